From an optimization exercise on the open Yosys and OpenROAD flow, aimed at small area, a short achievable clock period and few clock cycles per item; shortcuts taken in it are not production practice. RTL that was checked went through simulation tests only; none was proved equivalent to the original. The runs stand in the order in which they began. Some may have run side by side, so a run need not build on the results above it, and the first need not be the original design. Some runs may be left out. An edit can pass the tests and still lose a function that they never use. Only the layout flow was run in runs 3 to 11, 16 and 17; the RTL was not checked for function there.

--- flow/config.mk ---
export PLATFORM = sky130hd
export DESIGN_NAME = cordic
export DESIGN_NICKNAME = cordic
export VERILOG_FILES = /design/flow/design.v
export SDC_FILE = /design/flow/constraint.sdc
export NUM_CORES = 4
export LEC_CHECK = 0
export CAP_MARGIN = 20
export CORE_MARGIN = 2
export CORE_UTILIZATION = 40
export SLEW_MARGIN = 20
--- flow/constraint.sdc ---
create_clock -name core_clock -period 9.0 [get_ports {clk}]
set_input_delay 1.8000 -clock core_clock [delete_from_list [all_inputs] [get_ports {clk}]]
set_output_delay 1.8000 -clock core_clock [all_outputs]
set_load 0.01 [all_outputs]
--- flow/design.v ---
module cordic #(
    parameter WIDTH = 16,
    parameter ITERATIONS = 16,
    parameter FRAC_BITS = 14
) (
    input wire clk,
    input wire rst,
    input wire start,
    input wire signed [WIDTH-1:0] theta,
    output wire signed [WIDTH-1:0] cos_out,
    output wire signed [WIDTH-1:0] sin_out,
    output reg done
);
    reg signed [15:0] x, y, z;
    reg [3:0] cnt;           
    wire busy = |cnt;
    assign cos_out = x;
    assign sin_out = y;
    reg signed [15:0] atab;
    always @(*) begin
        case (cnt)
            4'd2:  atab = 16'h1DAC;
            4'd3:  atab = 16'h0FAD;
            4'd4:  atab = 16'h07F5;
            4'd5:  atab = 16'h03FE;
            4'd6:  atab = 16'h01FF;
            4'd7:  atab = 16'h00FF;
            4'd8:  atab = 16'h007F;
            4'd9:  atab = 16'h003F;
            4'd10: atab = 16'h001F;
            4'd11: atab = 16'h000F;
            4'd12: atab = 16'h0007;
            4'd13: atab = 16'h0003;
            4'd14: atab = 16'h0001;
            default: atab = 16'h0000;
        endcase
    end
    wire d0n = theta[15];
    wire signed [15:0] z1 = d0n ? theta + 16'sh3243 : theta - 16'sh3243;
    wire d1n = z1[15];
    wire signed [15:0] x2 = (d0n ^ d1n) ? 16'sh7497 : 16'sh26DD;
    wire signed [15:0] y2 = d0n ? (d1n ? 16'sh8B69 : 16'shD923)
                                : (d1n ? 16'sh26DD : 16'sh7497);
    wire signed [15:0] zn = z[15] ? z + atab : z - atab;
    wire dn = zn[15];
    wire signed [15:0] xs = x >>> cnt;
    wire signed [15:0] ys = y >>> cnt;
    wire signed [15:0] xn = dn ? x + ys : x - ys;
    wire signed [15:0] yn = dn ? y - xs : y + xs;
    always @(posedge clk or posedge rst) begin
        if (rst) begin
            cnt <= 4'd0;
            done <= 1'b0;
        end else if (start && !busy) begin
            cnt <= 4'd2;
            done <= 1'b0;
        end else if (busy) begin
            cnt <= cnt + 4'd1;
            if (cnt == 4'd15) done <= 1'b1;
        end
    end
    always @(posedge clk) begin
        if (start && !busy) begin
            x <= x2;
            y <= y2;
            z <= z1;
        end else if (busy) begin
            x <= xn;
            y <= yn;
            z <= zn;
        end
    end
endmodule
--- flow/run.sh ---
#!/bin/bash
# synth_recipe.tcl (not shown) runs the flow's synth.tcl, then flattens the netlist and writes it again
# the make line also repeats each setting of config.mk as NAME=value (left out here)
make -C /OpenROAD-flow-scripts/flow DESIGN_CONFIG=/design/flow/config.mk WORK_HOME=/design/flow/orfs CLKGATE_MAP_FILE= SYNTH_SCRIPT=/design/flow/synth_recipe.tcl finish
==> summary.md, run 1 <==
| Metric | Value |
|---|---|
| Commonest non-fill, non-tap cell in the layout | nand2_1 |
| Synthesis-to-finish area growth | 12.0% |
| Nets@finish | 911 |
| Sequential share of the synthesized area | 21.9% |
| Worst EP required | ~9.0 ns |
| Remaining global-route overflow | 0 |
| First-pass GRT wire length | roughly 31,000 µm |
| Clock root cell | clkbuf_16 |
| Post-CTS Hold Buffers | 0 |
| Die ar. | 19,000 µm² |
| Number of synthesized flops with an enable pin | 48 |
| Hold Path Depth | 2 |
| DRT iter0 DRCs | 476 |
| Drt total wl | 19,300 µm |
| Worst hold path class | reg -> reg |
| Fmax | around 0.14 GHz |
| Max Cap Viol | 0 |
| Uppermost layer routed | met4 |
| Hpwl dp | ~15,000 µm |
| I/O Buffers | 51 |
| Crit path arrival time | roughly 7.3 ns |
| Antenna diodes | 0 |
| Vias in the first global route | between 5,000 and 6,000 |
| Final setup violation count | 0 |
| Die height | between 100 and 150 µm |
| Vias/cell | ~5.9 |
| Fin crit period | ~7.3 ns |
| CP endpoint kind | flip-flop |
| IO Pins | 52 |
| Avg WL per Cell | ~18 µm |
| Yosys warning total | 1 |
| Crit-path max FO | between 40 and 50 |
| Initial antenna violation count | 0 |
| Die W | 138 µm |
| DR WL met3 | slightly below 1000 µm |
| Reg clk slew, reported paths | 0.08 ns |
| Most frequent cells in the layout | nand2_1, ha_1, nor2_1 |
| Flop and latch count out of synthesis | between 50 and 60 |
| Area of the mapped netlist | 7150 µm² |
| Final hold violations | 0 |
| Setup Fix Bufs, Post-CTS | 0 |
| R2r setup slk | ~1.7 ns |
| Post-synth ARST share | around a tenth |
| Vias | between 6,000 and 7,000 |
| CP Launch Type | flip-flop |
| Worst setup path category | reg -> reg |
| Slew Limit Fails | 0 |
| Starting Density | about two fifths |
| WL met2 | just over 8000 µm |
| Setup TNS | 0 ns |
| Post_cts resized | 0 |
| Final period util | around four fifths |
| Clk buf depth | 2 |
| Share of layout cells above drive strength 1 | under 10% |
| DRC viols | 0 |
| CTS buffer count | 5 |
| Gr usage total | between 20% and 30% |
| Placer Congestion | 0.926 |
| Mean post-synth cell area | around 9.1 µm² |
| M1 WL | around 9700 µm |
| Clock Skew | between 0.009 and 0.01 ns |
| Clk sinks | 53 |
| Ys flop type | edfxtp_1 |
| Iteration count of the initial detailed-routing pass | 5 |
| Worst r2r path cells | 24 |
| Worst Max-Slew Pin Slew | 0.921 ns |
| Syn nets | just under 900 |
| Row count | 48 |
| Status | no timing/DRC/antenna violations |
| Netlist cell types | 71 |
| Core ar. | 17,400 µm² |
| Worst-Skew Late Latency | approximately 0.32 ns |
| CTS tree | done |
| ANT nets after route | 0 |
| Unrepaired setup endpoints after global routing | false |
| Largest net degree at the start of global routing | 42 |
| Slew margin rel. | 38.6% |
| H-tree levels | 2 |
| Synthesized netlist cell count | 787 |
## stage by stage
stage          utilization, %  worst slack [ns]  area, µm²  hold WS (ns)  std cells
6_report                 46.1              1.71       8010         0.538       1048
5_1_grt                  46.1             0.940       8010         0.596       1048
4_1_cts                  46.1              1.77       8000         0.534       1048
3_5_place_dp             45.3              1.77       7860         0.517       1040
3_3_place_gp             45.3              1.95       7860         0.500       1040
2_1_floorplan               -              2.55       7150         0.529        787
## worst max-delay path, stage by stage, from the launching register on
cell	delay, ns
dfrtp_2	0.97
inv_1	0.31
ha_1	0.38
nor3_1	0.20
a211oi_1	0.07
buf_4	0.18
or3_1	0.35
nand2_1	0.07
ha_1	0.29
and4_1	0.23
a32oi_1	0.14
inv_1	0.05
a311o_1	0.39
a211o_1	0.32
nand3_1	0.47
o21ai_0	0.25
xor2_1	0.20
ha_1	0.24
a2111oi_0	0.41
a2bb2oi_1	0.20
o41ai_1	0.34
o21ai_0	0.23
mux2i_1	0.18
a2111oi_0	0.41
a311oi_1	0.09
## cell type report
type	instances	area, µm²
well taps	225	282
repair buffers	61	586
inverters	33	124
multi-input cells	668	5310
fillers	1700	9350
clock inverters	1	5.00
flip-flops and latches	53	1570
clock buffers	7	133
## flip-flops by register name, summed over array words and instances, names as in the netlist
signal and count:
x 16, cnt 4, z 16, y 16
done 1
## routing by layer
layer | global-route usage, % | vias up
met5 | 0 | -
met4 | 4.88 | 0
met3 | 4.27 | 17
met2 | 31.4 | 141
met1 | 32.0 | 3009
li1 | - | 3039
## worst paths after layout
check	from	endpoint
max	cnt[0]$_DFFE_PP0P_	y[15]$_DFFE_PP_
max reg2reg	cnt[0]$_DFFE_PP0P_	y[15]$_DFFE_PP_
min reg2reg	done$_DFFE_PP0P_	done$_DFFE_PP0P_
min in group asynchronous	rst	done$_DFFE_PP0P_
min	done$_DFFE_PP0P_	done$_DFFE_PP0P_
max in group asynchronous	rst	cnt[0]$_DFFE_PP0P_
## Yosys cell counts, drive strengths merged, types with 4 or more instances
master	number	area (µm²)
a211oi	8	60.1
buf	16	92.6
o21a	13	97.6
nand2b	11	68.8
o21ai	63	319
nand2	70	263
nor2	55	206
inv	33	124
ha	66	826
nand3	21	105
fa	4	80.1
mux2i	17	170
or2	9	56.3
o21bai	6	45.0
a21o	21	158
mux4	38	867
mux2	7	78.8
a21boi	6	45.0
a31oi	10	62.6
and2	5	31.3
dfrtp	5	125
a21oi	51	255
or3	9	56.3
edfxtp	48	1440
nor4	5	37.5
nor3	19	95.1
nor2b	5	31.3
xnor2	49	429
clkbuf	17	63.8
o31ai	13	97.6
xor2	35	307
## cells by family after synthesis
family	Yosys count	synth area share (%)
AOI/OAI and AO/OA	224	20.1
xor gates and xnor gates	84	10.3
adders and majority gates	70	12.7
buffers and inverters	66	3.92
DFF	53	21.9
muxes	62	15.6
and+or+nand+nor	228	15.5
Testbench counts, summed over its fixed seeds: cycles 48,000, items 3,200.
Power of run 1 is left out: the tool's default activity adds up to more than one toggle a clock period on the data nets, which glitch-free logic cannot reach.
==> inputs of run 2 (changes only) <==
--- a/flow/config.mk
+++ b/flow/config.mk
@@ -6,6 +6,8 @@
 export NUM_CORES = 4
 export LEC_CHECK = 0
+export ABC_CLOCK_PERIOD_IN_PS = 3000
 export CAP_MARGIN = 20
 export CORE_MARGIN = 2
 export CORE_UTILIZATION = 40
+export SETUP_SLACK_MARGIN = 5.0
 export SLEW_MARGIN = 20
==> summary.md, run 2 <==
| Metric | Value |
|---|---|
| Synthesized netlist cell count | 787 (unchanged) |
| Unrepaired setup endpoints after global routing | true |
| Critical Path Start | cnt[1]$_DFFE_PP0P_ |
| Core ar. | 17,400 µm² (unchanged) |
| Most common library cells after synthesis | nand2_1, ha_1, nor2_1, a21oi_1 |
| Crit-path max cell delay | 0.51 ns (-0.46 ns) |
| IO Pins | 52 (unchanged) |
| Fin cells | 1,117 (+6.6%) |
| Vias/cell | 6.12 (+3.4%) |
| Worst-Skew Late Latency | 0.31 ns (about the same) |
| Clk buf depth | 2 (unchanged) |
| Antenna diodes | 0 (unchanged) |
| First-pass GRT wire length | 36,200 µm (+16%) |
| CTS tree | done |
| Fin crit period | 5.69 ns (-1.61 ns) |
| Syn nets | 876 (unchanged) |
| Reg area | 1580 µm² (+0.40%) |
| Worst hold path class | reg -> reg |
| CTS buffer count | 5 (unchanged) |
| DRC viols | 0 (unchanged) |
| Drt total wl | 23,500 µm (+22%) |
| CP bufs+invs | 3 (unchanged) |
| Area of the mapped netlist | 7150 µm² (unchanged) |
| Leading cell type by number of instances after synthesis | nand2_1 |
| Gr usage total | 24.9% (+3.6 points) |
| Slew Limit Fails | 0 (unchanged) |
| Placed instance count | 1,036 (-0.38%) |
| Reg clk slew, reported paths | 0.07 ns (about the same) |
| Worst path slowest cell | dfrtp_4 |
| Setup TNS | 0 ns (unchanged) |
| Die W | 138 µm (unchanged) |
| Clock root cell | clkbuf_16 |
| Clk sinks | 53 (unchanged) |
| Max Cap Viol | 0 (unchanged) |
| Largest net degree at the start of global routing | 50 (+19%) |
| Post-synth top area cell | edfxtp_1 |
| Worst setup path category | reg -> reg |
| CP Launch Type | flip-flop |
| Placer Congestion | 0.870 (-6.1%) |
| WP depth | 26 (+8.3%) |
| Hpwl dp | 15,700 µm (+7.8%) |
| Multi-input gate area | 6030 µm² (+14%) |
| I/O Buffers | 51 (unchanged) |
| Final Core Density | 54.1% (+7.9 points) |
| DRT iter0 DRCs | 614 (+29%) |
| Starting Density | 41.2% (unchanged) |
| Share of layout cells above drive strength 1 | 27.9% (+19 points) |
| Final period util | 63.2% (-18 points) |
| R2r setup slk | 3.31 ns (+1.61 ns) |
| Vias | 6,839 (+10%) |
| Fmax | 0.176 GHz (+28%) |
| Crit path arrival time | 5.74 ns (-1.58 ns) |
| Iteration count of the initial detailed-routing pass | 4 (-1) |
| Initial antenna violation count | 0 (unchanged) |
| Number of synthesized flops with an enable pin | 48 (unchanged) |
| Proportion of netlist area held by the largest area contributor | 20.2% (unchanged) |
| Worst EP required | 9.06 ns (+0.03 ns) |
| Mean post-synth cell area | 9.08 µm² (unchanged) |
| Worst Max-Slew Pin Slew | 0.719 ns (-0.202 ns) |
| Hold_ws | 0.508 ns (-0.0304 ns) |
| Largest cells by area after synthesis | edfxtp_1, ha_1, mux4_2 |
| Most frequent cells in the layout | nand2_1, buf_4, ha_1 |
| ANT nets after route | 0 (unchanged) |
| Status | no timing/DRC/antenna violations |
| Slew margin rel. | 52.1% (+13 points) |
| # fillers | 1,510 (-11%) |
| Final hold violations | 0 (unchanged) |
| Netlist cell types | 71 (unchanged) |
| Family with the most delay on the worst path | compound AO/OA/AOI/OAI gates |
| Vias in the first global route | 6,597 (+14%) |
| Nets@finish | 980 (+7.6%) |
| Hold Path Depth | 2 (unchanged) |
| Remaining global-route overflow | 0 (unchanged) |
| Die ar. | 19,000 µm² (unchanged) |
| Flop and latch count out of synthesis | 53 (unchanged) |
| Post-synth ARST share | 9.43% (unchanged) |
| H-tree levels | 2 (unchanged) |
| Ys flop type | edfxtp_1 |
| Final setup violation count | 0 (unchanged) |
| Hold wc startpoint | done$_DFFE_PP0P_ |
| Avg WL per Cell | 21.0 µm (+14%) |
| Worst r2r path cells | 26 (+8.3%) |
| Crit-path max FO | 6 (-85%) |
| Reg2Reg Launch Point | cnt[1]$_DFFE_PP0P_ |
| Row count | 48 (unchanged) |
| Commonest non-fill, non-tap cell in the layout | nand2_1 |
| Yosys warning total | 1 (unchanged) |
| Clock Skew | 0.00536 ns (-0.00447 ns) |
| Synthesis-to-finish area growth | 31.2% |
| Largest regs | x (16), y (16), z (16) |
| Sequential share of the synthesized area | 21.9% (unchanged) |
| Die height | 138 µm (unchanged) |
| CP endpoint kind | flip-flop |
==> run 2: cell types whose count changed in the layout (fill, tap and decap cells not counted), moves of 7 or more <==
cell,previous run,this run
o21ai_0,49,27
o21ai_1,13,25
buf_4,10,63
ha_1,66,54
a21oi_1,51,39
a21oi_2,0,10
o21ai_2,1,8
a211oi_1,8,1
==> run 2: kinds of logic (layout without fill, tap and decap cells) <==
group	Yosys count	in the layout	share of synthesized area, %
simple gates	228	230	15.5
compound gates	224	224	20.1
xor+xnor	84	84	10.3
fa+ha+maj	70	70	12.7
buf+inv	66	169	3.92
mux	62	62	15.6
flops	53	53	21.9
==> run 2: worst reg2reg max path: stages, from the launching register on <==
cell	delay, ns
dfrtp_4	0.51
buf_12	0.14
ha_4	0.14
or4_4	0.43
o31ai_4	0.07
and2_4	0.21
nor2_4	0.05
xor2_1	0.18
ha_1	0.34
and4_1	0.18
a32oi_1	0.14
inv_1	0.05
a311o_1	0.36
a211o_4	0.39
nand3_4	0.13
buf_4	0.14
nor2_2	0.04
a21o_1	0.17
fa_2	0.37
nor2b_4	0.14
o21ai_4	0.08
a21boi_4	0.20
o21ai_2	0.10
a211oi_2	0.25
o311a_1	0.22
nor3_1	0.06
or3b_4	0.36
==> run 2: stage by stage <==
| stage | setup WS [ns] | cell area [µm²] |
|---|---|---|
| 2_1_floorplan | 3.59 | 7350 |
| 3_3_place_gp | 2.37 | 7980 |
| 3_5_place_dp | 2.18 | 7980 |
| 4_1_cts | 3.39 | 8840 |
| 5_1_grt | 3.11 | 9380 |
| 6_report | 3.31 | 9380 |
==> run 2: worst paths after layout <==
| path | to |
|---|---|
| setup / recovery | y[14]$_DFFE_PP_ |
| hold / removal | done$_DFFE_PP0P_ |
| min in group asynchronous | done$_DFFE_PP0P_ |
| max in group asynchronous | cnt[1]$_DFFE_PP0P_ |
| setup reg to reg | y[14]$_DFFE_PP_ |
| hold reg to reg | done$_DFFE_PP0P_ |
==> run 2: per-layer routing <==
metal | share of wire [%] | GRT usage [%]
met5 | 0 | 0
met4 | 2.0 | 5.44
met3 | 5.7 | 3.86
met2 | 47 | 39.3
met1 | 46 | 35.9
==> run 2: timing repair <==
item,in CTS,in global routing
gates resized for setup,74,83
pin swaps,33,69
hold buffers,0,0
setup buffers,43,26
cloned,3,1
endpoints found under the setup margin,42,36
==> run 2: cell type report <==
class | count | share of cell area (%)
Multi-Input combinational cell | 670 | 64.2
Sequential cell | 53 | 16.8
Timing Repair Buffer | 127 | 12.9
Tap cell | 225 | 3.00
Inverter | 33 | 1.49
Clock buffer | 7 | 1.41
Clock inverter | 1 | 0.0800
Timing Repair inverter | 1 | 0.0533
Power of run 2 is left out for the same reason.
==> inputs of run 3 (changes only) <==
==> flow/design.v (replaced) <==
module cordic #(
    parameter WIDTH = 16,
    parameter ITERATIONS = 16,
    parameter FRAC_BITS = 14
) (
    input wire clk,
    input wire rst,
    input wire start,
    input wire signed [WIDTH-1:0] theta,
    output wire signed [WIDTH-1:0] cos_out,
    output wire signed [WIDTH-1:0] sin_out,
    output reg done
);
    reg signed [15:0] x, y, z;
    reg [3:0] cnt;           
    wire busy = |cnt;
    assign cos_out = x;
    assign sin_out = y;
    reg signed [15:0] atab;
    always @(*) begin
        case (cnt)
            4'd1:  atab = 16'h1DAC;
            4'd2:  atab = 16'h0FAD;
            4'd3:  atab = 16'h07F5;
            4'd4:  atab = 16'h03FE;
            4'd5:  atab = 16'h01FF;
            4'd6:  atab = 16'h00FF;
            4'd7:  atab = 16'h007F;
            4'd8:  atab = 16'h003F;
            4'd9:  atab = 16'h001F;
            4'd10: atab = 16'h000F;
            4'd11: atab = 16'h0007;
            4'd12: atab = 16'h0003;
            4'd13: atab = 16'h0001;
            default: atab = 16'h0000;
        endcase
    end
    wire d0n = theta[15];
    wire signed [15:0] z1 = theta + (d0n ? 16'sh3243 : -16'sh3243);
    wire signed [15:0] y1 = d0n ? -16'sh4DBA : 16'sh4DBA;
    wire dn = z[15];
    wire signed [15:0] zn = z + (atab ^ {16{~dn}}) + {15'd0, ~dn};
    wire signed [15:0] xs = x >>> cnt;
    wire signed [15:0] ys = y >>> cnt;
    wire signed [15:0] xn = x + (ys ^ {16{~dn}}) + {15'd0, ~dn};
    wire signed [15:0] yn = y + (xs ^ {16{dn}}) + {15'd0, dn};
    always @(posedge clk or posedge rst) begin
        if (rst) begin
            cnt <= 4'd0;
            done <= 1'b0;
        end else if (start && !busy) begin
            cnt <= 4'd1;
            done <= 1'b0;
        end else if (busy) begin
            cnt <= cnt + 4'd1;
            if (cnt == 4'd15) done <= 1'b1;
        end
    end
    always @(posedge clk) begin
        if (start && !busy) begin
            x <= 16'sh4DBA;
            y <= y1;
            z <= z1;
        end else if (busy) begin
            x <= xn;
            y <= yn;
            z <= zn;
        end
    end
endmodule
==> summary.md, run 3 <==
| Metric | Value |
|---|---|
| Syn nets | 867 (-1.0%) |
| Starting Density | 40.8% (-0.38 points) |
| Worst-Skew Late Latency | 0.31 ns (about the same) |
| Max Cap Viol | 0 (unchanged) |
| Flop and latch count out of synthesis | 53 (unchanged) |
| Slew margin rel. | 35.3% (-17 points) |
| Clk sinks | 53 (unchanged) |
| Post-synth ARST share | 9.43% (unchanged) |
| Remaining global-route overflow | 0 (unchanged) |
| Ys flop type | edfxtp_1 |
| Largest net degree at the start of global routing | 42 (-16%) |
| Crit-path max cell delay | 0.55 ns (+0.04 ns) |
| Reg area | 1410 µm² (-10%) |
| Area of the mapped netlist | 6460 µm² (-9.7%) |
| Initial antenna violation count | 0 (unchanged) |
| CP Launch Type | flip-flop |
| Critical Path Start | cnt[1]$_DFFE_PP0P_ |
| CTS buffer count | 5 (unchanged) |
| IO Pins | 52 (unchanged) |
| Clock root cell | clkbuf_16 |
| Reg clk slew, reported paths | 0.08 ns (about the same) |
| Mean post-synth cell area | 8.28 µm² (-8.8%) |
| Row count | 46 (-4.2%) |
| Nets@finish | 957 (-2.3%) |
| Worst EP required | 9.05 ns (about the same) |
| Clk buf depth | 2 (unchanged) |
| Synthesis-to-finish area growth | 26.4% |
| Leading cell type by number of instances after synthesis | a21oi_1 |
| Largest cells by area after synthesis | edfxtp_1, ha_1, xnor2_1 |
| Die W | 131 µm (-4.8%) |
| Ordered list of cells on the worst path | buf_8 > mux2i_4 > nand2_2 > nand2_2 > mux2i_2 > mux2i_1 > xnor2_1 > ha_1 > a21o_1 > a21oi_2 > mux2_4 > o32a_1 > a21oi_2 > o31a_1 > o311a_1 > mux2i_1 > nand3_1 |
| # fillers | 1,450 (-4.0%) |
| I/O Buffers | 51 (unchanged) |
| Placer Congestion | 0.935 (+7.4%) |
| Post-synth top area cell | edfxtp_1 |
| CTS tree | done |
| Drt total wl | 19,500 µm (-17%) |
| Most frequent cells in the layout | xnor2_1, a21oi_1, nand2_1 |
| Most common library cells after synthesis | a21oi_1, o21ai_0, xnor2_1, nand2_1, ha_1 |
| Final hold violations | 0 (unchanged) |
| Reg2Reg Launch Point | cnt[1]$_DFFE_PP0P_ |
| Status | no timing/DRC/antenna violations |
| DRT iter0 DRCs | 427 (-30%) |
| Vias | 6,242 (-8.7%) |
| Worst hold path class | reg -> reg |
| Setup TNS | 0 ns (unchanged) |
| Unrepaired setup endpoints after global routing | true |
| Worst setup path category | reg -> reg |
| Die height | 131 µm (-4.8%) |
| Proportion of netlist area held by the largest area contributor | 14.9% (-5.3 points) |
| Antenna diodes | 0 (unchanged) |
| Number of synthesized flops with an enable pin | 32 (-33%) |
| Netlist cell types | 62 (-13%) |
| Crit-path max FO | 7 (+1) |
| Clock Skew | 0.00863 ns (+0.00328 ns) |
| Fmax | 0.252 GHz (+43%) |
| Share of layout cells above drive strength 1 | 18.6% (-9.3 points) |
| Vias/cell | 5.74 (-6.2%) |
| CP endpoint kind | flip-flop |
| H-tree levels | 2 (unchanged) |
| Gr usage total | 22.3% (-2.6 points) |
| Hold wc startpoint | done$_DFFE_PP0P_ |
| First-pass GRT wire length | 30,300 µm (-16%) |
| Core ar. | 15,800 µm² (-8.8%) |
| Final setup violation count | 0 (unchanged) |
| DRC viols | 0 (unchanged) |
| Iteration count of the initial detailed-routing pass | 5 (+1) |
| Largest regs | x (16), y (16), z (16) |
| Synthesized netlist cell count | 780 (-0.89%) |
| Vias in the first global route | 6,081 (-7.8%) |
| Commonest non-fill, non-tap cell in the layout | xnor2_1 |
| Fin crit period | 3.96 ns (-1.72 ns) |
| Hpwl dp | 12,900 µm (-18%) |
| Worst path slowest cell | dfrtp_4 |
| Slew Limit Fails | 0 (unchanged) |
| Final period util | 44.0% (-19 points) |
| Worst Max-Slew Pin Slew | 0.968 ns (+0.249 ns) |
| Sequential share of the synthesized area | 21.8% (-0.14 points) |
| Avg WL per Cell | 17.9 µm (-15%) |
| Crit path arrival time | 4.01 ns (-1.73 ns) |
| Yosys warning total | 1 (unchanged) |
| Hold_ws | 0.543 ns (+0.0351 ns) |
| Multi-input gate area | 5060 µm² (-16%) |
| Die ar. | 17,200 µm² (-9.4%) |
| ANT nets after route | 0 (unchanged) |
[run 3: cell types whose count changed after synthesis, moves of 9 or more]
| cell | delta |
|---|---|
| a21oi_1 | +25 |
| o21ai_0 | +25 |
| xnor2_1 | +25 |
| mux4_2 | -20 |
| xor2_1 | -19 |
| dfxtp_1 | +16 |
| edfxtp_1 | -16 |
| mux2i_1 | +15 |
| o21a_1 | -11 |
| a21o_1 | -10 |
| nand3_1 | -10 |
| buf_1 | +9 |
[run 3: cell families (layout without fill, tap and decap cells)]
family / count (synthesis) / after routing / share of synthesized area [%]
and+or+nand+nor: 208 / 208 / 14.9
AOI/OAI and AO/OA: 235 / 235 / 21.6
buffers and inverters: 71 / 162 / 4.30
xor gates and xnor gates: 90 / 90 / 12.2
adders and majority gates: 68 / 68 / 13.6
DFF: 53 / 53 / 21.8
muxes: 55 / 55 / 11.6
[run 3: repair_timing]
item	in CTS	in global routing
buffers inserted	29	26
resized for setup	35	67
hold buffers	0	0
pin swaps	11	42
endpoints found under the setup margin	30	21
gates cloned	2	2
[run 3: metrics by stage]
stage | cells | utilization [%] | area, µm² | setup WS [ns]
5_1_grt | 1087 | 51.6 | 8160 | 4.85
3_5_place_dp | 1020 | 45.3 | 7170 | 3.83
3_3_place_gp | 1020 | 45.3 | 7170 | 3.90
6_report | 1087 | 51.6 | 8160 | 5.04
4_1_cts | 1059 | 48.3 | 7640 | 4.97
2_1_floorplan | 780 | - | 6470 | 5.01
[run 3: layout make-up]
type	instances	area share, %
clock buffer	6	1.58
timing repair buffer	116	13.5
timing repair inverter	2	0.153
inverter	36	1.93
multi-input combinational	656	62.0
clock inverter	2	0.169
sequential	53	17.3
tap	216	3.31
[run 3: routing by layer]
| layer | part of all wire (%) | wire, µm | vias up | global-route usage (%) |
|---|---|---|---|---|
| li1 | - | - | 3010 | - |
| met1 | 45 | 8740 | 2935 | 29.8 |
| met2 | 46 | 8910 | 233 | 36.3 |
| met3 | 5.2 | 1020 | 64 | 2.92 |
| met4 | 4.0 | 788 | 0 | 9.45 |
| met5 | 0 | 0 | - | 0 |
[run 3: final timing paths]
kind	end	slack, ns	cells past startpoint
setup / recovery	y[15]$_DFFE_PP_	5.04	17
min in group asynchronous	done$_DFFE_PP0P_	1.69	2
setup reg to reg	y[15]$_DFFE_PP_	5.04	17
max in group asynchronous	cnt[1]$_DFFE_PP0P_	7.11	2
hold / removal	done$_DFFE_PP0P_	0.54	2
hold reg to reg	done$_DFFE_PP0P_	0.54	2
[run 3: critical path: cells and delay by family (launching register included)]
| family | cells | cell delay (ns) |
|---|---|---|
| simple gates | 3 | 0.25 |
| mux | 5 | 0.99 |
| compound gates | 6 | 1.22 |
| xor+xnor | 1 | 0.17 |
| buf+inv | 1 | 0.17 |
| flops | 1 | 0.55 |
| fa+ha+maj | 1 | 0.36 |
Power of run 3 is left out for the same reason.
==> inputs of run 4 (changes only) <==
--- a/flow/config.mk
+++ b/flow/config.mk
@@ -6,8 +6,6 @@
 export NUM_CORES = 4
 export LEC_CHECK = 0
-export ABC_CLOCK_PERIOD_IN_PS = 3000
 export CAP_MARGIN = 20
 export CORE_MARGIN = 2
 export CORE_UTILIZATION = 40
-export SETUP_SLACK_MARGIN = 5.0
 export SLEW_MARGIN = 20
==> summary.md, run 4 <==
| Metric | Value |
|---|---|
| Hold_ws | 0.533 ns (-0.0101 ns) |
| Starting Density | 40.8% (unchanged) |
| Status | no timing/DRC/antenna violations |
| Drt total wl | 17,700 µm (-8.9%) |
| Final period util | 54.2% (+10 points) |
| Largest regs | x (16), y (16), z (16) |
| Area of the mapped netlist | 6460 µm² (unchanged) |
| CP bufs+invs | 2 (+1) |
| Mean post-synth cell area | 8.28 µm² (unchanged) |
| H-tree levels | 2 (unchanged) |
| Vias in the first global route | 5,607 (-7.8%) |
| Core ar. | 15,800 µm² (unchanged) |
| Max Cap Viol | 0 (unchanged) |
| Clock Skew | 0.0120 ns (+0.00332 ns) |
| Clk buf depth | 2 (unchanged) |
| Clk sinks | 53 (unchanged) |
| Leading cell type by number of instances after synthesis | a21oi_1 |
| Final hold violations | 0 (unchanged) |
| Reg clk slew, reported paths | 0.07 ns (about the same) |
| Most frequent cells in the layout | a21oi_1, o21ai_0, xnor2_1 |
| I/O Buffers | 51 (unchanged) |
| CP Launch Type | primary input |
| Yosys warning total | 1 (unchanged) |
| Final setup violation count | 0 (unchanged) |
| Multi-input gate area | 4780 µm² (-5.7%) |
| # fillers | 1,540 (+6.2%) |
| Post_cts resized | 0 (-100%) |
| Worst hold path class | reg -> reg |
| CP most frequent cell | o21ai_0 |
| Family with the most delay on the worst path | compound AO/OA/AOI/OAI gates |
| Commonest non-fill, non-tap cell in the layout | a21oi_1 |
| Post-synth top area cell | edfxtp_1 |
| First-pass GRT wire length | 28,700 µm (-5.1%) |
| Post-synth ARST share | 9.43% (unchanged) |
| Number of synthesized flops with an enable pin | 32 (unchanged) |
| Fmax | 0.205 GHz (-19%) |
| Hpwl dp | 13,100 µm (+1.2%) |
| DRT iter0 DRCs | 343 (-20%) |
| Worst path slowest cell | clkdlybuf4s50_1 |
| Compound-gate portion of the synthesized area | 21.6% (unchanged) |
| Post-synthesis xor/xnor area fraction | 12.2% (unchanged) |
| Iteration count of the initial detailed-routing pass | 4 (-1) |
| Worst setup path category | in -> reg |
| Post-synthesis adder-cell area fraction | 13.6% (unchanged) |
| Main combinational cell family by area after synthesis | compound AO/OA/AOI/OAI gates |
| Initial antenna violation count | 0 (unchanged) |
| Clock root cell | clkbuf_16 |
| Remaining global-route overflow | 0 (unchanged) |
| Post-CTS Hold Buffers | 0 (unchanged) |
| Crit-path max cell delay | 0.64 ns (+0.09 ns) |
| Gr usage total | 21.2% (-1.1 points) |
| CP endpoint kind | flip-flop |
| Vias/cell | 5.71 (-0.55%) |
| Largest cells by area after synthesis | edfxtp_1, ha_1, xnor2_1 |
| CTS tree | done |
| Setup Fix Bufs, Post-CTS | 0 (-100%) |
| Reg area | 1410 µm² (-0.27%) |
| Worst EP required | 9.02 ns (-0.03 ns) |
| Nets@finish | 898 (-6.2%) |
| Simple-gate share of the synthesized area | 14.9% (unchanged) |
| CTS buffer count | 5 (unchanged) |
| Most common library cells after synthesis | a21oi_1, o21ai_0, xnor2_1, nand2_1, ha_1 |
| Ys flop type | edfxtp_1 |
| Synthesized netlist cell count | 780 (unchanged) |
| Proportion of synthesized area in mux cells | 11.6% (unchanged) |
| Die height | 131 µm (unchanged) |
| Sequential share of the synthesized area | 21.8% (unchanged) |
| Worst Max-Slew Pin Slew | 0.993 ns (+0.0252 ns) |
| Fin crit period | 4.88 ns (+0.912 ns) |
| Slew margin rel. | 33.8% (-1.5 points) |
| Setup TNS | 0 ns (unchanged) |
| Row count | 46 (unchanged) |
| Die ar. | 17,200 µm² (unchanged) |
| Worst-Skew Late Latency | 0.31 ns (about the same) |
| Placer Congestion | 0.906 (-3.0%) |
| IO Pins | 52 (unchanged) |
| Vias | 5,871 (-5.9%) |
| Crit path arrival time | 4.90 ns (+0.89 ns) |
| Netlist cell types | 62 (unchanged) |
| Proportion of netlist area held by the largest area contributor | 14.9% (unchanged) |
| Crit-path max FO | 11 (+4) |
| Slew Limit Fails | 0 (unchanged) |
| Syn nets | 867 (unchanged) |
| DRC viols | 0 (unchanged) |
| Ordered list of cells on the worst path | clkdlybuf4s50_1 > inv_1 > ha_1 > nor2b_1 > o21ai_0 > a21boi_0 > o311ai_0 > a21oi_1 > o211ai_1 > o21ai_0 > xnor2_1 > o21ai_0 |
| Share of layout cells above drive strength 1 | 5.91% (-13 points) |
| Flop and latch count out of synthesis | 53 (unchanged) |
| Antenna diodes | 0 (unchanged) |
| Synthesis-to-finish area growth | 13.1% |
| Die W | 131 µm (unchanged) |
| Unrepaired setup endpoints after global routing | false |
| Avg WL per Cell | 17.2 µm (-3.7%) |
| Largest net degree at the start of global routing | 49 (+17%) |
| ANT nets after route | 0 (unchanged) |
[run 4: routing by layer]
layer | GRT usage, % | vias up | part of all wire (%)
li1 | - | 2896 | -
met1 | 29.1 | 2792 | 47
met2 | 34.4 | 154 | 46
met3 | 3.04 | 29 | 4.5
met4 | 6.76 | 0 | 2.4
met5 | 0 | - | 0
[run 4: layout make-up]
class,instances,area share (%)
sequential,53,19.3
tap,216,3.70
multi-input combinational,656,65.4
timing repair buffer,59,7.81
clock inverter,2,0.188
clock buffer,6,1.76
inverter,36,1.85
[run 4: worst min-delay path, stage by stage, from the launching register on]
cell and delay, ns:
dfrtp_1 0.36, a21oi_1 0.05, nor2_1 0.09
[run 4: per-stage QoR]
stage	std cells	utilization [%]	area [µm²]	worst slack (ns)
after CTS	1028	46.1	7300	4.09
after global routing	1028	46.1	7300	3.75
after floorplan	780	-	6460	4.53
after detailed placement	1020	45.2	7160	3.78
final	1028	46.1	7300	4.12
after global placement	1020	45.2	7160	3.84
[run 4: cell families (layout without fill, tap and decap cells)]
group                      count (synthesis)  in the layout
AOI/OAI and AO/OA                        235            235
xor gates and xnor gates                  90             90
adders and majority gates                 68             68
buffers and inverters                     71            103
DFF                                       53             53
muxes                                     55             55
and+or+nand+nor                          208            208
[run 4: final timing paths]
kind / start / end / slack (ns) / depth (start not counted)
min in group asynchronous: rst / done$_DFFE_PP0P_ / 1.70 / 2
max in group asynchronous: rst / cnt[1]$_DFFE_PP0P_ / 7.11 / 2
worst min register to register: done$_DFFE_PP0P_ / done$_DFFE_PP0P_ / 0.53 / 2
worst min-delay path: done$_DFFE_PP0P_ / done$_DFFE_PP0P_ / 0.53 / 2
worst max-delay path: theta[15] / z[14]$_DFFE_PP_ / 4.12 / 12
worst max register to register: cnt[1]$_DFFE_PP0P_ / y[14]$_DFFE_PP_ / 4.13 / 15
Power of run 4 is left out for the same reason.
==> inputs of run 5 (changes only) <==
--- a/flow/config.mk
+++ b/flow/config.mk
@@ -6,6 +6,8 @@
 export NUM_CORES = 4
 export LEC_CHECK = 0
+export ABC_AREA = 1
 export CAP_MARGIN = 20
 export CORE_MARGIN = 2
 export CORE_UTILIZATION = 40
+export SETUP_SLACK_MARGIN = 5.0
 export SLEW_MARGIN = 20
==> summary.md, run 5 <==
| Metric | Value |
|---|---|
| Share of layout cells above drive strength 1 | 5.49% (-0.42 points) |
| Leading cell type by number of instances after synthesis | nand2_1 |
| Antenna diodes | 0 (unchanged) |
| Worst EP required | 9.04 ns (+0.02 ns) |
| CTS buffer count | 5 (unchanged) |
| Gr usage total | 21.3% (+0.14 points) |
| Reg2Reg Launch Point | cnt[0]$_DFFE_PP0P_ |
| CP Launch Type | flip-flop |
| Worst Max-Slew Pin Slew | 0.981 ns (-0.0124 ns) |
| Vias/cell | 5.28 (-7.5%) |
| Met2 Track Usage GR | 32.0% (-2.4 points) |
| Placer Congestion | 0.925 (+2.0%) |
| Flop and latch count out of synthesis | 53 (unchanged) |
| CTS tree | done |
| CP endpoint kind | flip-flop |
| Netlist cell types | 52 (-16%) |
| Sequential share of the synthesized area | 21.8% (about the same) |
| DRC viols | 0 (unchanged) |
| Die height | 131 µm (about the same) |
| # fillers | 1,685 (+9.4%) |
| Synthesis-to-finish area growth | 13.8% |
| Final hold violations | 0 (unchanged) |
| Max Cap Viol | 0 (unchanged) |
| Most common library cells after synthesis | nand2_1, o21ai_0, a21oi_1, inv_1, nand3_1 |
| Status | no timing/DRC/antenna violations |
| I/O Buffers | 51 (unchanged) |
| R2r setup slk | 5.29 ns (+1.16 ns) |
| Mean post-synth cell area | 6.70 µm² (-19%) |
| Number of synthesized flops with an enable pin | 32 (unchanged) |
| Die ar. | 17,200 µm² (about the same) |
| Die W | 131 µm (about the same) |
| Hold path endpoint | x[6]$_SDFFE_PP0P_ |
| IO Pins | 52 (unchanged) |
| Vias | 6,428 (+9.5%) |
| Largest cells by area after synthesis | nand2_1, edfxtp_1, ha_1 |
| Initial antenna violation count | 0 (unchanged) |
| Post-synth ARST share | 9.43% (unchanged) |
| Iteration count of the initial detailed-routing pass | 5 (+1) |
| Yosys warning total | 1 (unchanged) |
| Worst r2r path cells | 18 (+3) |
| Ys flop type | edfxtp_1 |
| Vias in the first global route | 5,896 (+5.2%) |
| Largest net degree at the start of global routing | 44 (-10%) |
| Unrepaired setup endpoints after global routing | false |
| Crit-path max FO | 34 (+23) |
| Core ar. | 15,800 µm² (unchanged) |
| Post-synth top area cell | nand2_1 |
| Syn nets | 1,052 (+21%) |
| Largest regs | x (16), y (16), z (16) |
| Area of the mapped netlist | 6460 µm² (about the same) |
| Hpwl dp | 14,000 µm (+7.1%) |
| Final period util | 41.2% (-13 points) |
| R2R Path End | y[12]$_DFFE_PP_ |
| Fmax | 0.269 GHz (+31%) |
| Clock root cell | clkbuf_16 |
| Worst hold path class | reg -> reg |
| Final setup violation count | 0 (unchanged) |
| GR Util met1 | 32.2% (+3.1 points) |
| Clock Skew | 0.00442 ns (-0.00753 ns) |
| Nets@finish | 1,087 (+21%) |
| Clk buf depth | 2 (unchanged) |
| Row count | 46 (unchanged) |
| Clk sinks | 53 (unchanged) |
| Slew Limit Fails | 0 (unchanged) |
| Remaining global-route overflow | 0 (unchanged) |
| Fin crit period | 3.71 ns (-1.16 ns) |
| Post-CTS Hold Buffers | 0 (unchanged) |
| Avg WL per Cell | 15.1 µm (-12%) |
| GRT met3 Usage | 2.93% (-0.11 points) |
| Most frequent cells in the layout | nand2_1, a21oi_1, o21ai_0 |
| Setup TNS | 0 ns (unchanged) |
| Starting Density | 40.8% (about the same) |
| Drt total wl | 18,400 µm (+4.0%) |
| Slew margin rel. | 34.5% (+0.73 points) |
| Worst-Skew Late Latency | 0.30 ns (about the same) |
| H-tree levels | 2 (unchanged) |
| Synthesized netlist cell count | 965 (+24%) |
| Crit path arrival time | 3.75 ns (-1.15 ns) |
| First-pass GRT wire length | 30,300 µm (+5.4%) |
| Worst setup path category | reg -> reg |
| Proportion of netlist area held by the largest area contributor | 15.3% (+0.40 points) |
| DRT iter0 DRCs | 548 (+60%) |
| Reg clk slew, reported paths | 0.07 ns (about the same) |
| Busiest grt layer | met1 |
| Hold Path Depth | 2 (unchanged) |
| Hold wc startpoint | x[6]$_SDFFE_PP0P_ |
| ANT nets after route | 0 (unchanged) |
| Commonest non-fill, non-tap cell in the layout | nand2_1 |
-- run 5: how the worst max path moves through the flow --
stage	from	to	cells past startpoint
after floorplan	theta[15]	z[12]$_DFFE_PP_	14
after global placement	theta[15]	z[12]$_DFFE_PP_	15
after detailed placement	theta[15]	z[12]$_DFFE_PP_	15
after CTS	theta[0]	z[12]$_DFFE_PP_	15
after global routing	cnt[0]$_DFFE_PP0P_	y[12]$_DFFE_PP_	18
final	cnt[0]$_DFFE_PP0P_	y[12]$_DFFE_PP_	18
-- run 5: what timing repair did --
action	4_1_cts	5_1_grt
pin swaps	0	2
setup endpoints to repair	21	8
resized for setup	13	24
gates cloned	0	0
setup buffers	0	5
-- run 5: cell families (layout without fill, tap and decap cells) --
family                   Yosys count  in the layout  share of synthesized area (%)
flip-flops                        53             53                           21.8
adder cells (fa/ha/maj)           68             68                           13.6
AO/OA/AOI/OAI                    246            246                           20.9
buffers and inverters            116            152                           7.57
AND/OR/NAND/NOR                  419            419                           27.6
XOR/XNOR                          60             60                           8.13
multiplexers                       3              3                          0.465
-- run 5: final cells by class --
type / count / area, µm² / area share (%)
clock buffers: 8 / 146 / 1.99
inverters: 84 / 330 / 4.49
multi-input cells: 796 / 4590 / 62.4
well taps: 216 / 270 / 3.67
repair buffers: 60 / 609 / 8.28
flip-flops and latches: 53 / 1410 / 19.2
-- run 5: stage by stage --
step / setup slack [ns] / instances / area (µm²) / util (%) / hold WS, ns
finish: 5.29 / 1217 / 7360 / 46.5 / 0.542
global route: 5.01 / 1217 / 7360 / 46.5 / 0.558
CTS: 5.00 / 1211 / 7260 / 45.9 / 0.539
detailed placement: 4.06 / 1203 / 7090 / 44.8 / 0.528
global placement: 4.14 / 1203 / 7090 / 44.8 / 0.518
floorplan: 5.23 / 965 / 6460 / - / 0.512
-- run 5: worst max-delay path, cell delays in order, from the launching register on --
cell	delay (ns)
dfrtp_1	0.40
buf_8	0.19
inv_6	0.22
nand2_1	0.07
o21ai_1	0.14
o21ai_0	0.17
nand2_1	0.08
o21ai_0	0.15
a32oi_1	0.28
xor2_1	0.16
fa_1	0.43
nand3_1	0.09
nand2_1	0.10
a21oi_2	0.20
o21ai_1	0.12
a21boi_1	0.22
o21ai_0	0.13
xor2_1	0.18
o21ai_0	0.09
-- run 5: metal layers --
metal	share of wire [%]	vias to the layer above
met5	0	-
met4	1.3	0
met3	6.0	18
met2	43	175
met1	50	2884
li1	-	3351
Power of run 5 is left out for the same reason.
==> inputs of run 6 (changes only) <==
--- a/flow/config.mk
+++ b/flow/config.mk
@@ -6,5 +6,5 @@
 export NUM_CORES = 4
 export LEC_CHECK = 0
-export ABC_AREA = 1
+export ABC_CLOCK_PERIOD_IN_PS = 2000
 export CAP_MARGIN = 20
 export CORE_MARGIN = 2
==> summary.md, run 6 <==
| Metric | Value |
|---|---|
| Worst EP required | 9.05 ns (about the same) |
| Clk sinks | 53 (unchanged) |
| Synthesized netlist cell count | 780 (-19%) |
| Remaining global-route overflow | 0 (unchanged) |
| Crit path arrival time | 4.01 ns (+0.26 ns) |
| Initial antenna violation count | 0 (unchanged) |
| Row count | 46 (unchanged) |
| Unrepaired setup endpoints after global routing | true |
| Post-synth ARST share | 9.43% (unchanged) |
| First-pass GRT wire length | 30,300 µm (about the same) |
| Die height | 131 µm (about the same) |
| H-tree levels | 2 (unchanged) |
| Placer Congestion | 0.935 (+1.1%) |
| Area of the mapped netlist | 6460 µm² (about the same) |
| Commonest non-fill, non-tap cell in the layout | xnor2_1 |
| Most frequent cells in the layout | xnor2_1, a21oi_1, nand2_1 |
| Placed cell areas | 7170 µm² (+1.0%) |
| Final setup violation count | 0 (unchanged) |
| Ys flop type | edfxtp_1 |
| Largest regs | x (16), y (16), z (16) |
| Clock Skew | 0.00863 ns (+0.00421 ns) |
| Drt total wl | 19,500 µm (+5.6%) |
| Die W | 131 µm (about the same) |
| CP endpoint kind | flip-flop |
| Final period util | 44.0% (+2.8 points) |
| Worst setup path category | reg -> reg |
| Crit-path max FO | 7 (-79%) |
| CP Launch Type | flip-flop |
| Vias/cell | 5.74 (+8.7%) |
| Flop and latch count out of synthesis | 53 (unchanged) |
| Leading cell type by number of instances after synthesis | a21oi_1 |
| Finished layout cell area | 8160 µm² (+11%) |
| Netlist cell types | 62 (+19%) |
| Sequential share of the synthesized area | 21.8% (about the same) |
| Core ar. | 15,800 µm² (unchanged) |
| Starting Density | 40.8% (about the same) |
| CP bufs+invs | 1 (-1) |
| Antenna diodes | 0 (unchanged) |
| Reg2Reg Launch Point | cnt[1]$_DFFE_PP0P_ |
| Status | no timing/DRC/antenna violations |
| Worst path slowest cell | dfrtp_4 |
| Gr usage total | 22.3% (+0.98 points) |
| Fmax | 0.252 GHz (-6.4%) |
| Vias in the first global route | 6,081 (+3.1%) |
| WP depth | 17 (-1) |
| Worst-Skew Late Latency | 0.31 ns (about the same) |
| Proportion of synthesized area in mux cells | 11.6% (+11 points) |
| DRC viols | 0 (unchanged) |
| Syn nets | 867 (-18%) |
| Multi-input gate area | 5060 µm² (+10%) |
| Worst hold path class | reg -> reg |
| Setup TNS | 0 ns (unchanged) |
| Crit-path max cell delay | 0.55 ns (+0.12 ns) |
| Die ar. | 17,200 µm² (about the same) |
| Slew margin rel. | 35.3% (+0.79 points) |
| Nets@finish | 957 (-12%) |
| CTS tree | done |
| Worst r2r path cells | 17 (-1) |
| Worst Max-Slew Pin Slew | 0.968 ns (-0.0128 ns) |
| Hpwl dp | 12,900 µm (-7.8%) |
| Critical Path Start | cnt[1]$_DFFE_PP0P_ |
| Placed instance count | 1,020 (-15%) |
| Ordered list of cells on the worst path | buf_8 > mux2i_4 > nand2_2 > nand2_2 > mux2i_2 > mux2i_1 > xnor2_1 > ha_1 > a21o_1 > a21oi_2 > mux2_4 > o32a_1 > a21oi_2 > o31a_1 > o311a_1 > mux2i_1 > nand3_1 |
| Post-synth top area cell | edfxtp_1 |
| Fin cells | 1,087 (-11%) |
| Max Cap Viol | 0 (unchanged) |
| ANT nets after route | 0 (unchanged) |
| Iteration count of the initial detailed-routing pass | 5 (unchanged) |
| Mean post-synth cell area | 8.28 µm² (+24%) |
| R2R Path End | y[15]$_DFFE_PP_ |
| Share of layout cells above drive strength 1 | 18.6% (+13 points) |
| Final hold violations | 0 (unchanged) |
| Post-synthesis adder-cell area fraction | 13.6% (about the same) |
| Clock root cell | clkbuf_16 |
| Yosys warning total | 1 (unchanged) |
| I/O Buffers | 51 (unchanged) |
| R2r setup slk | 5.04 ns (-0.25 ns) |
| Post-CTS Hold Buffers | 0 (unchanged) |
| Reg area | 1410 µm² (unchanged) |
| Largest net degree at the start of global routing | 42 (-4.5%) |
| Number of synthesized flops with an enable pin | 32 (unchanged) |
| # fillers | 1,450 (-14%) |
| Slew Limit Fails | 0 (unchanged) |
| Compound-gate portion of the synthesized area | 21.6% (+0.67 points) |
| Avg WL per Cell | 17.9 µm (+18%) |
| IO Pins | 52 (unchanged) |
| Fin crit period | 3.96 ns (+0.253 ns) |
| Most common library cells after synthesis | a21oi_1, o21ai_0, xnor2_1, nand2_1, ha_1 |
| CP endpoint | y[15]$_DFFE_PP_ |
| CTS buffer count | 5 (unchanged) |
| DRT iter0 DRCs | 427 (-22%) |
| Clk buf depth | 2 (unchanged) |
| Family with the most delay on the worst path | compound AO/OA/AOI/OAI gates |
| Main combinational cell family by area after synthesis | compound AO/OA/AOI/OAI gates |
| Reg clk slew, reported paths | 0.08 ns (about the same) |
| Synthesis-to-finish area growth | 26.4% |
| Largest cells by area after synthesis | edfxtp_1, ha_1, xnor2_1 |
| Simple-gate share of the synthesized area | 14.9% (-13 points) |
| Post-synthesis xor/xnor area fraction | 12.2% (+4.1 points) |
| Proportion of netlist area held by the largest area contributor | 14.9% (-0.40 points) |
| Vias | 6,242 (-2.9%) |
run 6: worst min-delay path by stage:
stage	end	startpoint	cells past startpoint	slack (ns)
2_1_floorplan	x[9]$_SDFFE_PP0P_	x[9]$_SDFFE_PP0P_	2	0.51
3_3_place_gp	done$_DFFE_PP0P_	done$_DFFE_PP0P_	2	0.52
3_5_place_dp	done$_DFFE_PP0P_	done$_DFFE_PP0P_	2	0.53
4_1_cts	x[9]$_SDFFE_PP0P_	x[9]$_SDFFE_PP0P_	2	0.54
5_1_grt	done$_DFFE_PP0P_	done$_DFFE_PP0P_	2	0.57
6_report	done$_DFFE_PP0P_	done$_DFFE_PP0P_	2	0.54
run 6: through the flow:
| stage | setup WS (ns) | utilization [%] | hold slack, ns |
|---|---|---|---|
| after global placement | 3.90 | 45.3 | 0.522 |
| after CTS | 4.97 | 48.3 | 0.543 |
| after detailed placement | 3.83 | 45.3 | 0.529 |
| after global routing | 4.85 | 51.6 | 0.570 |
| final | 5.04 | 51.6 | 0.543 |
| after floorplan | 5.01 | - | 0.514 |
run 6: cell families after synthesis:
group                    Yosys count
XOR/XNOR                          90
AND/OR/NAND/NOR                  208
buffers and inverters             71
AO/OA/AOI/OAI                    235
adder cells (fa/ha/maj)           68
flip-flops                        53
multiplexers                      55
run 6: area by class of cell:
| class | count | share of cell area (%) |
|---|---|---|
| well taps | 216 | 3.31 |
| repair buffers | 116 | 13.5 |
| repair inverters | 2 | 0.153 |
| clock inverters | 2 | 0.169 |
| multi-input cells | 656 | 62.0 |
| clock buffers | 6 | 1.58 |
| inverters | 36 | 1.93 |
| flip-flops and latches | 53 | 17.3 |
run 6: what timing repair did:
action / 4_1_cts / 5_1_grt
setup endpoints to repair: 30 / 21
setup buffers: 29 / 26
pin swaps: 11 / 42
resized for setup: 35 / 67
cloned: 2 / 2
run 6: tightest hold or removal path, delay by kind of cell (launching register included):
| kind | cells | cell delay (ns) |
|---|---|---|
| compound gates | 1 | 0.05 |
| flops | 1 | 0.37 |
| simple gates | 1 | 0.08 |
run 6: layer usage:
metal  wire length [µm]  share of wire, %  track usage, %  vias to the layer above
met1               8740                45            29.8                     2935
met5                  0                 0               0                        -
li1                   -                 -               -                     3010
met3               1020               5.2            2.92                       64
met2               8910                46            36.3                      233
met4                788               4.0            9.45                        0
Power of run 6 is left out for the same reason.
==> inputs of run 7 (changes only) <==
--- a/flow/design.v
+++ b/flow/design.v
@@ -15,10 +15,10 @@
     reg [3:0] cnt;           
     wire busy = |cnt;
+    wire first = (cnt == 4'd1);
     assign cos_out = x;
     assign sin_out = y;
-    reg signed [15:0] atab;
+    reg [15:0] atab;
     always @(*) begin
         case (cnt)
-            4'd1:  atab = 16'h1DAC;
             4'd2:  atab = 16'h0FAD;
             4'd3:  atab = 16'h07F5;
@@ -36,9 +36,12 @@
         endcase
     end
-    wire d0n = theta[15];
-    wire signed [15:0] z1 = theta + (d0n ? 16'sh3243 : -16'sh3243);
-    wire signed [15:0] y1 = d0n ? -16'sh4DBA : 16'sh4DBA;
-    wire dn = z[15];
-    wire signed [15:0] zn = z + (atab ^ {16{~dn}}) + {15'd0, ~dn};
+    wire n0 = z[15];
+    wire [15:0] z1 = z + (n0 ? 16'h3243 : 16'hCDBD);
+    wire n1 = z1[15];
+    wire [15:0] c01 = n0 ? (n1 ? 16'h4FEF : 16'h1497)
+                         : (n1 ? 16'hEB69 : 16'hB011);
+    wire dn = first ? n1 : z[15];
+    wire [15:0] zadd = first ? c01 : (atab ^ {16{~dn}});
+    wire signed [15:0] zn = z + zadd + {15'd0, ~first & ~dn};
     wire signed [15:0] xs = x >>> cnt;
     wire signed [15:0] ys = y >>> cnt;
@@ -60,6 +63,6 @@
         if (start && !busy) begin
             x <= 16'sh4DBA;
-            y <= y1;
-            z <= z1;
+            y <= theta[15] ? -16'sh4DBA : 16'sh4DBA;
+            z <= theta;
         end else if (busy) begin
             x <= xn;
--- a/flow/config.mk
+++ b/flow/config.mk
@@ -6,5 +6,5 @@
 export NUM_CORES = 4
 export LEC_CHECK = 0
-export ABC_CLOCK_PERIOD_IN_PS = 2000
+export ABC_AREA = 1
 export CAP_MARGIN = 20
 export CORE_MARGIN = 2
==> summary.md, run 7 <==
| Metric | Value |
|---|---|
| Multi-input gate area | 4570 µm² (-9.8%) |
| Slew Limit Fails | 0 (unchanged) |
| Final setup violation count | 0 (unchanged) |
| Unrepaired setup endpoints after global routing | true |
| Clk buf depth | 2 (unchanged) |
| Crit-path max FO | 11 (+4) |
| Die ar. | 16,900 µm² (-1.8%) |
| Final period util | 42.3% (-1.7 points) |
| Nets@finish | 1,085 (+13%) |
| Worst setup path category | reg -> reg |
| Clk sinks | 53 (unchanged) |
| Hpwl dp | 13,900 µm (+7.6%) |
| Vias | 6,411 (+2.7%) |
| Die W | 130 µm (-0.92%) |
| Worst Max-Slew Pin Slew | 0.645 ns (-0.323 ns) |
| Reg area | 1410 µm² (unchanged) |
| Largest regs | x (16), y (16), z (16) |
| Most common library cells after synthesis | nand2_1, inv_1, nand3_1, o21ai_0, a21oi_1 |
| Fin crit period | 3.81 ns (-0.153 ns) |
| Proportion of netlist area held by the largest area contributor | 15.2% (+0.28 points) |
| Reg clk slew, reported paths | 0.08 ns (about the same) |
| Area of the mapped netlist | 6340 µm² (-1.9%) |
| CP endpoint kind | flip-flop |
| H-tree levels | 2 (unchanged) |
| Hold Path Depth | 2 (unchanged) |
| Final hold violations | 0 (unchanged) |
| Number of synthesized flops with an enable pin | 32 (unchanged) |
| Post-synth top area cell | edfxtp_1 |
| Syn nets | 1,026 (+18%) |
| CTS buffer count | 5 (unchanged) |
| Leading cell type by number of instances after synthesis | nand2_1 |
| Largest cells by area after synthesis | edfxtp_1, nand2_1, ha_1 |
| Largest net degree at the start of global routing | 40 (-4.8%) |
| Crit path arrival time | 3.87 ns (-0.14 ns) |
| Setup TNS | 0 ns (unchanged) |
| First-pass GRT wire length | 30,500 µm (+0.68%) |
| Gr usage total | 23.0% (+0.75 points) |
| CTS tree | done |
| DRT iter0 DRCs | 556 (+30%) |
| Flop and latch count out of synthesis | 53 (unchanged) |
| # fillers | 1,614 (+11%) |
| Ordered list of cells on the worst path | clkinvlp_4 > buf_4 > ha_4 > nor2_2 > nand3_1 > nor2_1 > nand2_2 > nand3_2 > nand2_2 > buf_4 > bufbuf_16 > xnor2_1 > ha_1 > nand2_1 > o21ai_0 > inv_1 > nand2_2 > nand2_1 > nand2_1 > nand2_1 > nand3_1 > nand2_1 |
| Vias in the first global route | 5,964 (-1.9%) |
| Sequential share of the synthesized area | 22.2% (+0.42 points) |
| Antenna diodes | 0 (unchanged) |
| Post-CTS Hold Buffers | 0 (unchanged) |
| Worst r2r path cells | 22 (+5) |
| ANT nets after route | 0 (unchanged) |
| Placer Congestion | 0.924 (-1.1%) |
| Mean post-synth cell area | 6.78 µm² (-18%) |
| Commonest non-fill, non-tap cell in the layout | nand2_1 |
| Share of layout cells above drive strength 1 | 12.1% (-6.5 points) |
| Worst path slowest cell | edfxtp_1 |
| Core ar. | 15,700 µm² (-1.1%) |
| Fmax | 0.262 GHz (+4.0%) |
| CP most frequent cell | nand2_1 |
| Starting Density | 40.5% (-0.33 points) |
| Synthesized netlist cell count | 935 (+20%) |
| Iteration count of the initial detailed-routing pass | 5 (unchanged) |
| Crit-path max cell delay | 0.47 ns (-0.08 ns) |
| Worst hold path class | reg -> reg |
| Netlist cell types | 49 (-21%) |
| Clock Skew | 0.00968 ns (+0.00105 ns) |
| Yosys warning total | 1 (unchanged) |
| Avg WL per Cell | 15.7 µm (-12%) |
| Synthesis-to-finish area growth | 20.1% |
| I/O Buffers | 51 (unchanged) |
| Worst-Skew Late Latency | 0.31 ns (about the same) |
| Worst EP required | 9.06 ns (about the same) |
| Die height | 130 µm (-0.92%) |
| Most frequent cells in the layout | nand2_1, nand3_1, inv_1 |
| DRC viols | 0 (unchanged) |
| Ys flop type | edfxtp_1 |
| Initial antenna violation count | 0 (unchanged) |
| CP Launch Type | flip-flop |
| Vias/cell | 5.29 (-7.8%) |
| Drt total wl | 19,100 µm (-2.1%) |
| Status | no timing/DRC/antenna violations |
| Remaining global-route overflow | 0 (unchanged) |
| Clock root cell | clkbuf_16 |
| Final worst slack | 5.19 ns (+0.153 ns) |
| Slew margin rel. | 57.0% (+22 points) |
| IO Pins | 52 (unchanged) |
| Row count | 46 (unchanged) |
| Post-synth ARST share | 9.43% (unchanged) |
| Setup Slack @ Placement | 4.23 ns (+0.396 ns) |
| Max Cap Viol | 0 (unchanged) |
## run 7: metal layers
metal,part of all wire [%],track usage (%),vias to the layer above
met1,49,33.6,2889
met3,5.2,2.38,30
met4,2.2,7.08,0
met2,43,35.8,198
li1,-,-,3294
met5,0,0,-
## run 7: logic make-up after synthesis
logic type                 after synthesis  share of synthesized area (%)
buffers and inverters                  120                           8.39
AOI/OAI and AO/OA                      213                           18.6
xor gates and xnor gates                52                           7.19
adders and majority gates               72                           14.7
and+or+nand+nor                        425                           28.9
DFF                                     53                           22.2
## run 7: per-stage QoR
step,cells,hold WS [ns],instance area [µm²],utilization [%]
5_1_grt,1211,0.585,7610,48.6
3_3_place_gp,1178,0.520,6980,44.6
2_1_floorplan,935,0.514,6340,-
3_5_place_dp,1178,0.520,6980,44.6
6_report,1211,0.536,7610,48.6
4_1_cts,1198,0.542,7330,46.8
## run 7: timing repair
| item | 4_1_cts | 5_1_grt |
|---|---|---|
| hold endpoints to repair | 0 | 0 |
| pin swaps | 3 | 16 |
| endpoints found under the setup margin | 50 | 44 |
| resized for setup | 23 | 46 |
| buffers inserted | 9 | 12 |
| cloned | 3 | 1 |
## run 7: critical path, delay by kind of cell, from the launching register on
| family | cells | cell delay, ns |
|---|---|---|
| simple gates | 13 | 1.20 |
| flops | 1 | 0.47 |
| buf+inv | 5 | 0.91 |
| compound gates | 1 | 0.26 |
| xor+xnor | 1 | 0.13 |
| fa+ha+maj | 2 | 0.58 |
## run 7: worst paths after layout
path | start | to | slack, ns
max in group asynchronous | rst | cnt[1]$_DFFE_PP0P_ | 7.08
max reg2reg | z[15]$_DFFE_PP_ | y[15]$_DFFE_PP_ | 5.19
max | z[15]$_DFFE_PP_ | y[15]$_DFFE_PP_ | 5.19
min | done$_DFFE_PP0P_ | done$_DFFE_PP0P_ | 0.54
min reg2reg | done$_DFFE_PP0P_ | done$_DFFE_PP0P_ | 0.54
min in group asynchronous | rst | done$_DFFE_PP0P_ | 1.70
## run 7: final cells by class
class,count,share of cell area [%]
clock inverter,2,0.460
sequential,53,18.5
tap,216,3.55
multi-input combinational,762,60.0
inverter,89,4.95
timing repair buffer,81,10.7
clock buffer,6,1.69
timing repair inverter,2,0.164
Power of run 7 is left out for the same reason.
==> inputs of run 8 (changes only) <==
--- a/flow/design.v
+++ b/flow/design.v
@@ -15,10 +15,10 @@
     reg [3:0] cnt;           
     wire busy = |cnt;
-    wire first = (cnt == 4'd1);
     assign cos_out = x;
     assign sin_out = y;
-    reg [15:0] atab;
+    reg signed [15:0] atab;
     always @(*) begin
         case (cnt)
+            4'd1:  atab = 16'h1DAC;
             4'd2:  atab = 16'h0FAD;
             4'd3:  atab = 16'h07F5;
@@ -36,12 +36,9 @@
         endcase
     end
-    wire n0 = z[15];
-    wire [15:0] z1 = z + (n0 ? 16'h3243 : 16'hCDBD);
-    wire n1 = z1[15];
-    wire [15:0] c01 = n0 ? (n1 ? 16'h4FEF : 16'h1497)
-                         : (n1 ? 16'hEB69 : 16'hB011);
-    wire dn = first ? n1 : z[15];
-    wire [15:0] zadd = first ? c01 : (atab ^ {16{~dn}});
-    wire signed [15:0] zn = z + zadd + {15'd0, ~first & ~dn};
+    wire d0n = theta[15];
+    wire signed [15:0] z1 = theta + (d0n ? 16'sh3243 : -16'sh3243);
+    wire signed [15:0] y1 = d0n ? -16'sh4DBA : 16'sh4DBA;
+    wire dn = z[15];
+    wire signed [15:0] zn = z + (atab ^ {16{~dn}}) + {15'd0, ~dn};
     wire signed [15:0] xs = x >>> cnt;
     wire signed [15:0] ys = y >>> cnt;
@@ -63,6 +60,6 @@
         if (start && !busy) begin
             x <= 16'sh4DBA;
-            y <= theta[15] ? -16'sh4DBA : 16'sh4DBA;
-            z <= theta;
+            y <= y1;
+            z <= z1;
         end else if (busy) begin
             x <= xn;
==> flow/flow/run.sh (new file) <==
#!/bin/bash
# The standard layout, with repair_timing aiming at a tighter period
# than the clock's (the SDC and everything else stay as they are).
set -euo pipefail
bash standard.sh SETUP_SLACK_MARGIN=6.0 finish > flow_make.log 2>&1
==> flow/standard.sh (new file) <==
#!/bin/bash
# synth_recipe.tcl (not shown) runs the flow's synth.tcl, then flattens the netlist and writes it again
# the make line also repeats each setting of config.mk as NAME=value (left out here)
make -C /OpenROAD-flow-scripts/flow DESIGN_CONFIG=/design/flow/config.mk WORK_HOME=/design/flow/orfs CLKGATE_MAP_FILE= SYNTH_SCRIPT=/design/flow/synth_recipe.tcl "${@:-finish}"
removed: flow/run.sh
==> summary.md, run 8 <==
| Metric | Value |
|---|---|
| Clk sinks | 53 (unchanged) |
| Avg WL per Cell | 16.8 µm (+7.0%) |
| Crit-path max FO | 5 (-6) |
| CP endpoint kind | flip-flop |
| Worst Max-Slew Pin Slew | 0.559 ns (-0.0860 ns) |
| Largest regs | x (16), y (16), z (16) |
| Setup TNS | 0 ns (unchanged) |
| Starting Density | 40.8% (+0.35 points) |
| Placer Congestion | 0.947 (+2.5%) |
| Die ar. | 17,200 µm² (+1.9%) |
| Area of the mapped netlist | 6460 µm² (+2.0%) |
| I/O Buffers | 51 (unchanged) |
| CP Launch Type | primary input |
| Fin crit period | 3.38 ns (-0.428 ns) |
| First-pass GRT wire length | 34,600 µm (+13%) |
| Clk buf depth | 2 (unchanged) |
| Worst EP required | 9.06 ns (about the same) |
| Clock Skew | 0.00781 ns (-0.00188 ns) |
| Ordered list of cells on the worst path | buf_12 > clkinvlp_4 > buf_6 > buf_6 > ha_4 > a21oi_2 > o21ai_2 > nand2_1 > nand4_1 > nand3_1 > nand2_1 > xor2_1 > nand2_1 > o21ai_1 |
| Antenna diodes | 0 (unchanged) |
| Mean post-synth cell area | 6.70 µm² (-1.2%) |
| Sequential share of the synthesized area | 21.8% (-0.43 points) |
| ANT nets after route | 0 (unchanged) |
| Drt total wl | 22,100 µm (+16%) |
| Crit-path max cell delay | 0.22 ns (-0.25 ns) |
| Yosys warning total | 1 (unchanged) |
| Core ar. | 15,800 µm² (+1.1%) |
| Final period util | 37.6% (-4.8 points) |
| Final setup violation count | 0 (unchanged) |
| Nets@finish | 1,185 (+9.2%) |
| CTS tree | done |
| Synthesized netlist cell count | 965 (+3.2%) |
| Remaining global-route overflow | 0 (unchanged) |
| CTS buffer count | 5 (unchanged) |
| Most frequent cells in the layout | nand2_1, buf_4, a21oi_1 |
| Initial antenna violation count | 0 (unchanged) |
| Proportion of netlist area held by the largest area contributor | 15.3% (+0.11 points) |
| Fmax | 0.296 GHz (+13%) |
| Most common library cells after synthesis | nand2_1, o21ai_0, a21oi_1, inv_1, nand3_1 |
| Post-CTS Hold Buffers | 0 (unchanged) |
| Die W | 131 µm (+0.95%) |
| Hpwl dp | 14,000 µm (+0.32%) |
| Worst setup path category | in -> reg |
| Syn nets | 1,052 (+2.5%) |
| Netlist cell types | 52 (+6.1%) |
| Gr usage total | 24.6% (+1.5 points) |
| Slew margin rel. | 62.7% (+5.7 points) |
| Synthesis-to-finish area growth | 42.8% |
| IO Pins | 52 (unchanged) |
| Largest cells by area after synthesis | nand2_1, edfxtp_1, ha_1 |
| Reg clk slew, reported paths | 0.07 ns (about the same) |
| Flop and latch count out of synthesis | 53 (unchanged) |
| Status | no timing/DRC/antenna violations |
| Row count | 46 (unchanged) |
| H-tree levels | 2 (unchanged) |
| Die height | 131 µm (+0.95%) |
| Largest net degree at the start of global routing | 44 (+10%) |
| Unrepaired setup endpoints after global routing | true |
| Worst hold path class | reg -> reg |
| Commonest non-fill, non-tap cell in the layout | nand2_1 |
| Final hold violations | 0 (unchanged) |
| Leading cell type by number of instances after synthesis | nand2_1 |
| Number of synthesized flops with an enable pin | 32 (unchanged) |
| Max Cap Viol | 0 (unchanged) |
| Worst-Skew Late Latency | 0.31 ns (about the same) |
| Vias in the first global route | 6,689 (+12%) |
| Hold_ws | 0.500 ns (-0.0361 ns) |
| Worst path slowest cell | ha_4 |
| DRT iter0 DRCs | 525 (-5.6%) |
| Vias/cell | 5.46 (+3.1%) |
| Post-synth ARST share | 9.43% (unchanged) |
| Post-synth top area cell | nand2_1 |
| Vias | 7,177 (+12%) |
| Iteration count of the initial detailed-routing pass | 5 (unchanged) |
| Crit path arrival time | 3.45 ns (-0.42 ns) |
| CP most frequent cell | nand2_1 |
| Share of layout cells above drive strength 1 | 31.3% (+19 points) |
| DRC viols | 0 (unchanged) |
| Clock root cell | clkbuf_16 |
| Slew Limit Fails | 0 (unchanged) |
| Ys flop type | edfxtp_1 |
-- run 8: cell families (layout without fill, tap and decap cells) --
family | count (synthesis) | in the layout | synth area share (%)
fa+ha+maj | 68 | 68 | 13.6
flops | 53 | 53 | 21.8
xor+xnor | 60 | 60 | 8.13
simple gates | 419 | 420 | 27.6
mux | 3 | 3 | 0.465
buf+inv | 116 | 249 | 7.57
compound gates | 246 | 246 | 20.9
-- run 8: timing repair --
item / in CTS / in global routing
pin swaps: 61 / 76
resized for setup: 271 / 114
setup buffers: 77 / 25
gates cloned: 3 / 0
endpoints found under the setup margin: 114 / 54
-- run 8: final cells by class --
class / count / area (µm²)
fill: 1441 / 6600
multi-input combinational: 797 / 5560
sequential: 53 / 1440
timing repair buffer: 155 / 1420
inverter: 84 / 390
tap: 216 / 270
clock buffer: 8 / 136
timing repair inverter: 2 / 16.3
-- run 8: path summary, 6_finish.rpt --
check | slack, ns | cells past startpoint | to | startpoint
setup / recovery | 5.62 | 14 | z[13]$_DFFE_PP_ | theta[15]
hold / removal | 0.50 | 2 | x[9]$_SDFFE_PP0P_ | x[9]$_SDFFE_PP0P_
setup reg to reg | 5.68 | 20 | y[12]$_DFFE_PP_ | cnt[0]$_DFFE_PP0P_
hold reg to reg | 0.50 | 2 | x[9]$_SDFFE_PP0P_ | x[9]$_SDFFE_PP0P_
max in group asynchronous | 7.08 | 2 | cnt[1]$_DFFE_PP0P_ | rst
min in group asynchronous | 1.70 | 2 | cnt[0]$_DFFE_PP0P_ | rst
-- run 8: critical path: cells and delay by family --
family / cells / cell delay, ns
fa+ha+maj: 1 / 0.22
buf+inv: 4 / 0.52
simple gates: 5 / 0.47
compound gates: 3 / 0.30
xor+xnor: 1 / 0.15
-- run 8: per-layer routing --
| layer | global-route usage (%) | wire [µm] | vias up |
|---|---|---|---|
| met3 | 3.32 | 1350 | 46 |
| met4 | 6.40 | 539 | 0 |
| met1 | 35.6 | 10300 | 3332 |
| met5 | 0 | 0 | - |
| met2 | 38.5 | 9950 | 241 |
| li1 | - | - | 3558 |
-- run 8: stage by stage --
| step | cell area, µm² | worst slack [ns] | instances | utilization [%] |
|---|---|---|---|---|
| floorplan | 6510 | 5.48 | 965 | - |
| global placement | 7120 | 4.30 | 1202 | 45.0 |
| detailed placement | 7120 | 4.23 | 1202 | 45.0 |
| CTS | 8620 | 5.57 | 1290 | 54.5 |
| global route | 9230 | 5.48 | 1315 | 58.3 |
| finish | 9230 | 5.62 | 1315 | 58.3 |
Power of run 8 is left out for the same reason.
==> inputs of run 9 (changes only) <==
==> flow/flow/run.sh (replaced) <==
#!/bin/bash
# The standard layout, with repair_timing aiming at a tighter period
# than the clock's and plain buffers on the ports (the SDC and everything
# else stay as they are).
set -euo pipefail
bash standard.sh SETUP_SLACK_MARGIN=6.0 "BUFFER_PORTS_ARGS=-buffer_cell sky130_fd_sc_hd__buf_2" finish > flow_make.log 2>&1
==> summary.md, run 9 <==
| Metric | Value |
|---|---|
| Status | no timing/DRC/antenna violations |
| Most frequent cells in the layout | nand2_1, inv_1, a21oi_1 |
| Post-CTS Hold Buffers | 0 (unchanged) |
| Slew margin rel. | 59.6% (-3.1 points) |
| Mean post-synth cell area | 6.70 µm² (unchanged) |
| DRT iter0 DRCs | 510 (-2.9%) |
| DRC viols | 0 (unchanged) |
| Clock root cell | clkbuf_16 |
| Gr usage total | 23.5% (-1.1 points) |
| Nets@finish | 1,157 (-2.4%) |
| Unrepaired setup endpoints after global routing | true |
| Placer Congestion | 0.947 (unchanged) |
| Setup TNS | 0 ns (unchanged) |
| Flop and latch count out of synthesis | 53 (unchanged) |
| Syn nets | 1,052 (unchanged) |
| CTS buffer count | 5 (unchanged) |
| Vias | 7,081 (-1.3%) |
| Avg WL per Cell | 17.0 µm (+1.1%) |
| Share of layout cells above drive strength 1 | 33.4% (+2.1 points) |
| GR Util met1 | 34.3% (-1.2 points) |
| Worst EP required | 9.08 ns (+0.02 ns) |
| I/O Buffers | 51 (unchanged) |
| Post-synth ARST share | 9.43% (unchanged) |
| Vias/cell | 5.50 (+0.81%) |
| Busiest grt layer | met2 |
| Crit-path max FO | 6 (+1) |
| Clock Skew | 0.00883 ns (+0.00102 ns) |
| Largest regs | x (16), y (16), z (16) |
| # fillers | 1,462 (+1.5%) |
| R2R Path End | z[12]$_DFFE_PP_ |
| IO Pins | 52 (unchanged) |
| GRT met3 Usage | 2.93% (-0.39 points) |
| Slew Limit Fails | 0 (unchanged) |
| Netlist cell types | 52 (unchanged) |
| Starting Density | 40.8% (unchanged) |
| Hpwl dp | 14,200 µm (+1.5%) |
| Synthesized netlist cell count | 965 (unchanged) |
| Largest cells by area after synthesis | nand2_1, edfxtp_1, ha_1 |
| Synthesis-to-finish area growth | 36.2% |
| Yosys warning total | 1 (unchanged) |
| Worst-Skew Late Latency | 0.31 ns (about the same) |
| Crit-path max cell delay | 0.41 ns (+0.19 ns) |
| Die W | 131 µm (unchanged) |
| Ys flop type | edfxtp_1 |
| Reg2Reg Launch Point | cnt[3]$_DFFE_PP0P_ |
| H-tree levels | 2 (unchanged) |
| Post-synth top area cell | nand2_1 |
| Initial antenna violation count | 0 (unchanged) |
| Area of the mapped netlist | 6460 µm² (unchanged) |
| Hold Path Depth | 2 (unchanged) |
| R2r setup slk | 5.74 ns (+0.06 ns) |
| Sequential share of the synthesized area | 21.8% (unchanged) |
| Clk buf depth | 2 (unchanged) |
| Core ar. | 15,800 µm² (unchanged) |
| Hold wc startpoint | x[6]$_SDFFE_PP0P_ |
| CTS tree | done |
| Most common library cells after synthesis | nand2_1, o21ai_0, a21oi_1, inv_1, nand3_1 |
| Fmax | 0.290 GHz (-2.0%) |
| Ordered list of cells on the worst path | buf_12 > clkinvlp_4 > fa_2 > inv_2 > nand3_2 > nand2_2 > inv_2 > o21ai_4 > nand3_2 > nand2_2 > a21boi_2 > o21ai_2 > a21oi_2 > o21ai_1 > nand2_1 |
| Worst hold path class | reg -> reg |
| Final setup violation count | 0 (unchanged) |
| Fin crit period | 3.45 ns (+0.0689 ns) |
| Vias in the first global route | 6,428 (-3.9%) |
| Clk sinks | 53 (unchanged) |
| Drt total wl | 21,900 µm (-1.1%) |
| Hold path endpoint | x[6]$_SDFFE_PP0P_ |
| Worst Max-Slew Pin Slew | 0.606 ns (+0.0473 ns) |
| Proportion of netlist area held by the largest area contributor | 15.3% (unchanged) |
| Die height | 131 µm (unchanged) |
| Iteration count of the initial detailed-routing pass | 5 (unchanged) |
| CP endpoint kind | flip-flop |
| Number of synthesized flops with an enable pin | 32 (unchanged) |
| ANT nets after route | 0 (unchanged) |
| Worst r2r path cells | 14 (-30%) |
| Antenna diodes | 0 (unchanged) |
| Worst setup path category | in -> reg |
| Remaining global-route overflow | 0 (unchanged) |
| Met2 Track Usage GR | 35.9% (-2.6 points) |
| CP Launch Type | primary input |
| Row count | 46 (unchanged) |
| Die ar. | 17,200 µm² (unchanged) |
| Leading cell type by number of instances after synthesis | nand2_1 |
| Final period util | 38.3% (+0.77 points) |
| First-pass GRT wire length | 33,200 µm (-4.0%) |
| Worst path slowest cell | fa_2 |
| Reg clk slew, reported paths | 0.08 ns (about the same) |
| Final hold violations | 0 (unchanged) |
| Max Cap Viol | 0 (unchanged) |
| Crit path arrival time | 3.53 ns (+0.08 ns) |
| Largest net degree at the start of global routing | 44 (unchanged) |
| Commonest non-fill, non-tap cell in the layout | nand2_1 |
run 9: cell types whose count changed in the layout (fill, tap and decap cells not counted), sizes merged:
cell | previous run | this run
dlygate4sd2 | 36 | 0
bufinv | 0 | 1
nand2 | 271 | 270
clkdlybuf4s50 | 9 | 0
dlymetal6s2s | 2 | 0
clkbuf | 9 | 7
clkinv | 2 | 3
buf | 107 | 127
run 9: through the flow:
step                      instance area [µm²]  setup WS (ns)  hold slack, ns  util (%)  std cells
final                                    8800           5.55           0.550      55.6       1287
after floorplan                          6510           5.48           0.512         -        965
after detailed placement                 6870           4.78           0.526      43.4       1203
after global placement                   6870           4.76           0.524      43.4       1203
after global routing                     8800           5.43           0.582      55.6       1287
after CTS                                7900           5.53           0.545      49.9       1260
run 9: critical path, delay by kind of cell:
kind / cells / cell delay (ns)
buf+inv: 4 / 0.38
simple gates: 5 / 0.38
fa+ha+maj: 1 / 0.41
compound gates: 5 / 0.55
run 9: worst max-delay path by stage:
stage	startpoint	endpoint	slack, ns	cells after the start
final	theta[15]	z[12]$_DFFE_PP_	5.55	15
after detailed placement	theta[15]	z[12]$_DFFE_PP_	4.78	14
after global placement	theta[15]	z[12]$_DFFE_PP_	4.76	14
after floorplan	theta[15]	z[12]$_DFFE_PP_	5.48	14
after CTS	theta[15]	z[12]$_DFFE_PP_	5.53	15
after global routing	theta[15]	z[12]$_DFFE_PP_	5.43	15
run 9: timing repair:
action                     CTS  global route
pin swaps                   43            83
cloned                       2             1
buffers inserted            47            26
resized for setup          152           177
setup endpoints to repair   80            36
run 9: area by class of cell:
type,instances,area (µm²),area share (%)
Multi-Input combinational cell,796,5570,63.3
Inverter,84,374,4.25
Tap cell,216,270,3.07
Timing Repair Buffer,128,986,11.2
Clock buffer,6,129,1.46
Timing Repair inverter,2,23.8,0.270
Sequential cell,53,1420,16.1
Clock inverter,2,33.8,0.384
run 9: layer usage:
metal	vias to the layer above	wire length (µm)
met3	52	1180
li1	3501	-
met1	3288	10300
met2	240	9800
met5	-	0
met4	0	612
run 9: cell families after synthesis:
group	Yosys count	share of synthesized area (%)
flops	53	21.8
buf+inv	116	7.57
mux	3	0.465
compound gates	246	20.9
simple gates	419	27.6
xor+xnor	60	8.13
fa+ha+maj	68	13.6
Power of run 9 is left out for the same reason.
==> inputs of run 10 (changes only) <==
==> flow/flow/run.sh (replaced) <==
#!/bin/bash
# The standard layout with plain buffers on the ports.
set -euo pipefail
bash standard.sh "BUFFER_PORTS_ARGS=-buffer_cell sky130_fd_sc_hd__buf_1" finish > flow_make.log 2>&1
--- a/flow/config.mk
+++ b/flow/config.mk
@@ -9,5 +9,5 @@
 export CAP_MARGIN = 20
 export CORE_MARGIN = 2
-export CORE_UTILIZATION = 40
+export CORE_UTILIZATION = 65
 export SETUP_SLACK_MARGIN = 5.0
 export SLEW_MARGIN = 20
==> summary.md, run 10 <==
| Metric | Value |
|---|---|
| Status | no timing/DRC/antenna violations |
| Nets@finish | 1,083 (-6.4%) |
| Starting Density | 66.4% (+26 points) |
| Netlist cell types | 52 (unchanged) |
| Crit-path max FO | 34 (+28) |
| I/O Buffers | 51 (unchanged) |
| Placed instance count | 1,120 (-6.9%) |
| Family with the most delay on the worst path | compound AO/OA/AOI/OAI gates |
| Yosys warning total | 1 (unchanged) |
| Clk sinks | 53 (unchanged) |
| Fmax | 0.268 GHz (-7.4%) |
| Iteration count of the initial detailed-routing pass | 8 (+3) |
| Most common library cells after synthesis | nand2_1, o21ai_0, a21oi_1, inv_1, nand3_1 |
| DRT iter0 DRCs | 804 (+58%) |
| Worst EP required | 9.09 ns (about the same) |
| Antenna diodes | 0 (unchanged) |
| Vias | 6,897 (-2.6%) |
| Avg WL per Cell | 16.5 µm (-2.8%) |
| First-pass GRT wire length | 30,600 µm (-7.7%) |
| Worst-Skew Late Latency | 0.33 ns (+0.02 ns) |
| Final period util | 41.4% (+3.1 points) |
| Post-synth ARST share | 9.43% (unchanged) |
| Crit path arrival time | 3.81 ns (+0.28 ns) |
| Synthesized netlist cell count | 965 (unchanged) |
| Final hold violations | 0 (unchanged) |
| Core ar. | 9730 µm² (-39%) |
| Post-CTS Hold Buffers | 0 (unchanged) |
| Mean post-synth cell area | 6.70 µm² (unchanged) |
| Ordered list of cells on the worst path | buf_6 > inv_6 > ha_1 > inv_1 > nand2_1 > o21ai_0 > xor2_1 > fa_1 > nand3_1 > nand2_1 > a21oi_2 > o21ai_0 > a21boi_1 > o21ai_0 > o21ai_0 > nand2_1 |
| Ys flop type | edfxtp_1 |
| H-tree levels | 2 (unchanged) |
| Synthesis-to-finish area growth | 5.48% |
| Die ar. | 10,800 µm² (-37%) |
| Number of synthesized flops with an enable pin | 32 (unchanged) |
| DRC viols | 0 (unchanged) |
| IO Pins | 52 (unchanged) |
| Vias/cell | 6.10 (+11%) |
| Most frequent cells in the layout | nand2_1, a21oi_1, o21ai_0 |
| Commonest non-fill, non-tap cell in the layout | nand2_1 |
| Fin cells | 1,130 (-12%) |
| Leading cell type by number of instances after synthesis | nand2_1 |
| Worst setup path category | reg -> reg |
| CP endpoint kind | flip-flop |
| Hpwl dp | 14,300 µm (+0.56%) |
| Largest regs | x (16), y (16), z (16) |
| Fin crit period | 3.73 ns (+0.276 ns) |
| Clock Skew | 0.0147 ns (+0.00588 ns) |
| Max Cap Viol | 0 (unchanged) |
| Flop and latch count out of synthesis | 53 (unchanged) |
| Final setup violation count | 0 (unchanged) |
| CTS buffer count | 5 (unchanged) |
| Worst hold path class | reg -> reg |
| Initial antenna violation count | 0 (unchanged) |
| CP most frequent cell | o21ai_0 |
| Setup TNS | 0 ns (unchanged) |
| Largest cells by area after synthesis | nand2_1, edfxtp_1, ha_1 |
| Remaining global-route overflow | 0 (unchanged) |
| Largest net degree at the start of global routing | 44 (unchanged) |
| CP bufs+invs | 3 (-1) |
| Proportion of netlist area held by the largest area contributor | 15.3% (unchanged) |
| Worst path slowest cell | fa_1 |
| Sequential share of the synthesized area | 21.8% (unchanged) |
| Share of layout cells above drive strength 1 | 5.12% (-28 points) |
| Slew Limit Fails | 0 (unchanged) |
| Die height | 104 µm (-21%) |
| Post-synth top area cell | nand2_1 |
| Reg clk slew, reported paths | 0.12 ns (+0.04 ns) |
| Area of the mapped netlist | 6460 µm² (unchanged) |
| CP Launch Type | flip-flop |
| Finished layout cell area | 6820 µm² (-23%) |
| Syn nets | 1,052 (unchanged) |
| Worst Max-Slew Pin Slew | 0.993 ns (+0.387 ns) |
| Slew margin rel. | 33.7% (-26 points) |
| Clock root cell | clkbuf_8 |
| Crit-path max cell delay | 0.47 ns (+0.06 ns) |
| Gr usage total | 34.3% (+11 points) |
| Placed cell areas | 6670 µm² (-2.9%) |
| Die W | 104 µm (-21%) |
| Placer Congestion | 0.952 (+0.49%) |
| Drt total wl | 18,700 µm (-15%) |
| Clk buf depth | 2 (unchanged) |
| Row count | 36 (-22%) |
| ANT nets after route | 0 (unchanged) |
| CTS tree | done |
| Unrepaired setup endpoints after global routing | true |
| Vias in the first global route | 6,467 (+0.61%) |
[run 10: final timing paths]
path	from	slack [ns]	endpoint	depth (start not counted)
max in group asynchronous	rst	7.42	cnt[1]$_DFFE_PP0P_	2
max	cnt[0]$_DFFE_PP0P_	5.27	z[12]$_DFFE_PP_	16
min in group asynchronous	rst	1.35	cnt[1]$_DFFE_PP0P_	2
min reg2reg	done$_DFFE_PP0P_	0.53	done$_DFFE_PP0P_	2
min	done$_DFFE_PP0P_	0.53	done$_DFFE_PP0P_	2
max reg2reg	cnt[0]$_DFFE_PP0P_	5.27	z[12]$_DFFE_PP_	16
[run 10: kinds of logic after synthesis]
logic type	share of synthesized area (%)
adder cells (fa/ha/maj)	13.6
AND/OR/NAND/NOR	27.6
multiplexers	0.465
XOR/XNOR	8.13
buffers and inverters	7.57
flip-flops	21.8
AO/OA/AOI/OAI	20.9
[run 10: routing by layer]
metal	share of wire, %	wire, µm	GRT usage [%]	up-vias
li1	-	-	-	3359
met3	9.8	1830	6.04	48
met5	0	0	0	-
met1	44	8190	47.1	3153
met2	44	8250	55.7	337
met4	2.3	434	9.94	0
[run 10: worst register-to-register path: stages, from the launching register on]
cell,delay (ns)
dfrtp_1,0.36
buf_6,0.27
inv_6,0.16
ha_1,0.23
inv_1,0.10
nand2_1,0.09
o21ai_0,0.33
xor2_1,0.18
fa_1,0.47
nand3_1,0.10
nand2_1,0.10
a21oi_2,0.27
o21ai_0,0.19
a21boi_1,0.27
o21ai_0,0.15
o21ai_0,0.17
nand2_1,0.06
[run 10: timing repair]
item	in CTS	in global routing
gates resized for setup	5	17
gates cloned	0	1
endpoints found under the setup margin	8	7
setup buffers	0	1
pin swaps	0	1
[run 10: layout make-up]
| cell class | count | area (µm²) |
|---|---|---|
| clock buffers | 5 | 68.8 |
| clock inverters | 3 | 21.3 |
| fillers | 884 | 2910 |
| inverters | 84 | 335 |
| multi-input cells | 796 | 4580 |
| flip-flops and latches | 53 | 1410 |
| well taps | 133 | 166 |
| repair buffers | 55 | 230 |
| repair inverters | 1 | 5.00 |
[run 10: metrics by stage]
step | setup slack (ns) | utilization, % | hold WS, ns
2_1_floorplan | 5.23 | - | 0.512
3_3_place_gp | 4.56 | 68.6 | 0.486
3_5_place_dp | 4.35 | 68.6 | 0.510
4_1_cts | 4.95 | 69.5 | 0.536
5_1_grt | 4.97 | 70.1 | 0.596
6_report | 5.27 | 70.1 | 0.533
Power of run 10 is left out for the same reason.
==> inputs of run 11 (changes only) <==
==> flow/flow/run.sh (replaced) <==
#!/bin/bash
# The standard layout with plain buffers on the ports.
set -euo pipefail
bash standard.sh "BUFFER_PORTS_ARGS=-buffer_cell sky130_fd_sc_hd__buf_2" finish > flow_make.log 2>&1
--- a/flow/config.mk
+++ b/flow/config.mk
@@ -9,5 +9,5 @@
 export CAP_MARGIN = 20
 export CORE_MARGIN = 2
-export CORE_UTILIZATION = 65
+export CORE_UTILIZATION = 40
 export SETUP_SLACK_MARGIN = 5.0
 export SLEW_MARGIN = 20
==> summary.md, run 11 <==
| Metric | Value |
|---|---|
| Leading cell type by number of instances after synthesis | nand2_1 |
| Family with the most delay on the worst path | compound AO/OA/AOI/OAI gates |
| I/O Buffers | 51 (unchanged) |
| Post-CTS Hold Buffers | 0 (unchanged) |
| Clock Skew | 0.00816 ns (-0.00655 ns) |
| Vias in the first global route | 5,900 (-8.8%) |
| Number of synthesized flops with an enable pin | 32 (unchanged) |
| Syn nets | 1,052 (unchanged) |
| R2R Path End | z[12]$_DFFE_PP_ |
| Slew margin rel. | 33.2% (-0.48 points) |
| Clock root cell | clkbuf_16 |
| Area of the mapped netlist | 6460 µm² (unchanged) |
| Largest cells by area after synthesis | nand2_1, edfxtp_1, ha_1 |
| Slew Limit Fails | 0 (unchanged) |
| Iteration count of the initial detailed-routing pass | 5 (-3) |
| Multi-input gate area | 4570 µm² (-0.16%) |
| Reg clk slew, reported paths | 0.08 ns (-0.04 ns) |
| Status | no timing/DRC/antenna violations |
| CTS tree | done |
| Post-synth top area cell | nand2_1 |
| WP depth | 15 (-1) |
| Synthesis-to-finish area growth | 9.78% |
| Vias | 6,477 (-6.1%) |
| Nets@finish | 1,089 (+0.55%) |
| Worst-Skew Late Latency | 0.31 ns (-0.02 ns) |
| Critical Path Start | theta[15] |
| First-pass GRT wire length | 29,800 µm (-2.9%) |
| Worst EP required | 9.07 ns (-0.02 ns) |
| Crit path arrival time | 3.79 ns (-0.02 ns) |
| Row count | 46 (+28%) |
| Commonest non-fill, non-tap cell in the layout | nand2_1 |
| Antenna diodes | 0 (unchanged) |
| Post-synth ARST share | 9.43% (unchanged) |
| Die ar. | 17,200 µm² (+60%) |
| Worst hold path class | reg -> reg |
| CP bufs+invs | 4 (+1) |
| Setup TNS | 0 ns (unchanged) |
| Avg WL per Cell | 15.2 µm (-8.4%) |
| Fmax | 0.269 GHz (+0.19%) |
| Share of layout cells above drive strength 1 | 10.4% (+5.3 points) |
| Hold wc startpoint | x[13]$_SDFFE_PP0P_ |
| Die W | 131 µm (+26%) |
| # fillers | 1,683 (+90%) |
| Reg area | 1410 µm² (unchanged) |
| DRT iter0 DRCs | 500 (-38%) |
| Drt total wl | 18,500 µm (-1.1%) |
| Flop and latch count out of synthesis | 53 (unchanged) |
| CP Launch Type | primary input |
| Initial antenna violation count | 0 (unchanged) |
| IO Pins | 52 (unchanged) |
| Worst r2r path cells | 16 (unchanged) |
| Worst path slowest cell | fa_1 |
| Gr usage total | 21.1% (-13 points) |
| Final period util | 41.3% (-0.077 points) |
| ANT nets after route | 0 (unchanged) |
| Most common library cells after synthesis | nand2_1, o21ai_0, a21oi_1, inv_1, nand3_1 |
| Largest net degree at the start of global routing | 44 (unchanged) |
| Final hold violations | 0 (unchanged) |
| Vias/cell | 5.31 (-13%) |
| Hold_ws | 0.551 ns (+0.0180 ns) |
| Ys flop type | edfxtp_1 |
| Synthesized netlist cell count | 965 (unchanged) |
| Worst setup path category | in -> reg |
| CTS buffer count | 5 (unchanged) |
| Hpwl dp | 14,000 µm (-1.4%) |
| Largest regs | x (16), y (16), z (16) |
| Yosys warning total | 1 (unchanged) |
| Clk buf depth | 2 (unchanged) |
| Remaining global-route overflow | 0 (unchanged) |
| Sequential share of the synthesized area | 21.8% (unchanged) |
| Placer Congestion | 0.946 (-0.63%) |
| Crit-path max FO | 8 (-76%) |
| R2r setup slk | 5.37 ns (+0.10 ns) |
| H-tree levels | 2 (unchanged) |
| Clk sinks | 53 (unchanged) |
| DRC viols | 0 (unchanged) |
| Final setup violation count | 0 (unchanged) |
| Starting Density | 40.8% (-26 points) |
| Unrepaired setup endpoints after global routing | true |
| Mean post-synth cell area | 6.70 µm² (unchanged) |
| Fin crit period | 3.72 ns (-0.00691 ns) |
| Max Cap Viol | 0 (unchanged) |
| CP most frequent cell | nand2_1 |
| Worst Max-Slew Pin Slew | 1.00 ns (+0.00719 ns) |
| Crit-path max cell delay | 0.42 ns (-0.05 ns) |
| Die height | 131 µm (+26%) |
| Most frequent cells in the layout | nand2_1, a21oi_1, o21ai_0 |
| Core ar. | 15,800 µm² (+63%) |
| Netlist cell types | 52 (unchanged) |
| CP endpoint | z[12]$_DFFE_PP_ |
| Proportion of netlist area held by the largest area contributor | 15.3% (unchanged) |
| Ordered list of cells on the worst path | clkbuf_4 > clkinvlp_4 > fa_1 > inv_1 > nand3_1 > nand2_1 > inv_1 > o21ai_2 > nand3_1 > nand2_1 > a21boi_1 > o21ai_1 > a21oi_1 > o21ai_0 > nand2_1 |
| CP endpoint kind | flip-flop |
| Reg2Reg Launch Point | cnt[3]$_DFFE_PP0P_ |
## run 11: cell counts after synthesis
Identical to the previous run, type by type.
## run 11: per-stage QoR
stage / area (µm²) / setup WS (ns) / cells / utilization (%)
floorplan: 6460 / 5.23 / 965 / -
global placement: 6840 / 4.68 / 1203 / 43.2
detailed placement: 6840 / 4.61 / 1203 / 43.2
CTS: 7000 / 5.07 / 1211 / 44.2
global route: 7090 / 4.95 / 1219 / 44.8
finish: 7090 / 5.28 / 1219 / 44.8
## run 11: worst reg2reg max path, cell delays in order (launching register included)
cell and delay [ns]:
dfrtp_1 0.36, buf_4 0.24, inv_4 0.27, nand2_2 0.20
o221ai_2 0.25, nand2_1 0.10, o21ai_1 0.17, inv_1 0.09
fa_1 0.40, nand3_1 0.10, nand2_1 0.08, a21oi_1 0.28
o21ai_0 0.19, a21boi_1 0.24, o21ai_0 0.14, o21ai_0 0.18
nand2_1 0.07
## run 11: repair_timing
item / 4_1_cts / 5_1_grt
gates cloned: 0 / 1
pin swaps: 0 / 2
buffers inserted: 0 / 7
gates resized for setup: 4 / 18
setup endpoints to repair: 7 / 9
## run 11: layer usage
metal | wire length, µm | part of all wire, % | track usage (%)
met1 | 9680 | 52 | 32.0
met2 | 7640 | 41 | 31.5
met4 | 345 | 1.9 | 5.56
met3 | 822 | 4.4 | 2.51
met5 | 0 | 0 | 0
## run 11: final cells by class
type,instances,share of cell area [%]
sequential,53,19.9
multi-input combinational,796,64.4
tap,216,3.81
timing repair inverter,1,0.0705
clock buffer,7,2.17
timing repair buffer,61,4.74
clock inverter,1,0.0705
inverter,84,4.81
## run 11: how the worst min path moves through the flow
| stage | end | depth (start not counted) | slack (ns) |
|---|---|---|---|
| after floorplan | x[13]$_SDFFE_PP0P_ | 2 | 0.51 |
| after global placement | x[13]$_SDFFE_PP0P_ | 2 | 0.53 |
| after detailed placement | x[13]$_SDFFE_PP0P_ | 2 | 0.53 |
| after CTS | x[13]$_SDFFE_PP0P_ | 2 | 0.54 |
| after global routing | x[12]$_SDFFE_PP0P_ | 2 | 0.60 |
| final | x[13]$_SDFFE_PP0P_ | 2 | 0.55 |
## run 11: cell families (layout without fill, tap and decap cells)
group,after synthesis,in the layout,synth area share [%]
simple gates,419,419,27.6
compound gates,246,246,20.9
buf+inv,116,154,7.57
fa+ha+maj,68,68,13.6
xor+xnor,60,60,8.13
flops,53,53,21.8
mux,3,3,0.465
Power of run 11 is left out for the same reason.
==> inputs of run 12 (changes only) <==
--- a/flow/design.v
+++ b/flow/design.v
@@ -13,12 +13,12 @@
 );
     reg signed [15:0] x, y, z;
+    reg dir;
     reg [3:0] cnt;           
     wire busy = |cnt;
     assign cos_out = x;
     assign sin_out = y;
-    reg signed [15:0] atab;
+    reg [15:0] atab;
     always @(*) begin
         case (cnt)
-            4'd1:  atab = 16'h1DAC;
             4'd2:  atab = 16'h0FAD;
             4'd3:  atab = 16'h07F5;
@@ -36,13 +36,15 @@
         endcase
     end
-    wire d0n = theta[15];
-    wire signed [15:0] z1 = theta + (d0n ? 16'sh3243 : -16'sh3243);
-    wire signed [15:0] y1 = d0n ? -16'sh4DBA : 16'sh4DBA;
-    wire dn = z[15];
-    wire signed [15:0] zn = z + (atab ^ {16{~dn}}) + {15'd0, ~dn};
+    wire [15:0] c01 = z[15] ? (dir ? 16'h4FEF : 16'h1497)
+                            : (dir ? 16'hEB69 : 16'hB011);
+    wire first = (cnt == 4'd1);
+    wire [15:0] zadd = first ? c01 : (atab ^ {16{~dir}});
+    wire zcin = ~dir & ~first;
+    wire [15:0] zn = z + zadd + {15'd0, zcin};
+    wire [15:0] t1 = theta + (theta[15] ? 16'h3243 : 16'hCDBD);
     wire signed [15:0] xs = x >>> cnt;
     wire signed [15:0] ys = y >>> cnt;
-    wire signed [15:0] xn = x + (ys ^ {16{~dn}}) + {15'd0, ~dn};
-    wire signed [15:0] yn = y + (xs ^ {16{dn}}) + {15'd0, dn};
+    wire signed [15:0] xn = x + (ys ^ {16{~dir}}) + {15'd0, ~dir};
+    wire signed [15:0] yn = y + (xs ^ {16{dir}}) + {15'd0, dir};
     always @(posedge clk or posedge rst) begin
         if (rst) begin
@@ -58,12 +60,17 @@
     end
     always @(posedge clk) begin
+        if (busy) begin
+            z <= zn;
+            dir <= zn[15];
+        end else begin
+            z <= theta;
+            dir <= t1[15];
+        end
         if (start && !busy) begin
             x <= 16'sh4DBA;
-            y <= y1;
-            z <= z1;
+            y <= theta[15] ? -16'sh4DBA : 16'sh4DBA;
         end else if (busy) begin
             x <= xn;
             y <= yn;
-            z <= zn;
         end
     end
--- a/flow/config.mk
+++ b/flow/config.mk
@@ -9,5 +9,5 @@
 export CAP_MARGIN = 20
 export CORE_MARGIN = 2
-export CORE_UTILIZATION = 40
+export CORE_UTILIZATION = 65
 export SETUP_SLACK_MARGIN = 5.0
 export SLEW_MARGIN = 20
==> summary.md, run 12 <==
| Metric | Value |
|---|---|
| Initial antenna violation count | 0 (unchanged) |
| # fillers | 814 (-52%) |
| Setup Slack @ Placement | 4.35 ns (-0.252 ns) |
| First-pass GRT wire length | 28,600 µm (-3.8%) |
| Final hold violations | 0 (unchanged) |
| Syn nets | 1,017 (-3.3%) |
| Share of layout cells above drive strength 1 | 9.05% (-1.3 points) |
| Most frequent cells in the layout | nand2_1, inv_1, o21ai_0 |
| Remaining global-route overflow | 0 (unchanged) |
| Antenna diodes | 0 (unchanged) |
| Clock root cell | clkbuf_8 |
| Fmax | 0.264 GHz (-1.7%) |
| ANT nets after route | 0 (unchanged) |
| Reg area | 1270 µm² (-9.8%) |
| Hpwl dp | 13,300 µm (-5.0%) |
| Ys flop type | dfxtp_1 |
| DRT iter0 DRCs | 578 (+16%) |
| Clk buf depth | 2 (unchanged) |
| Most common library cells after synthesis | nand2_1, inv_1, o21ai_0, a21oi_1 |
| Vias in the first global route | 6,140 (+4.1%) |
| Largest net degree at the start of global routing | 35 (-20%) |
| Largest regs | x (16), y (16), z (16) |
| I/O Buffers | 51 (unchanged) |
| Clk sinks | 54 (+1.9%) |
| Flop and latch count out of synthesis | 54 (+1.9%) |
| Final setup violation count | 0 (unchanged) |
| Die height | 101 µm (-23%) |
| Hold Path Depth | 2 (unchanged) |
| Area of the mapped netlist | 6110 µm² (-5.4%) |
| Setup TNS | 0 ns (unchanged) |
| Final worst slack | 5.22 ns (-0.0626 ns) |
| Ordered list of cells on the worst path | inv_6 > nand2_1 > and2_1 > o21ai_0 > o21ai_0 > a21oi_1 > xor2_1 > ha_1 > nand3_1 > nand2_1 > inv_1 > o21a_1 > o21ai_1 > a21boi_0 > o21ai_0 > a21oi_1 > o21ai_0 > nand2_1 |
| Synthesis-to-finish area growth | 6.92% |
| Crit-path max FO | 31 (+23) |
| Starting Density | 66.5% (+26 points) |
| Core ar. | 9200 µm² (-42%) |
| Slew Limit Fails | 0 (unchanged) |
| Largest cells by area after synthesis | nand2_1, ha_1, dfxtp_1 |
| Leading cell type by number of instances after synthesis | nand2_1 |
| Worst setup path category | reg -> reg |
| Worst-Skew Late Latency | 0.33 ns (+0.02 ns) |
| Number of synthesized flops with an enable pin | 16 (-50%) |
| Worst r2r path cells | 18 (+2) |
| Clock Skew | 0.0152 ns (+0.00703 ns) |
| Reg clk slew, reported paths | 0.12 ns (+0.04 ns) |
| Vias | 6,527 (+0.77%) |
| Crit-path max cell delay | 0.61 ns (+0.19 ns) |
| Vias/cell | 6.09 (+15%) |
| Synthesized netlist cell count | 925 (-4.1%) |
| Worst EP required | 9.10 ns (+0.03 ns) |
| CTS buffer count | 5 (unchanged) |
| Sequential share of the synthesized area | 20.7% (-1.1 points) |
| Yosys warning total | 1 (unchanged) |
| Fin crit period | 3.78 ns (+0.0626 ns) |
| Row count | 35 (-24%) |
| Final period util | 42.0% (+0.70 points) |
| Commonest non-fill, non-tap cell in the layout | nand2_1 |
| IO Pins | 52 (unchanged) |
| DRC viols | 0 (unchanged) |
| H-tree levels | 2 (unchanged) |
| Slew margin rel. | 36.0% (+2.8 points) |
| Proportion of netlist area held by the largest area contributor | 16.2% (+0.93 points) |
| Multi-input gate area | 4360 µm² (-4.7%) |
| Worst Max-Slew Pin Slew | 0.959 ns (-0.0418 ns) |
| Worst hold path class | reg -> reg |
| CTS tree | done |
| Worst path slowest cell | dfrtp_4 |
| CP endpoint kind | flip-flop |
| Max Cap Viol | 0 (unchanged) |
| Post-synth ARST share | 9.26% (-0.17 points) |
| Die W | 101 µm (-23%) |
| Status | no timing/DRC/antenna violations |
| Die ar. | 10,200 µm² (-41%) |
| Placer Congestion | 1.02 (+7.5%) |
| Unrepaired setup endpoints after global routing | true |
| Gr usage total | 34.9% (+14 points) |
| Iteration count of the initial detailed-routing pass | 6 (+1) |
| Netlist cell types | 46 (-12%) |
| CP most frequent cell | o21ai_0 |
| Crit path arrival time | 3.88 ns (+0.09 ns) |
| Avg WL per Cell | 16.5 µm (+8.6%) |
| CP Launch Type | flip-flop |
| Drt total wl | 17,600 µm (-4.5%) |
| Mean post-synth cell area | 6.61 µm² (-1.3%) |
| Post-synth top area cell | nand2_1 |
| Nets@finish | 1,052 (-3.4%) |
## run 12: layout make-up
| type | instances | area share [%] |
|---|---|---|
| clock inverter | 1 | 0.115 |
| timing repair buffer | 58 | 4.77 |
| tap | 111 | 2.12 |
| timing repair inverter | 1 | 0.115 |
| clock buffer | 7 | 1.49 |
| inverter | 87 | 5.26 |
| sequential | 54 | 19.5 |
| multi-input combinational | 753 | 66.6 |
## run 12: logic make-up (layout without fill, tap and decap cells)
group | after synthesis | count (layout) | synth area share (%)
xor+xnor | 58 | 58 | 8.31
buf+inv | 118 | 154 | 8.04
mux | 4 | 4 | 0.655
flops | 54 | 54 | 20.7
fa+ha+maj | 73 | 73 | 15.4
compound gates | 208 | 208 | 19.0
simple gates | 410 | 410 | 27.8
## run 12: layer usage
| metal | up-vias | GRT usage (%) | wire length (µm) |
|---|---|---|---|
| li1 | 3187 | - | - |
| met1 | 2954 | 43.2 | 7200 |
| met2 | 310 | 60.2 | 8470 |
| met3 | 76 | 3.05 | 1100 |
| met4 | 0 | 18.3 | 891 |
| met5 | - | 0 | 0 |
## run 12: worst paths after layout
kind	start	end	slack, ns
worst max-delay path	cnt[0]$_DFFE_PP0P_	y[12]$_DFFE_PP_	5.22
worst min register to register	done$_DFFE_PP0P_	done$_DFFE_PP0P_	0.53
max in group asynchronous	rst	cnt[0]$_DFFE_PP0P_	7.38
worst max register to register	cnt[0]$_DFFE_PP0P_	y[12]$_DFFE_PP_	5.22
worst min-delay path	done$_DFFE_PP0P_	done$_DFFE_PP0P_	0.53
min in group asynchronous	rst	cnt[1]$_DFFE_PP0P_	1.37
## run 12: through the flow
step	instance area [µm²]	cells	hold slack, ns	utilization (%)
floorplan	6110	925	0.511	-
global placement	6370	1060	0.487	69.3
detailed placement	6370	1060	0.499	69.3
CTS	6490	1069	0.528	70.6
global route	6540	1072	0.571	71.1
finish	6540	1072	0.526	71.1
## run 12: what timing repair did
item                                    CTS  global route
gates resized for setup                   5            10
gates cloned                              1             0
hold buffers                              0             0
buffers inserted                          0             3
endpoints found under the setup margin   42            13
## run 12: worst max-delay path, delay by kind of cell (launching register included)
family / cells / cell delay, ns
AOI/OAI and AO/OA: 9 / 1.64
buffers and inverters: 2 / 0.30
xor gates and xnor gates: 1 / 0.11
DFF: 1 / 0.61
and+or+nand+nor: 5 / 0.51
adders and majority gates: 1 / 0.38
Testbench counts for the RTL of run 12, summed over its fixed seeds: cycles 51,200, items 3,200.
Power of run 12 is left out for the same reason.
==> inputs of run 13 (changes only) <==
==> flow/flow/run.sh (replaced) <==
#!/bin/bash
# The standard layout with plain buffers on the ports.
set -euo pipefail
bash standard.sh "BUFFER_PORTS_ARGS=-buffer_cell sky130_fd_sc_hd__buf_1" finish > flow_make.log 2>&1
--- a/flow/config.mk
+++ b/flow/config.mk
@@ -10,4 +10,4 @@
 export CORE_MARGIN = 2
 export CORE_UTILIZATION = 65
-export SETUP_SLACK_MARGIN = 5.0
+export SETUP_SLACK_MARGIN = 4.5
 export SLEW_MARGIN = 20
==> summary.md, run 13 <==
| Metric | Value |
|---|---|
| IO Pins | 52 (unchanged) |
| Setup TNS | 0 ns (unchanged) |
| Die ar. | 10,200 µm² (unchanged) |
| Mean post-synth cell area | 6.61 µm² (unchanged) |
| Largest net degree at the start of global routing | 35 (unchanged) |
| CTS tree | done |
| First-pass GRT wire length | 28,000 µm (-2.2%) |
| Worst hold path class | reg -> reg |
| Hold wc startpoint | done$_DFFE_PP0P_ |
| Fin crit period | 4.04 ns (+0.253 ns) |
| DRC viols | 0 (unchanged) |
| Most common library cells after synthesis | nand2_1, inv_1, o21ai_0, a21oi_1 |
| Syn nets | 1,017 (unchanged) |
| Vias/cell | 6.05 (-0.66%) |
| Worst setup path category | reg -> reg |
| Vias | 6,466 (-0.93%) |
| Clock root cell | clkbuf_8 |
| DRT iter0 DRCs | 439 (-24%) |
| CP Launch Type | flip-flop |
| Row count | 35 (unchanged) |
| Vias in the first global route | 6,066 (-1.2%) |
| Slew Limit Fails | 0 (unchanged) |
| Worst-Skew Late Latency | 0.33 ns (about the same) |
| Clk sinks | 54 (unchanged) |
| Worst path slowest cell | dfrtp_2 |
| Max Cap Viol | 0 (unchanged) |
| H-tree levels | 2 (unchanged) |
| Status | no timing/DRC/antenna violations |
| Reg clk slew, reported paths | 0.12 ns (about the same) |
| Number of synthesized flops with an enable pin | 16 (unchanged) |
| Fmax | 0.248 GHz (-6.3%) |
| Die W | 101 µm (unchanged) |
| Slew margin rel. | 34.3% (-1.8 points) |
| Final setup violation count | 0 (unchanged) |
| Netlist cell types | 46 (unchanged) |
| Crit-path max FO | 22 (-29%) |
| Final worst slack | 4.96 ns (-0.253 ns) |
| Post-CTS Hold Buffers | 0 (unchanged) |
| Clk buf depth | 2 (unchanged) |
| Critical Path Start | cnt[2]$_DFFE_PP0P_ |
| Setup Fix Bufs, Post-CTS | 0 (unchanged) |
| CP endpoint kind | flip-flop |
| Worst EP required | 9.08 ns (-0.02 ns) |
| Ys flop type | dfxtp_1 |
| ANT nets after route | 0 (unchanged) |
| Post-synth ARST share | 9.26% (unchanged) |
| Die height | 101 µm (unchanged) |
| Avg WL per Cell | 16.2 µm (-1.6%) |
| Crit path arrival time | 4.12 ns (+0.24 ns) |
| Setup Slack @ Placement | 4.47 ns (+0.116 ns) |
| Ordered list of cells on the worst path | clkinvlp_4 > nand2_1 > a21oi_1 > o21ai_0 > o211ai_1 > o21ai_0 > xor2_1 > fa_1 > nand3_1 > nand2_1 > inv_1 > o21a_1 > o21ai_0 > a21boi_0 > o21ai_0 > a21oi_1 > o21ai_0 > nand2_1 |
| Reg2Reg Launch Point | cnt[2]$_DFFE_PP0P_ |
| Proportion of netlist area held by the largest area contributor | 16.2% (unchanged) |
| Commonest non-fill, non-tap cell in the layout | nand2_1 |
| CP most frequent cell | o21ai_0 |
| Area of the mapped netlist | 6110 µm² (unchanged) |
| Antenna diodes | 0 (unchanged) |
| Crit-path max cell delay | 0.68 ns (+0.07 ns) |
| Flop and latch count out of synthesis | 54 (unchanged) |
| Yosys warning total | 1 (unchanged) |
| Final hold violations | 0 (unchanged) |
| Iteration count of the initial detailed-routing pass | 5 (-1) |
| Largest regs | x (16), y (16), z (16) |
| Synthesis-to-finish area growth | 4.95% |
| Gr usage total | 34.2% (-0.73 points) |
| I/O Buffers | 51 (unchanged) |
| Post-synth top area cell | nand2_1 |
| Placer Congestion | 1.02 (+0.55%) |
| Initial antenna violation count | 0 (unchanged) |
| Synthesized netlist cell count | 925 (unchanged) |
| Sequential share of the synthesized area | 20.7% (unchanged) |
| Core ar. | 9200 µm² (unchanged) |
| Nets@finish | 1,049 (-0.29%) |
| Hold_ws | 0.534 ns (+0.00790 ns) |
| Final period util | 44.8% (+2.8 points) |
| CTS buffer count | 5 (unchanged) |
| Share of layout cells above drive strength 1 | 3.44% (-5.6 points) |
| Worst Max-Slew Pin Slew | 0.985 ns (+0.0265 ns) |
| Family with the most delay on the worst path | compound AO/OA/AOI/OAI gates |
| Leading cell type by number of instances after synthesis | nand2_1 |
| Largest cells by area after synthesis | nand2_1, ha_1, dfxtp_1 |
| Drt total wl | 17,300 µm (-1.9%) |
| Clock Skew | 0.00895 ns (-0.00624 ns) |
| Hpwl dp | 13,200 µm (-0.77%) |
| Starting Density | 66.5% (unchanged) |
| Remaining global-route overflow | 0 (unchanged) |
| Most frequent cells in the layout | nand2_1, inv_1, o21ai_0 |
| Unrepaired setup endpoints after global routing | false |
| CP bufs+invs | 2 (unchanged) |
[run 13: cell counts after synthesis]
Identical to the previous run, type by type.
[run 13: final timing paths]
path / to / slack, ns / cells after the start
setup / recovery: y[12]$_DFFE_PP_ / 4.96 / 18
setup reg to reg: y[12]$_DFFE_PP_ / 4.96 / 18
min in group asynchronous: done$_DFFE_PP0P_ / 1.34 / 2
hold reg to reg: done$_DFFE_PP0P_ / 0.53 / 2
max in group asynchronous: cnt[0]$_DFFE_PP0P_ / 7.43 / 2
hold / removal: done$_DFFE_PP0P_ / 0.53 / 2
[run 13: tightest hold or removal path, stage by stage (launching register included)]
cell	delay, ns
dfrtp_1	0.36
o21ai_0	0.09
inv_1	0.05
[run 13: what timing repair did]
item / 4_1_cts / 5_1_grt
gates cloned: 0 / 1
endpoints found under the setup margin: 1 / 5
gates resized for setup: 1 / 5
[run 13: layer usage]
layer	share of wire (%)	routed length, µm	vias to the layer above	global-route usage (%)
li1	-	-	3176	-
met1	41	7180	2956	41.3
met2	49	8420	283	61.0
met3	6.0	1050	51	4.30
met4	3.9	674	0	14.0
met5	0	0	-	0
[run 13: area by class of cell]
class                           instances  area, µm²
Multi-Input combinational cell        753       4360
Tap cell                              111        139
Clock buffer                            5       68.8
Clock inverter                          3       22.5
Inverter                               87        333
Timing Repair Buffer                   55        221
Fill cell                             828       2780
Sequential cell                        54       1270
Timing Repair inverter                  1       5.00
[run 13: cell families after synthesis]
family / count (synthesis) / synth area share (%)
and+or+nand+nor: 410 / 27.8
AOI/OAI and AO/OA: 208 / 19.0
buffers and inverters: 118 / 8.04
adders and majority gates: 73 / 15.4
xor gates and xnor gates: 58 / 8.31
DFF: 54 / 20.7
muxes: 4 / 0.655
[run 13: stage by stage]
stage / area, µm² / std cells / utilization, %
CTS: 6400 / 1068 / 69.6
floorplan: 6110 / 925 / -
finish: 6420 / 1069 / 69.8
global placement: 6310 / 1060 / 68.6
global route: 6420 / 1069 / 69.8
detailed placement: 6310 / 1060 / 68.6
Power of run 13 is left out for the same reason.
==> inputs of run 14 (changes only) <==
==> flow/flow/run.sh (replaced) <==
#!/bin/bash
# The standard layout with plain buffers on the ports, and repair_timing
# aiming at a tighter period than the clock's (the SDC stays as it is).
set -euo pipefail
bash standard.sh "BUFFER_PORTS_ARGS=-buffer_cell sky130_fd_sc_hd__buf_1" SETUP_SLACK_MARGIN=5.5 finish > flow_make.log 2>&1
--- a/flow/config.mk
+++ b/flow/config.mk
@@ -10,4 +10,4 @@
 export CORE_MARGIN = 2
 export CORE_UTILIZATION = 65
-export SETUP_SLACK_MARGIN = 4.5
+export SETUP_SLACK_MARGIN = 5.0
 export SLEW_MARGIN = 20
==> summary.md, run 14 <==
| Metric | Value |
|---|---|
| Final period util | 38.3% (-6.6 points) |
| CP most frequent cell | nand2_1 |
| CTS buffer count | 5 (unchanged) |
| Crit-path max cell delay | 0.56 ns (-0.12 ns) |
| CP bufs+invs | 3 (+1) |
| Netlist cell types | 46 (unchanged) |
| Worst setup path category | reg -> reg |
| Mean post-synth cell area | 6.61 µm² (unchanged) |
| Clock root cell | clkbuf_8 |
| Ordered list of cells on the worst path | buf_4 > buf_4 > nand2_1 > nand3_1 > o21ai_2 > nand2_1 > o21ai_2 > nand2_1 > o21ai_1 > xor2_1 > fa_2 > nand3_1 > nand2_1 > inv_1 > o21a_2 > o21ai_4 > a21boi_2 > o21ai_2 > a21oi_1 > o21ai_0 > nand2_1 |
| IO Pins | 52 (unchanged) |
| Slew margin rel. | 59.8% (+26 points) |
| Placed cell areas | 6310 µm² (unchanged) |
| Slew Limit Fails | 0 (unchanged) |
| Commonest non-fill, non-tap cell in the layout | nand2_1 |
| Unrepaired setup endpoints after global routing | true |
| Crit-path max FO | 7 (-68%) |
| Worst EP required | 9.08 ns (about the same) |
| Status | no timing/DRC/antenna violations |
| Worst-Skew Late Latency | 0.33 ns (about the same) |
| Initial antenna violation count | 0 (unchanged) |
| Worst Max-Slew Pin Slew | 0.603 ns (-0.382 ns) |
| Worst hold path class | reg -> reg |
| Vias in the first global route | 6,188 (+2.0%) |
| Number of synthesized flops with an enable pin | 16 (unchanged) |
| CP Launch Type | flip-flop |
| Drt total wl | 19,400 µm (+12%) |
| Die height | 101 µm (unchanged) |
| Avg WL per Cell | 17.5 µm (+8.2%) |
| Remaining global-route overflow | 0 (unchanged) |
| Crit path arrival time | 3.52 ns (-0.60 ns) |
| Ys flop type | dfxtp_1 |
| I/O Buffers | 51 (unchanged) |
| Starting Density | 66.5% (unchanged) |
| Final setup violation count | 0 (unchanged) |
| Final hold violations | 0 (unchanged) |
| First-pass GRT wire length | 28,700 µm (+2.6%) |
| Largest net degree at the start of global routing | 34 (-2.9%) |
| Yosys warning total | 1 (unchanged) |
| Die ar. | 10,200 µm² (unchanged) |
| Syn nets | 1,017 (unchanged) |
| Worst path slowest cell | dfrtp_4 |
| Placer Congestion | 1.02 (unchanged) |
| Family with the most delay on the worst path | compound AO/OA/AOI/OAI gates |
| Share of layout cells above drive strength 1 | 11.2% (+7.8 points) |
| Flop and latch count out of synthesis | 54 (unchanged) |
| Finished layout cell area | 6980 µm² (+8.7%) |
| Core ar. | 9200 µm² (unchanged) |
| Sequential share of the synthesized area | 20.7% (unchanged) |
| Clock Skew | 0.00985 ns (+0.000904 ns) |
| H-tree levels | 2 (unchanged) |
| Synthesis-to-finish area growth | 14.1% |
| Post-CTS Hold Buffers | 0 (unchanged) |
| Max Cap Viol | 0 (unchanged) |
| CP endpoint kind | flip-flop |
| Reg clk slew, reported paths | 0.12 ns (about the same) |
| Nets@finish | 1,087 (+3.6%) |
| Row count | 35 (unchanged) |
| Post-synth ARST share | 9.26% (unchanged) |
| Leading cell type by number of instances after synthesis | nand2_1 |
| Area of the mapped netlist | 6110 µm² (unchanged) |
| Proportion of netlist area held by the largest area contributor | 16.2% (unchanged) |
| Antenna diodes | 0 (unchanged) |
| Largest cells by area after synthesis | nand2_1, ha_1, dfxtp_1 |
| Fmax | 0.290 GHz (+17%) |
| DRT iter0 DRCs | 685 (+56%) |
| ANT nets after route | 0 (unchanged) |
| Fin crit period | 3.44 ns (-0.593 ns) |
| Post-synth top area cell | nand2_1 |
| Setup TNS | 0 ns (unchanged) |
| Most frequent cells in the layout | nand2_1, inv_1, nand3_1 |
| DRC viols | 0 (unchanged) |
| Gr usage total | 35.2% (+1.1 points) |
| Clk buf depth | 2 (unchanged) |
| Clk sinks | 54 (unchanged) |
| Synthesized netlist cell count | 925 (unchanged) |
| Largest regs | x (16), y (16), z (16) |
| Iteration count of the initial detailed-routing pass | 8 (+3) |
| Hold_ws | 0.538 ns (+0.00400 ns) |
| Die W | 101 µm (unchanged) |
| Hpwl dp | 13,200 µm (unchanged) |
| Vias/cell | 6.28 (+3.8%) |
| Vias | 6,952 (+7.5%) |
| Most common library cells after synthesis | nand2_1, inv_1, o21ai_0, a21oi_1 |
| CTS tree | done |
==> run 14: cell counts after synthesis <==
Identical to the previous run, type by type.
==> run 14: worst paths after layout <==
path                                 endpoint                from  slack, ns  cells past startpoint
hold / removal               done$_DFFE_PP0P_    done$_DFFE_PP0P_       0.54                      2
hold reg to reg              done$_DFFE_PP0P_    done$_DFFE_PP0P_       0.54                      2
min in group asynchronous    done$_DFFE_PP0P_                 rst       1.35                      2
max in group asynchronous  cnt[0]$_DFFE_PP0P_                 rst       7.42                      2
setup / recovery              y[12]$_DFFE_PP_  cnt[0]$_DFFE_PP0P_       5.56                     21
setup reg to reg              y[12]$_DFFE_PP_  cnt[0]$_DFFE_PP0P_       5.56                     21
==> run 14: kinds of logic after synthesis <==
| family | after synthesis | synth area share, % |
|---|---|---|
| AO/OA/AOI/OAI | 208 | 19.0 |
| AND/OR/NAND/NOR | 410 | 27.8 |
| adder cells (fa/ha/maj) | 73 | 15.4 |
| multiplexers | 4 | 0.655 |
| XOR/XNOR | 58 | 8.31 |
| flip-flops | 54 | 20.7 |
| buffers and inverters | 118 | 8.04 |
==> run 14: tightest hold or removal path: stages (launching register included) <==
cell,delay [ns]
dfrtp_1,0.37
o21ai_0,0.09
inv_1,0.05
==> run 14: metal layers <==
metal / vias up / part of all wire, % / track usage, % / routed length [µm]
met2: 429 / 47 / 60.9 / 9180
met3: 99 / 8.4 / 4.65 / 1620
li1: 3258 / - / - / -
met5: - / 0 / 0 / 0
met1: 3166 / 38 / 42.7 / 7400
met4: 0 / 6.2 / 18.2 / 1190
==> run 14: final cells by class <==
type                            count  area (µm²)
Timing Repair Buffer               91         546
Sequential cell                    54        1270
Tap cell                          111         139
Clock buffer                        5        68.8
Timing Repair inverter              3        20.0
Multi-Input combinational cell    753        4530
Fill cell                         734        2220
Inverter                           87         380
Clock inverter                      3        22.5
==> run 14: repair_timing <==
action	4_1_cts	5_1_grt
pin swaps	0	14
endpoints found under the setup margin	59	40
gates resized for setup	22	76
buffers inserted	9	27
cloned	3	0
==> run 14: metrics by stage <==
| step | util, % | std cells | setup WS (ns) |
|---|---|---|---|
| finish | 75.9 | 1107 | 5.56 |
| floorplan | - | 925 | 5.63 |
| global placement | 68.6 | 1060 | 4.66 |
| global route | 75.9 | 1107 | 5.40 |
| detailed placement | 68.6 | 1060 | 4.47 |
| CTS | 71.1 | 1080 | 5.47 |
Power of run 14 is left out for the same reason.
==> inputs of run 15 (changes only) <==
==> flow/flow/run.sh (replaced) <==
#!/bin/bash
# The standard layout with plain buffers on the ports.
set -euo pipefail
bash standard.sh "BUFFER_PORTS_ARGS=-buffer_cell sky130_fd_sc_hd__buf_1" finish > flow_make.log 2>&1
==> summary.md, run 15 <==
| Metric | Value |
|---|---|
| Nets@finish | 1,054 (-3.0%) |
| Worst Max-Slew Pin Slew | 0.989 ns (+0.386 ns) |
| Worst hold path class | reg -> reg |
| Avg WL per Cell | 16.2 µm (-7.5%) |
| Final hold violations | 0 (unchanged) |
| Synthesized netlist cell count | 925 (unchanged) |
| Iteration count of the initial detailed-routing pass | 6 (-2) |
| Slew Limit Fails | 0 (unchanged) |
| Post-synth top area cell | nand2_1 |
| Most common library cells after synthesis | nand2_1, inv_1, o21ai_0, a21oi_1 |
| Area of the mapped netlist | 6110 µm² (unchanged) |
| Largest cells by area after synthesis | nand2_1, ha_1, dfxtp_1 |
| Clock Skew | 0.00996 ns (+0.000109 ns) |
| Row count | 35 (unchanged) |
| Post-synth ARST share | 9.26% (unchanged) |
| Fmax | 0.265 GHz (-8.9%) |
| I/O Buffers | 51 (unchanged) |
| CTS buffer count | 5 (unchanged) |
| Crit-path max FO | 25 (+18) |
| Worst EP required | 9.22 ns (+0.14 ns) |
| Proportion of netlist area held by the largest area contributor | 16.2% (unchanged) |
| Final setup violation count | 0 (unchanged) |
| DRT iter0 DRCs | 416 (-39%) |
| ANT nets after route | 0 (unchanged) |
| Commonest non-fill, non-tap cell in the layout | nand2_1 |
| Number of synthesized flops with an enable pin | 16 (unchanged) |
| Netlist cell types | 46 (unchanged) |
| Most frequent cells in the layout | nand2_1, inv_1, o21ai_0 |
| Setup TNS | 0 ns (unchanged) |
| Crit path arrival time | 4.00 ns (+0.48 ns) |
| Synthesis-to-finish area growth | 5.85% |
| Vias/cell | 6.02 (-4.1%) |
| Worst setup path category | reg -> reg |
| Flop and latch count out of synthesis | 54 (unchanged) |
| Syn nets | 1,017 (unchanged) |
| Clk buf depth | 2 (unchanged) |
| Leading cell type by number of instances after synthesis | nand2_1 |
| DRC viols | 0 (unchanged) |
| H-tree levels | 2 (unchanged) |
| Share of layout cells above drive strength 1 | 4.05% (-7.2 points) |
| Fin crit period | 3.78 ns (+0.336 ns) |
| First-pass GRT wire length | 28,100 µm (-2.1%) |
| CP endpoint kind | flip-flop |
| Vias | 6,466 (-7.0%) |
| CTS tree | done |
| Gr usage total | 34.3% (-0.98 points) |
| Post-CTS Hold Buffers | 0 (unchanged) |
| Mean post-synth cell area | 6.61 µm² (unchanged) |
| Slew margin rel. | 34.0% (-26 points) |
| Antenna diodes | 0 (unchanged) |
| Initial antenna violation count | 0 (unchanged) |
| Die height | 101 µm (unchanged) |
| IO Pins | 52 (unchanged) |
| Largest net degree at the start of global routing | 35 (+2.9%) |
| Clock root cell | clkbuf_8 |
| CP Launch Type | flip-flop |
| Placer Congestion | 1.02 (unchanged) |
| Status | no timing/DRC/antenna violations |
| Ys flop type | dfxtp_1 |
| Yosys warning total | 1 (unchanged) |
| Die W | 101 µm (unchanged) |
| Core ar. | 9200 µm² (unchanged) |
| Remaining global-route overflow | 0 (unchanged) |
| Sequential share of the synthesized area | 20.7% (unchanged) |
| Die ar. | 10,200 µm² (unchanged) |
| Starting Density | 66.5% (unchanged) |
| Worst-Skew Late Latency | 0.33 ns (about the same) |
| Hpwl dp | 13,200 µm (unchanged) |
| Max Cap Viol | 0 (unchanged) |
| Reg clk slew, reported paths | 0.12 ns (about the same) |
| Largest regs | x (16), y (16), z (16) |
| Vias in the first global route | 6,088 (-1.6%) |
| Unrepaired setup endpoints after global routing | true |
| Clk sinks | 54 (unchanged) |
| R2r setup slk | 5.22 ns (-0.34 ns) |
| Drt total wl | 17,400 µm (-10%) |
| Final period util | 42.0% (+3.7 points) |
-- run 15: cell count changes in the layout (fill, tap and decap cells not counted), sizes merged --
| cell | previous run | this run |
|---|---|---|
| inv | 84 | 87 |
| clkinvlp | 7 | 4 |
| buf | 90 | 59 |
| clkinv | 2 | 1 |
| clkbuf | 6 | 5 |
-- run 15: cell type report --
class	count	area, µm²
Clock buffer	5	68.8
Clock inverter	3	22.5
Fill cell	822	2720
Inverter	87	344
Multi-Input combinational cell	753	4360
Sequential cell	54	1270
Tap cell	111	139
Timing Repair Buffer	59	255
Timing Repair inverter	2	12.5
-- run 15: cells by family after synthesis --
group	Yosys count	share of synthesized area, %
compound gates	208	19.0
xor+xnor	58	8.31
fa+ha+maj	73	15.4
buf+inv	118	8.04
flops	54	20.7
mux	4	0.655
simple gates	410	27.8
-- run 15: metrics by stage --
stage	hold slack, ns	instances	cell area, µm²	util, %	setup WS (ns)
detailed placement	0.508	1060	6310	68.6	4.47
finish	0.533	1074	6470	70.4	5.22
global placement	0.490	1060	6310	68.6	4.66
floorplan	0.511	925	6110	-	5.63
global route	0.569	1074	6470	70.4	4.95
CTS	0.539	1069	6420	69.8	5.08
-- run 15: final timing paths --
kind | endpoint | start | cells past startpoint
max | x[10]$_SDFFE_PP1N_ | cnt[2]$_DFFE_PP0P_ | 9
min | done$_DFFE_PP0P_ | done$_DFFE_PP0P_ | 2
max reg2reg | x[10]$_SDFFE_PP1N_ | cnt[2]$_DFFE_PP0P_ | 9
min reg2reg | done$_DFFE_PP0P_ | done$_DFFE_PP0P_ | 2
max in group asynchronous | cnt[0]$_DFFE_PP0P_ | rst | 2
min in group asynchronous | done$_DFFE_PP0P_ | rst | 2
-- run 15: metal layers --
layer | share of wire [%] | wire [µm] | up-vias | global-route usage, %
li1 | - | - | 3188 | -
met5 | 0 | 0 | - | 0
met2 | 49 | 8470 | 270 | 61.3
met1 | 41 | 7100 | 2951 | 41.6
met4 | 4.1 | 718 | 0 | 13.5
met3 | 6.4 | 1110 | 57 | 4.30
-- run 15: worst max-delay path, cell delays in order, from the launching register on --
cell and delay, ns:
dfrtp_4 0.63, nor2_2 0.42, inv_2 0.15, nor2_2 0.51, buf_4 0.37, inv_2 0.26
nor2_2 0.54, inv_2 0.44, o22ai_1 0.28, inv_1 0.05
-- run 15: what timing repair did --
action | 4_1_cts | 5_1_grt
cloned | 1 | 1
gates resized for setup | 5 | 10
endpoints found under the setup margin | 22 | 15
setup buffers | 0 | 4
Power of run 15 is left out for the same reason.
==> inputs of run 16 (changes only) <==
--- a/flow/design.v
+++ b/flow/design.v
@@ -13,7 +13,8 @@
 );
     reg signed [15:0] x, y, z;
-    reg dir;
+    reg dir;                 
+    reg zpos;                
     reg [3:0] cnt;           
-    wire busy = |cnt;
+    reg busy;                
     assign cos_out = x;
     assign sin_out = y;
@@ -36,9 +37,9 @@
         endcase
     end
-    wire [15:0] c01 = z[15] ? (dir ? 16'h4FEF : 16'h1497)
-                            : (dir ? 16'hEB69 : 16'hB011);
+    wire [15:0] c01 = z[15] ? (zpos ? 16'h1497 : 16'h4FEF)
+                            : (zpos ? 16'hB011 : 16'hEB69);
     wire first = (cnt == 4'd1);
-    wire [15:0] zadd = first ? c01 : (atab ^ {16{~dir}});
-    wire zcin = ~dir & ~first;
+    wire [15:0] zadd = first ? c01 : (atab ^ {16{zpos}});
+    wire zcin = zpos & ~first;
     wire [15:0] zn = z + zadd + {15'd0, zcin};
     wire [15:0] t1 = theta + (theta[15] ? 16'h3243 : 16'hCDBD);
@@ -50,11 +51,16 @@
         if (rst) begin
             cnt <= 4'd0;
+            busy <= 1'b0;
             done <= 1'b0;
         end else if (start && !busy) begin
             cnt <= 4'd1;
+            busy <= 1'b1;
             done <= 1'b0;
         end else if (busy) begin
             cnt <= cnt + 4'd1;
-            if (cnt == 4'd15) done <= 1'b1;
+            if (cnt == 4'd15) begin
+                busy <= 1'b0;
+                done <= 1'b1;
+            end
         end
     end
@@ -63,7 +69,9 @@
             z <= zn;
             dir <= zn[15];
+            zpos <= ~zn[15];
         end else begin
             z <= theta;
             dir <= t1[15];
+            zpos <= ~t1[15];
         end
         if (start && !busy) begin
==> flow/flow/run.sh (replaced) <==
#!/bin/bash
# The standard layout with plain buffers on the ports, and repair_timing
# aiming at a tighter period than the clock's (the SDC stays as it is).
set -euo pipefail
bash standard.sh "BUFFER_PORTS_ARGS=-buffer_cell sky130_fd_sc_hd__buf_1" SETUP_SLACK_MARGIN=5.5 finish > flow_make.log 2>&1
==> summary.md, run 16 <==
| Metric | Value |
|---|---|
| Ys flop type | dfxtp_1 |
| Iteration count of the initial detailed-routing pass | 6 (unchanged) |
| Largest regs | x (16), y (16), z (16) |
| Area of the mapped netlist | 6240 µm² (+2.0%) |
| GRT met3 Usage | 5.27% (+0.97 points) |
| Hpwl dp | 14,100 µm (+6.3%) |
| Synthesis-to-finish area growth | 14.3% |
| Initial antenna violation count | 0 (unchanged) |
| Worst EP required | 9.08 ns (-0.14 ns) |
| Post-synth ARST share | 10.7% (+1.5 points) |
| DRC viols | 0 (unchanged) |
| Final setup violation count | 0 (unchanged) |
| Starting Density | 67.2% (+0.72 points) |
| Row count | 35 (unchanged) |
| Slew Limit Fails | 0 (unchanged) |
| Remaining global-route overflow | 0 (unchanged) |
| Yosys warning total | 1 (unchanged) |
| Crit path arrival time | 3.53 ns (-0.47 ns) |
| CTS buffer count | 5 (unchanged) |
| Antenna diodes | 0 (unchanged) |
| Largest cells by area after synthesis | nand2_1, ha_1, dfxtp_1 |
| Most frequent cells in the layout | nand2_1, inv_1, nand3_1 |
| Reg clk slew, reported paths | 0.11 ns (about the same) |
| R2r setup slk | 5.55 ns (+0.33 ns) |
| Fmax | 0.290 GHz (+9.6%) |
| # fillers | 762 (-7.3%) |
| Vias/cell | 6.09 (+1.2%) |
| Worst hold path class | reg -> reg |
| Slew margin rel. | 61.3% (+27 points) |
| Die height | 102 µm (+0.98%) |
| Most common library cells after synthesis | nand2_1, o21ai_0, inv_1, a21oi_1, nand3_1 |
| CP endpoint kind | flip-flop |
| GR Util met1 | 47.0% (+5.3 points) |
| Commonest non-fill, non-tap cell in the layout | nand2_1 |
| CTS tree | done |
| Netlist cell types | 49 (+6.5%) |
| Largest net degree at the start of global routing | 36 (+2.9%) |
| Clk sinks | 56 (+3.7%) |
| Placer Congestion | 1.08 (+5.4%) |
| Mean post-synth cell area | 6.58 µm² (-0.43%) |
| ANT nets after route | 0 (unchanged) |
| Number of synthesized flops with an enable pin | 16 (unchanged) |
| Status | no timing/DRC/antenna violations |
| Syn nets | 1,040 (+2.3%) |
| Reg area | 1320 µm² (+3.8%) |
| Vias in the first global route | 6,273 (+3.0%) |
| Die W | 102 µm (+0.98%) |
| DRT iter0 DRCs | 519 (+25%) |
| Hold wc startpoint | done$_DFFE_PP0P_ |
| Clk buf depth | 2 (unchanged) |
| Placed instance count | 1,102 (+4.0%) |
| Max Cap Viol | 0 (unchanged) |
| Clock root cell | clkbuf_8 |
| Vias | 6,979 (+7.9%) |
| Multi-input gate area | 4560 µm² (+4.6%) |
| Gr usage total | 36.1% (+1.9 points) |
| Synthesized netlist cell count | 948 (+2.5%) |
| Sequential share of the synthesized area | 21.0% (+0.31 points) |
| Hold path endpoint | done$_DFFE_PP0P_ |
| Unrepaired setup endpoints after global routing | true |
| Post-synth top area cell | nand2_1 |
| Hold_ws | 0.502 ns (-0.0316 ns) |
| Worst-Skew Late Latency | 0.33 ns (about the same) |
| Post-CTS Hold Buffers | 0 (unchanged) |
| Clock Skew | 0.00893 ns (-0.00103 ns) |
| Fin cells | 1,146 (+6.7%) |
| Busiest grt layer | met2 |
| Leading cell type by number of instances after synthesis | nand2_1 |
| Drt total wl | 19,500 µm (+12%) |
| I/O Buffers | 51 (unchanged) |
| Share of layout cells above drive strength 1 | 10.5% (+6.5 points) |
| Nets@finish | 1,108 (+5.1%) |
| Worst Max-Slew Pin Slew | 0.579 ns (-0.410 ns) |
| IO Pins | 52 (unchanged) |
| CP Launch Type | flip-flop |
| H-tree levels | 2 (unchanged) |
| Proportion of netlist area held by the largest area contributor | 16.8% (+0.64 points) |
| Met2 Track Usage GR | 61.2% (-0.098 points) |
| Core ar. | 9280 µm² (+0.95%) |
| Worst setup path category | reg -> reg |
| Setup TNS | 0 ns (unchanged) |
| Hold Path Depth | 1 (-1) |
| Final period util | 38.3% (-3.7 points) |
| First-pass GRT wire length | 30,000 µm (+6.6%) |
| Flop and latch count out of synthesis | 56 (+3.7%) |
| Reg2Reg Launch Point | cnt[2]$_DFFE_PP0P_ |
| R2R Path End | y[13]$_DFFE_PP_ |
| Worst r2r path cells | 15 (+6) |
| Fin crit period | 3.45 ns (-0.330 ns) |
| Crit-path max FO | 12 (-52%) |
| Final hold violations | 0 (unchanged) |
| Die ar. | 10,400 µm² (+2.0%) |
| Avg WL per Cell | 17.0 µm (+5.0%) |
## run 16: changes by cell type in the layout (fill, tap and decap cells not counted), moves of 6 or more
cell / before / now
a21oi_1: 74 / 67
a21oi_2: 0 / 7
buf_4: 7 / 31
inv_1: 80 / 74
nand2_1: 264 / 278
nor2_1: 46 / 52
o21ai_0: 78 / 64
o21ai_1: 7 / 20
o21ai_2: 0 / 9
## run 16: layout make-up
class | count | area share, %
Multi-Input combinational cell | 779 | 63.9
Sequential cell | 56 | 18.5
Timing Repair Buffer | 91 | 8.69
Inverter | 81 | 4.70
Tap cell | 129 | 2.26
Clock buffer | 5 | 0.965
Clock inverter | 3 | 0.649
Timing Repair inverter | 2 | 0.263
## run 16: through the flow
step | worst slack [ns] | utilization, % | instance area, µm²
3_3_place_gp | 4.78 | 69.7 | 6470
6_report | 5.55 | 76.8 | 7130
2_1_floorplan | 5.52 | - | 6240
3_5_place_dp | 4.69 | 69.7 | 6470
5_1_grt | 5.38 | 76.8 | 7130
4_1_cts | 5.50 | 71.9 | 6680
## run 16: kinds of logic after synthesis
group,count (synthesis),share of synthesized area [%]
buffers and inverters,113,7.58
XOR/XNOR,52,7.30
adder cells (fa/ha/maj),73,15.1
flip-flops,56,21.0
multiplexers,3,0.481
AO/OA/AOI/OAI,211,18.8
AND/OR/NAND/NOR,440,29.7
## run 16: critical path, stage by stage (launching register included)
cell and delay [ns]:
dfrtp_4 0.60, clkinvlp_4 0.13, buf_4 0.20, nor2_1 0.20, inv_1 0.17, o22ai_1 0.20
a21oi_1 0.09, xor2_1 0.17, ha_1 0.35, a21o_1 0.20, a31oi_1 0.30, o21ai_0 0.16
a31oi_1 0.20, nand3_1 0.11, nand3_1 0.08, nand2_1 0.06
## run 16: layer usage
| layer | up-vias | part of all wire (%) |
|---|---|---|
| met5 | - | 0 |
| met4 | 0 | 3.9 |
| met3 | 73 | 7.9 |
| met2 | 374 | 47 |
| met1 | 3200 | 41 |
| li1 | 3332 | - |
## run 16: worst max-delay path by stage
stage	endpoint	slack [ns]	start
2_1_floorplan	z[12]$_DFF_P_	5.52	cnt[1]$_DFFE_PP0P_
5_1_grt	y[12]$_DFFE_PP_	5.38	cnt[0]$_DFFE_PP0P_
4_1_cts	y[12]$_DFFE_PP_	5.50	cnt[0]$_DFFE_PP0P_
6_report	y[13]$_DFFE_PP_	5.55	cnt[2]$_DFFE_PP0P_
3_3_place_gp	y[12]$_DFFE_PP_	4.78	cnt[2]$_DFFE_PP0P_
3_5_place_dp	y[12]$_DFFE_PP_	4.69	cnt[1]$_DFFE_PP0P_
## run 16: timing repair
action,in CTS,in global routing
endpoints found under the setup margin,37,12
pin swaps,1,10
buffers inserted,6,24
gates resized for setup,21,52
gates cloned,1,4
Power of run 16 is left out for the same reason.
==> inputs of run 17 (changes only) <==
--- a/flow/design.v
+++ b/flow/design.v
@@ -13,4 +13,5 @@
 );
     reg signed [15:0] x, y, z;
+    reg n1;                  
     reg dir;                 
     reg zpos;                
@@ -22,5 +23,4 @@
     always @(*) begin
         case (cnt)
-            4'd2:  atab = 16'h0FAD;
             4'd3:  atab = 16'h07F5;
             4'd4:  atab = 16'h03FE;
@@ -37,11 +37,34 @@
         endcase
     end
-    wire [15:0] c01 = z[15] ? (zpos ? 16'h1497 : 16'h4FEF)
-                            : (zpos ? 16'hB011 : 16'hEB69);
-    wire first = (cnt == 4'd1);
-    wire [15:0] zadd = first ? c01 : (atab ^ {16{zpos}});
-    wire zcin = zpos & ~first;
+    reg [15:0] c012;
+    always @(*) begin
+        case ({z[15], n1, zpos})
+            3'b001: c012 = 16'hA064;
+            3'b000: c012 = 16'hBFBE;
+            3'b011: c012 = 16'hDBBC;
+            3'b010: c012 = 16'hFB16;
+            3'b101: c012 = 16'h04EA;
+            3'b100: c012 = 16'h2444;
+            3'b111: c012 = 16'h4042;
+            default: c012 = 16'h5F9C;
+        endcase
+    end
+    wire second = (cnt == 4'd2);
+    wire [15:0] zadd = second ? c012 : (atab ^ {16{zpos}});
+    wire zcin = zpos & ~second;
     wire [15:0] zn = z + zadd + {15'd0, zcin};
-    wire [15:0] t1 = theta + (theta[15] ? 16'h3243 : 16'hCDBD);
+    wire s0 = theta[15];
+    wire signed [15:0] th = theta;
+    wire lt_p0  = th < 16'sd12867;
+    wire lt_pm  = th < 16'sd5271;
+    wire lt_pp  = th < 16'sd20463;
+    wire lt_n0  = th < -16'sd12867;
+    wire lt_nm  = th < -16'sd5271;
+    wire lt_nn  = th < -16'sd20463;
+    wire s1 = s0 ? lt_n0 : lt_p0;
+    wire s2 = s0 ? (lt_n0 ? lt_nn : lt_nm) : (lt_p0 ? lt_pm : lt_pp);
+    wire [15:0] x2 = (s0 ^ s1) ? 16'h7497 : 16'h26DD;
+    wire [15:0] y2 = s0 ? (s1 ? 16'h8B69 : 16'hD923)
+                        : (s1 ? 16'h26DD : 16'h7497);
     wire signed [15:0] xs = x >>> cnt;
     wire signed [15:0] ys = y >>> cnt;
@@ -54,5 +77,5 @@
             done <= 1'b0;
         end else if (start && !busy) begin
-            cnt <= 4'd1;
+            cnt <= 4'd2;
             busy <= 1'b1;
             done <= 1'b0;
@@ -72,10 +95,11 @@
         end else begin
             z <= theta;
-            dir <= t1[15];
-            zpos <= ~t1[15];
+            n1 <= s1;
+            dir <= s2;
+            zpos <= ~s2;
         end
         if (start && !busy) begin
-            x <= 16'sh4DBA;
-            y <= theta[15] ? -16'sh4DBA : 16'sh4DBA;
+            x <= x2;
+            y <= y2;
         end else if (busy) begin
             x <= xn;
==> summary.md, run 17 <==
| Metric | Value |
|---|---|
| Status | no timing/DRC/antenna violations |
| Starting Density | 66.6% (-0.65 points) |
| Avg WL per Cell | 18.5 µm (+9.0%) |
| Worst-Skew Late Latency | 0.38 ns (+0.05 ns) |
| Most common library cells after synthesis | nand2_1, inv_1, o21ai_0, a21oi_1, nor2_1 |
| Post-synthesis adder-cell area fraction | 10.7% (-4.4 points) |
| Slew margin rel. | 57.0% (-4.3 points) |
| CP Launch Type | flip-flop |
| Netlist cell types | 51 (+4.1%) |
| Family with the most delay on the worst path | simple AND/OR/NAND/NOR gates |
| IO Pins | 52 (unchanged) |
| WL met2 | 9980 µm (+8.9%) |
| Hpwl dp | 15,000 µm (+6.4%) |
| Row count | 36 (+2.9%) |
| Max Cap Viol | 0 (unchanged) |
| Iteration count of the initial detailed-routing pass | 10 (+4) |
| CP endpoint kind | flip-flop |
| I/O Buffers | 51 (unchanged) |
| Reg clk slew, reported paths | 0.08 ns (-0.03 ns) |
| Final setup violation count | 0 (unchanged) |
| Main combinational cell family by area after synthesis | simple AND/OR/NAND/NOR gates |
| Largest regs | x (16), y (16), z (16) |
| H-tree levels | 3 (+1) |
| Initial antenna violation count | 0 (unchanged) |
| Clk buf depth | 2 (unchanged) |
| Synthesis-to-finish area growth | 17.1% |
| Setup TNS | 0 ns (unchanged) |
| Post-synth ARST share | 10.5% (-0.19 points) |
| Area of the mapped netlist | 6480 µm² (+3.8%) |
| Antenna diodes | 0 (unchanged) |
| Crit-path max FO | 25 (+13) |
| DRT iter0 DRCs | 987 (+90%) |
| Mean post-synth cell area | 6.64 µm² (+0.92%) |
| Fin crit period | 3.57 ns (+0.120 ns) |
| Post-synth top area cell | nand2_1 |
| Vias | 7,445 (+6.7%) |
| Largest cells by area after synthesis | nand2_1, edfxtp_1, ha_1 |
| Share of layout cells above drive strength 1 | 17.0% (+6.5 points) |
| Die W | 104 µm (+1.8%) |
| Leading cell type by number of instances after synthesis | nand2_1 |
| Gr usage total | 37.6% (+1.5 points) |
| Reg area | 1510 µm² (+14%) |
| Crit-path max cell delay | 0.49 ns (-0.11 ns) |
| DRC viols | 0 (unchanged) |
| Nets@finish | 1,123 (+1.4%) |
| Simple-gate share of the synthesized area | 30.8% (+1.1 points) |
| CTS buffer count | 9 (+4) |
| Synthesized netlist cell count | 975 (+2.8%) |
| Worst hold path class | reg -> reg |
| M1 WL | 8560 µm (+6.7%) |
| Clock root cell | clkbuf_8 |
| Unrepaired setup endpoints after global routing | true |
| Uppermost layer routed | met4 |
| Largest net degree at the start of global routing | 34 (-5.6%) |
| Proportion of synthesized area in mux cells | 0.464% (-0.018 points) |
| Most frequent cells in the layout | nand2_1, inv_1, a21oi_1 |
| Drt total wl | 22,000 µm (+13%) |
| Worst EP required | 9.27 ns (+0.19 ns) |
| # fillers | 721 (-5.4%) |
| Finished layout cell area | 7580 µm² (+6.4%) |
| Sequential share of the synthesized area | 23.2% (+2.2 points) |
| Final period util | 39.7% (+1.3 points) |
| Ordered list of cells on the worst path | buf_12 > inv_16 > ha_2 > nand2_2 > buf_4 > nor3_1 > inv_1 > nand2_1 > inv_1 > ha_2 > nand3_1 > nand2_2 > a21oi_4 > o21ai_2 > a21boi_2 > o21ai_1 > xor2_1 > o21ai_1 |
| Vias in the first global route | 6,506 (+3.7%) |
| First-pass GRT wire length | 32,200 µm (+7.6%) |
| Setup Slack @ Placement | 4.42 ns (-0.274 ns) |
| Syn nets | 1,047 (+0.67%) |
| Remaining global-route overflow | 0 (unchanged) |
| Core ar. | 9730 µm² (+4.8%) |
| Clk sinks | 57 (+1.8%) |
| Final worst slack | 5.43 ns (-0.120 ns) |
| Proportion of netlist area held by the largest area contributor | 15.5% (-1.3 points) |
| Placer Congestion | 0.936 (-13%) |
| Final Core Density | 78.0% (+1.2 points) |
| CP bufs+invs | 5 (+2) |
| Flop and latch count out of synthesis | 57 (+1.8%) |
| Number of synthesized flops with an enable pin | 33 (+17) |
| Post-synthesis xor/xnor area fraction | 6.63% (-0.67 points) |
| Die ar. | 10,800 µm² (+3.6%) |
| Ys flop type | edfxtp_1 |
| Slew Limit Fails | 0 (unchanged) |
| Final hold violations | 0 (unchanged) |
| Vias/cell | 6.26 (+2.8%) |
| Worst Max-Slew Pin Slew | 0.642 ns (+0.0628 ns) |
| Yosys warning total | 1 (unchanged) |
| Fmax | 0.280 GHz (-3.4%) |
| ANT nets after route | 0 (unchanged) |
| Placed cell areas | 6690 µm² (+3.3%) |
| Clock Skew | 0.0109 ns (+0.00196 ns) |
| Compound-gate portion of the synthesized area | 19.9% (+1.1 points) |
| DR WL met3 | 2670 µm (+73%) |
| Die height | 104 µm (+1.8%) |
| Worst path slowest cell | dfrtp_2 |
| Crit path arrival time | 3.84 ns (+0.31 ns) |
| Multi-input gate area | 4690 µm² (+2.9%) |
| Commonest non-fill, non-tap cell in the layout | nand2_1 |
| CTS tree | done |
| Worst setup path category | reg -> reg |
-- run 17: cell count changes in the layout (fill, tap and decap cells not counted), sizes merged, moves of 3 or more --
cell    change
xnor2       +3
a31o        +5
edfxtp     +17
xor2        -6
buf         +7
o31ai       +3
nor2       +13
nor3        +9
inv        +18
dfxtp      -16
o211ai      +5
ha         -20
nand3       -5
-- run 17: worst register-to-register path, cell delays in order, from the launching register on --
cell and delay [ns]:
dfrtp_2 0.49, buf_12 0.18, inv_16 0.10, ha_2 0.18, nand2_2 0.10, buf_4 0.16
nor3_1 0.47, inv_1 0.11, nand2_1 0.09, inv_1 0.05, ha_2 0.39, nand3_1 0.13
nand2_2 0.14, a21oi_4 0.09, o21ai_2 0.19, a21boi_2 0.09, o21ai_1 0.19, xor2_1 0.24
o21ai_1 0.08
-- run 17: what timing repair did --
action                     4_1_cts  5_1_grt
setup endpoints to repair       43       19
pin swaps                        1       26
hold buffers                     0        0
resized for setup               28       89
cloned                           1        2
setup buffers                   12       28
-- run 17: cell families (layout without fill, tap and decap cells) --
kind of cell / after synthesis / count (layout)
buf+inv: 129 / 210
xor+xnor: 49 / 49
compound gates: 226 / 226
fa+ha+maj: 53 / 53
mux: 3 / 3
simple gates: 458 / 458
flops: 57 / 57
-- run 17: stage by stage --
step / hold slack (ns) / instances
floorplan: 0.518 / 975
global placement: 0.462 / 1130
detailed placement: 0.474 / 1130
CTS: 0.493 / 1159
global route: 0.516 / 1189
finish: 0.486 / 1189
-- run 17: worst paths after layout --
path	start	to	slack, ns	depth (start not counted)
max in group asynchronous	rst	cnt[1]$_DFFE_PP0P_	7.46	2
min in group asynchronous	rst	done$_DFFE_PP0P_	1.30	2
setup reg to reg	cnt[0]$_DFFE_PP0P_	z[12]$_DFF_P_	5.43	18
hold / removal	done$_DFFE_PP0P_	done$_DFFE_PP0P_	0.49	1
setup / recovery	cnt[0]$_DFFE_PP0P_	z[12]$_DFF_P_	5.43	18
hold reg to reg	done$_DFFE_PP0P_	done$_DFFE_PP0P_	0.49	1
-- run 17: final cells by class --
type	count	share of cell area (%)
Timing Repair inverter	1	0.0660
Inverter	97	5.41
Clock buffer	9	1.63
Timing Repair Buffer	96	7.89
Tap cell	133	2.19
Clock inverter	7	1.01
Multi-Input combinational cell	789	61.8
Sequential cell	57	20.0
-- run 17: per-layer routing --
metal  GRT usage [%]  vias up
li1                -     3444
met3            8.68       98
met1            51.2     3362
met4            13.1        0
met2            58.8      541
met5               0        -
Power of run 17 is left out for the same reason.
==> inputs of run 18 (changes only) <==
==> flow/design.v (replaced) <==
module cordic #(
    parameter WIDTH = 16,
    parameter ITERATIONS = 16,
    parameter FRAC_BITS = 14
) (
    input wire clk,
    input wire rst,
    input wire start,
    input wire signed [WIDTH-1:0] theta,
    output wire signed [WIDTH-1:0] cos_out,
    output wire signed [WIDTH-1:0] sin_out,
    output reg done
);
    reg signed [15:0] x, y, z;
    reg dir;
    reg [3:0] cnt;           
    wire busy = |cnt;
    assign cos_out = x;
    assign sin_out = y;
    reg [15:0] atab;
    always @(*) begin
        case (cnt)
            4'd2:  atab = 16'h0FAD;
            4'd3:  atab = 16'h07F5;
            4'd4:  atab = 16'h03FE;
            4'd5:  atab = 16'h01FF;
            4'd6:  atab = 16'h00FF;
            4'd7:  atab = 16'h007F;
            4'd8:  atab = 16'h003F;
            4'd9:  atab = 16'h001F;
            4'd10: atab = 16'h000F;
            4'd11: atab = 16'h0007;
            4'd12: atab = 16'h0003;
            4'd13: atab = 16'h0001;
            default: atab = 16'h0000;
        endcase
    end
    wire [15:0] c01 = z[15] ? (dir ? 16'h4FEF : 16'h1497)
                            : (dir ? 16'hEB69 : 16'hB011);
    wire first = (cnt == 4'd1);
    wire [15:0] zadd = first ? c01 : (atab ^ {16{~dir}});
    wire zcin = ~dir & ~first;
    wire [15:0] zn = z + zadd + {15'd0, zcin};
    wire [15:0] t1 = theta + (theta[15] ? 16'h3243 : 16'hCDBD);
    wire signed [15:0] xs = x >>> cnt;
    wire signed [15:0] ys = y >>> cnt;
    wire signed [15:0] xn = x + (ys ^ {16{~dir}}) + {15'd0, ~dir};
    wire signed [15:0] yn = y + (xs ^ {16{dir}}) + {15'd0, dir};
    always @(posedge clk or posedge rst) begin
        if (rst) begin
            cnt <= 4'd0;
            done <= 1'b0;
        end else if (start && !busy) begin
            cnt <= 4'd1;
            done <= 1'b0;
        end else if (busy) begin
            cnt <= cnt + 4'd1;
            if (cnt == 4'd15) done <= 1'b1;
        end
    end
    always @(posedge clk) begin
        if (busy) begin
            z <= zn;
            dir <= zn[15];
        end else begin
            z <= theta;
            dir <= t1[15];
        end
        if (start && !busy) begin
            x <= 16'sh4DBA;
            y <= theta[15] ? -16'sh4DBA : 16'sh4DBA;
        end else if (busy) begin
            x <= xn;
            y <= yn;
        end
    end
endmodule
==> flow/flow/run.sh (replaced) <==
#!/bin/bash
# The standard layout with plain buffers on the ports, and repair_timing
# aiming at a tighter period than the clock's (the SDC stays as it is).
set -euo pipefail
bash standard.sh "BUFFER_PORTS_ARGS=-buffer_cell sky130_fd_sc_hd__buf_1" SETUP_SLACK_MARGIN=6.0 finish > flow_make.log 2>&1
==> summary.md, run 18 <==
| Metric | Value |
|---|---|
| Sequential share of the synthesized area | 20.7% (-2.5 points) |
| IO Pins | 52 (unchanged) |
| Clk sinks | 54 (-5.3%) |
| Clk buf depth | 2 (unchanged) |
| H-tree levels | 2 (-1) |
| Area of the mapped netlist | 6110 µm² (-5.6%) |
| Leading cell type by number of instances after synthesis | nand2_1 |
| Failed at | global routing |
| Clock root cell | clkbuf_8 |
| Proportion of netlist area held by the largest area contributor | 16.2% (+0.67 points) |
| Ys flop type | dfxtp_1 |
| Most common library cells after synthesis | nand2_1, inv_1, o21ai_0, a21oi_1 |
| Netlist cell types | 46 (-9.8%) |
| I/O Buffers | 51 (unchanged) |
| Flop and latch count out of synthesis | 54 (-5.3%) |
| Hpwl dp | 13,400 µm (-11%) |
| Worst ep type | sequential cell input |
| Post-synth ARST share | 9.26% (-1.3 points) |
| Post-synth top area cell | nand2_1 |
| Die W | 101 µm (-2.7%) |
| CTS buffer count | 5 (-4) |
| Err | [ERROR GRT-0232] Routing congestion too high. Check the congestion heatmap in the GUI. |
| Synthesized netlist cell count | 925 (-5.1%) |
| Syn nets | 1,017 (-2.9%) |
| Yosys warning total | 1 (unchanged) |
| Largest cells by area after synthesis | nand2_1, ha_1, dfxtp_1 |
| Largest net degree at the start of global routing | 34 |
| Starting Density | 66.5% (-0.074 points) |
| Mean post-synth cell area | 6.61 µm² (-0.48%) |
| Gr usage total | between 70% and 80% |
| Grt repair worst endpoint | y[12]$_DFFE_PP_/D |
| Status | did not finish |
| Remaining global-route overflow | 52 |
| Row count | 35 (-2.8%) |
| Placer Congestion | 0.956 (+2.1%) |
| Placed instance count | 1,059 (-6.3%) |
| Die height | 101 µm (-2.7%) |
| Number of synthesized flops with an enable pin | 16 (-52%) |
==> run 18: per-stage QoR <==
stage / instance area (µm²) / setup WS (ns)
floorplan: 6180 / 5.93
global placement: 6340 / 4.82
detailed placement: 6340 / 4.71
CTS: 7480 / 5.77
==> run 18: cells by family after synthesis <==
group / synth area share, %
AOI/OAI and AO/OA: 19.0
buffers and inverters: 8.04
xor gates and xnor gates: 8.31
and+or+nand+nor: 27.8
muxes: 0.655
DFF: 20.7
adders and majority gates: 15.4
==> run 18: what timing repair did <==
item | 4_1_cts
setup endpoints to repair | 66
hold buffers | 0
gates resized for setup | 164
buffers inserted | 58
pin swaps | 67
cloned | 6
==> run 18: metal layers <==
layer	GRT usage, %	GRT overflow
met1	76.7	1
met5	8.21	0
met4	77.9	20
met3	51.8	1
met2	94.2	30
==> run 18: worst min-delay path by stage <==
stage,end,depth (start not counted),start
4_1_cts,done$_DFFE_PP0P_,2,done$_DFFE_PP0P_
3_3_place_gp,done$_DFFE_PP0P_,2,done$_DFFE_PP0P_
2_1_floorplan,x[13]$_SDFFE_PP0N_,2,x[13]$_SDFFE_PP0N_
3_5_place_dp,done$_DFFE_PP0P_,2,done$_DFFE_PP0P_
Testbench counts for the RTL of run 18, summed over its fixed seeds: cycles 51,200, items 3,200.
==> inputs of run 19 (changes only) <==
==> flow/flow/run.sh (replaced) <==
#!/bin/bash
# The standard layout with plain buffers on the ports, and repair_timing
# aiming at a tighter period than the clock's (the SDC stays as it is).
set -euo pipefail
bash standard.sh "BUFFER_PORTS_ARGS=-buffer_cell sky130_fd_sc_hd__buf_1" SETUP_SLACK_MARGIN=5.75 finish > flow_make.log 2>&1
--- a/flow/config.mk
+++ b/flow/config.mk
@@ -9,5 +9,5 @@
 export CAP_MARGIN = 20
 export CORE_MARGIN = 2
-export CORE_UTILIZATION = 65
+export CORE_UTILIZATION = 55
 export SETUP_SLACK_MARGIN = 5.0
 export SLEW_MARGIN = 20
==> summary.md, run 19 <==
| Metric | Value |
|---|---|
| DRC viols | 0 |
| Slew Limit Fails | 0 |
| Gr usage total | about 33% |
| Worst EP required | approximately 9 ns |
| Sequential share of the synthesized area | 20.7% (unchanged) |
| Share of layout cells above drive strength 1 | between 10 and 15% |
| CP endpoint kind | flip-flop |
| Leading cell type by number of instances after synthesis | nand2_1 |
| Yosys warning total | 1 (unchanged) |
| Final hold violations | 0 |
| Worst hold path class | reg -> reg |
| Fin cells | between 1,000 and 1,500 |
| Nets@finish | around 1,100 |
| Most frequent cells in the layout | nand2_1, inv_1, nand3_1 |
| Final period util | 36.9% |
| Remaining global-route overflow | 0 |
| Number of synthesized flops with an enable pin | 16 (unchanged) |
| Status | no timing/DRC/antenna violations |
| CP Launch Type | flip-flop |
| Vias/cell | just under 6 |
| H-tree levels | 2 (unchanged) |
| Largest regs | x (16), y (16), z (16) |
| Row count | 38 (+8.6%) |
| Drt total wl | ~19,000 µm |
| Clk sinks | 54 (unchanged) |
| First-pass GRT wire length | approximately 30,000 µm |
| Synthesized netlist cell count | 925 (unchanged) |
| R2r setup slk | ~5.7 ns |
| Die height | 109 µm (+8.4%) |
| Largest cells by area after synthesis | nand2_1, ha_1, dfxtp_1 |
| Final setup violation count | 0 |
| # fillers | approximately 1,000 |
| Antenna diodes | 0 |
| Area of the mapped netlist | 6110 µm² (unchanged) |
| IO Pins | 52 (unchanged) |
| Post-synth top area cell | nand2_1 |
| DRT iter0 DRCs | approximately 540 |
| Die W | 109 µm (+8.4%) |
| Reg clk slew, reported paths | about 0.1 ns |
| Iteration count of the initial detailed-routing pass | 6 |
| Placer Congestion | 0.936 (-2.0%) |
| Clock Skew | between 0.004 and 0.005 ns |
| Crit path arrival time | approximately 3.6 ns |
| Placed instance count | 1,091 (+3.0%) |
| Die ar. | 12,000 µm² |
| Unrepaired setup endpoints after global routing | true |
| ANT nets after route | 0 |
| Worst setup path category | reg -> reg |
| Clk buf depth | 2 (unchanged) |
| Setup TNS | 0 ns |
| Worst-Skew Late Latency | around 0.34 ns |
| Fmax | between 0.3 and 0.4 GHz |
| Slew margin rel. | about three fifths |
| Avg WL per Cell | about 17 µm |
| Vias | 6,670 |
| Synthesis-to-finish area growth | 15.9% |
| Fin crit period | roughly 3.3 ns |
| Flop and latch count out of synthesis | 54 (unchanged) |
| Core ar. | 10,800 µm² |
| CTS tree | done |
| Post-synth ARST share | 9.26% (unchanged) |
| Clock root cell | clkbuf_8 |
| Largest net degree at the start of global routing | 34 |
| Initial antenna violation count | 0 |
| Starting Density | 56.4% (-10 points) |
| Vias in the first global route | ~6,200 |
| Hold_ws | approximately 0.52 ns |
| Ys flop type | dfxtp_1 |
| Commonest non-fill, non-tap cell in the layout | nand2_1 |
| Crit-path max FO | 25 |
| Hpwl dp | 14,000 µm (+4.8%) |
| Most common library cells after synthesis | nand2_1, inv_1, o21ai_0, a21oi_1 |
| Proportion of netlist area held by the largest area contributor | 16.2% (unchanged) |
| Worst Max-Slew Pin Slew | between 0.5 and 0.6 ns |
| CTS buffer count | 5 (unchanged) |
| Max Cap Viol | 0 |
| Netlist cell types | 46 (unchanged) |
| Mean post-synth cell area | 6.61 µm² (unchanged) |
| Syn nets | 1,017 (unchanged) |
| I/O Buffers | 51 (unchanged) |
run 19: cell counts after synthesis:
No cell type changed its count.
run 19: cells by family (layout without fill, tap and decap cells):
logic type / Yosys count / after routing / share of synthesized area, %
flops: 54 / 54 / 20.7
mux: 4 / 4 / 0.655
xor+xnor: 58 / 58 / 8.31
buf+inv: 118 / 184 / 8.04
simple gates: 410 / 410 / 27.8
compound gates: 208 / 208 / 19.0
fa+ha+maj: 73 / 73 / 15.4
run 19: routing by layer:
metal	track usage, %	up-vias	wire [µm]
li1	-	3257	-
met1	40.9	3105	8090
met2	56.2	251	9210
met3	3.08	57	1170
met4	16.5	0	890
met5	0	-	0
run 19: worst max-delay path: stages (launching register included):
cell and delay, ns:
dfrtp_2 0.44, buf_12 0.17, clkinv_16 0.10, ha_2 0.18, nand2_1 0.07, a21oi_2 0.16
xor2_1 0.16, nor2_1 0.07, fa_1 0.40, inv_2 0.08, fa_2 0.21, nand3_1 0.10
a31oi_1 0.23, nor2_2 0.09, o21ai_2 0.18, nand2_1 0.10, nand2_1 0.10, nand3_1 0.07
nand2_1 0.08, xor2_1 0.14, o21ai_1 0.08
run 19: path summary, 6_finish.rpt:
path / cells past startpoint / end / startpoint
setup / recovery: 20 / z[12]$_DFF_P_ / cnt[1]$_DFFE_PP0P_
hold / removal: 2 / done$_DFFE_PP0P_ / done$_DFFE_PP0P_
setup reg to reg: 20 / z[12]$_DFF_P_ / cnt[1]$_DFFE_PP0P_
hold reg to reg: 2 / done$_DFFE_PP0P_ / done$_DFFE_PP0P_
max in group asynchronous: 2 / cnt[2]$_DFFE_PP0P_ / rst
min in group asynchronous: 2 / cnt[0]$_DFFE_PP0P_ / rst
run 19: cell type report:
| cell class | instances | area (µm²) | area share (%) |
|---|---|---|---|
| timing repair inverter | 3 | 21.3 | 0.300 |
| sequential | 54 | 1270 | 18.0 |
| timing repair buffer | 86 | 548 | 7.73 |
| inverter | 87 | 379 | 5.35 |
| clock buffer | 7 | 97.6 | 1.38 |
| multi-input combinational | 753 | 4590 | 64.7 |
| clock inverter | 1 | 7.51 | 0.106 |
| tap | 140 | 175 | 2.47 |
run 19: repair_timing:
action / in CTS / in global routing
cloned: 4 / 1
hold buffers: 0 / 0
endpoints found under the setup margin: 62 / 33
pin swaps: 6 / 12
hold endpoints to repair: 0 / 0
resized for setup: 44 / 75
setup buffers: 17 / 10
run 19: metrics by stage:
step	util [%]	area [µm²]	setup WS, ns
2_1_floorplan	-	6120	5.76
3_3_place_gp	58.7	6360	4.89
3_5_place_dp	58.7	6360	4.72
4_1_cts	62.3	6750	5.60
5_1_grt	65.4	7090	5.47
6_report	65.4	7090	5.68
Power of run 19 is left out for the same reason.
==> inputs of run 20 (changes only) <==
--- a/flow/design.v
+++ b/flow/design.v
@@ -13,7 +13,10 @@
 );
     reg signed [15:0] x, y, z;
-    reg dir;
+    reg dir;                 
+    reg zpos;                
     reg [3:0] cnt;           
-    wire busy = |cnt;
+    reg [3:0] cx;            
+    reg [3:0] cyn;           
+    reg busy;                
     assign cos_out = x;
     assign sin_out = y;
@@ -36,13 +39,13 @@
         endcase
     end
-    wire [15:0] c01 = z[15] ? (dir ? 16'h4FEF : 16'h1497)
-                            : (dir ? 16'hEB69 : 16'hB011);
+    wire [15:0] c01 = z[15] ? (zpos ? 16'h1497 : 16'h4FEF)
+                            : (zpos ? 16'hB011 : 16'hEB69);
     wire first = (cnt == 4'd1);
-    wire [15:0] zadd = first ? c01 : (atab ^ {16{~dir}});
-    wire zcin = ~dir & ~first;
+    wire [15:0] zadd = first ? c01 : (atab ^ {16{zpos}});
+    wire zcin = zpos & ~first;
     wire [15:0] zn = z + zadd + {15'd0, zcin};
     wire [15:0] t1 = theta + (theta[15] ? 16'h3243 : 16'hCDBD);
-    wire signed [15:0] xs = x >>> cnt;
-    wire signed [15:0] ys = y >>> cnt;
+    wire signed [15:0] xs = x >>> cx;
+    wire signed [15:0] ys = y >>> ~cyn;
     wire signed [15:0] xn = x + (ys ^ {16{~dir}}) + {15'd0, ~dir};
     wire signed [15:0] yn = y + (xs ^ {16{dir}}) + {15'd0, dir};
@@ -50,11 +53,16 @@
         if (rst) begin
             cnt <= 4'd0;
+            busy <= 1'b0;
             done <= 1'b0;
         end else if (start && !busy) begin
             cnt <= 4'd1;
+            busy <= 1'b1;
             done <= 1'b0;
         end else if (busy) begin
             cnt <= cnt + 4'd1;
-            if (cnt == 4'd15) done <= 1'b1;
+            if (cnt == 4'd15) begin
+                busy <= 1'b0;
+                done <= 1'b1;
+            end
         end
     end
@@ -63,7 +71,13 @@
             z <= zn;
             dir <= zn[15];
+            zpos <= ~zn[15];
+            cx <= cx + 4'd1;
+            cyn <= cyn - 4'd1;
         end else begin
+            cx <= 4'd1;
+            cyn <= ~4'd1;
             z <= theta;
             dir <= t1[15];
+            zpos <= ~t1[15];
         end
         if (start && !busy) begin
==> flow/flow/run.sh (replaced) <==
#!/bin/bash
# The standard layout with plain buffers on the ports, and repair_timing
# aiming at a tighter period than the clock's (the SDC stays as it is).
set -euo pipefail
bash standard.sh "BUFFER_PORTS_ARGS=-buffer_cell sky130_fd_sc_hd__buf_1" SETUP_SLACK_MARGIN=5.5 finish > flow_make.log 2>&1
--- a/flow/config.mk
+++ b/flow/config.mk
@@ -9,5 +9,5 @@
 export CAP_MARGIN = 20
 export CORE_MARGIN = 2
-export CORE_UTILIZATION = 55
+export CORE_UTILIZATION = 65
 export SETUP_SLACK_MARGIN = 5.0
 export SLEW_MARGIN = 20
==> summary.md, run 20 <==
| Metric | Value |
|---|---|
| Status | no timing/DRC/antenna violations |
| Mean post-synth cell area | 6.77 µm² (+2.4%) |
| # fillers | 849 (-16%) |
| Clock root cell | clkbuf_8 |
| CP endpoint kind | flip-flop |
| Final setup violation count | 0 (unchanged) |
| Largest regs | x (16), y (16), z (16) |
| CTS buffer count | 9 (+4) |
| Row count | 36 (-5.3%) |
| Setup TNS | 0 ns (unchanged) |
| Fmax | 0.306 GHz (+1.8%) |
| I/O Buffers | 51 (unchanged) |
| Vias/cell | 5.91 (+0.13%) |
| Iteration count of the initial detailed-routing pass | 6 (unchanged) |
| Largest net degree at the start of global routing | 34 (unchanged) |
| Largest cells by area after synthesis | nand2_1, ha_1, dfxtp_1 |
| Initial antenna violation count | 0 (unchanged) |
| H-tree levels | 3 (+1) |
| Ordered list of cells on the worst path | inv_2 > nand3_1 > nand3_1 > nand2_2 > nand2_2 > and2_1 > fa_1 > nand3_1 > nand2_1 > a21oi_2 > o21ai_1 > a21boi_1 > o21ai_1 > xor2_1 > o21ai_1 |
| Reg clk slew, reported paths | 0.08 ns (-0.02 ns) |
| Share of layout cells above drive strength 1 | 8.17% (-3.9 points) |
| Nets@finish | 1,117 (+3.2%) |
| Commonest non-fill, non-tap cell in the layout | nand2_1 |
| Ys flop type | dfxtp_1 |
| Gr usage total | 33.5% (+0.74 points) |
| Drt total wl | 18,500 µm (-4.3%) |
| Placer Congestion | 1.03 (+9.7%) |
| Slew Limit Fails | 0 (unchanged) |
| Multi-input gate area | 4660 µm² (+1.7%) |
| Max Cap Viol | 0 (unchanged) |
| Worst setup path category | reg -> reg |
| Area of the mapped netlist | 6670 µm² (+9.1%) |
| Remaining global-route overflow | 0 (unchanged) |
| Core ar. | 9860 µm² (-9.0%) |
| Sequential share of the synthesized area | 22.1% (+1.4 points) |
| First-pass GRT wire length | 30,000 µm (-1.7%) |
| Post-synth top area cell | nand2_1 |
| Leading cell type by number of instances after synthesis | nand2_1 |
| CP Launch Type | flip-flop |
| CTS tree | done |
| Avg WL per Cell | 16.0 µm (-6.8%) |
| Slew margin rel. | 47.8% (-14 points) |
| Worst hold path class | reg -> reg |
| Clk sinks | 64 (+19%) |
| Synthesized netlist cell count | 985 (+6.5%) |
| Final hold violations | 0 (unchanged) |
| Crit-path max FO | 17 (-32%) |
| DRT iter0 DRCs | 638 (+18%) |
| Die W | 105 µm (-3.8%) |
| Final period util | 36.3% (-0.64 points) |
| Die ar. | 11,100 µm² (-7.4%) |
| Hold Path Depth | 1 (-1) |
| Vias in the first global route | 6,405 (+3.8%) |
| Netlist cell types | 49 (+6.5%) |
| Hpwl dp | 14,400 µm (+2.5%) |
| Unrepaired setup endpoints after global routing | true |
| Crit path arrival time | 3.36 ns (-0.19 ns) |
| Vias | 6,856 (+2.8%) |
| Worst r2r path cells | 15 (-25%) |
| Worst EP required | 9.09 ns (-0.14 ns) |
| Worst Max-Slew Pin Slew | 0.780 ns (+0.205 ns) |
| R2R Path End | y[12]$_DFFE_PP_ |
| Number of synthesized flops with an enable pin | 16 (unchanged) |
| Hold wc startpoint | done$_DFFE_PP0P_ |
| Starting Density | 67.6% (+11 points) |
| Antenna diodes | 0 (unchanged) |
| Clock Skew | 0.0121 ns (+0.00788 ns) |
| Reg area | 1490 µm² (+17%) |
| R2r setup slk | 5.74 ns (+0.06 ns) |
| Most frequent cells in the layout | nand2_1, o21ai_0, nand3_1 |
| DRC viols | 0 (unchanged) |
| Most common library cells after synthesis | nand2_1, o21ai_0, nand3_1, inv_1, a21oi_1 |
| Hold path endpoint | done$_DFFE_PP0P_ |
| Flop and latch count out of synthesis | 64 (+19%) |
| Worst-Skew Late Latency | 0.37 ns (+0.03 ns) |
| Worst path slowest cell | dfxtp_1 |
| Synthesis-to-finish area growth | 7.07% |
| ANT nets after route | 0 (unchanged) |
| Proportion of netlist area held by the largest area contributor | 13.6% (-2.6 points) |
| IO Pins | 52 (unchanged) |
| Fin crit period | 3.26 ns (-0.0580 ns) |
| Post-synth ARST share | 9.38% (+0.12 points) |
| Die height | 105 µm (-3.8%) |
| Clk buf depth | 2 (unchanged) |
| Yosys warning total | 1 (unchanged) |
| Crit-path max cell delay | 0.62 ns (+0.18 ns) |
| Reg2Reg Launch Point | cx[2]$_SDFF_PN0_ |
| Syn nets | 1,079 (+6.1%) |
run 20: logic make-up after synthesis:
| logic type | count (synthesis) | share of synthesized area (%) |
|---|---|---|
| simple gates | 436 | 29.2 |
| compound gates | 225 | 18.3 |
| buf+inv | 128 | 8.27 |
| fa+ha+maj | 75 | 14.5 |
| flops | 64 | 22.1 |
| xor+xnor | 54 | 7.09 |
| mux | 3 | 0.450 |
run 20: how the worst max path moves through the flow:
| stage | slack (ns) | from | endpoint | cells after the start |
|---|---|---|---|---|
| 6_report | 5.74 | cx[2]$_SDFF_PN0_ | y[12]$_DFFE_PP_ | 15 |
| 2_1_floorplan | 5.90 | theta[15] | zpos$_DFF_P_ | 10 |
| 3_3_place_gp | 5.12 | cx[0]$_SDFF_PN1_ | y[12]$_DFFE_PP_ | 16 |
| 3_5_place_dp | 5.08 | theta[15] | zpos$_DFF_P_ | 11 |
| 4_1_cts | 5.45 | cx[1]$_SDFF_PN0_ | y[12]$_DFFE_PP_ | 16 |
| 5_1_grt | 5.47 | cnt[0]$_DFFE_PP0P_ | z[12]$_DFF_P_ | 19 |
run 20: area by class of cell:
type | count | share of cell area [%]
clock buffer | 10 | 2.09
clock inverter | 6 | 0.561
tap | 133 | 2.33
inverter | 95 | 5.12
multi-input combinational | 793 | 65.3
timing repair buffer | 60 | 3.75
sequential | 64 | 20.8
run 20: metrics by stage:
stage	instances	setup slack (ns)	hold WS [ns]	util [%]	cell area (µm²)
after floorplan	985	5.90	0.513	-	6670
after global placement	1138	5.12	0.462	69.5	6850
after detailed placement	1138	5.08	0.476	69.5	6850
after CTS	1154	5.45	0.492	71.5	7050
after global routing	1161	5.47	0.516	72.4	7140
final	1161	5.74	0.493	72.4	7140
run 20: metal layers:
layer	share of wire (%)	wire, µm	GRT usage (%)	vias to the layer above
li1	-	-	-	3408
met1	41	7640	42.5	3105
met2	48	8940	57.2	281
met3	6.9	1280	3.71	62
met4	3.6	668	15.0	0
met5	0	0	0	-
run 20: critical path, delay by kind of cell (launching register included):
kind | cells | cell delay (ns)
xor gates and xnor gates | 1 | 0.14
DFF | 1 | 0.62
and+or+nand+nor | 7 | 0.84
buffers and inverters | 1 | 0.24
AOI/OAI and AO/OA | 5 | 0.75
adders and majority gates | 1 | 0.41
run 20: repair_timing:
| action | CTS | global route |
|---|---|---|
| gates resized for setup | 8 | 20 |
| pin swaps | 0 | 1 |
| endpoints found under the setup margin | 10 | 14 |
| hold buffers | 0 | 0 |
| setup buffers | 0 | 6 |
Testbench counts for the RTL of run 20, summed over its fixed seeds: cycles 51,200, items 3,200.
Power of run 20 is left out for the same reason.
==> inputs of run 21 (changes only) <==
==> flow/flow/run.sh (replaced) <==
#!/bin/bash
# The standard layout with plain buffers on the ports, and repair_timing
# aiming at a tighter period than the clock's (the SDC stays as it is).
set -euo pipefail
bash standard.sh "BUFFER_PORTS_ARGS=-buffer_cell sky130_fd_sc_hd__buf_1" SETUP_SLACK_MARGIN=5.75 finish > flow_make.log 2>&1
--- a/flow/config.mk
+++ b/flow/config.mk
@@ -9,5 +9,5 @@
 export CAP_MARGIN = 20
 export CORE_MARGIN = 2
-export CORE_UTILIZATION = 65
+export CORE_UTILIZATION = 55
 export SETUP_SLACK_MARGIN = 5.0
 export SLEW_MARGIN = 20
==> summary.md, run 21 <==
| Metric | Value |
|---|---|
| Crit-path max cell delay | 0.42 ns (-0.20 ns) |
| Slew Limit Fails | 0 (unchanged) |
| First-pass GRT wire length | 30,400 µm (+1.5%) |
| CTS tree | done |
| Leading cell type by number of instances after synthesis | nand2_1 |
| Mean post-synth cell area | 6.77 µm² (unchanged) |
| Flop and latch count out of synthesis | 64 (unchanged) |
| Yosys warning total | 1 (unchanged) |
| Vias | 6,720 (-2.0%) |
| Family with the most delay on the worst path | compound AO/OA/AOI/OAI gates |
| Fin crit period | 3.11 ns (-0.156 ns) |
| Placer Congestion | 0.915 (-11%) |
| Iteration count of the initial detailed-routing pass | 5 (-1) |
| Clk buf depth | 2 (unchanged) |
| Number of synthesized flops with an enable pin | 16 (unchanged) |
| Row count | 40 (+11%) |
| Die height | 114 µm (+8.4%) |
| Hpwl dp | 14,100 µm (-2.2%) |
| Nets@finish | 1,133 (+1.4%) |
| Final setup violation count | 0 (unchanged) |
| Proportion of netlist area held by the largest area contributor | 13.6% (unchanged) |
| Gr usage total | 29.7% (-3.8 points) |
| Clock Skew | 0.0140 ns (+0.00193 ns) |
| Post-synth top area cell | nand2_1 |
| DRC viols | 0 (unchanged) |
| Crit path arrival time | 3.20 ns (-0.16 ns) |
| Area of the mapped netlist | 6670 µm² (unchanged) |
| Drt total wl | 19,100 µm (+2.9%) |
| Worst hold path class | reg -> reg |
| Antenna diodes | 0 (unchanged) |
| Ordered list of cells on the worst path | buf_4 > nand2_1 > nand2_1 > o21ai_0 > o211ai_1 > o21ai_0 > xor2_1 > ha_1 > a21oi_1 > nand2_1 > a21oi_2 > o21ai_1 > a21boi_2 > o21ai_1 > xor2_1 > o21ai_1 |
| IO Pins | 52 (unchanged) |
| CP endpoint kind | flip-flop |
| CP bufs+invs | 1 (unchanged) |
| Most frequent cells in the layout | nand2_1, o21ai_0, nand3_1 |
| Largest cells by area after synthesis | nand2_1, ha_1, dfxtp_1 |
| Synthesis-to-finish area growth | 13.2% |
| Final period util | 34.5% (-1.7 points) |
| Sequential share of the synthesized area | 22.1% (unchanged) |
| ANT nets after route | 0 (unchanged) |
| Most common library cells after synthesis | nand2_1, o21ai_0, nand3_1, inv_1, a21oi_1 |
| CTS buffer count | 9 (unchanged) |
| Core ar. | 11,900 µm² (+21%) |
| Netlist cell types | 49 (unchanged) |
| Share of layout cells above drive strength 1 | 12.3% (+4.1 points) |
| Initial antenna violation count | 0 (unchanged) |
| Post-synth ARST share | 9.38% (unchanged) |
| Syn nets | 1,079 (unchanged) |
| Ys flop type | dfxtp_1 |
| Vias/cell | 5.64 (-4.5%) |
| Vias in the first global route | 6,066 (-5.3%) |
| Clk sinks | 64 (unchanged) |
| Status | no timing/DRC/antenna violations |
| Worst path slowest cell | dfxtp_4 |
| Avg WL per Cell | 16.0 µm (+0.31%) |
| Setup TNS | 0 ns (unchanged) |
| Slew margin rel. | 54.6% (+6.8 points) |
| I/O Buffers | 51 (unchanged) |
| Crit-path max FO | 12 (-5) |
| Remaining global-route overflow | 0 (unchanged) |
| Largest net degree at the start of global routing | 35 (+2.9%) |
| Max Cap Viol | 0 (unchanged) |
| H-tree levels | 3 (unchanged) |
| Worst setup path category | reg -> reg |
| Die ar. | 13,000 µm² (+17%) |
| Die W | 114 µm (+8.4%) |
| Largest regs | x (16), y (16), z (16) |
| Fmax | 0.322 GHz (+5.0%) |
| Starting Density | 56.0% (-12 points) |
| Worst Max-Slew Pin Slew | 0.680 ns (-0.0996 ns) |
| DRT iter0 DRCs | 489 (-23%) |
| CP Launch Type | flip-flop |
| Final hold violations | 0 (unchanged) |
| Worst-Skew Late Latency | 0.35 ns (-0.02 ns) |
| Clock root cell | clkbuf_16 |
| Post-CTS Hold Buffers | 0 (unchanged) |
| Synthesized netlist cell count | 985 (unchanged) |
| Reg clk slew, reported paths | 0.06 ns (-0.02 ns) |
| Worst EP required | 9.09 ns (about the same) |
| Commonest non-fill, non-tap cell in the layout | nand2_1 |
| Unrepaired setup endpoints after global routing | true |
==> run 21: metrics by stage <==
| step | util, % | hold WS [ns] | area (µm²) | setup slack (ns) | cells |
|---|---|---|---|---|---|
| 2_1_floorplan | - | 0.513 | 6670 | 5.90 | 985 |
| 3_3_place_gp | 57.7 | 0.465 | 6870 | 5.15 | 1152 |
| 3_5_place_dp | 57.7 | 0.486 | 6870 | 5.13 | 1152 |
| 4_1_cts | 61.0 | 0.499 | 7260 | 5.77 | 1171 |
| 5_1_grt | 63.4 | 0.540 | 7550 | 5.69 | 1191 |
| 6_report | 63.4 | 0.513 | 7550 | 5.89 | 1191 |
==> run 21: layout make-up <==
| cell class | count | area (µm²) |
|---|---|---|
| multi-input combinational | 793 | 4760 |
| sequential | 64 | 1500 |
| timing repair buffer | 75 | 373 |
| tap | 147 | 184 |
| inverter | 95 | 389 |
| clock inverter | 2 | 60.1 |
| fill | 1150 | 4360 |
| timing repair inverter | 1 | 7.51 |
| clock buffer | 14 | 275 |
==> run 21: cells by family (layout without fill, tap and decap cells) <==
logic type	after synthesis	after routing	share of synthesized area (%)
compound gates	225	225	18.3
simple gates	436	436	29.2
buf+inv	128	187	8.27
mux	3	3	0.450
xor+xnor	54	54	7.09
fa+ha+maj	75	75	14.5
flops	64	64	22.1
==> run 21: routing by layer <==
layer / up-vias / GRT usage [%] / wire [µm]
met5: - / 0 / 0
met4: 0 / 13.8 / 709
met3: 42 / 3.60 / 1010
met2: 215 / 47.0 / 8550
met1: 3035 / 40.6 / 8790
li1: 3428 / - / -
==> run 21: worst reg2reg max path, stage by stage, from the launching register on <==
cell      delay [ns]
dfxtp_4         0.42
buf_4           0.20
nand2_1         0.07
nand2_1         0.10
o21ai_0         0.10
o211ai_1        0.18
o21ai_0         0.14
xor2_1          0.18
ha_1            0.36
a21oi_1         0.14
nand2_1         0.10
a21oi_2         0.21
o21ai_1         0.13
a21boi_2        0.22
o21ai_1         0.09
xor2_1          0.13
o21ai_1         0.07
==> run 21: worst paths after layout <==
kind / from / end / slack (ns) / depth (start not counted)
worst min register to register: done$_DFFE_PP0P_ / done$_DFFE_PP0P_ / 0.51 / 1
min in group asynchronous: rst / cnt[0]$_DFFE_PP0P_ / 1.34 / 2
max in group asynchronous: rst / cnt[1]$_DFFE_PP0P_ / 7.44 / 2
worst max-delay path: cx[0]$_SDFF_PN1_ / y[12]$_DFFE_PP_ / 5.89 / 16
worst max register to register: cx[0]$_SDFF_PN1_ / y[12]$_DFFE_PP_ / 5.89 / 16
worst min-delay path: done$_DFFE_PP0P_ / done$_DFFE_PP0P_ / 0.51 / 1
==> run 21: repair_timing <==
item | in CTS | in global routing
gates resized for setup | 23 | 53
gates cloned | 1 | 0
setup endpoints to repair | 42 | 21
buffers inserted | 2 | 20
pin swaps | 2 | 11
Power of run 21 is left out for the same reason.
==> inputs of run 22 (changes only) <==
--- a/flow/design.v
+++ b/flow/design.v
@@ -13,4 +13,5 @@
 );
     reg signed [15:0] x, y, z;
+    reg n1;                  
     reg dir;                 
     reg zpos;                
@@ -18,4 +19,5 @@
     reg [3:0] cx;            
     reg [3:0] cyn;           
+    reg sec;                 
     reg busy;                
     assign cos_out = x;
@@ -24,5 +26,4 @@
     always @(*) begin
         case (cnt)
-            4'd2:  atab = 16'h0FAD;
             4'd3:  atab = 16'h07F5;
             4'd4:  atab = 16'h03FE;
@@ -39,11 +40,33 @@
         endcase
     end
-    wire [15:0] c01 = z[15] ? (zpos ? 16'h1497 : 16'h4FEF)
-                            : (zpos ? 16'hB011 : 16'hEB69);
-    wire first = (cnt == 4'd1);
-    wire [15:0] zadd = first ? c01 : (atab ^ {16{zpos}});
-    wire zcin = zpos & ~first;
+    reg [15:0] c012;
+    always @(*) begin
+        case ({z[15], n1, zpos})
+            3'b001: c012 = 16'hA064;
+            3'b000: c012 = 16'hBFBE;
+            3'b011: c012 = 16'hDBBC;
+            3'b010: c012 = 16'hFB16;
+            3'b101: c012 = 16'h04EA;
+            3'b100: c012 = 16'h2444;
+            3'b111: c012 = 16'h4042;
+            default: c012 = 16'h5F9C;
+        endcase
+    end
+    wire [15:0] zadd = sec ? c012 : (atab ^ {16{zpos}});
+    wire zcin = zpos & ~sec;
     wire [15:0] zn = z + zadd + {15'd0, zcin};
-    wire [15:0] t1 = theta + (theta[15] ? 16'h3243 : 16'hCDBD);
+    wire s0 = theta[15];
+    wire signed [15:0] th = theta;
+    wire lt_p0  = th < 16'sd12867;
+    wire lt_pm  = th < 16'sd5271;
+    wire lt_pp  = th < 16'sd20463;
+    wire lt_n0  = th < -16'sd12867;
+    wire lt_nm  = th < -16'sd5271;
+    wire lt_nn  = th < -16'sd20463;
+    wire s1 = s0 ? lt_n0 : lt_p0;
+    wire s2 = s0 ? (lt_n0 ? lt_nn : lt_nm) : (lt_p0 ? lt_pm : lt_pp);
+    wire [15:0] x2 = (s0 ^ s1) ? 16'h7497 : 16'h26DD;
+    wire [15:0] y2 = s0 ? (s1 ? 16'h8B69 : 16'hD923)
+                        : (s1 ? 16'h26DD : 16'h7497);
     wire signed [15:0] xs = x >>> cx;
     wire signed [15:0] ys = y >>> ~cyn;
@@ -56,5 +79,5 @@
             done <= 1'b0;
         end else if (start && !busy) begin
-            cnt <= 4'd1;
+            cnt <= 4'd2;
             busy <= 1'b1;
             done <= 1'b0;
@@ -74,14 +97,17 @@
             cx <= cx + 4'd1;
             cyn <= cyn - 4'd1;
+            sec <= 1'b0;
         end else begin
-            cx <= 4'd1;
-            cyn <= ~4'd1;
             z <= theta;
-            dir <= t1[15];
-            zpos <= ~t1[15];
+            cx <= 4'd2;
+            cyn <= ~4'd2;
+            sec <= start;
+            n1 <= s1;
+            dir <= s2;
+            zpos <= ~s2;
         end
         if (start && !busy) begin
-            x <= 16'sh4DBA;
-            y <= theta[15] ? -16'sh4DBA : 16'sh4DBA;
+            x <= x2;
+            y <= y2;
         end else if (busy) begin
             x <= xn;
==> summary.md, run 22 <==
| Metric | Value |
|---|---|
| Hold path endpoint | done$_DFFE_PP0P_ |
| Vias | 6,952 (+3.5%) |
| Area of the mapped netlist | 6730 µm² (+0.92%) |
| Largest cells by area after synthesis | edfxtp_1, nand2_1, ha_1 |
| Reg clk slew, reported paths | 0.06 ns (about the same) |
| Hold Path Depth | 1 (unchanged) |
| Crit path arrival time | 3.25 ns (+0.05 ns) |
| Sequential share of the synthesized area | 25.0% (+2.9 points) |
| Clk buf depth | 2 (unchanged) |
| Yosys warning total | 1 (unchanged) |
| Starting Density | 56.3% (+0.28 points) |
| Unrepaired setup endpoints after global routing | true |
| Crit-path max FO | 4 (-8) |
| Remaining global-route overflow | 0 (unchanged) |
| Post-synth top area cell | edfxtp_1 |
| IO Pins | 52 (unchanged) |
| Reg2Reg Launch Point | y[11]$_DFFE_PP_ |
| Worst hold path class | reg -> reg |
| Most frequent cells in the layout | nand2_1, nand3_1, inv_1 |
| Max Cap Viol | 0 (unchanged) |
| CP endpoint kind | flip-flop |
| Fin crit period | 3.16 ns (+0.0539 ns) |
| ANT nets after route | 0 (unchanged) |
| Ordered list of cells on the worst path | buf_4 > nand2_4 > nand3_1 > nand2_1 > nand2_1 > o21ai_1 > o21ai_0 > xor2_1 > ha_1 > nand3_1 > nand2_1 > inv_1 > nor2_1 > nor2_2 > o21ai_2 > a21oi_2 > o21ai_1 > xor2_1 > a21oi_1 |
| Placer Congestion | 0.921 (+0.72%) |
| Crit-path max cell delay | 0.46 ns (+0.04 ns) |
| Flop and latch count out of synthesis | 66 (+3.1%) |
| Row count | 40 (unchanged) |
| Hold wc startpoint | done$_DFFE_PP0P_ |
| Finished layout cell area | 7850 µm² (+3.9%) |
| Netlist cell types | 53 (+8.2%) |
| Fmax | 0.316 GHz (-1.7%) |
| Worst Max-Slew Pin Slew | 0.757 ns (+0.0770 ns) |
| Post-synth ARST share | 9.09% (-0.28 points) |
| Setup TNS | 0 ns (unchanged) |
| Iteration count of the initial detailed-routing pass | 5 (unchanged) |
| Nets@finish | 1,143 (+0.88%) |
| Antenna diodes | 0 (unchanged) |
| Number of synthesized flops with an enable pin | 33 (+17) |
| Initial antenna violation count | 0 (unchanged) |
| Worst r2r path cells | 19 (+3) |
| CTS tree | done |
| Commonest non-fill, non-tap cell in the layout | nand2_1 |
| Family with the most delay on the worst path | compound AO/OA/AOI/OAI gates |
| Post-CTS Hold Buffers | 0 (unchanged) |
| DRT iter0 DRCs | 613 (+25%) |
| DRC viols | 0 (unchanged) |
| Syn nets | 1,074 (-0.46%) |
| H-tree levels | 3 (unchanged) |
| Mean post-synth cell area | 6.72 µm² (-0.69%) |
| Die height | 115 µm (+0.44%) |
| Final setup violation count | 0 (unchanged) |
| Hpwl dp | 14,300 µm (+2.0%) |
| Ys flop type | edfxtp_1 |
| Die ar. | 13,100 µm² (+0.89%) |
| CP Launch Type | flip-flop |
| Clk sinks | 66 (+3.1%) |
| First-pass GRT wire length | 31,300 µm (+2.8%) |
| Share of layout cells above drive strength 1 | 15.6% (+3.4 points) |
| Worst path slowest cell | edfxtp_1 |
| CP bufs+invs | 2 (+1) |
| Final hold violations | 0 (unchanged) |
| Largest net degree at the start of global routing | 33 (-5.7%) |
| Clock Skew | 0.00845 ns (-0.00554 ns) |
| Synthesis-to-finish area growth | 16.6% |
| Leading cell type by number of instances after synthesis | nand2_1 |
| Gr usage total | 30.5% (+0.78 points) |
| Worst-Skew Late Latency | 0.35 ns (about the same) |
| Final period util | 35.1% (+0.60 points) |
| Proportion of netlist area held by the largest area contributor | 14.7% (+1.1 points) |
| Drt total wl | 19,900 µm (+4.5%) |
| CTS buffer count | 9 (unchanged) |
| CP most frequent cell | nand2_1 |
| Avg WL per Cell | 16.3 µm (+1.9%) |
| Most common library cells after synthesis | nand2_1, o21ai_0, inv_1, nand3_1 |
| Placed cell areas | 6940 µm² (+1.0%) |
| Core ar. | 12,000 µm² (+0.42%) |
| Clock root cell | clkbuf_16 |
| Slew margin rel. | 49.3% (-5.4 points) |
| R2R Path End | x[12]$_DFFE_PP_ |
| Vias in the first global route | 6,142 (+1.3%) |
| Worst setup path category | reg -> reg |
| I/O Buffers | 51 (unchanged) |
| Slew Limit Fails | 0 (unchanged) |
| Die W | 115 µm (+0.44%) |
| R2r setup slk | 5.84 ns (-0.05 ns) |
| Largest regs | x (16), y (16), z (16) |
| Worst EP required | 9.08 ns (about the same) |
| Status | no timing/DRC/antenna violations |
| Synthesized netlist cell count | 1,001 (+1.6%) |
| Vias/cell | 5.69 (+0.83%) |
-- run 22: cell types whose count changed in the layout (fill, tap and decap cells not counted), moves of 11 or more --
cell,change
ha_1,-25
dfxtp_1,-15
xor2_1,-11
o21ai_1,+12
buf_4,+12
o21ai_0,-22
a21oi_1,-17
edfxtp_1,+17
-- run 22: area by class of cell --
type,instances,area (µm²)
Clock buffer,14,265
Timing Repair inverter,2,12.5
Sequential cell,66,1710
Inverter,100,410
Fill cell,1118,4120
Clock inverter,2,11.3
Tap cell,147,184
Timing Repair Buffer,90,489
Multi-Input combinational cell,801,4760
-- run 22: worst reg2reg max path: stages (launching register included) --
cell	delay [ns]
edfxtp_1	0.46
buf_4	0.16
nand2_4	0.05
nand3_1	0.06
nand2_1	0.08
nand2_1	0.06
o21ai_1	0.07
o21ai_0	0.29
xor2_1	0.35
ha_1	0.36
nand3_1	0.11
nand2_1	0.05
inv_1	0.08
nor2_1	0.05
nor2_2	0.11
o21ai_2	0.09
a21oi_2	0.16
o21ai_1	0.09
xor2_1	0.14
a21oi_1	0.07
-- run 22: kinds of logic after synthesis --
kind of cell               synth area share, %
and+or+nand+nor                           30.2
AOI/OAI and AO/OA                         19.1
buffers and inverters                     8.40
DFF                                       25.0
adders and majority gates                 10.5
xor gates and xnor gates                  6.25
muxes                                    0.595
-- run 22: how the worst max path moves through the flow --
stage / start / end / cells after the start
after global placement: cx[0]$_SDFF_PN0_ / y[15]$_DFFE_PP_ / 17
after global routing: y[13]$_DFFE_PP_ / x[12]$_DFFE_PP_ / 18
after floorplan: cx[0]$_SDFF_PN0_ / y[12]$_DFFE_PP_ / 18
after CTS: y[12]$_DFFE_PP_ / x[12]$_DFFE_PP_ / 20
after detailed placement: cx[1]$_SDFF_PN1_ / y[15]$_DFFE_PP_ / 16
final: y[11]$_DFFE_PP_ / x[12]$_DFFE_PP_ / 19
-- run 22: metrics by stage --
step	std cells	setup slack, ns	hold slack [ns]	util, %
after floorplan	1001	5.88	0.518	-
after global routing	1222	5.59	0.503	65.6
after global placement	1167	5.23	0.466	58.0
after CTS	1202	5.72	0.486	62.1
final	1222	5.84	0.482	65.6
after detailed placement	1167	5.18	0.472	58.0
-- run 22: timing repair --
item	4_1_cts	5_1_grt
gates resized for setup	37	99
endpoints found under the setup margin	28	29
pin swaps	1	29
cloned	2	0
buffers inserted	17	20
-- run 22: metal layers --
metal	up-vias	GRT usage (%)	wire length, µm
met3	34	5.24	1340
met5	-	0	0
li1	3542	-	-
met4	0	10.7	481
met1	3125	45.9	9770
met2	251	43.5	8330
Testbench counts for the RTL of run 22, summed over its fixed seeds: cycles 48,000, items 3,200.
Power of run 22 is left out for the same reason.
==> inputs of run 23 (changes only) <==
==> flow/flow/run.sh (replaced) <==
#!/bin/bash
# The standard layout with plain buffers on the ports, and repair_timing
# aiming at a tighter period than the clock's (the SDC stays as it is).
set -euo pipefail
bash standard.sh "BUFFER_PORTS_ARGS=-buffer_cell sky130_fd_sc_hd__buf_1" SETUP_SLACK_MARGIN=5.5 finish > flow_make.log 2>&1
--- a/flow/config.mk
+++ b/flow/config.mk
@@ -9,5 +9,5 @@
 export CAP_MARGIN = 20
 export CORE_MARGIN = 2
-export CORE_UTILIZATION = 55
+export CORE_UTILIZATION = 65
 export SETUP_SLACK_MARGIN = 5.0
 export SLEW_MARGIN = 20
==> summary.md, run 23 <==
| Metric | Value |
|---|---|
| Final period util | 37.3% (+2.2 points) |
| Starting Density | 66.1% (+9.8 points) |
| Vias | 6,905 (-0.68%) |
| Placed cell areas | 6930 µm² (about the same) |
| Gr usage total | 33.5% (+3.0 points) |
| Nets@finish | 1,122 (-1.8%) |
| Finished layout cell area | 7340 µm² (-6.5%) |
| Worst-Skew Late Latency | 0.36 ns (about the same) |
| Row count | 37 (-7.5%) |
| Iteration count of the initial detailed-routing pass | 5 (unchanged) |
| Crit-path max FO | 6 (+2) |
| Commonest non-fill, non-tap cell in the layout | nand2_1 |
| Clk buf depth | 2 (unchanged) |
| Largest cells by area after synthesis | edfxtp_1, nand2_1, ha_1 |
| Netlist cell types | 53 (unchanged) |
| Worst r2r path cells | 19 (unchanged) |
| Clock root cell | clkbuf_8 |
| Worst setup path category | reg -> reg |
| IO Pins | 52 (unchanged) |
| Critical Path Start | cnt[0]$_DFFE_PP0P_ |
| H-tree levels | 3 (unchanged) |
| Die ar. | 11,200 µm² (-15%) |
| Reg clk slew, reported paths | 0.08 ns (+0.02 ns) |
| Status | no timing/DRC/antenna violations |
| Ys flop type | edfxtp_1 |
| Sequential share of the synthesized area | 25.0% (unchanged) |
| Remaining global-route overflow | 0 (unchanged) |
| Leading cell type by number of instances after synthesis | nand2_1 |
| R2r setup slk | 5.64 ns (-0.19 ns) |
| Setup TNS | 0 ns (unchanged) |
| Proportion of synthesized area in mux cells | 0.595% (unchanged) |
| Yosys warning total | 1 (unchanged) |
| First-pass GRT wire length | 29,800 µm (-4.7%) |
| CP Launch Type | flip-flop |
| ANT nets after route | 0 (unchanged) |
| Slew margin rel. | 54.0% (+4.7 points) |
| Reg2Reg Launch Point | cnt[0]$_DFFE_PP0P_ |
| Post-synth ARST share | 9.09% (unchanged) |
| Most frequent cells in the layout | nand2_1, nand3_1, inv_1 |
| Syn nets | 1,074 (unchanged) |
| Clock Skew | 0.0102 ns (+0.00172 ns) |
| Post-synthesis adder-cell area fraction | 10.5% (unchanged) |
| Post-synth top area cell | edfxtp_1 |
| DRC viols | 0 (unchanged) |
| Die height | 106 µm (-7.7%) |
| Initial antenna violation count | 0 (unchanged) |
| CTS tree | done |
| Synthesis-to-finish area growth | 9.05% |
| Final setup violation count | 0 (unchanged) |
| Slew Limit Fails | 0 (unchanged) |
| Compound-gate portion of the synthesized area | 19.1% (unchanged) |
| Max Cap Viol | 0 (unchanged) |
| Post-CTS Hold Buffers | 0 (unchanged) |
| Main combinational cell family by area after synthesis | simple AND/OR/NAND/NOR gates |
| Flop and latch count out of synthesis | 66 (unchanged) |
| Number of synthesized flops with an enable pin | 33 (unchanged) |
| Avg WL per Cell | 15.7 µm (-3.7%) |
| Drt total wl | 18,700 µm (-6.2%) |
| R2R Path End | z[12]$_DFF_P_ |
| Simple-gate share of the synthesized area | 30.2% (unchanged) |
| Placer Congestion | 0.999 (+8.4%) |
| Vias/cell | 5.80 (+2.0%) |
| CP endpoint | z[12]$_DFF_P_ |
| Clk sinks | 66 (unchanged) |
| Synthesized netlist cell count | 1,001 (unchanged) |
| Most common library cells after synthesis | nand2_1, o21ai_0, inv_1, nand3_1 |
| Hpwl dp | 14,100 µm (-1.7%) |
| Largest regs | x (16), y (16), z (16) |
| Unrepaired setup endpoints after global routing | true |
| Die W | 106 µm (-7.7%) |
| Proportion of netlist area held by the largest area contributor | 14.7% (unchanged) |
| Mean post-synth cell area | 6.72 µm² (unchanged) |
| Final hold violations | 0 (unchanged) |
| Fin cells | 1,190 (-2.6%) |
| Fmax | 0.298 GHz (-5.8%) |
| Crit path arrival time | 3.59 ns (+0.34 ns) |
| Fin crit period | 3.36 ns (+0.195 ns) |
| # fillers | 922 (-18%) |
| Worst Max-Slew Pin Slew | 0.690 ns (-0.0665 ns) |
| Antenna diodes | 0 (unchanged) |
| CP endpoint kind | flip-flop |
| Core ar. | 10,200 µm² (-15%) |
| Area of the mapped netlist | 6730 µm² (unchanged) |
| Placed instance count | 1,157 (-0.86%) |
| Worst hold path class | reg -> reg |
| I/O Buffers | 51 (unchanged) |
| DRT iter0 DRCs | 642 (+4.7%) |
| Post-synthesis xor/xnor area fraction | 6.25% (unchanged) |
| Worst EP required | 9.24 ns (+0.16 ns) |
| CTS buffer count | 9 (unchanged) |
| Vias in the first global route | 6,197 (+0.90%) |
| Share of layout cells above drive strength 1 | 9.01% (-6.6 points) |
| Largest net degree at the start of global routing | 34 (+3.0%) |
-- run 23: cell count changes in the layout (fill, tap and decap cells not counted), sizes merged --
cell      previous run  this run
buf                 88        68
clkbuf              16        11
clkinv               2         6
clkinvlp             4         6
inv                 98        96
-- run 23: area by class of cell --
class / instances / area (µm²) / share of cell area [%]
inverters: 100 / 397 / 5.40
repair buffers: 69 / 352 / 4.79
repair inverters: 2 / 12.5 / 0.170
multi-input cells: 801 / 4550 / 61.9
flip-flops and latches: 66 / 1700 / 23.2
clock buffers: 10 / 128 / 1.74
well taps: 136 / 170 / 2.32
clock inverters: 6 / 33.8 / 0.460
-- run 23: logic make-up (layout without fill, tap and decap cells) --
kind of cell / count (synthesis) / after routing
AOI/OAI and AO/OA: 226 / 226
and+or+nand+nor: 469 / 469
DFF: 66 / 66
adders and majority gates: 54 / 54
buffers and inverters: 134 / 187
xor gates and xnor gates: 48 / 48
muxes: 4 / 4
-- run 23: critical path: stages, from the launching register on --
cell and delay, ns:
dfrtp_2 0.44, ha_1 0.22, inv_1 0.12, a21oi_2 0.09, a22oi_1 0.24, o21ai_0 0.12
a21o_1 0.20, fa_1 0.40, inv_1 0.09, fa_1 0.19, nand2_1 0.07, nand2_1 0.06
nand2_1 0.07, nand2_1 0.10, a21oi_2 0.09, o21ai_2 0.17, a21boi_1 0.12, o21ai_0 0.21
xor2_1 0.16, o21ai_0 0.08
-- run 23: per-stage QoR --
step                      hold WS [ns]  util, %  setup slack [ns]
after floorplan                  0.518        -              5.88
after global placement           0.467     68.1              5.13
after detailed placement         0.465     68.1              5.14
after CTS                        0.481     70.1              5.46
after global routing             0.499     72.1              5.38
final                            0.474     72.1              5.64
-- run 23: worst min-delay path by stage --
stage,from,to,slack [ns],cells past startpoint
2_1_floorplan,done$_DFFE_PP0P_,done$_DFFE_PP0P_,0.52,1
3_3_place_gp,done$_DFFE_PP0P_,done$_DFFE_PP0P_,0.47,1
3_5_place_dp,done$_DFFE_PP0P_,done$_DFFE_PP0P_,0.47,1
4_1_cts,done$_DFFE_PP0P_,done$_DFFE_PP0P_,0.48,1
5_1_grt,done$_DFFE_PP0P_,done$_DFFE_PP0P_,0.50,1
6_report,done$_DFFE_PP0P_,done$_DFFE_PP0P_,0.47,1
-- run 23: layer usage --
metal  global-route usage, %  share of wire, %  vias to the layer above
met5                       0                 0                        -
met4                    13.3               3.3                        0
met3                    5.19               6.8                       47
met2                    55.7                47                      251
met1                    43.6                43                     3110
li1                        -                 -                     3497
-- run 23: repair_timing --
item                                    CTS  global route
gates cloned                              0             2
gates resized for setup                  14            34
buffers inserted                          3            12
endpoints found under the setup margin    9            24
Power of run 23 is left out for the same reason.
==> inputs of run 24 (changes only) <==
--- a/flow/design.v
+++ b/flow/design.v
@@ -69,6 +69,8 @@
     wire [15:0] y2 = s0 ? (s1 ? 16'h8B69 : 16'hD923)
                         : (s1 ? 16'h26DD : 16'h7497);
-    wire signed [15:0] xs = x >>> cx;
-    wire signed [15:0] ys = y >>> ~cyn;
+    wire signed [15:0] xg = x & {16{busy}};
+    wire signed [15:0] yg = y & {16{busy}};
+    wire signed [15:0] xs = xg >>> cx;
+    wire signed [15:0] ys = yg >>> ~cyn;
     wire signed [15:0] xn = x + (ys ^ {16{~dir}}) + {15'd0, ~dir};
     wire signed [15:0] yn = y + (xs ^ {16{dir}}) + {15'd0, dir};
@@ -110,5 +112,5 @@
             x <= x2;
             y <= y2;
-        end else if (busy) begin
+        end else begin
             x <= xn;
             y <= yn;
==> summary.md, run 24 <==
| Metric | Value |
|---|---|
| Status | no timing/DRC/antenna violations |
| Vias/cell | 5.89 (+1.5%) |
| Number of synthesized flops with an enable pin | 1 (-97%) |
| Hold path endpoint | done$_DFFE_PP0P_ |
| Die height | 105 µm (-0.80%) |
| IO Pins | 52 (unchanged) |
| Clock Skew | 0.0131 ns (+0.00290 ns) |
| Drt total wl | 18,700 µm (about the same) |
| Hold Path Depth | 1 (unchanged) |
| Max Cap Viol | 0 (unchanged) |
| Final setup violation count | 0 (unchanged) |
| Clk buf depth | 2 (unchanged) |
| GRT met3 Usage | 6.49% (+1.3 points) |
| Worst r2r path cells | 18 (-1) |
| Hold wc startpoint | done$_DFFE_PP0P_ |
| R2R Path End | x[12]$_DFF_P_ |
| CP Launch Type | flip-flop |
| Final period util | 37.1% (-0.16 points) |
| Reg clk slew, reported paths | 0.08 ns (about the same) |
| Netlist cell types | 54 (+1.9%) |
| Fin crit period | 3.34 ns (-0.0143 ns) |
| Mean post-synth cell area | 6.55 µm² (-2.6%) |
| Antenna diodes | 0 (unchanged) |
| DRC viols | 0 (unchanged) |
| Avg WL per Cell | 15.7 µm (+0.16%) |
| Worst-Skew Late Latency | 0.37 ns (about the same) |
| Leading cell type by number of instances after synthesis | nand2_1 |
| Nets@finish | 1,122 (unchanged) |
| Slew margin rel. | 52.0% (-2.0 points) |
| Most frequent cells in the layout | nand2_1, nand3_1, inv_1 |
| CTS buffer count | 9 (unchanged) |
| Remaining global-route overflow | 0 (unchanged) |
| Worst setup path category | reg -> reg |
| Flop and latch count out of synthesis | 66 (unchanged) |
| Met2 Track Usage GR | 50.8% (-4.9 points) |
| Clk sinks | 66 (unchanged) |
| GR Util met1 | 49.1% (+5.5 points) |
| Ys flop type | dfxtp_1 |
| ANT nets after route | 0 (unchanged) |
| Synthesized netlist cell count | 1,011 (+1.0%) |
| Post-synth ARST share | 9.09% (unchanged) |
| Sequential share of the synthesized area | 20.6% (-4.4 points) |
| Syn nets | 1,084 (+0.93%) |
| Busiest grt layer | met2 |
| Crit-path max FO | 29 (+23) |
| Most common library cells after synthesis | nand2_1, nand3_1, inv_1, a21oi_1, o21ai_0 |
| R2r setup slk | 5.66 ns (about the same) |
| Placer Congestion | 0.972 (-2.7%) |
| Synthesis-to-finish area growth | 8.90% |
| Clock root cell | clkbuf_8 |
| Vias | 6,989 (+1.2%) |
| Initial antenna violation count | 0 (unchanged) |
| I/O Buffers | 51 (unchanged) |
| Worst EP required | 9.25 ns (about the same) |
| Post-synth top area cell | dfxtp_1 |
| Core ar. | 9820 µm² (-3.6%) |
| Reg2Reg Launch Point | busy$_DFF_PP0_ |
| Slew Limit Fails | 0 (unchanged) |
| Unrepaired setup endpoints after global routing | true |
| Worst Max-Slew Pin Slew | 0.717 ns (+0.0270 ns) |
| Crit path arrival time | 3.60 ns (about the same) |
| # fillers | 877 (-4.9%) |
| Die ar. | 11,000 µm² (-1.6%) |
| H-tree levels | 3 (unchanged) |
| Commonest non-fill, non-tap cell in the layout | nand2_1 |
| CTS tree | done |
| Worst hold path class | reg -> reg |
| Vias in the first global route | 6,218 (+0.34%) |
| Area of the mapped netlist | 6620 µm² (-1.7%) |
| Yosys warning total | 1 (unchanged) |
| Setup TNS | 0 ns (unchanged) |
| Gr usage total | 33.9% (+0.39 points) |
| DRT iter0 DRCs | 526 (-18%) |
| Largest cells by area after synthesis | dfxtp_1, nand2_1, ha_1 |
| Share of layout cells above drive strength 1 | 10.2% (+1.2 points) |
| Largest net degree at the start of global routing | 31 (-8.8%) |
| Starting Density | 67.4% (+1.3 points) |
| Row count | 36 (-2.7%) |
| Proportion of netlist area held by the largest area contributor | 17.8% (+3.1 points) |
| Die W | 105 µm (-0.80%) |
| Final hold violations | 0 (unchanged) |
| First-pass GRT wire length | 30,200 µm (+1.3%) |
| Critical Path Start | busy$_DFF_PP0_ |
| CP endpoint kind | flip-flop |
| Largest regs | x (16), y (16), z (16) |
| Hpwl dp | 13,600 µm (-3.4%) |
| Iteration count of the initial detailed-routing pass | 5 (unchanged) |
| Fmax | 0.299 GHz (+0.43%) |
-- run 24: critical path: stages (launching register included) --
cell and delay (ns):
dfrtp_4 0.53, buf_12 0.15, buf_16 0.16, nand3_1 0.12, nand3_1 0.11, a21oi_1 0.17
o21ai_0 0.11, o21ai_1 0.19, xor2_1 0.31, ha_1 0.34, nand3b_1 0.12, nand2_1 0.06
inv_1 0.08, o21a_1 0.18, o21ai_2 0.10, a21boi_2 0.22, o21ai_2 0.08, xnor2_1 0.14
o21ai_1 0.07
-- run 24: layout make-up --
type / count / area, µm² / share of cell area (%)
Multi-Input combinational cell: 812 / 4750 / 65.9
Sequential cell: 66 / 1370 / 19.0
Timing Repair Buffer: 68 / 372 / 5.16
Inverter: 91 / 354 / 4.91
Clock buffer: 14 / 173 / 2.40
Tap cell: 133 / 166 / 2.31
Clock inverter: 2 / 10.0 / 0.139
Timing Repair inverter: 1 / 7.51 / 0.104
-- run 24: metal layers --
layer / vias to the layer above / routed length [µm]
met5: - / 0
met4: 0 / 477
met3: 40 / 1420
met2: 249 / 7980
met1: 3171 / 8800
li1: 3529 / -
-- run 24: what timing repair did --
item / in CTS / in global routing
cloned: 2 / 0
endpoints found under the hold margin: 0 / 0
gates resized for setup: 11 / 36
setup buffers: 4 / 9
hold buffers: 0 / 0
endpoints found under the setup margin: 23 / 14
pin swaps: 0 / 12
-- run 24: cells by family after synthesis --
group / synth area share (%)
AO/OA/AOI/OAI: 20.6
XOR/XNOR: 6.88
adder cells (fa/ha/maj): 10.7
buffers and inverters: 8.90
flip-flops: 20.6
AND/OR/NAND/NOR: 32.4
-- run 24: stage by stage --
stage / instance area, µm² / worst slack [ns] / cells / hold WS [ns] / utilization (%)
2_1_floorplan: 6620 / 5.90 / 1011 / 0.512 / -
3_3_place_gp: 6760 / 4.97 / 1156 / 0.459 / 68.8
3_5_place_dp: 6760 / 4.92 / 1156 / 0.496 / 68.8
4_1_cts: 7040 / 5.51 / 1178 / 0.510 / 71.7
5_1_grt: 7210 / 5.41 / 1187 / 0.528 / 73.4
6_report: 7210 / 5.66 / 1187 / 0.501 / 73.4
-- run 24: worst max-delay path by stage --
stage	slack [ns]	endpoint
6_report	5.66	x[12]$_DFF_P_
3_5_place_dp	4.92	y[12]$_DFF_P_
4_1_cts	5.51	y[15]$_DFF_P_
5_1_grt	5.41	y[15]$_DFF_P_
3_3_place_gp	4.97	y[12]$_DFF_P_
2_1_floorplan	5.90	x[12]$_DFF_P_
Testbench counts for the RTL of run 24, summed over its fixed seeds: cycles 48,000, items 3,200.
Power of run 24 is left out for the same reason.
==> inputs of run 25 (changes only) <==
--- a/flow/design.v
+++ b/flow/design.v
@@ -21,4 +21,6 @@
     reg sec;                 
     reg busy;                
+    reg ax;                  
+    reg ayn;                 
     assign cos_out = x;
     assign sin_out = y;
@@ -69,6 +71,6 @@
     wire [15:0] y2 = s0 ? (s1 ? 16'h8B69 : 16'hD923)
                         : (s1 ? 16'h26DD : 16'h7497);
-    wire signed [15:0] xg = x & {16{busy}};
-    wire signed [15:0] yg = y & {16{busy}};
+    wire signed [15:0] xg = x & {16{ax}};
+    wire signed [15:0] yg = y & {16{~ayn}};
     wire signed [15:0] xs = xg >>> cx;
     wire signed [15:0] ys = yg >>> ~cyn;
@@ -100,4 +102,6 @@
             cyn <= cyn - 4'd1;
             sec <= 1'b0;
+            ax <= (cnt != 4'd15);
+            ayn <= (cnt == 4'd15);
         end else begin
             z <= theta;
@@ -105,4 +109,6 @@
             cyn <= ~4'd2;
             sec <= start;
+            ax <= start;
+            ayn <= ~start;
             n1 <= s1;
             dir <= s2;
==> summary.md, run 25 <==
| Metric | Value |
|---|---|
| Worst Max-Slew Pin Slew | 0.648 ns (-0.0691 ns) |
| Initial antenna violation count | 0 (unchanged) |
| # fillers | 898 (+2.4%) |
| Largest net degree at the start of global routing | 29 (-6.5%) |
| First-pass GRT wire length | 29,900 µm (-0.94%) |
| Worst path slowest cell | dfrtp_2 |
| Slew Limit Fails | 0 (unchanged) |
| Status | no timing/DRC/antenna violations |
| Yosys warning total | 1 (unchanged) |
| Iteration count of the initial detailed-routing pass | 5 (unchanged) |
| Netlist cell types | 47 (-13%) |
| Worst-Skew Late Latency | 0.36 ns (about the same) |
| Post-synth top area cell | dfxtp_1 |
| CP endpoint kind | flip-flop |
| Flop and latch count out of synthesis | 68 (+3.0%) |
| Vias/cell | 5.87 (-0.29%) |
| Final period util | 36.5% (-0.60 points) |
| Unrepaired setup endpoints after global routing | true |
| Placer Congestion | 0.964 (-0.85%) |
| Proportion of netlist area held by the largest area contributor | 18.5% (+0.64 points) |
| Family with the most delay on the worst path | compound AO/OA/AOI/OAI gates |
| Post-synth ARST share | 8.82% (-0.27 points) |
| Row count | 36 (unchanged) |
| Most common library cells after synthesis | nand2_1, o21ai_0, nand3_1, inv_1, a21oi_1 |
| Commonest non-fill, non-tap cell in the layout | nand2_1 |
| Final hold violations | 0 (unchanged) |
| Fmax | 0.304 GHz (+1.6%) |
| R2r setup slk | 5.71 ns (+0.05 ns) |
| Ys flop type | dfxtp_1 |
| Clk buf depth | 2 (unchanged) |
| IO Pins | 52 (unchanged) |
| Vias in the first global route | 6,284 (+1.1%) |
| Hold Path Depth | 2 (+1) |
| Max Cap Viol | 0 (unchanged) |
| Drt total wl | 18,500 µm (-0.72%) |
| Reg clk slew, reported paths | 0.08 ns (about the same) |
| Most frequent cells in the layout | nand2_1, nand3_1, o21ai_0 |
| DRT iter0 DRCs | 758 (+44%) |
| Worst r2r path cells | 19 (+1) |
| CTS tree | done |
| Number of synthesized flops with an enable pin | 1 (unchanged) |
| Setup TNS | 0 ns (unchanged) |
| Synthesized netlist cell count | 1,050 (+3.9%) |
| Share of layout cells above drive strength 1 | 7.16% (-3.1 points) |
| Starting Density | 67.3% (-0.11 points) |
| Gr usage total | 33.5% (-0.39 points) |
| Slew margin rel. | 56.6% (+4.6 points) |
| Leading cell type by number of instances after synthesis | nand2_1 |
| H-tree levels | 3 (unchanged) |
| Die height | 105 µm (about the same) |
| Largest regs | x (16), y (16), z (16) |
| Fin crit period | 3.29 ns (-0.0541 ns) |
| Mean post-synth cell area | 6.29 µm² (-3.9%) |
| Antenna diodes | 0 (unchanged) |
| Vias | 7,174 (+2.6%) |
| ANT nets after route | 0 (unchanged) |
| CP Launch Type | flip-flop |
| Largest cells by area after synthesis | dfxtp_1, nand2_1, ha_1 |
| Crit-path max FO | 6 (-79%) |
| Clk sinks | 68 (+3.0%) |
| DRC viols | 0 (unchanged) |
| Synthesis-to-finish area growth | 7.82% |
| CP most frequent cell | nand2_1 |
| Area of the mapped netlist | 6610 µm² (-0.17%) |
| Worst setup path category | reg -> reg |
| Nets@finish | 1,157 (+3.1%) |
| Avg WL per Cell | 15.2 µm (-3.6%) |
| Syn nets | 1,123 (+3.6%) |
| WP depth | 19 (+1) |
| Core ar. | 9820 µm² (unchanged) |
| Crit-path max cell delay | 0.45 ns (-0.08 ns) |
| I/O Buffers | 51 (unchanged) |
| Ordered list of cells on the worst path | ha_1 > inv_1 > a21oi_2 > a22oi_1 > o21ai_0 > a21o_1 > fa_1 > inv_1 > fa_1 > nand2_1 > nand2_1 > nand2_1 > a21oi_2 > nor2_2 > o21ai_2 > a21boi_1 > o21ai_1 > xor2_1 > o21ai_0 |
| Worst EP required | 9.23 ns (-0.02 ns) |
| Sequential share of the synthesized area | 21.2% (+0.64 points) |
| Clock Skew | 0.0113 ns (-0.00181 ns) |
| Worst hold path class | reg -> reg |
| CTS buffer count | 9 (unchanged) |
| Crit path arrival time | 3.52 ns (-0.08 ns) |
| CP bufs+invs | 2 (-1) |
| Die W | 105 µm (about the same) |
| Hpwl dp | 14,100 µm (+3.9%) |
| Clock root cell | clkbuf_8 |
| Die ar. | 11,000 µm² (-0.16%) |
| Final setup violation count | 0 (unchanged) |
| Remaining global-route overflow | 0 (unchanged) |
==> run 25: cell count changes after synthesis, sizes merged, moves of 4 or more <==
cell	before	now
inv	89	98
buf	30	18
nand2	228	282
nor2	69	77
nand3	131	104
clkbuf	12	19
o211ai	6	10
==> run 25: final timing paths <==
path / startpoint / to
worst max-delay path: cnt[0]$_DFFE_PP0P_ / z[12]$_DFF_P_
worst min-delay path: done$_DFFE_PP0P_ / done$_DFFE_PP0P_
worst max register to register: cnt[0]$_DFFE_PP0P_ / z[12]$_DFF_P_
worst min register to register: done$_DFFE_PP0P_ / done$_DFFE_PP0P_
max in group asynchronous: rst / cnt[0]$_DFFE_PP0P_
min in group asynchronous: rst / busy$_DFF_PP0_
==> run 25: repair_timing <==
action	4_1_cts	5_1_grt
resized for setup	7	39
endpoints found under the setup margin	7	17
pin swaps	0	2
hold endpoints to repair	0	0
hold buffers	0	0
buffers inserted	0	5
==> run 25: cells by family after synthesis <==
logic type	count (synthesis)	share of synthesized area [%]
AND/OR/NAND/NOR	490	31.9
AO/OA/AOI/OAI	247	20.8
XOR/XNOR	52	6.89
adder cells (fa/ha/maj)	54	10.7
flip-flops	68	21.2
buffers and inverters	139	8.58
==> run 25: final cells by class <==
| cell class | count | area, µm² | share of cell area [%] |
|---|---|---|---|
| inverters | 102 | 398 | 5.58 |
| clock inverters | 6 | 65.1 | 0.913 |
| flip-flops and latches | 68 | 1430 | 20.0 |
| well taps | 133 | 166 | 2.34 |
| clock buffers | 10 | 128 | 1.79 |
| multi-input cells | 843 | 4680 | 65.7 |
| repair buffers | 60 | 259 | 3.64 |
==> run 25: worst min-delay path: stages (launching register included) <==
cell	delay, ns
dfrtp_1	0.35
nand2_1	0.05
nand2_1	0.05
==> run 25: stage by stage <==
| step | hold WS [ns] | setup slack (ns) | std cells | area [µm²] | utilization, % |
|---|---|---|---|---|---|
| 2_1_floorplan | 0.516 | 5.88 | 1050 | 6610 | - |
| 3_3_place_gp | 0.464 | 5.45 | 1201 | 6810 | 69.4 |
| 3_5_place_dp | 0.470 | 5.35 | 1201 | 6810 | 69.4 |
| 4_1_cts | 0.495 | 5.49 | 1217 | 7010 | 71.4 |
| 5_1_grt | 0.516 | 5.43 | 1222 | 7120 | 72.6 |
| 6_report | 0.489 | 5.71 | 1222 | 7120 | 72.6 |
==> run 25: metal layers <==
| layer | vias up | global-route usage, % | routed length [µm] |
|---|---|---|---|
| met4 | 0 | 12.2 | 456 |
| met3 | 32 | 6.11 | 1460 |
| met1 | 3250 | 46.8 | 8490 |
| li1 | 3606 | - | - |
| met2 | 286 | 51.5 | 8130 |
| met5 | - | 0 | 0 |
Testbench counts for the RTL of run 25, summed over its fixed seeds: cycles 48,000, items 3,200.
Power of run 25 is left out for the same reason.
==> inputs of run 26 (changes only) <==
==> flow/flow/run.sh (replaced) <==
#!/bin/bash
# The standard layout with plain buffers on the ports, and repair_timing
# aiming at a tighter period than the clock's (the SDC stays as it is).
set -euo pipefail
bash standard.sh "BUFFER_PORTS_ARGS=-buffer_cell sky130_fd_sc_hd__buf_1" SETUP_SLACK_MARGIN=5.75 finish > flow_make.log 2>&1
--- a/flow/config.mk
+++ b/flow/config.mk
@@ -9,5 +9,5 @@
 export CAP_MARGIN = 20
 export CORE_MARGIN = 2
-export CORE_UTILIZATION = 65
+export CORE_UTILIZATION = 55
 export SETUP_SLACK_MARGIN = 5.0
 export SLEW_MARGIN = 20
==> summary.md, run 26 <==
| Metric | Value |
|---|---|
| Antenna diodes | 0 (unchanged) |
| Crit-path max cell delay | 0.93 ns (+0.48 ns) |
| Vias/cell | 5.69 (-3.1%) |
| Yosys warning total | 1 (unchanged) |
| Worst path slowest cell | dfrtp_1 |
| H-tree levels | 3 (unchanged) |
| Flop and latch count out of synthesis | 68 (unchanged) |
| Final period util | 34.2% (-2.4 points) |
| CTS buffer count | 9 (unchanged) |
| Status | no timing/DRC/antenna violations |
| Leading cell type by number of instances after synthesis | nand2_1 |
| Die ar. | 12,900 µm² (+17%) |
| Netlist cell types | 47 (unchanged) |
| Die W | 114 µm (+8.4%) |
| Number of synthesized flops with an enable pin | 1 (unchanged) |
| Avg WL per Cell | 15.5 µm (+2.1%) |
| Most common library cells after synthesis | nand2_1, o21ai_0, nand3_1, inv_1, a21oi_1 |
| Main combinational cell family by area after synthesis | simple AND/OR/NAND/NOR gates |
| DRC viols | 0 (unchanged) |
| CP endpoint kind | flip-flop |
| Ordered list of cells on the worst path | clkinv_2 > nand2_1 > buf_4 > inv_1 > nand2_1 > inv_1 > a21oi_1 |
| Initial antenna violation count | 0 (unchanged) |
| Worst hold path class | reg -> reg |
| Unrepaired setup endpoints after global routing | true |
| # fillers | 1,180 (+31%) |
| Iteration count of the initial detailed-routing pass | 5 (unchanged) |
| Worst Max-Slew Pin Slew | 0.897 ns (+0.249 ns) |
| Final hold violations | 0 (unchanged) |
| Proportion of synthesized area in mux cells | 0% (unchanged) |
| Setup TNS | 0 ns (unchanged) |
| Post-synthesis adder-cell area fraction | 10.7% (unchanged) |
| IO Pins | 52 (unchanged) |
| Slew Limit Fails | 0 (unchanged) |
| Post-synth ARST share | 8.82% (unchanged) |
| Slew margin rel. | 40.2% (-16 points) |
| Clk sinks | 68 (unchanged) |
| Row count | 40 (+11%) |
| Gr usage total | 30.3% (-3.2 points) |
| DRT iter0 DRCs | 604 (-20%) |
| Clk buf depth | 2 (unchanged) |
| First-pass GRT wire length | 31,200 µm (+4.2%) |
| ANT nets after route | 0 (unchanged) |
| Hold Path Depth | 1 (-1) |
| Simple-gate share of the synthesized area | 31.9% (unchanged) |
| Synthesized netlist cell count | 1,050 (unchanged) |
| Compound-gate portion of the synthesized area | 20.8% (unchanged) |
| Sequential share of the synthesized area | 21.2% (unchanged) |
| Vias in the first global route | 6,447 (+2.6%) |
| Post-synthesis xor/xnor area fraction | 6.89% (unchanged) |
| Placer Congestion | 0.926 (-4.0%) |
| Ys flop type | dfxtp_1 |
| Nets@finish | 1,168 (+0.95%) |
| Worst r2r path cells | 7 (-12) |
| Fin crit period | 3.08 ns (-0.212 ns) |
| Worst setup path category | reg -> reg |
| Die height | 114 µm (+8.4%) |
| Crit-path max FO | 28 (+22) |
| Crit path arrival time | 3.35 ns (-0.17 ns) |
| Post-CTS Hold Buffers | 0 (unchanged) |
| Largest net degree at the start of global routing | 29 (unchanged) |
| Starting Density | 55.7% (-12 points) |
| Clock Skew | 0.0109 ns (-0.000389 ns) |
| Drt total wl | 19,300 µm (+4.2%) |
| Largest cells by area after synthesis | dfxtp_1, nand2_1, ha_1 |
| Final setup violation count | 0 (unchanged) |
| Area of the mapped netlist | 6610 µm² (unchanged) |
| Commonest non-fill, non-tap cell in the layout | nand2_1 |
| Fmax | 0.325 GHz (+6.9%) |
| Syn nets | 1,123 (unchanged) |
| Mean post-synth cell area | 6.29 µm² (unchanged) |
| Remaining global-route overflow | 0 (unchanged) |
| Max Cap Viol | 0 (unchanged) |
| Synthesis-to-finish area growth | 14.5% |
| Vias | 7,093 (-1.1%) |
| CP Launch Type | flip-flop |
| Post-synth top area cell | dfxtp_1 |
| Most frequent cells in the layout | nand2_1, nand3_1, inv_1 |
| Clock root cell | clkbuf_16 |
| Share of layout cells above drive strength 1 | 11.9% (+4.7 points) |
| Proportion of netlist area held by the largest area contributor | 18.5% (unchanged) |
| Worst EP required | 9.28 ns (+0.05 ns) |
| Largest regs | x (16), y (16), z (16) |
| Worst-Skew Late Latency | 0.35 ns (about the same) |
| CTS tree | done |
| Core ar. | 11,900 µm² (+21%) |
| I/O Buffers | 51 (unchanged) |
| Hpwl dp | 14,500 µm (+2.4%) |
| Reg clk slew, reported paths | 0.06 ns (-0.02 ns) |
## run 26: worst paths after layout
check / from / endpoint / slack, ns
hold / removal: cyn[0]$_SDFF_PN1_ / cyn[0]$_SDFF_PN1_ / 0.48
hold reg to reg: cyn[0]$_SDFF_PN1_ / cyn[0]$_SDFF_PN1_ / 0.48
setup reg to reg: busy$_DFF_PP0_ / x[14]$_DFF_P_ / 5.92
max in group asynchronous: rst / cnt[3]$_DFFE_PP0P_ / 7.47
min in group asynchronous: rst / cnt[2]$_DFFE_PP0P_ / 1.32
setup / recovery: busy$_DFF_PP0_ / x[14]$_DFF_P_ / 5.92
## run 26: cell type report
| class | count | area, µm² | share of cell area [%] |
|---|---|---|---|
| multi-input cells | 843 | 4850 | 64.1 |
| flip-flops and latches | 68 | 1430 | 18.9 |
| well taps | 147 | 184 | 2.43 |
| clock buffers | 12 | 268 | 3.54 |
| inverters | 102 | 417 | 5.51 |
| repair buffers | 71 | 348 | 4.60 |
| clock inverters | 4 | 70.1 | 0.926 |
## run 26: worst max-delay path: cells and delay by family (launching register included)
kind	cells	cell delay [ns]
AND/OR/NAND/NOR	2	0.45
AO/OA/AOI/OAI	1	0.12
buffers and inverters	4	1.48
flip-flops	1	0.93
## run 26: through the flow
step	worst slack, ns	hold WS [ns]	util (%)	area [µm²]	cells
5_1_grt	5.68	0.505	63.8	7570	1247
6_report	5.92	0.480	63.8	7570	1247
4_1_cts	5.75	0.486	61.2	7260	1237
2_1_floorplan	5.88	0.516	-	6610	1050
3_3_place_gp	5.42	0.467	57.4	6810	1213
3_5_place_dp	5.32	0.472	57.4	6810	1213
## run 26: logic make-up (layout without fill, tap and decap cells)
group	Yosys count	count (layout)
buf+inv	139	189
fa+ha+maj	54	54
compound gates	247	247
simple gates	490	490
xor+xnor	52	52
flops	68	68
## run 26: routing by layer
metal,up-vias,share of wire (%),GRT usage [%]
met5,-,0,0
met4,0,2.2,11.1
met3,28,3.8,3.51
met2,185,46,48.8
met1,3248,48,42.1
li1,3632,-,-
## run 26: what timing repair did
action | CTS | global route
cloned | 0 | 0
endpoints found under the setup margin | 22 | 24
resized for setup | 27 | 80
setup buffers | 8 | 10
pin swaps | 3 | 12
Power of run 26 is left out for the same reason.
==> inputs of run 27 (changes only) <==
==> flow/flow/run.sh (replaced) <==
#!/bin/bash
# The standard layout with plain buffers on the ports, and repair_timing
# aiming at a tighter period than the clock's (the SDC stays as it is).
set -euo pipefail
bash standard.sh "BUFFER_PORTS_ARGS=-buffer_cell sky130_fd_sc_hd__buf_1" SETUP_SLACK_MARGIN=6.0 finish > flow_make.log 2>&1
--- a/flow/config.mk
+++ b/flow/config.mk
@@ -9,5 +9,5 @@
 export CAP_MARGIN = 20
 export CORE_MARGIN = 2
-export CORE_UTILIZATION = 55
+export CORE_UTILIZATION = 50
 export SETUP_SLACK_MARGIN = 5.0
 export SLEW_MARGIN = 20
==> summary.md, run 27 <==
| Metric | Value |
|---|---|
| Crit-path max FO | 3 (-89%) |
| Crit path arrival time | 3.39 ns (+0.04 ns) |
| Placer Congestion | 0.937 (+1.2%) |
| Post-CTS Hold Buffers | 0 (unchanged) |
| Mean post-synth cell area | 6.29 µm² (unchanged) |
| Synthesized netlist cell count | 1,050 (unchanged) |
| Fmax | 0.322 GHz (-0.90%) |
| Nets@finish | 1,213 (+3.9%) |
| Hpwl dp | 15,200 µm (+5.0%) |
| Starting Density | 51.7% (-4.0 points) |
| Final setup violation count | 0 (unchanged) |
| Share of layout cells above drive strength 1 | 21.2% (+9.3 points) |
| Syn nets | 1,123 (unchanged) |
| Most frequent cells in the layout | nand2_1, nand3_1, inv_1 |
| Gr usage total | 28.5% (-1.8 points) |
| Status | no timing/DRC/antenna violations |
| Placed instance count | 1,238 (+2.1%) |
| Post-synth ARST share | 8.82% (unchanged) |
| R2r setup slk | 5.90 ns (-0.03 ns) |
| Final period util | 34.5% (+0.31 points) |
| Largest net degree at the start of global routing | 29 (unchanged) |
| Area of the mapped netlist | 6610 µm² (unchanged) |
| # fillers | 1,147 (-2.8%) |
| Worst setup path category | reg -> reg |
| Worst-Skew Late Latency | 0.35 ns (about the same) |
| Proportion of netlist area held by the largest area contributor | 18.5% (unchanged) |
| Vias | 7,456 (+5.1%) |
| Synthesis-to-finish area growth | 25.8% |
| First-pass GRT wire length | 32,200 µm (+3.5%) |
| CP Launch Type | flip-flop |
| Slew Limit Fails | 0 (unchanged) |
| Unrepaired setup endpoints after global routing | true |
| H-tree levels | 3 (unchanged) |
| Commonest non-fill, non-tap cell in the layout | nand2_1 |
| CTS buffer count | 9 (unchanged) |
| Worst Max-Slew Pin Slew | 0.726 ns (-0.170 ns) |
| Final hold violations | 0 (unchanged) |
| Clk buf depth | 2 (unchanged) |
| CTS tree | done |
| Avg WL per Cell | 16.2 µm (+4.7%) |
| Critical Path Start | cnt[0]$_DFFE_PP0P_ |
| Row count | 41 (+2.5%) |
| Worst EP required | 9.29 ns (about the same) |
| Worst hold path class | reg -> reg |
| Vias/cell | 5.66 (-0.47%) |
| Hold_ws | 0.459 ns (-0.0206 ns) |
| Final Core Density | 65.1% (+1.3 points) |
| Reg clk slew, reported paths | 0.06 ns (about the same) |
| Hold wc startpoint | cyn[0]$_SDFF_PN1_ |
| Number of synthesized flops with an enable pin | 1 (unchanged) |
| Post-synth top area cell | dfxtp_1 |
| Ys flop type | dfxtp_1 |
| Remaining global-route overflow | 0 (unchanged) |
| Most common library cells after synthesis | nand2_1, o21ai_0, nand3_1, inv_1, a21oi_1 |
| CP endpoint kind | flip-flop |
| Fin cells | 1,317 (+5.6%) |
| Die W | 119 µm (+4.7%) |
| Core ar. | 12,800 µm² (+7.7%) |
| Flop and latch count out of synthesis | 68 (unchanged) |
| DRT iter0 DRCs | 608 (+0.66%) |
| Netlist cell types | 47 (unchanged) |
| Die height | 119 µm (+4.7%) |
| Yosys warning total | 1 (unchanged) |
| Setup TNS | 0 ns (unchanged) |
| Die ar. | 14,200 µm² (+9.6%) |
| Vias in the first global route | 6,479 (+0.50%) |
| Clock Skew | 0.0120 ns (+0.00111 ns) |
| Largest regs | x (16), y (16), z (16) |
| Largest cells by area after synthesis | dfxtp_1, nand2_1, ha_1 |
| Drt total wl | 21,400 µm (+11%) |
| Sequential share of the synthesized area | 21.2% (unchanged) |
| Max Cap Viol | 0 (unchanged) |
| Leading cell type by number of instances after synthesis | nand2_1 |
| DRC viols | 0 (unchanged) |
| IO Pins | 52 (unchanged) |
| Clk sinks | 68 (unchanged) |
| I/O Buffers | 51 (unchanged) |
| Reg2Reg Launch Point | cnt[0]$_DFFE_PP0P_ |
| Iteration count of the initial detailed-routing pass | 5 (unchanged) |
| Initial antenna violation count | 0 (unchanged) |
| Fin crit period | 3.10 ns (+0.0281 ns) |
| Slew margin rel. | 51.5% (+11 points) |
| ANT nets after route | 0 (unchanged) |
| Antenna diodes | 0 (unchanged) |
| Clock root cell | clkbuf_16 |
## run 27: critical path, stage by stage, from the launching register on
cell and delay (ns):
dfrtp_1 0.42, buf_6 0.15, inv_4 0.05, ha_4 0.12, nand2_2 0.05, a22oi_2 0.18
o21ai_1 0.08, a21o_1 0.19, fa_2 0.36, inv_2 0.07, buf_4 0.10, buf_6 0.09
nand3_4 0.06, nand2_4 0.07, buf_6 0.10, nand2_2 0.06, nand2_2 0.09, a21oi_4 0.07
o21ai_2 0.22, a21oi_2 0.10, or2_4 0.25, a31oi_2 0.16
## run 27: cells by family after synthesis
logic type               after synthesis  synth area share [%]
AND/OR/NAND/NOR                      490                  31.9
AO/OA/AOI/OAI                        247                  20.8
XOR/XNOR                              52                  6.89
buffers and inverters                139                  8.58
flip-flops                            68                  21.2
adder cells (fa/ha/maj)               54                  10.7
## run 27: repair_timing
| item | 4_1_cts | 5_1_grt |
|---|---|---|
| resized for setup | 76 | 155 |
| buffers inserted | 20 | 43 |
| setup endpoints to repair | 39 | 34 |
| pin swaps | 14 | 58 |
## run 27: area by class of cell
type                       count  area (µm²)  share of cell area [%]
multi-input combinational    843        5220                    62.8
sequential                    68        1440                    17.3
timing repair buffer         116         713                    8.58
inverter                     102         432                    5.19
clock buffer                  12         246                    2.97
tap                          172         215                    2.59
clock inverter                 4        50.0                   0.602
## run 27: final timing paths
check	end	cells past startpoint
max	z[9]$_DFF_P_	21
max reg2reg	z[9]$_DFF_P_	21
min	cyn[0]$_SDFF_PN1_	1
min reg2reg	cyn[0]$_SDFF_PN1_	1
min in group asynchronous	done$_DFFE_PP0P_	2
max in group asynchronous	cnt[2]$_DFFE_PP0P_	2
## run 27: through the flow
stage,cell area (µm²),setup slack (ns)
after global routing,8310,5.74
after CTS,7470,5.93
after floorplan,6620,6.00
after detailed placement,6850,5.33
final,8310,5.90
after global placement,6850,5.35
## run 27: per-layer routing
layer | vias up | GRT usage, % | share of wire, %
li1 | 3713 | - | -
met4 | 0 | 9.60 | 2.7
met3 | 43 | 4.21 | 5.7
met1 | 3428 | 39.7 | 46
met2 | 272 | 45.2 | 46
met5 | - | 0 | 0
Power of run 27 is left out for the same reason.
==> inputs of run 28 (changes only) <==
==> flow/flow/run.sh (replaced) <==
#!/bin/bash
# The standard layout with plain buffers on the ports, and repair_timing
# aiming at a tighter period than the clock's (the SDC stays as it is).
set -euo pipefail
bash standard.sh "BUFFER_PORTS_ARGS=-buffer_cell sky130_fd_sc_hd__buf_1" SETUP_SLACK_MARGIN=5.5 finish > flow_make.log 2>&1
--- a/flow/config.mk
+++ b/flow/config.mk
@@ -9,5 +9,6 @@
 export CAP_MARGIN = 20
 export CORE_MARGIN = 2
-export CORE_UTILIZATION = 50
+export CORE_UTILIZATION = 65
 export SETUP_SLACK_MARGIN = 5.0
 export SLEW_MARGIN = 20
+export TNS_END_PERCENT = 10
==> summary.md, run 28 <==
| Metric | Value |
|---|---|
| Crit-path max cell delay | 0.45 ns (+0.03 ns) |
| Worst-Skew Late Latency | 0.36 ns (about the same) |
| Remaining global-route overflow | 0 (unchanged) |
| Vias in the first global route | 6,284 (-3.0%) |
| Worst hold path class | reg -> reg |
| Netlist cell types | 47 (unchanged) |
| DRT iter0 DRCs | 814 (+34%) |
| Most common library cells after synthesis | nand2_1, o21ai_0, nand3_1, inv_1, a21oi_1 |
| Worst setup path category | reg -> reg |
| Antenna diodes | 0 (unchanged) |
| CTS buffer count | 9 (unchanged) |
| Reg clk slew, reported paths | 0.09 ns (+0.03 ns) |
| Placer Congestion | 0.964 (+2.9%) |
| Worst Max-Slew Pin Slew | 0.661 ns (-0.0649 ns) |
| Vias/cell | 5.91 (+4.5%) |
| Die ar. | 11,000 µm² (-22%) |
| Status | no timing/DRC/antenna violations |
| Initial antenna violation count | 0 (unchanged) |
| Worst EP required | 9.28 ns (about the same) |
| Gr usage total | 33.5% (+5.0 points) |
| CP most frequent cell | a21oi_1 |
| Sequential share of the synthesized area | 21.2% (unchanged) |
| Most frequent cells in the layout | nand2_1, nand3_1, o21ai_0 |
| Final setup violation count | 0 (unchanged) |
| Syn nets | 1,123 (unchanged) |
| Setup TNS | 0 ns (unchanged) |
| Flop and latch count out of synthesis | 68 (unchanged) |
| CP Launch Type | flip-flop |
| Setup Slack @ Placement | 5.35 ns (+0.0214 ns) |
| Avg WL per Cell | 15.1 µm (-6.7%) |
| Iteration count of the initial detailed-routing pass | 6 (+1) |
| Crit-path max FO | 21 (+18) |
| Yosys warning total | 1 (unchanged) |
| Share of layout cells above drive strength 1 | 6.89% (-14 points) |
| Core ar. | 9820 µm² (-23%) |
| DRC viols | 0 (unchanged) |
| Vias | 7,221 (-3.2%) |
| Final hold violations | 0 (unchanged) |
| Post-synth ARST share | 8.82% (unchanged) |
| Slew Limit Fails | 0 (unchanged) |
| Max Cap Viol | 0 (unchanged) |
| # fillers | 899 (-22%) |
| Row count | 36 (-12%) |
| Starting Density | 67.3% (+16 points) |
| Leading cell type by number of instances after synthesis | nand2_1 |
| Synthesized netlist cell count | 1,050 (unchanged) |
| Synthesis-to-finish area growth | 7.59% |
| Fmax | 0.302 GHz (-6.3%) |
| Drt total wl | 18,500 µm (-13%) |
| Clk sinks | 68 (unchanged) |
| Ordered list of cells on the worst path | inv_4 > o21ai_0 > nand2_1 > o21ai_1 > nor2_1 > a311oi_1 > a21oi_1 > xor2_1 > ha_1 > a21o_1 > nor2_2 > inv_1 > nand3_1 > o2111ai_1 > or2_2 > a21oi_1 |
| Fin crit period | 3.31 ns (+0.210 ns) |
| Clk buf depth | 2 (unchanged) |
| Commonest non-fill, non-tap cell in the layout | nand2_1 |
| Unrepaired setup endpoints after global routing | true |
| Post-synth top area cell | dfxtp_1 |
| Clock root cell | clkbuf_8 |
| Slew margin rel. | 55.7% (+4.2 points) |
| Hpwl dp | 14,100 µm (-7.0%) |
| Largest cells by area after synthesis | dfxtp_1, nand2_1, ha_1 |
| Finished layout cell area | 7110 µm² (-14%) |
| Die height | 105 µm (-12%) |
| Largest net degree at the start of global routing | 29 (unchanged) |
| First-pass GRT wire length | 29,900 µm (-7.3%) |
| ANT nets after route | 0 (unchanged) |
| Worst path slowest cell | dfxtp_4 |
| Proportion of netlist area held by the largest area contributor | 18.5% (unchanged) |
| Nets@finish | 1,156 (-4.7%) |
| CP endpoint kind | flip-flop |
| CTS tree | done |
| Crit path arrival time | 3.59 ns (+0.20 ns) |
| Die W | 105 µm (-12%) |
| Area of the mapped netlist | 6610 µm² (unchanged) |
| Mean post-synth cell area | 6.29 µm² (unchanged) |
| Largest regs | x (16), y (16), z (16) |
| Final Core Density | 72.4% (+7.3 points) |
| I/O Buffers | 51 (unchanged) |
| Final period util | 36.8% (+2.3 points) |
| Ys flop type | dfxtp_1 |
| Post-CTS Hold Buffers | 0 (unchanged) |
| Clock Skew | 0.0131 ns (+0.00110 ns) |
| Final worst slack | 5.69 ns (-0.210 ns) |
| IO Pins | 52 (unchanged) |
| H-tree levels | 3 (unchanged) |
| Placed cell areas | 6810 µm² (-0.58%) |
| Number of synthesized flops with an enable pin | 1 (unchanged) |
==> run 28: timing repair <==
item	4_1_cts	5_1_grt
endpoints found under the setup margin	7	19
gates resized for setup	5	37
pin swaps	0	2
buffers inserted	0	4
==> run 28: cell type report <==
cell class                      count  area [µm²]  share of cell area [%]
Timing Repair Buffer               59         251                    3.54
Clock buffer                       10         128                    1.80
Inverter                          102         393                    5.53
Tap cell                          133         166                    2.34
Clock inverter                      6        65.1                   0.915
Sequential cell                    68        1420                    20.0
Multi-Input combinational cell    843        4680                    65.9
==> run 28: logic make-up after synthesis <==
family          count (synthesis)  synth area share, %
simple gates                  490                 31.9
flops                          68                 21.2
fa+ha+maj                      54                 10.7
buf+inv                       139                 8.58
compound gates                247                 20.8
xor+xnor                       52                 6.89
==> run 28: final timing paths <==
| path | from | endpoint | slack (ns) | depth (start not counted) |
|---|---|---|---|---|
| setup / recovery | cyn[0]$_SDFF_PN1_ | x[14]$_DFF_P_ | 5.69 | 16 |
| hold reg to reg | done$_DFFE_PP0P_ | done$_DFFE_PP0P_ | 0.49 | 2 |
| hold / removal | done$_DFFE_PP0P_ | done$_DFFE_PP0P_ | 0.49 | 2 |
| max in group asynchronous | rst | cnt[0]$_DFFE_PP0P_ | 7.48 | 2 |
| setup reg to reg | cyn[0]$_SDFF_PN1_ | x[14]$_DFF_P_ | 5.69 | 16 |
| min in group asynchronous | rst | busy$_DFF_PP0_ | 1.31 | 2 |
==> run 28: worst max-delay path: cells and delay by family (launching register included) <==
family	cells	cell delay (ns)
DFF	1	0.45
adders and majority gates	1	0.34
and+or+nand+nor	5	0.69
AOI/OAI and AO/OA	7	1.29
buffers and inverters	2	0.19
xor gates and xnor gates	1	0.27
==> run 28: metrics by stage <==
stage | std cells | hold slack (ns)
finish | 1221 | 0.489
global route | 1221 | 0.510
global placement | 1201 | 0.464
detailed placement | 1201 | 0.470
floorplan | 1050 | 0.516
CTS | 1217 | 0.495
==> run 28: layer usage <==
metal / global-route usage [%] / vias to the layer above / part of all wire (%)
met1: 46.8 / 3278 / 45
met5: 0 / - / 0
li1: - / 3600 / -
met3: 6.11 / 35 / 8.0
met2: 51.5 / 308 / 44
met4: 12.2 / 0 / 2.5
Power of run 28 is left out for the same reason.
==> inputs of run 29 (changes only) <==
==> flow/flow/run.sh (replaced) <==
#!/bin/bash
# The standard layout with plain buffers on the ports, and repair_timing
# aiming at a tighter period than the clock's (the SDC stays as it is).
set -euo pipefail
bash standard.sh "BUFFER_PORTS_ARGS=-buffer_cell sky130_fd_sc_hd__buf_1" SETUP_SLACK_MARGIN=5.75 finish > flow_make.log 2>&1
--- a/flow/config.mk
+++ b/flow/config.mk
@@ -9,5 +9,5 @@
 export CAP_MARGIN = 20
 export CORE_MARGIN = 2
-export CORE_UTILIZATION = 65
+export CORE_UTILIZATION = 55
 export SETUP_SLACK_MARGIN = 5.0
 export SLEW_MARGIN = 20
==> summary.md, run 29 <==
| Metric | Value |
|---|---|
| Status | no timing/DRC/antenna violations |
| Initial antenna violation count | 0 (unchanged) |
| Largest cells by area after synthesis | dfxtp_1, nand2_1, ha_1 |
| Synthesized netlist cell count | 1,050 (unchanged) |
| Vias/cell | 5.68 (-4.0%) |
| Fin crit period | 3.11 ns (-0.202 ns) |
| Crit-path max FO | 5 (-76%) |
| Yosys warning total | 1 (unchanged) |
| Starting Density | 55.7% (-12 points) |
| GRT met3 Usage | 3.51% (-2.6 points) |
| Worst path slowest cell | o41ai_1 |
| # fillers | 1,190 (+32%) |
| I/O Buffers | 51 (unchanged) |
| CP endpoint kind | flip-flop |
| Fmax | 0.321 GHz (+6.5%) |
| Gr usage total | 30.2% (-3.3 points) |
| First-pass GRT wire length | 31,000 µm (+3.9%) |
| Syn nets | 1,123 (unchanged) |
| Hpwl dp | 14,500 µm (+2.4%) |
| Reg2Reg Launch Point | cyn[0]$_SDFF_PN1_ |
| Number of synthesized flops with an enable pin | 1 (unchanged) |
| Area of the mapped netlist | 6610 µm² (unchanged) |
| Final hold violations | 0 (unchanged) |
| Largest net degree at the start of global routing | 29 (unchanged) |
| Final setup violation count | 0 (unchanged) |
| Hold path endpoint | cyn[0]$_SDFF_PN1_ |
| Most frequent cells in the layout | nand2_1, nand3_1, inv_1 |
| Placed cell areas | 6810 µm² (about the same) |
| Multi-input gate area | 4820 µm² (+3.0%) |
| Max Cap Viol | 0 (unchanged) |
| CP Launch Type | primary input |
| Netlist cell types | 47 (unchanged) |
| Commonest non-fill, non-tap cell in the layout | nand2_1 |
| Setup TNS | 0 ns (unchanged) |
| Hold Path Depth | 1 (-1) |
| Row count | 40 (+11%) |
| R2R Path End | x[14]$_DFF_P_ |
| Final period util | 34.6% (-2.2 points) |
| Flop and latch count out of synthesis | 68 (unchanged) |
| Drt total wl | 19,100 µm (+3.5%) |
| Crit-path max cell delay | 0.46 ns (about the same) |
| GR Util met1 | 42.0% (-4.8 points) |
| CTS buffer count | 9 (unchanged) |
| Family with the most delay on the worst path | compound AO/OA/AOI/OAI gates |
| Slew margin rel. | 42.4% (-13 points) |
| Synthesis-to-finish area growth | 13.6% |
| Die height | 114 µm (+8.4%) |
| Placer Congestion | 0.926 (-4.0%) |
| Worst EP required | 9.21 ns (-0.07 ns) |
| Clock root cell | clkbuf_16 |
| Unrepaired setup endpoints after global routing | true |
| Vias | 7,061 (-2.2%) |
| Antenna diodes | 0 (unchanged) |
| CTS tree | done |
| Worst hold path class | reg -> reg |
| CP bufs+invs | 4 (+2) |
| Ordered list of cells on the worst path | buf_1 > inv_1 > o41ai_1 > a21oi_1 > nand2_1 > nand2_1 > inv_1 > nor2_2 > inv_1 > o21ai_0 |
| Die W | 114 µm (+8.4%) |
| ANT nets after route | 0 (unchanged) |
| Worst setup path category | in -> reg |
| Clk sinks | 68 (unchanged) |
| Post-synth top area cell | dfxtp_1 |
| Iteration count of the initial detailed-routing pass | 6 (unchanged) |
| Remaining global-route overflow | 0 (unchanged) |
| Reg area | 1430 µm² (+0.44%) |
| Worst-Skew Late Latency | 0.35 ns (about the same) |
| Reg clk slew, reported paths | 0.06 ns (-0.03 ns) |
| Finished layout cell area | 7500 µm² (+5.5%) |
| Most common library cells after synthesis | nand2_1, o21ai_0, nand3_1, inv_1, a21oi_1 |
| Worst Max-Slew Pin Slew | 0.864 ns (+0.203 ns) |
| Core ar. | 11,900 µm² (+21%) |
| Vias in the first global route | 6,411 (+2.0%) |
| Hold_ws | 0.480 ns (-0.00913 ns) |
| Met2 Track Usage GR | 48.4% (-3.1 points) |
| Die ar. | 12,900 µm² (+17%) |
| IO Pins | 52 (unchanged) |
| Busiest grt layer | met2 |
| Nets@finish | 1,165 (+0.78%) |
| Share of layout cells above drive strength 1 | 11.2% (+4.3 points) |
| Clk buf depth | 2 (unchanged) |
| Mean post-synth cell area | 6.29 µm² (unchanged) |
| Post-synth ARST share | 8.82% (unchanged) |
| Sequential share of the synthesized area | 21.2% (unchanged) |
| WP depth | 10 (-6) |
| Proportion of netlist area held by the largest area contributor | 18.5% (unchanged) |
| Ys flop type | dfxtp_1 |
| Largest regs | x (16), y (16), z (16) |
| DRC viols | 0 (unchanged) |
| Avg WL per Cell | 15.4 µm (+1.6%) |
| Slew Limit Fails | 0 (unchanged) |
| Crit path arrival time | 3.32 ns (-0.27 ns) |
| CP most frequent cell | inv_1 |
| Clock Skew | 0.00969 ns (-0.00338 ns) |
| H-tree levels | 3 (unchanged) |
| DRT iter0 DRCs | 551 (-32%) |
| Leading cell type by number of instances after synthesis | nand2_1 |
| Worst r2r path cells | 16 (unchanged) |
| Hold wc startpoint | cyn[0]$_SDFF_PN1_ |
| R2r setup slk | 5.91 ns (+0.22 ns) |
-- run 29: worst max path at each step --
| stage | start | end | slack (ns) |
|---|---|---|---|
| global route | ax$_DFF_P_ | y[12]$_DFF_P_ | 5.67 |
| floorplan | cnt[0]$_DFFE_PP0P_ | z[12]$_DFF_P_ | 5.88 |
| CTS | cnt[0]$_DFFE_PP0P_ | z[12]$_DFF_P_ | 5.71 |
| global placement | cx[0]$_SDFF_PN0_ | y[12]$_DFF_P_ | 5.42 |
| detailed placement | cx[0]$_SDFF_PN0_ | y[12]$_DFF_P_ | 5.32 |
| finish | theta[7] | y[3]$_DFF_P_ | 5.89 |
-- run 29: per-stage QoR --
| stage | utilization [%] | std cells | worst slack, ns |
|---|---|---|---|
| 6_report | 63.3 | 1244 | 5.89 |
| 5_1_grt | 63.3 | 1244 | 5.67 |
| 4_1_cts | 60.9 | 1232 | 5.71 |
| 3_5_place_dp | 57.4 | 1213 | 5.32 |
| 3_3_place_gp | 57.4 | 1213 | 5.42 |
| 2_1_floorplan | - | 1050 | 5.88 |
-- run 29: cells by family (layout without fill, tap and decap cells) --
logic type | count (synthesis) | count (layout) | synth area share (%)
xor+xnor | 52 | 52 | 6.89
simple gates | 490 | 490 | 31.9
flops | 68 | 68 | 21.2
compound gates | 247 | 247 | 20.8
fa+ha+maj | 54 | 54 | 10.7
buf+inv | 139 | 186 | 8.58
-- run 29: final cells by class --
class,instances,area share [%]
Clock inverter,4,0.934
Sequential cell,68,19.0
Multi-Input combinational cell,843,64.3
Timing Repair Buffer,68,4.22
Clock buffer,12,3.57
Inverter,102,5.50
Tap cell,147,2.45
-- run 29: layer usage --
metal  vias up  part of all wire, %
met5         -                    0
met4         0                  2.1
met3        24                  4.5
met2       201                   46
met1      3225                   47
li1       3611                    -
-- run 29: repair_timing --
item / in CTS / in global routing
setup buffers: 3 / 12
gates resized for setup: 24 / 76
endpoints found under the setup margin: 22 / 26
hold buffers: 0 / 0
pin swaps: 1 / 10
Power of run 29 is left out for the same reason.

port drivers added, routing unchanged:
In the flow no input, the clock included, has a driving cell. The finished layouts below were timed again as built, in two steps.
Step 1, drivers: a clkbuf_16 drives clk and a buf_2 each remaining input, both assumed.
Step 2, shift: input delay + t, output delay - t, t = (earliest + latest rising clock arrival at the registers) / 2. This alone moves slack from input paths to output paths.
a / b / c = ideal / step 1 / step 2; a / b = the first two.
run	t (ns)	setup slack, ns	worst hold slack (ns)	worst data-port slew with drivers (ns)
run 1	0.352	1.706 / 1.706 / 1.706	0.538 / 0.538 / 0.538	0.03
run 2	0.348	3.313 / 3.313 / 3.313	0.508 / 0.508 / 0.508	0.06
run 3	0.341	5.037 / 5.037 / 4.799	0.543 / 0.543 / 0.543	0.03
run 4	0.342	4.124 / 4.127 / 3.796	0.533 / 0.533 / 0.533	0.04
run 5	0.345	5.289 / 5.289 / 5.003	0.542 / 0.542 / 0.542	0.03
run 6	0.341	5.037 / 5.037 / 4.799	0.543 / 0.543 / 0.543	0.03
run 7	0.348	5.190 / 5.190 / 4.992	0.536 / 0.536 / 0.536	0.03
run 8	0.347	5.618 / 5.598 / 5.251	0.500 / 0.500 / 0.500	0.06
run 9	0.355	5.549 / 5.519 / 5.164	0.550 / 0.550 / 0.550	0.07
run 10	0.360	5.273 / 5.273 / 4.941	0.533 / 0.533 / 0.533	0.04
run 11	0.347	5.280 / 5.300 / 4.953	0.551 / 0.551 / 0.551	0.03
run 12	0.354	5.217 / 5.217 / 5.217	0.526 / 0.526 / 0.526	0.03
run 13	0.362	4.964 / 4.964 / 4.964	0.534 / 0.534 / 0.534	0.04
run 14	0.358	5.557 / 5.557 / 5.370	0.538 / 0.538 / 0.538	0.04
run 15	0.356	5.220 / 5.220 / 5.014	0.533 / 0.533 / 0.533	0.04
run 16	0.359	5.551 / 5.551 / 5.345	0.502 / 0.502 / 0.502	0.04
run 17	0.409	5.430 / 5.430 / 5.230	0.486 / 0.486 / 0.486	0.04
run 19	0.374	5.678 / 5.678 / 5.376	0.516 / 0.516 / 0.516	0.04
run 20	0.395	5.736 / 5.736 / 5.364	0.493 / 0.493 / 0.493	0.04
run 21	0.383	5.892 / 5.892 / 5.538	0.513 / 0.513 / 0.513	0.03
run 22	0.387	5.838 / 5.838 / 5.547	0.482 / 0.482 / 0.482	0.03
run 23	0.395	5.644 / 5.644 / 5.320	0.474 / 0.474 / 0.474	0.03
run 24	0.401	5.658 / 5.658 / 5.449	0.501 / 0.501 / 0.501	0.04
run 25	0.391	5.712 / 5.712 / 5.485	0.489 / 0.489 / 0.489	0.03
run 26	0.384	5.924 / 5.924 / 5.600	0.480 / 0.480 / 0.480	0.04
run 27	0.390	5.896 / 5.896 / 5.774	0.459 / 0.459 / 0.459	0.03
run 28	0.392	5.686 / 5.686 / 5.484	0.489 / 0.489 / 0.489	0.03
run 29	0.386	5.888 / 5.910 / 5.525	0.480 / 0.480 / 0.480	0.04
After both steps every run listed still meets setup and hold. For run 9, which loses most, drivers alone change the setup slack by -0.030 ns; drivers and shift together by -0.385 ns.
